From an optimization exercise on the open Yosys and OpenROAD flow, aimed at small area, a short achievable clock period and few clock cycles; shortcuts taken in it are not production practice.
At most, simulation tests tie the RTL to the original design; equivalence was not proved.
Order is by start time. A run may have started before the one above it ended, and the first run may already hold edits.
Not every run is shown, and edits may drop behaviour that the tests do not exercise.
Function not checked in runs 2 to 6, 9 to 13, 24 to 28, 31 and 32: the RTL went through the layout flow alone.
Power figures rest on the tool's default switching activity, not on a simulated workload.

$ cat design/flow/design.v
module rle (
	clk,
	nreset,
	start,
	message_addr,
	message_size,
	rle_addr,
	rle_size,
	done,
        port_A_data_in,
        port_A_data_out,
        port_A_addr,
        port_A_we
	);
input	clk;
input	nreset;
input	start;
input 	[31:0] message_addr;
input	[31:0] message_size;
input	[31:0] rle_addr;
input   [31:0] port_A_data_out;
output  [31:0] port_A_data_in;
output  [15:0] port_A_addr;
output  port_A_we;
output	[31:0] rle_size;
output	done;
reg        busy;       
reg        done_r;
reg        we;         
reg        dv;         
reg        lastw;      
reg        fl;         
reg        fls;        
reg [13:0] ra;         
reg [13:0] wa;         
reg [10:0] wleft;      
reg [1:0]  nvl;        
reg [7:0]  val;        
reg [7:0]  cnt;        
reg [13:0] np;         
reg [2:0]  c;          
reg [15:0] q0, q1, q2, q3, q4;
wire [7:0] b0 = port_A_data_out[7:0];
wire [7:0] b1 = port_A_data_out[15:8];
wire [7:0] b2 = port_A_data_out[23:16];
wire [7:0] b3 = port_A_data_out[31:24];
assign port_A_we = we;
assign port_A_data_in = {q1, q0};
assign port_A_addr = ~busy ? {message_addr[15:2], 2'b00} :
                     we ? {wa, 2'b00} : {ra, 2'b00};
assign rle_size = {17'd0, np, 1'b0};
assign done = done_r;
wire have = (cnt != 8'd0);
wire [2:0] nv = (lastw && nvl != 2'd0) ? {1'b0, nvl} : 3'd4;
wire v1 = nv > 3'd1;
wire v2 = nv > 3'd2;
wire v3 = nv > 3'd3;
wire s0 = (cnt == 8'd255);
wire s1 = (cnt == 8'd254);
wire s2 = (cnt == 8'd253);
wire s3 = (cnt == 8'd252);
wire B0 = ~have | (b0 != val) | s0;
wire B1 = v1 & ((b1 != b0) | (~B0 & s1));
wire B2 = v2 & ((b2 != b1) | (~B0 & ~B1 & s2));
wire B3 = v3 & ((b3 != b2) | (~B0 & ~B1 & ~B2 & s3));
wire E0 = B0 & have;
wire E1 = B1;
wire E2 = B2;
wire E3 = B3;
wire [7:0] K0 = cnt;
wire [7:0] K1 = B0 ? 8'd1 : cnt + 8'd1;
wire [7:0] K2 = B1 ? 8'd1 : B0 ? 8'd2 : cnt + 8'd2;
wire [7:0] K3 = B2 ? 8'd1 : B1 ? 8'd2 : B0 ? 8'd3 : cnt + 8'd3;
wire [15:0] C0 = {val, K0};
wire [15:0] C1 = {b0, K1};
wire [15:0] C2 = {b1, K2};
wire [15:0] C3 = {b2, K3};
wire [7:0] cnt_w = ~v1 ? K1 : ~v2 ? K2 : ~v3 ? K3 :
                   (B3 ? 8'd1 : B2 ? 8'd2 : B1 ? 8'd3 : B0 ? 8'd4 : cnt + 8'd4);
wire [7:0] val_w = ~v1 ? b0 : ~v2 ? b1 : ~v3 ? b2 : b3;
wire [1:0] e01 = {1'b0, E0} + {1'b0, E1};
wire [2:0] ke = {2'b0, E0} + {2'b0, E1} + {2'b0, E2} + {2'b0, E3};
wire [15:0] N0 = E0 ? C0 : E1 ? C1 : E2 ? C2 : C3;
wire [15:0] N1 = (E0 & E1) ? C1 : (e01 == 2'd1 & E2) ? C2 : C3;
wire [15:0] N2 = (E0 & E1 & E2) ? C2 : C3;
wire [15:0] N3 = C3;
wire [2:0] cw = ~we ? c : (c[2:1] == 2'd0) ? 3'd0 : c - 3'd2;  
wire room = (cw <= 3'd1);
wire fire = dv & room;                         
wire flush = fl & room;                        
wire [2:0] k = fire ? ke : flush ? 3'd1 : 3'd0;
wire [15:0] M0 = fire ? N0 : {val, cnt};
wire [2:0] c_n = cw + k;
wire [15:0] S0 = we ? q2 : q0;
wire [15:0] S1 = we ? q3 : q1;
wire [15:0] S2 = we ? q4 : q2;
wire [15:0] S3 = we ? 16'd0 : q3;
wire [15:0] S4 = q4;
wire ins = fire | flush;
wire sh = ins & (cw == 3'd1);
always @(posedge clk) begin
    if (~nreset) begin
        busy <= 1'b0;
        done_r <= 1'b0;
        we <= 1'b0;
    end
    else if (~busy) begin
        if (start) begin
            busy <= 1'b1;
            done_r <= 1'b0;
            we <= 1'b0;
            dv <= 1'b1;
            fl <= 1'b0;
            fls <= 1'b0;
            ra <= message_addr[15:2] + 14'd1;
            wa <= rle_addr[15:2];
            wleft <= message_size[12:2] + {10'd0, |message_size[1:0]} - 11'd1;
            lastw <= (message_size[13:2] + {11'd0, |message_size[1:0]}) == 12'd1;
            nvl <= message_size[1:0];
            cnt <= 8'd0;
            np <= 14'd0;
            c <= 3'd0;
        end
    end
    else begin
        if (we) begin
            wa <= wa + 14'd1;
            if (fire) dv <= 1'b0;
        end
        else begin
            if (wleft != 11'd0) begin
                ra <= ra + 14'd1;
                wleft <= wleft - 11'd1;
                dv <= 1'b1;
                lastw <= (wleft == 11'd1);
            end
            else if (fire)
                dv <= 1'b0;
        end
        if (fire) begin
            val <= val_w;
            cnt <= cnt_w;
            if (lastw) fl <= 1'b1;
        end
        if (flush) begin
            fl <= 1'b0;
            fls <= 1'b1;
        end
        np <= np + {11'd0, k};
        c <= c_n;
        if (ins) begin
            q0 <= sh ? S0 : M0;
            q1 <= sh ? M0 : N1;
            q2 <= sh ? N1 : N2;
            q3 <= sh ? N2 : N3;
            q4 <= N3;
        end
        else begin
            q0 <= S0;
            q1 <= S1;
            q2 <= S2;
            q3 <= S3;
            q4 <= S4;
        end
        we <= (c_n >= 3'd2) | ((fls | flush) & (c_n == 3'd1));
        if (we & fls & (cw == 3'd0)) begin
            busy <= 1'b0;
            done_r <= 1'b1;
            we <= 1'b0;
        end
    end
end
endmodule
$ cat design/flow/run.sh
#!/bin/bash
# synth_recipe.tcl (not shown) runs the flow's synth.tcl, then flattens the netlist and writes it again
# the make line also repeats each setting of config.mk as NAME=value (left out here)
make -C /OpenROAD-flow-scripts/flow DESIGN_CONFIG=/design/flow/config.mk WORK_HOME=/design/flow/orfs CLKGATE_MAP_FILE= SYNTH_SCRIPT=/design/flow/synth_recipe.tcl finish
$ cat design/flow/config.mk
export PLATFORM = sky130hd
export DESIGN_NAME = rle
export DESIGN_NICKNAME = rle
export VERILOG_FILES = /design/flow/design.v
export SDC_FILE = /design/flow/constraint.sdc
export NUM_CORES = 4
export LEC_CHECK = 0
export CAP_MARGIN = 20
export CORE_MARGIN = 2
export CORE_UTILIZATION = 40
export SLEW_MARGIN = 20
$ cat design/flow/constraint.sdc
create_clock -name core_clock -period 5.0 [get_ports {clk}]
set_input_delay 1.0000 -clock core_clock [delete_from_list [all_inputs] [get_ports {clk}]]
set_output_delay 1.0000 -clock core_clock [all_outputs]
set_load 0.01 [all_outputs]
==> results of run 1 <==
-- area by class of cell --
type	instances	share of cell area [%]
timing repair buffer	223	14.6
tap	378	3.42
clock buffer	18	3.10
inverter	43	1.26
multi-input combinational	906	42.0
clock inverter	14	0.778
sequential	161	34.8
-- cells by family (layout without fill, tap and decap cells) --
| logic type | count (synthesis) | in the layout | synth area share, % |
|---|---|---|---|
| AOI/OAI and AO/OA | 343 | 343 | 20.3 |
| xor gates and xnor gates | 103 | 103 | 8.10 |
| adders and majority gates | 27 | 27 | 3.23 |
| buffers and inverters | 149 | 298 | 6.12 |
| DFF | 161 | 161 | 43.1 |
| muxes | 35 | 35 | 3.17 |
| other | 1 | 20 | 0.0337 |
| and+or+nand+nor | 378 | 378 | 15.9 |
-- worst min-delay path, cell delays in order, from the launching register on --
cell and delay (ns):
dfxtp_1 0.32, o21ai_0 0.06, a21boi_0 0.07
-- power by group through the flow --
| stage | Combinational (mW) | Clock, mW | Sequential, mW |
|---|---|---|---|
| finish | 0.818 | 1.25 | 1.65 |
| global route | 0.897 | 1.31 | 1.66 |
| detailed placement | 0.806 | 0 | 1.68 |
| global placement | 0.799 | 0 | 1.67 |
| floorplan | 0.488 | 0 | 1.67 |
| CTS | 0.811 | 1.26 | 1.65 |
-- metrics by stage --
stage	util, %	hold slack, ns	instance area [um^2]	cells
floorplan	-	0.406	11200	1216
global placement	47.8	0.479	13200	1708
detailed placement	47.8	0.488	13200	1708
CTS	49.8	0.501	13800	1740
global route	50.0	0.534	13800	1743
finish	50.0	0.499	13800	1743
-- state kept, by name, indices dropped and copies added (netlist names), 2 cells and up --
name	cells
val	8
q1	16
nvl	2
q2	16
c	3
q3	16
ra	14
wa	14
q0	16
cnt	8
q4	16
np	14
wleft	11
-- worst max-delay path by stage --
stage	to	slack [ns]	cells after the start
after global placement	np[4]$_SDFFCE_PN0P_	-0.61	18
after CTS	np[10]$_SDFFCE_PN0P_	0.01	18
after floorplan	np[13]$_SDFFCE_PN0P_	0.03	20
after detailed placement	np[10]$_SDFFCE_PN0P_	-0.71	17
after global routing	np[13]$_SDFFCE_PN0P_	-0.03	21
final	np[13]$_SDFFCE_PN0P_	0.18	20
-- cells in the mapped netlist (3+ instances only) --
master and instances:
nor2b_1 33, a22oi_1 11, xnor2_1 59, buf_1 7, a221oi_1 3, nor2_1 130
edfxtp_1 158, o21ai_1 9, nand3_1 30, and2_1 6, buf_4 23, or2_2 4
a32oi_1 7, clkbuf_1 67, buf_2 7, o211ai_1 12, xor2_1 44, nand4_1 12
o21ai_0 56, a32o_1 5, a21oi_1 92, a2bb2oi_1 8, and3_1 10, nand2_1 96
a211oi_1 14, nor4_1 10, nand2b_1 7, a22o_1 8, o21a_1 9, inv_1 39
o21bai_1 9, or3_1 8, o22ai_1 29, nor3_1 17, a31oi_1 16, ha_1 24
mux2i_1 33, o221ai_1 19, or4_1 3, a311oi_1 3, a21o_1 6, dfxtp_1 3
a221o_1 6, fa_1 3
-- layer usage --
metal,global-route usage (%),vias up,share of wire [%]
li1,-,4696,-
met2,34.3,396,46
met4,6.67,0,1.9
met5,0,-,0
met3,3.59,37,7.6
met1,31.0,4499,45
-- timing repair --
action	4_1_cts	5_1_grt
setup endpoints to repair	8	12
gates cloned	0	0
buffers inserted	0	3
resized for setup	10	9
pin swaps	2	5
==> impl_metrics.tcl, run 1 <==
set metrics [dict create \
    ios 213 \
    ant_nets 0 \
    clkTransAtPathRegs_ns 0.07 \
    num_rows 61 \
    crit_start "port_A_data_out[6]" \
    worst_skew_pair.late_latency_ns 0.44 \
    cts-root-buf "clkbuf_16" \
    ys.flop_type "edfxtp_1" \
    setup_viol 0 \
    end_kind "register" \
    status "complete, no violations" \
    finalHoldViolations 0 \
    cts_max_path_buffers 2 \
    dp_hpwl_mm 23.8 \
    p_clk_share_pct 33.6 \
    antenna_found_initial 0 \
    synth_top_area_share_pct 42.6 \
    seq_area_um2 4810 \
    fp.dieH_um 171 \
    grt_max_degree 70 \
    r2r_setup_slack_ns 0.41 \
    p_per_area_nw_per_um2 268 \
    multi_input_area_um2 5810 \
    worstPathRequired_ns 5.16 \
    critPathLaunchType "input port" \
    final_layout_size_suffix_gt1_share_pct 11.0 \
    finalSetupTns_ns 0 \
    fmax_mhz 208 \
    firstDrtPassIters 6 \
    portBuffers 138 \
    cts_buffers 17 \
    p_leak_nw 4.84 \
    path_max_fanout 3 \
    fillers 2584 \
    synthArstFlopShare_pct 0 \
    finalNetCount 1510 \
    area.growth.synth_to_final_pct 24.1 \
    netlist_area_um2 11100 \
    cts_tree "yes" \
    slowest_delay_ns 0.55 \
    holdPathStages 2 \
    maxSlewViolCount 0 \
    ys_seq_area_share_pct 43.1 \
    floorplan.initialDensity_pct 40.3 \
    worstMarginPinSlew_ns 1.09 \
    yosysUniqueCellTypes 75 \
    critPathKind "in -> reg" \
    synth_largest_area_cell "edfxtp_1" \
    via_count 9628 \
    htree_levels 4 \
    hold_path.class "reg -> reg" \
    skew_ns 0.0219 \
    total_power_mw 3.71 \
    synthTopCellsByArea "edfxtp_1 43%, xnor2_1 4.6%, nor2_1 4.4%, a21oi_1 4.1%, xor2_1 3.5%" \
    layout_commonest_cell "edfxtp_1" \
    synth_cells 1197 \
    cap_violations 0 \
    post-route-period-util_pct 96.3 \
    r2r_start "cnt[3]$_SDFFCE_PN0P_" \
    r2r_end "np[13]$_SDFFCE_PN0P_" \
    antenna_cells 0 \
    ys_ff_latch 161 \
    core_area_um2 27600 \
    place_congestion 0.955 \
    fin_ws_ns 0.185 \
    chipWidth_um 171 \
    synth_edf_count 158 \
    grt-ovfl-total 0 \
    die_area_um2 29200 \
    pre_cts_ws_ns -0.714 \
    r2r_cells 21 \
    fin_crit_ns 4.82 \
    drc 0 \
    pwr-share-seq_pct 44.4 \
    p_sw_share_pct 30.1 \
    vias_per_cell 5.52 \
    postCtsHoldBufs 0 \
    ys_warn_count 1 \
    syn_area_per_cell_um2 9.31 \
    slew_headroom_pct 26.6 \
    holdPathEnd "done_r$_SDFFE_PN0P_" \
    critPathArrivalTime_ns 4.97 \
    vdd_drop_max_mv 0.221 \
    wl_per_cell_um 18.4 \
    drtIter0Drc 912 \
    worst-path-buf-inv 4 \
    path_cells "dlygate4sd2_1, xor2_1, a311o_1, or4_4, o31a_1, buf_4, clkinv_8, fa_1, ha_2, ha_1, nand2_2, inv_1, ha_1, a21o_1, a21oi_2, nor2b_2, and4_1, nand3_1, xor2_1, nor2_1" \
    p_sw_mw 1.12 \
    holdCritStartpoint "done_r$_SDFFE_PN0P_" \
    p_int_mw 2.59 \
    grt_pass1_wl_mm 50.0 \
    layout_common_cells "158 x edfxtp_1, 130 x clkdlybuf4s50_1, 125 x nor2_1, 95 x nand2_1, 91 x a21oi_1" \
    critPathTopFamily "adder cells" \
    cp_slowest_cell "or4_4" \
    wl_mm 32.2 \
    cts_sinks 161 \
    p_comb_share_pct 22.0 \
    grt_usage_pct 21.9 \
    grt_pass1_vias 9040 \
]
Testbench counts, summed over its fixed seeds: cycles 22,297.
==> inputs of run 2 (changes only) <==
--- a/design/flow/design.v
+++ b/design/flow/design.v
@@ -41,8 +41,11 @@
 reg [2:0]  c;          
 reg [15:0] q0, q1, q2, q3, q4;
-wire [7:0] b0 = port_A_data_out[7:0];
-wire [7:0] b1 = port_A_data_out[15:8];
-wire [7:0] b2 = port_A_data_out[23:16];
-wire [7:0] b3 = port_A_data_out[31:24];
+reg [31:0] dr;         
+reg        dv2;        
+reg        lastw2;     
+wire [7:0] b0 = dr[7:0];
+wire [7:0] b1 = dr[15:8];
+wire [7:0] b2 = dr[23:16];
+wire [7:0] b3 = dr[31:24];
 assign port_A_we = we;
 assign port_A_data_in = {q1, q0};
@@ -52,5 +55,5 @@
 assign done = done_r;
 wire have = (cnt != 8'd0);
-wire [2:0] nv = (lastw && nvl != 2'd0) ? {1'b0, nvl} : 3'd4;
+wire [2:0] nv = (lastw2 && nvl != 2'd0) ? {1'b0, nvl} : 3'd4;
 wire v1 = nv > 3'd1;
 wire v2 = nv > 3'd2;
@@ -87,5 +90,5 @@
 wire [2:0] cw = ~we ? c : (c[2:1] == 2'd0) ? 3'd0 : c - 3'd2;  
 wire room = (cw <= 3'd1);
-wire fire = dv & room;                         
+wire fire = dv2 & room;                        
 wire flush = fl & room;                        
 wire [2:0] k = fire ? ke : flush ? 3'd1 : 3'd0;
@@ -111,4 +114,5 @@
             we <= 1'b0;
             dv <= 1'b1;
+            dv2 <= 1'b0;
             fl <= 1'b0;
             fls <= 1'b0;
@@ -124,7 +128,12 @@
     end
     else begin
+        if (fire | ~dv2) begin
+            dr <= port_A_data_out;
+            dv2 <= dv;
+            lastw2 <= lastw;
+        end
         if (we) begin
             wa <= wa + 14'd1;
-            if (fire) dv <= 1'b0;
+            if (fire | ~dv2) dv <= 1'b0;
         end
         else begin
@@ -135,5 +144,5 @@
                 lastw <= (wleft == 11'd1);
             end
-            else if (fire)
+            else
                 dv <= 1'b0;
         end
@@ -141,5 +150,5 @@
             val <= val_w;
             cnt <= cnt_w;
-            if (lastw) fl <= 1'b1;
+            if (lastw2) fl <= 1'b1;
         end
         if (flush) begin
==> impl_metrics.tcl, run 2 <==
set metrics [dict create \
    status "complete, no violations" \
    vdd_drop_max_mv 0.262 \
    ys_seq_area_share_pct 46.0 \
    worst-path-buf-inv 3 \
    worstMarginPinSlew_ns 1.01 \
    cap_violations 0 \
    grt_pass1_vias 9675 \
    synth_cells 1263 \
    skew_ns 0.0172 \
    synth_edf_count 192 \
    num_rows 65 \
    synth_largest_area_cell "edfxtp_1" \
    synthArstFlopShare_pct 0 \
    cts_max_path_buffers 2 \
    syn_area_per_cell_um2 10.0 \
    ant_nets 0 \
    hold_path.class "reg -> reg" \
    grt-ovfl-total 0 \
    critPathLaunchType "register" \
    worstPathRequired_ns 5.39 \
    fp.dieH_um 182 \
    setup_viol 0 \
    finalHoldViolations 0 \
    largest_register_ffs 32 \
    fmax_mhz 209 \
    post-route-period-util_pct 95.7 \
    antenna_found_initial 0 \
    worst_skew_pair.late_latency_ns 0.47 \
    firstDrtPassIters 7 \
    netlist_area_um2 12700 \
    antenna_cells 0 \
    htree_levels 4 \
    rsz0062_at_grt "no" \
    finalSetupTns_ns 0 \
    path_cells "inv_1, ha_1, and2_1, a211oi_1, and4_1, a31oi_4, inv_6, fa_1, ha_1, mux2i_1, nor3_1, ha_1, inv_1, fa_1, xor2_1, xnor2_1, and3b_1, o32a_1, nor2b_1" \
    ys.flop_type "edfxtp_1" \
    drtIter0Drc 1112 \
    cts_sinks 195 \
    maxSlewViolCount 0 \
    postCtsHoldBufs 0 \
    dp_hpwl_mm 25.7 \
    fin_ws_ns 0.217 \
    grt_max_degree 76 \
    cts_buffers 17 \
    final_design_area_no_fill_um2 15100 \
    synth_top_area_share_pct 45.5 \
    floorplan.initialDensity_pct 40.3 \
    via_count 10300 \
    place_congestion 0.914 \
    critPathTopFamily "adder cells" \
    grt_usage_pct 21.2 \
    slowest_delay_ns 0.48 \
    ys_warn_count 1 \
    wl_mm 35.4 \
    end_kind "register" \
    clkTransAtPathRegs_ns 0.08 \
    cp_slowest_cell "fa_1" \
    chipWidth_um 182 \
    grt_pass1_wl_mm 54.9 \
    p_leak_nw 5.14 \
    slew_headroom_pct 32.4 \
    final_layout_size_suffix_gt1_share_pct 9.16 \
    synth_most_common_cell "edfxtp_1" \
    drc 0 \
    path_max_fanout 4 \
    cts_tree "yes" \
    ys_ff_latch 195 \
    layout_common_cells "192 x edfxtp_1, 138 x clkdlybuf4s50_1, 123 x nor2_1, 89 x a21oi_1, 88 x nand2_1" \
    crit_top_cell "ha_1" \
    critPathArrivalTime_ns 5.17 \
    synthTopCellsByArea "edfxtp_1 46%, xor2_1 4.3%, nor2_1 3.8%, a21oi_1 3.6%, mux2i_1 3.6%" \
    ios 213 \
    yosysUniqueCellTypes 82 \
    top_register "dr" \
    finalNetCount 1533 \
    vias_per_cell 5.77 \
    die_area_um2 33100 \
    cts-root-buf "clkbuf_16" \
    critPathKind "reg -> reg" \
    portBuffers 138 \
    whs_ns 0.516 \
    area.growth.synth_to_final_pct 18.8 \
    layout_commonest_cell "edfxtp_1" \
    core_area_um2 31400 \
    fin_crit_ns 4.78 \
    synthTopCellsByCount "192 x edfxtp_1, 127 x nor2_1, 90 x a21oi_1" \
    postPlaceCellArea_um2 14400 \
    pre_cts_ws_ns 0.223 \
    wl_per_cell_um 19.8 \
    total_power_mw 4.06 \
    p_per_area_nw_per_um2 270 \
]
==> run 2: worst paths after layout <==
path,slack [ns],endpoint,cells past startpoint,start
worst max-delay path,0.22,we$_SDFFE_PN0N_,19,cnt[3]$_SDFFCE_PN0P_
worst min-delay path,0.52,lastw2$_DFFE_PP_,0,lastw$_DFFE_PP_
worst max register to register,0.22,we$_SDFFE_PN0N_,19,cnt[3]$_SDFFCE_PN0P_
worst min register to register,0.52,lastw2$_DFFE_PP_,0,lastw$_DFFE_PP_
==> run 2: area by class of cell <==
type | instances | area, um^2
clock inverter | 14 | 154
tap | 402 | 503
fill | 2899 | 16300
multi-input combinational | 947 | 6300
inverter | 31 | 121
timing repair buffer | 183 | 1720
sequential | 195 | 5830
clock buffer | 17 | 425
==> run 2: metrics by stage <==
step           utilization [%]  cells
6_report                  47.9   1789
5_1_grt                   47.9   1789
4_1_cts                   47.8   1785
3_5_place_dp              46.0   1754
3_3_place_gp              46.0   1754
2_1_floorplan                -   1282
==> run 2: worst register-to-register path: stages (launching register included) <==
cell and delay, ns:
edfxtp_1 0.47, inv_1 0.15, ha_1 0.24, and2_1 0.20
a211oi_1 0.35, and4_1 0.33, a31oi_4 0.13, inv_6 0.08
fa_1 0.48, ha_1 0.31, mux2i_1 0.08, nor3_1 0.30
ha_1 0.21, inv_1 0.05, fa_1 0.37, xor2_1 0.23
xnor2_1 0.18, and3b_1 0.21, o32a_1 0.27, nor2b_1 0.10
==> run 2: timing repair <==
action,4_1_cts,5_1_grt
setup buffers,0,4
gates resized for setup,0,1
endpoints found under the setup margin,0,2
==> run 2: logic make-up (layout without fill, tap and decap cells) <==
group	Yosys count	in the layout	synth area share [%]
mux	60	60	5.10
buf+inv	140	245	5.26
simple gates	426	426	17.0
fa+ha+maj	27	27	2.85
flops	195	195	46.0
compound gates	310	310	16.6
other cells	1	20	0.0296
xor+xnor	104	104	7.19
==> run 2: power breakdown <==
group | internal, mW | switching, mW
clock network | 0.741 | 0.658
logic | 0.299 | 0.384
registers | 1.90 | 0.0777
==> run 2: per-layer routing <==
| metal | part of all wire (%) | wire length, um | GRT usage, % | vias to the layer above |
|---|---|---|---|---|
| met2 | 44 | 15600 | 32.2 | 420 |
| met3 | 7.6 | 2700 | 3.97 | 44 |
| met4 | 1.6 | 566 | 5.97 | 0 |
| met5 | 0 | 0 | 0 | - |
| li1 | - | - | - | 4882 |
| met1 | 47 | 16500 | 31.0 | 4975 |
==> inputs of run 3 (changes only) <==
--- a/design/flow/design.v
+++ b/design/flow/design.v
@@ -39,4 +39,5 @@
 reg [7:0]  cnt;        
 reg [13:0] np;         
+reg [2:0]  kq;         
 reg [2:0]  c;          
 reg [15:0] q0, q1, q2, q3, q4;
@@ -52,5 +53,5 @@
 assign port_A_addr = ~busy ? {message_addr[15:2], 2'b00} :
                      we ? {wa, 2'b00} : {ra, 2'b00};
-assign rle_size = {17'd0, np, 1'b0};
+assign rle_size = {17'd0, np, 1'b0};    
 assign done = done_r;
 wire have = (cnt != 8'd0);
@@ -124,4 +125,5 @@
             cnt <= 8'd0;
             np <= 14'd0;
+            kq <= 3'd0;
             c <= 3'd0;
         end
@@ -156,5 +158,6 @@
             fls <= 1'b1;
         end
-        np <= np + {11'd0, k};
+        kq <= k;
+        np <= np + {11'd0, kq};
         c <= c_n;
         if (ins) begin
--- a/design/flow/config.mk
+++ b/design/flow/config.mk
@@ -6,6 +6,8 @@
 export NUM_CORES = 4
 export LEC_CHECK = 0
+export ABC_CLOCK_PERIOD_IN_PS = 2500
 export CAP_MARGIN = 20
 export CORE_MARGIN = 2
-export CORE_UTILIZATION = 40
+export CORE_UTILIZATION = 50
+export SETUP_SLACK_MARGIN = 2.0
 export SLEW_MARGIN = 20
==> impl_metrics.tcl, run 3 <==
set metrics [dict create \
    use_met2_pct 40.5 \
    synthTopCellsByArea "edfxtp_1 46%, nor2_1 3.9%, xor2_1 3.6%, xnor2_1 3.5%, nand2_1 3.0%" \
    ys_warn_count 1 \
    grt_pass1_wl_mm 58.6 \
    pre_cts_ws_ns 0.729 \
    setup_viol 0 \
    synth_most_common_cell "edfxtp_1" \
    slowest_delay_ns 0.54 \
    crit_path_end "we$_SDFFE_PN0N_" \
    path_max_fanout 4 \
    grt_util_met3_pct 6.87 \
    rsz0062_at_grt "yes" \
    ys_ff_latch 198 \
    layout_common_cells "195 x edfxtp_1, 122 x nor2_1, 117 x clkdlybuf4s50_1, 98 x nand2_1, 94 x buf_4" \
    critPathTopFamily "adder cells" \
    crit_start "dr[2]$_DFFE_PP_" \
    r2r_cells 19 \
    slew_headroom_pct 32.6 \
    critPathArrivalTime_ns 4.24 \
    synth_cells 1273 \
    r2r_end "we$_SDFFE_PN0N_" \
    path_cells "buf_4, buf_6, xnor2_4, nand4_4, buf_4, buf_4, o31a_1, nor3_2, a31oi_1, nor2_2, ha_4, nand2_4, o21ai_4, ha_4, inv_2, fa_2, nand2_1, o211ai_1, a21boi_1" \
    top_usage_layer "met1" \
    yosysUniqueCellTypes 81 \
    cap_violations 0 \
    maxSlewViolCount 0 \
    synth_edf_count 195 \
    wl_mm 38.1 \
    p_leak_nw 5.90 \
    ys_seq_area_share_pct 46.1 \
    layout.cells.non_filler 1798 \
    layout_commonest_cell "edfxtp_1" \
    r2r_start "dr[2]$_DFFE_PP_" \
    total_power_mw 4.30 \
    path_depth 19 \
    hold_path.class "reg -> reg" \
    htree_levels 4 \
    worst_skew_pair.late_latency_ns 0.44 \
    pwr-share-seq_pct 46.3 \
    cts_max_path_buffers 2 \
    top_register "dr" \
    critPathKind "reg -> reg" \
    cts-root-buf "clkbuf_16" \
    antenna_found_initial 0 \
    worstMarginPinSlew_ns 1.01 \
    p_sw_mw 1.28 \
    grt_pass1_vias 10200 \
    p_int_mw 3.03 \
    fp.dieH_um 164 \
    largest_register_ffs 32 \
    num_rows 58 \
    grt_usage_pct 28.3 \
    ant_nets 0 \
    cts_buffers 17 \
    fillers 2031 \
    core_area_um2 25200 \
    grt.met1_usage_pct 42.9 \
    die_area_um2 26900 \
    netlist_area_um2 12800 \
    finalNetCount 1613 \
    fin_util_pct 65.8 \
    syn_area_per_cell_um2 10.1 \
    floorplan.initialDensity_pct 50.9 \
    fin_ws_ns 1.09 \
    worstPathRequired_ns 5.32 \
    end_kind "register" \
    cts_tree "yes" \
    chipWidth_um 164 \
    ys.flop_type "edfxtp_1" \
    synth_largest_area_cell "edfxtp_1" \
    via_count 11000 \
    finalHoldViolations 0 \
    fin_crit_ns 3.91 \
    p_per_area_nw_per_um2 259 \
    antenna_cells 0 \
    skew_ns 0.0147 \
    wl_per_cell_um 21.2 \
    p_sw_share_pct 29.7 \
    worst-path-buf-inv 5 \
    vdd_drop_max_mv 0.194 \
    portBuffers 138 \
    p_comb_share_pct 18.9 \
    vias_per_cell 6.10 \
    critPathLaunchType "register" \
    final_layout_size_suffix_gt1_share_pct 20.6 \
    p_clk_share_pct 34.8 \
    synthArstFlopShare_pct 0 \
    dp_hpwl_mm 25.5 \
    synth_top_area_share_pct 45.7 \
    finalSetupTns_ns 0 \
    firstDrtPassIters 5 \
    area.growth.synth_to_final_pct 29.2 \
    drc 0 \
    ios 213 \
    drtIter0Drc 1145 \
    cp_slowest_cell "fa_2" \
    grt_max_degree 45 \
    synthTopCellsByCount "195 x edfxtp_1, 132 x nor2_1, 101 x nand2_1" \
    fmax_mhz 255 \
    status "complete, no violations" \
    crit_top_cell "buf_4" \
    place_congestion 0.950 \
    dp.cells 1679 \
    r2r_setup_slack_ns 1.09 \
    post-route-period-util_pct 78.3 \
    clkTransAtPathRegs_ns 0.09 \
    cts_sinks 198 \
    grt-ovfl-total 0 \
]
run 3: metrics by stage:
step / cell area [um^2] / hold slack, ns
global route: 16600 / 0.475
global placement: 14500 / 0.420
floorplan: 13000 / 0.400
finish: 16600 / 0.457
detailed placement: 14500 / 0.411
CTS: 16100 / 0.461
run 3: power by group through the flow:
stage	combinational [mW]	clock [mW]	sequential, mW
after CTS	0.770	1.51	1.99
after floorplan	0.463	0	2.01
after global placement	0.687	0	2.04
after detailed placement	0.696	0	2.04
final	0.815	1.49	1.99
after global routing	0.881	1.58	2.00
run 3: final cells by class:
cell class	instances	area, um^2	share of cell area [%]
inverter	46	201	1.22
timing repair buffer	257	2430	14.6
sequential	198	5920	35.7
clock buffer	17	425	2.57
clock inverter	15	218	1.31
timing repair inverter	1	5.00	0.0302
tap	330	413	2.49
multi-input combinational	934	6960	42.0
run 3: timing repair:
item	CTS	global route
pin swaps	56	29
hold buffers	0	0
setup endpoints to repair	126	117
buffers inserted	63	20
gates cloned	3	0
gates resized for setup	131	57
run 3: layer usage:
layer	wire length, um	up-vias
li1	-	5061
met1	17100	5290
met2	16600	566
met3	3790	42
met4	612	0
met5	0	-
run 3: kinds of logic after synthesis:
group           after synthesis  share of synthesized area (%)
mux                          49                           4.15
flops                       198                           46.1
fa+ha+maj                    27                           2.81
buf+inv                     160                           6.04
xor+xnor                    103                           7.03
other cells                   1                         0.0292
compound gates              299                           16.8
simple gates                436                           17.1
run 3: how the worst min path moves through the flow:
| stage | slack [ns] | from | depth (start not counted) | to |
|---|---|---|---|---|
| after global routing | 0.48 | lastw$_DFFE_PP_ | 0 | lastw2$_DFFE_PP_ |
| after global placement | 0.42 | lastw$_DFFE_PP_ | 0 | lastw2$_DFFE_PP_ |
| final | 0.46 | lastw$_DFFE_PP_ | 0 | lastw2$_DFFE_PP_ |
| after detailed placement | 0.41 | lastw$_DFFE_PP_ | 0 | lastw2$_DFFE_PP_ |
| after floorplan | 0.40 | lastw$_DFFE_PP_ | 0 | lastw2$_DFFE_PP_ |
| after CTS | 0.46 | lastw$_DFFE_PP_ | 0 | lastw2$_DFFE_PP_ |
run 3: worst reg2reg max path: stages (launching register included):
cell	delay, ns
edfxtp_1	0.46
buf_4	0.18
buf_6	0.12
xnor2_4	0.16
nand4_4	0.15
buf_4	0.17
buf_4	0.14
o31a_1	0.35
nor3_2	0.20
a31oi_1	0.14
nor2_2	0.32
ha_4	0.21
nand2_4	0.05
o21ai_4	0.09
ha_4	0.15
inv_2	0.04
fa_2	0.54
nand2_1	0.06
o211ai_1	0.20
a21boi_1	0.09
==> inputs of run 4 (changes only) <==
--- a/design/flow/config.mk
+++ b/design/flow/config.mk
@@ -6,5 +6,4 @@
 export NUM_CORES = 4
 export LEC_CHECK = 0
-export ABC_CLOCK_PERIOD_IN_PS = 2500
 export CAP_MARGIN = 20
 export CORE_MARGIN = 2
==> impl_metrics.tcl, run 4 <==
set metrics [dict create \
    status "complete, no violations" \
    critPathTopFamily "adder cells" \
    finalNetCount 1613 \
    area.growth.synth_to_final_pct 29.2 \
    chipWidth_um 164 \
    wl_met1_mm 17.1 \
    dp_hpwl_mm 25.5 \
    wl_mm 38.1 \
    cts_buffers 17 \
    worst-path-buf-inv 5 \
    core_area_um2 25200 \
    postCtsHoldBufs 0 \
    critPathArrivalTime_ns 4.24 \
    netlist_area_um2 12800 \
    r2r_start "dr[2]$_DFFE_PP_" \
    skew_ns 0.0147 \
    top_layer_used "met4" \
    grt_max_degree 45 \
    crit_top_cell "buf_4" \
    synth_largest_area_cell "edfxtp_1" \
    grt_usage_pct 28.3 \
    cts_sinks 198 \
    final_layout_size_suffix_gt1_share_pct 20.6 \
    num_rows 58 \
    cts-root-buf "clkbuf_16" \
    ys_warn_count 1 \
    worst_skew_pair.late_latency_ns 0.44 \
    slowest_delay_ns 0.54 \
    setup_viol 0 \
    holdPathStages 0 \
    largest_register_ffs 32 \
    path_cells "buf_4, buf_6, xnor2_4, nand4_4, buf_4, buf_4, o31a_1, nor3_2, a31oi_1, nor2_2, ha_4, nand2_4, o21ai_4, ha_4, inv_2, fa_2, nand2_1, o211ai_1, a21boi_1" \
    floorplan.initialDensity_pct 50.9 \
    wl_met3_mm 3.79 \
    p_sw_share_pct 29.7 \
    firstDrtPassIters 5 \
    grt_pass1_wl_mm 58.6 \
    end_kind "register" \
    grt-ovfl-total 0 \
    r2r_end "we$_SDFFE_PN0N_" \
    ys_ff_latch 198 \
    slew_headroom_pct 32.6 \
    portBuffers 138 \
    layout_commonest_cell "edfxtp_1" \
    ys.flop_type "edfxtp_1" \
    synth_top_area_share_pct 45.7 \
    drc 0 \
    top_register "dr" \
    r2r_setup_slack_ns 1.09 \
    total_power_mw 4.30 \
    holdCritStartpoint "lastw$_DFFE_PP_" \
    synthTopCellsByCount "195 x edfxtp_1, 132 x nor2_1, 101 x nand2_1" \
    cts_tree "yes" \
    maxSlewViolCount 0 \
    worstPathRequired_ns 5.32 \
    critPathLaunchType "register" \
    syn_area_per_cell_um2 10.1 \
    via_count 11000 \
    fillers 2031 \
    grt_pass1_vias 10200 \
    fmax_mhz 255 \
    synth_most_common_cell "edfxtp_1" \
    r2r_cells 19 \
    die_area_um2 26900 \
    critPathKind "reg -> reg" \
    ant_nets 0 \
    wl_met2_mm 16.6 \
    cp_slowest_cell "fa_2" \
    synthTopCellsByArea "edfxtp_1 46%, nor2_1 3.9%, xor2_1 3.6%, xnor2_1 3.5%, nand2_1 3.0%" \
    htree_levels 4 \
    synthArstFlopShare_pct 0 \
    cap_violations 0 \
    yosysUniqueCellTypes 81 \
    fin_util_pct 65.8 \
    finalSetupTns_ns 0 \
    synth_edf_count 195 \
    clkTransAtPathRegs_ns 0.09 \
    layout_common_cells "195 x edfxtp_1, 122 x nor2_1, 117 x clkdlybuf4s50_1, 98 x nand2_1, 94 x buf_4" \
    worstMarginPinSlew_ns 1.01 \
    fp.dieH_um 164 \
    hold_path.class "reg -> reg" \
    p_int_mw 3.03 \
    vias_per_cell 6.10 \
    p_clk_share_pct 34.8 \
    synth_cells 1273 \
    ys_seq_area_share_pct 46.1 \
    p_per_area_nw_per_um2 259 \
    holdPathEnd "lastw2$_DFFE_PP_" \
    place_congestion 0.950 \
    antenna_cells 0 \
    rsz0062_at_grt "yes" \
    vdd_drop_max_mv 0.194 \
    ios 213 \
    pwr-share-seq_pct 46.3 \
    p_comb_share_pct 18.9 \
    wl_per_cell_um 21.2 \
    cts_max_path_buffers 2 \
    post-route-period-util_pct 78.3 \
    path_max_fanout 4 \
    p_leak_nw 5.90 \
    antenna_found_initial 0 \
    drtIter0Drc 1145 \
    fin_crit_ns 3.91 \
    p_sw_mw 1.28 \
    finalHoldViolations 0 \
]
## run 4: power groups by stage
stage | Combinational [mW] | Sequential [mW] | Clock (mW)
2_1_floorplan | 0.463 | 2.01 | 0
3_3_place_gp | 0.687 | 2.04 | 0
3_5_place_dp | 0.696 | 2.04 | 0
4_1_cts | 0.770 | 1.99 | 1.51
5_1_grt | 0.881 | 2.00 | 1.58
6_report | 0.815 | 1.99 | 1.49
## run 4: worst max path at each step
stage	from	endpoint	slack, ns	depth (start not counted)
2_1_floorplan	cnt[2]$_SDFFCE_PN0P_	we$_SDFFE_PN0N_	1.22	19
3_3_place_gp	cnt[0]$_SDFFCE_PN0P_	we$_SDFFE_PN0N_	0.76	18
3_5_place_dp	cnt[0]$_SDFFCE_PN0P_	we$_SDFFE_PN0N_	0.73	18
4_1_cts	dr[1]$_DFFE_PP_	we$_SDFFE_PN0N_	1.22	16
5_1_grt	val[2]$_DFFE_PP_	we$_SDFFE_PN0N_	0.95	17
6_report	dr[2]$_DFFE_PP_	we$_SDFFE_PN0N_	1.09	19
## run 4: layout make-up
type / instances / area (um^2) / area share (%)
Timing Repair inverter: 1 / 5.00 / 0.0302
Inverter: 46 / 201 / 1.22
Tap cell: 330 / 413 / 2.49
Clock inverter: 15 / 218 / 1.31
Clock buffer: 17 / 425 / 2.57
Multi-Input combinational cell: 934 / 6960 / 42.0
Sequential cell: 198 / 5920 / 35.7
Timing Repair Buffer: 257 / 2430 / 14.6
## run 4: cells by family (layout without fill, tap and decap cells)
group	Yosys count	count (layout)	share of synthesized area, %
fa+ha+maj	27	27	2.81
other cells	1	20	0.0292
mux	49	49	4.15
flops	198	198	46.1
compound gates	299	299	16.8
buf+inv	160	336	6.04
xor+xnor	103	103	7.03
simple gates	436	436	17.1
## run 4: timing repair
action | CTS | global route
resized for setup | 131 | 57
buffers inserted | 63 | 20
pin swaps | 56 | 29
gates cloned | 3 | 0
endpoints found under the setup margin | 126 | 117
## run 4: layer usage
layer	vias to the layer above	global-route usage (%)
met5	-	0
met4	0	6.82
met3	42	6.87
met2	566	40.5
met1	5290	42.9
li1	5061	-
## run 4: metrics by stage
stage | hold slack [ns] | setup WS, ns | area (um^2) | std cells
floorplan | 0.400 | 1.22 | 13000 | 1292
global placement | 0.420 | 0.755 | 14500 | 1679
detailed placement | 0.411 | 0.729 | 14500 | 1679
CTS | 0.461 | 1.22 | 16100 | 1777
global route | 0.475 | 0.953 | 16600 | 1798
finish | 0.457 | 1.09 | 16600 | 1798
==> inputs of run 5 (changes only) <==
==> design/flow/design.v (replaced) <==
module rle (
	clk,
	nreset,
	start,
	message_addr,
	message_size,
	rle_addr,
	rle_size,
	done,
        port_A_data_in,
        port_A_data_out,
        port_A_addr,
        port_A_we
	);
input	clk;
input	nreset;
input	start;
input 	[31:0] message_addr;
input	[31:0] message_size;
input	[31:0] rle_addr;
input   [31:0] port_A_data_out;
output  [31:0] port_A_data_in;
output  [15:0] port_A_addr;
output  port_A_we;
output	[31:0] rle_size;
output	done;
reg        busy;       
reg        done_r;
reg        we;         
reg        dv;         
reg        lastw;      
reg        fl;         
reg        fls;        
reg [13:0] ra;         
reg [13:0] wa;         
reg [10:0] wleft;      
reg [1:0]  nvl;        
reg [7:0]  val;        
reg [7:0]  cnt;        
reg [13:0] np;         
reg [3:0]  kq;         
reg [4:0]  T;          
reg [15:0] q0, q1, q2, q3, q4;
wire [7:0] b0 = port_A_data_out[7:0];
wire [7:0] b1 = port_A_data_out[15:8];
wire [7:0] b2 = port_A_data_out[23:16];
wire [7:0] b3 = port_A_data_out[31:24];
assign port_A_we = we;
assign port_A_data_in = {q1, q0};
assign port_A_addr = ~busy ? {message_addr[15:2], 2'b00} :
                     we ? {wa, 2'b00} : {ra, 2'b00};
assign rle_size = {17'd0, np, 1'b0};    
assign done = done_r;
wire have = (cnt != 8'd0);
wire part = lastw & (nvl != 2'd0);      
wire v1 = ~part | (nvl[1]);             
wire v2 = ~part | (nvl == 2'd3);        
wire v3 = ~part;                        
wire x0 = (b0 == val);
wire x1 = (b1 == b0);
wire x2 = (b2 == b1);
wire x3 = (b3 == b2);
wire s0 = (cnt == 8'd255);
wire s1 = (cnt == 8'd254);
wire s2 = (cnt == 8'd253);
wire s3 = (cnt == 8'd252);
wire B0 = ~have | ~x0 | s0;
wire B1 = v1 & (~x1 | (x0 & s1));
wire B2 = v2 & (~x2 | (x0 & x1 & s2));
wire B3 = v3 & (~x3 | (x0 & x1 & x2 & s3));
wire E0 = have & (~x0 | s0);
wire E1 = B1;
wire E2 = B2;
wire E3 = B3;
wire ke1 = E0 | E1 | E2 | E3;
wire ke2 = (E0 & (E1 | E2 | E3)) | (E1 & (E2 | E3)) | (E2 & E3);
wire ke3 = (E0 & E1 & (E2 | E3)) | (E2 & E3 & (E0 | E1));
wire ke4 = E0 & E1 & E2 & E3;
wire [7:0] cp1 = cnt + 8'd1;
wire [7:0] cp2 = cnt + 8'd2;
wire [7:0] cp3 = cnt + 8'd3;
wire [15:0] N0 = E0 ? {val, cnt} : E1 ? {b0, cp1} : E2 ? {b1, cp2} : {b2, cp3};
wire n1a = E0 & E1;
wire n1b = E2 & (E0 ^ E1);
wire [1:0] n1c = n1a ? 2'd1 : n1b ? (E0 ? 2'd2 : 2'd1) : (E0 ? 2'd3 : E1 ? 2'd2 : 2'd1);
wire [15:0] N1 = {n1a ? b0 : n1b ? b1 : b2, 6'd0, n1c};
wire n2a = E0 & E1 & E2;
wire [1:0] n2c = n2a ? 2'd1 : (E2 ? 2'd1 : E1 ? 2'd2 : 2'd3);
wire [15:0] N2 = {n2a ? b1 : b2, 6'd0, n2c};
wire [15:0] N3 = {b2, 8'd1};
wire [2:0] nv = part ? {1'b0, nvl} : 3'd4;
wire [7:0] cnt_w = B3 ? 8'd1 : B2 ? {5'd0, nv - 3'd2} : B1 ? {5'd0, nv - 3'd1} :
                   B0 ? {5'd0, nv} : cnt + {5'd0, nv};
wire [7:0] val_w = ~v1 ? b0 : ~v2 ? b1 : ~v3 ? b2 : b3;
wire W1 = we ? T[2] : T[0];
wire W2 = we & T[3];
wire W3 = we & T[4];
wire room = ~W2;
wire fire = dv & room;                  
wire flush = fl & room;                 
wire ins = fire | flush;
wire sh = ins & W1;                     
wire k1 = flush | ke1;
wire k2 = ~flush & ke2;
wire k3 = ~flush & ke3;
wire k4 = ~flush & ke4;
wire [4:0] Tn = ~ins ? {2'b0, W3, W2, W1} :
                W1 ? {k4, k3, k2, k1, 1'b1} : {1'b0, k4, k3, k2, k1};
wire [15:0] M0 = fire ? N0 : {val, cnt};
wire [15:0] S0 = we ? q2 : q0;
wire [15:0] S1 = we ? q3 : q1;
wire [15:0] S2 = we ? q4 : q2;
always @(posedge clk) begin
    if (~nreset) begin
        busy <= 1'b0;
        done_r <= 1'b0;
        we <= 1'b0;
    end
    else if (~busy) begin
        if (start) begin
            busy <= 1'b1;
            done_r <= 1'b0;
            we <= 1'b0;
            dv <= 1'b1;
            fl <= 1'b0;
            fls <= 1'b0;
            ra <= message_addr[15:2] + 14'd1;
            wa <= rle_addr[15:2];
            wleft <= message_size[12:2] + {10'd0, |message_size[1:0]} - 11'd1;
            lastw <= (message_size[13:2] + {11'd0, |message_size[1:0]}) == 12'd1;
            nvl <= message_size[1:0];
            cnt <= 8'd0;
            np <= 14'd0;
            kq <= 4'd0;
            T <= 5'd0;
        end
    end
    else begin
        if (we) begin
            wa <= wa + 14'd1;
            if (fire) dv <= 1'b0;
        end
        else begin
            if (wleft != 11'd0) begin
                ra <= ra + 14'd1;
                wleft <= wleft - 11'd1;
                dv <= 1'b1;
                lastw <= (wleft == 11'd1);
            end
            else if (fire)
                dv <= 1'b0;
        end
        if (fire) begin
            val <= val_w;
            cnt <= cnt_w;
            if (lastw) fl <= 1'b1;
        end
        if (flush) begin
            fl <= 1'b0;
            fls <= 1'b1;
        end
        kq <= ins ? {k4, k3, k2, k1} : 4'd0;
        np <= np + {11'd0, kq[3], kq[1] & ~kq[3], (kq[0] & ~kq[1]) | (kq[2] & ~kq[3])};
        T <= Tn;
        if (ins) begin
            q0 <= sh ? S0 : M0;
            q1 <= sh ? M0 : N1;
            q2 <= sh ? N1 : N2;
            q3 <= sh ? N2 : N3;
            q4 <= N3;
        end
        else begin
            q0 <= S0;
            q1 <= S1;
            q2 <= S2;
            q3 <= we ? q4 : q3;
        end
        we <= Tn[1] | ((fls | flush) & Tn[0]);
        if (we & fls & ~W1) begin
            busy <= 1'b0;
            done_r <= 1'b1;
            we <= 1'b0;
        end
    end
end
endmodule
==> impl_metrics.tcl, run 5 <==
set metrics [dict create \
    status "complete, no violations" \
    fin_ws_ns 1.54 \
    postCtsHoldBufs 0 \
    finalSetupTns_ns 0 \
    worstPathRequired_ns 5.14 \
    end_kind "register" \
    cts_max_path_buffers 2 \
    ys_warn_count 1 \
    wl_mm 32.2 \
    drc 0 \
    slowest_delay_ns 0.44 \
    final_layout_size_suffix_gt1_share_pct 25.6 \
    p_sw_mw 1.13 \
    maxSlewViolCount 0 \
    skew_ns 0.0112 \
    critPathArrivalTime_ns 3.61 \
    r2r_end "q1[12]$_DFFE_PP_" \
    path_cells "buf_12, xor2_4, nor4_4, and4_4, nor2_8, ha_4, and2_4, nand4_1, o22ai_4, buf_12, buf_16, nor2b_1, o311ai_2, o211ai_1" \
    grt_usage_pct 27.2 \
    cap_violations 0 \
    seq_area_um2 4360 \
    synthArstFlopShare_pct 0 \
    crit_path_end "q1[12]$_DFFE_PP_" \
    grt_pass1_wl_mm 47.0 \
    rsz0062_at_grt "yes" \
    place_congestion 0.903 \
    path_depth 14 \
    cts_buffers 17 \
    pre_cts_ws_ns 0.263 \
    yosysUniqueCellTypes 80 \
    synth_largest_area_cell "edfxtp_1" \
    critPathTopFamily "simple AND/OR/NAND/NOR gates" \
    synth_edf_count 143 \
    antenna_found_initial 0 \
    p_sw_share_pct 29.7 \
    cts_tree "yes" \
    cts-root-buf "clkbuf_16" \
    portBuffers 138 \
    synthTopCellsByCount "143 x edfxtp_1, 90 x nand2_1, 82 x nor2_1" \
    ys.flop_type "edfxtp_1" \
    clkTransAtPathRegs_ns 0.06 \
    chipWidth_um 148 \
    synth_cells 1078 \
    p_clk_share_pct 35.4 \
    critPathLaunchType "input port" \
    critPathKind "in -> reg" \
    p_leak_nw 5.24 \
    synth_most_common_cell "edfxtp_1" \
    ant_nets 0 \
    largestRegisters "q0 (16), q1 (16)" \
    vias_per_cell 5.99 \
    synthTopCellsByArea "edfxtp_1 41%, mux2i_1 5.2%, xor2_1 4.6%, a21oi_1 3.6%, nand2_1 3.3%" \
    fp.dieH_um 148 \
    fin_crit_ns 3.46 \
    p_per_area_nw_per_um2 264 \
    p_comb_share_pct 24.6 \
    r2r_cells 14 \
    ios 213 \
    area.growth.synth_to_final_pct 38.6 \
    dp_hpwl_mm 20.1 \
    finalHoldViolations 0 \
    r2r_start "cnt[5]$_SDFFCE_PP0P_" \
    die_area_um2 21900 \
    firstDrtPassIters 7 \
    num_rows 52 \
    worstMarginPinSlew_ns 0.943 \
    crit_start "port_A_data_out[7]" \
    grt_pass1_vias 8741 \
    p_int_mw 2.67 \
    cts_sinks 146 \
    grt-ovfl-total 0 \
    cp_slowest_cell "nor4_4" \
    grt_max_degree 43 \
    setup_viol 0 \
    synth_top_area_share_pct 41.3 \
    crit_top_cell "buf_12" \
    fillers 1532 \
    holdCritStartpoint "done_r$_SDFFE_PN0P_" \
    pwr-share-seq_pct 40.0 \
    htree_levels 4 \
    ys_ff_latch 146 \
    fmax_mhz 289 \
    layout_commonest_cell "edfxtp_1" \
    antenna_cells 0 \
    worst-path-buf-inv 3 \
    drtIter0Drc 959 \
    multi_input_area_um2 6420 \
    worst_skew_pair.late_latency_ns 0.43 \
    layout_common_cells "143 x edfxtp_1, 97 x clkdlybuf4s50_1, 94 x buf_4, 89 x nand2_1, 78 x nor2_1" \
    slew_headroom_pct 36.9 \
    path_max_fanout 6 \
    via_count 9413 \
    netlist_area_um2 10400 \
    syn_area_per_cell_um2 9.64 \
    hold_path.class "reg -> reg" \
    vdd_drop_max_mv 0.221 \
    core_area_um2 20300 \
    floorplan.initialDensity_pct 51.2 \
    post-route-period-util_pct 69.3 \
    ys_seq_area_share_pct 41.9 \
    r2r_setup_slack_ns 1.54 \
    wl_per_cell_um 20.5 \
    finalNetCount 1445 \
]
[run 5: cell count changes after synthesis, sizes merged, moves of 11 or more]
| cell | before | now |
|---|---|---|
| edfxtp | 195 | 143 |
| nor2 | 132 | 83 |
| mux2i | 34 | 54 |
| inv | 46 | 29 |
| o211ai | 29 | 13 |
| xnor2 | 51 | 36 |
| a211oi | 23 | 11 |
| mux2 | 15 | 3 |
| nor2b | 32 | 44 |
| a221oi | 12 | 1 |
| nand2 | 102 | 91 |
[run 5: cell type report]
class / count / share of cell area (%)
multi-input combinational: 823 / 44.6
tap: 270 / 2.35
sequential: 146 / 30.3
clock inverter: 14 / 1.24
clock buffer: 18 / 2.98
timing repair buffer: 268 / 17.6
inverter: 32 / 0.904
[run 5: worst reg2reg max path, stage by stage, from the launching register on]
cell,delay [ns]
edfxtp_1,0.49
nand4_1,0.20
buf_4,0.21
nor3_1,0.39
and4_4,0.35
nor2_8,0.06
ha_4,0.26
and2_4,0.13
nand4_1,0.12
o22ai_4,0.22
buf_12,0.15
buf_16,0.14
nor2b_1,0.08
o311ai_2,0.26
o211ai_1,0.12
[run 5: power by group through the flow]
stage          combinational [mW]  sequential [mW]  clock [mW]
4_1_cts                     0.845             1.52        1.36
3_3_place_gp                0.750             1.56           0
2_1_floorplan               0.499             1.53           0
5_1_grt                      1.00             1.53        1.41
3_5_place_dp                0.757             1.56           0
6_report                    0.936             1.52        1.35
[run 5: how the worst min path moves through the flow]
stage               cells after the start  slack (ns)                   to
finish                                  2        0.49  done_r$_SDFFE_PN0P_
global route                            2        0.50  done_r$_SDFFE_PN0P_
CTS                                     2        0.48  done_r$_SDFFE_PN0P_
detailed placement                      2        0.48  done_r$_SDFFE_PN0P_
global placement                        2        0.47  done_r$_SDFFE_PN0P_
floorplan                               0        0.41        fls$_DFFE_PP_
[run 5: timing repair]
action,CTS,global route
setup buffers,48,38
gates resized for setup,161,117
pin swaps,43,64
cloned,2,1
endpoints found under the setup margin,84,75
[run 5: metrics by stage]
stage                     power (mW)  hold WS, ns  cell area, um^2  util, %  cells
after floorplan                 2.03        0.406            10800        -   1097
after global placement          2.31        0.474            12200     60.2   1450
final                           3.80        0.492            14400     70.9   1571
after detailed placement        2.32        0.477            12200     60.2   1450
after global routing            3.94        0.501            14400     70.9   1571
after CTS                       3.73        0.485            13700     67.4   1532
[run 5: cells by family after synthesis]
| logic type | Yosys count | synth area share (%) |
|---|---|---|
| AO/OA/AOI/OAI | 246 | 16.1 |
| XOR/XNOR | 90 | 7.59 |
| adder cells (fa/ha/maj) | 27 | 3.37 |
| buffers and inverters | 129 | 5.99 |
| flip-flops | 146 | 41.9 |
| multiplexers | 57 | 5.53 |
| other | 1 | 0.0361 |
| AND/OR/NAND/NOR | 382 | 19.5 |
[run 5: metal layers]
| layer | track usage [%] | vias up | routed length, um |
|---|---|---|---|
| li1 | - | 4341 | - |
| met5 | 0 | - | 0 |
| met3 | 5.40 | 87 | 2220 |
| met1 | 38.7 | 4542 | 13800 |
| met2 | 42.8 | 443 | 15000 |
| met4 | 7.57 | 0 | 1180 |
==> inputs of run 6 (changes only) <==
--- a/design/flow/config.mk
+++ b/design/flow/config.mk
@@ -8,5 +8,4 @@
 export CAP_MARGIN = 20
 export CORE_MARGIN = 2
-export CORE_UTILIZATION = 50
-export SETUP_SLACK_MARGIN = 2.0
+export CORE_UTILIZATION = 40
 export SLEW_MARGIN = 20
==> impl_metrics.tcl, run 6 <==
set metrics [dict create \
    holdCritStartpoint "done_r$_SDFFE_PN0P_" \
    end_kind "register" \
    hold_path.class "reg -> reg" \
    worstMarginPinSlew_ns 1.08 \
    r2r_start "cnt[0]$_SDFFCE_PN0P_" \
    ys.flop_type "edfxtp_1" \
    antenna_found_initial 0 \
    fp.dieH_um 165 \
    ios 213 \
    layout_common_cells "143 x edfxtp_1, 138 x clkdlybuf4s50_1, 90 x nand2_1, 80 x nor2_1, 73 x a21oi_1" \
    synthTopCellsByCount "143 x edfxtp_1, 90 x nand2_1, 82 x nor2_1" \
    grt_pass1_vias 8186 \
    place_congestion 0.908 \
    vias_per_cell 5.57 \
    synthAdderAreaFrac_pct 3.37 \
    synthTopCellsByArea "edfxtp_1 41%, mux2i_1 5.2%, xor2_1 4.6%, a21oi_1 3.6%, nand2_1 3.3%" \
    maxSlewViolCount 0 \
    postCtsHoldBufs 0 \
    yosys.area_share.simple_pct 19.5 \
    synth_compound_area_share_pct 16.1 \
    pre_cts_ws_ns 0.388 \
    p_per_area_nw_per_um2 280 \
    ys_warn_count 1 \
    cts-root-buf "clkbuf_16" \
    fmax_mhz 237 \
    die_area_um2 27300 \
    grt_pass1_wl_mm 43.3 \
    ys_ff_latch 146 \
    r2r_cells 13 \
    num_rows 58 \
    worst_skew_pair.late_latency_ns 0.43 \
    area.growth.synth_to_final_pct 21.4 \
    finalSetupTns_ns 0 \
    cap_violations 0 \
    fin_crit_ns 4.21 \
    cts_sinks 146 \
    finalHoldViolations 0 \
    crit_top_cell "and2_1" \
    synth_most_common_cell "edfxtp_1" \
    synth_mux_area_share_pct 5.53 \
    dp_hpwl_mm 19.8 \
    synth_largest_area_cell "edfxtp_1" \
    fin_util_pct 49.8 \
    ant_nets 0 \
    postPlaceCellArea_um2 12000 \
    p_leak_nw 4.44 \
    grt_usage_pct 20.2 \
    synthArstFlopShare_pct 0 \
    cts_resized 0 \
    synthXorXnorAreaFrac_pct 7.59 \
    syn_area_per_cell_um2 9.64 \
    skew_ns 0.0131 \
    grt-ovfl-total 0 \
    final_layout_size_suffix_gt1_share_pct 8.31 \
    final_design_area_no_fill_um2 12600 \
    antenna_cells 0 \
    r2r_setup_slack_ns 1.09 \
    drtIter0Drc 637 \
    via_count 8542 \
    synth_edf_count 143 \
    holdPathStages 2 \
    portBuffers 138 \
    vdd_drop_max_mv 0.207 \
    htree_levels 4 \
    cts_buffers 17 \
    wl_per_cell_um 17.6 \
    setup_viol 0 \
    wl_mm 27.0 \
    post-route-period-util_pct 84.2 \
    cp_slowest_cell "clkdlybuf4s50_1" \
    holdPathEnd "done_r$_SDFFE_PN0P_" \
    drc 0 \
    core_area_um2 25300 \
    layout_commonest_cell "edfxtp_1" \
    cts_max_path_buffers 2 \
    finalNetCount 1347 \
    path_max_fanout 14 \
    chipWidth_um 165 \
    critPathArrivalTime_ns 4.37 \
    clkTransAtPathRegs_ns 0.07 \
    fillers 2412 \
    floorplan.initialDensity_pct 41.0 \
    largestRegisters "q0 (16), q1 (16)" \
    slew_headroom_pct 26.1 \
    grt_max_degree 83 \
    firstDrtPassIters 6 \
    rsz0062_at_grt "no" \
    critPathKind "in -> reg" \
    post_cts_buffers 0 \
    total_power_mw 3.53 \
    status "complete, no violations" \
    cts_tree "yes" \
    slowest_delay_ns 0.54 \
    fin_ws_ns 0.788 \
    worstPathRequired_ns 5.15 \
    path_cells "clkdlybuf4s50_1, xor2_1, nor4_4, and4_1, nor2_8, ha_1, and2_1, nand4_1, o22ai_2, buf_12, and2_1, o311ai_0, o211ai_1" \
    yosysUniqueCellTypes 80 \
    synth_top_area_share_pct 41.3 \
    synth_top_family_by_area "simple AND/OR/NAND/NOR gates" \
    critPathLaunchType "input port" \
    crit_start "port_A_data_out[4]" \
    synth_cells 1078 \
    ys_seq_area_share_pct 41.9 \
    netlist_area_um2 10400 \
    r2r_end "q1[10]$_DFFE_PP_" \
]
## run 6: routing by layer
layer / part of all wire (%) / up-vias / track usage (%)
met5: 0 / - / 0
met4: 1.7 / 0 / 6.17
met3: 5.8 / 23 / 3.32
met2: 47 / 261 / 32.3
met1: 46 / 4090 / 28.2
li1: - / 4168 / -
## run 6: cell families (layout without fill, tap and decap cells)
| group | count (synthesis) | in the layout |
|---|---|---|
| muxes | 57 | 57 |
| xor gates and xnor gates | 90 | 90 |
| DFF | 146 | 146 |
| buffers and inverters | 129 | 235 |
| adders and majority gates | 27 | 27 |
| AOI/OAI and AO/OA | 246 | 246 |
| other | 1 | 20 |
| and+or+nand+nor | 382 | 382 |
## run 6: final cells by class
| class | count | area [um^2] | area share, % |
|---|---|---|---|
| tap | 330 | 413 | 3.28 |
| multi-input combinational | 822 | 5510 | 43.7 |
| timing repair buffer | 171 | 1640 | 13.0 |
| inverter | 32 | 120 | 0.953 |
| sequential | 146 | 4360 | 34.6 |
| clock buffer | 17 | 425 | 3.37 |
| clock inverter | 15 | 140 | 1.11 |
## run 6: metrics by stage
stage	instances	hold slack, ns
after floorplan	1097	0.406
after global placement	1501	0.475
after detailed placement	1501	0.509
after CTS	1533	0.521
after global routing	1533	0.557
final	1533	0.521
## run 6: worst max-delay path: cells and delay by family
family | cells | cell delay (ns)
AOI/OAI and AO/OA | 3 | 0.79
and+or+nand+nor | 6 | 1.28
xor gates and xnor gates | 1 | 0.24
buffers and inverters | 2 | 0.71
adders and majority gates | 1 | 0.31
## run 6: report_power, final
part	leakage (nW)	internal, mW	switching (mW)
sequential	1.37	1.46	0.0808
combinational	2.79	0.327	0.399
clock	0.280	0.661	0.609
## run 6: worst max-delay path by stage
stage                             endpoint  cells past startpoint  slack [ns]
after global routing      q1[10]$_DFFE_PP_                     13        0.64
after global placement    q2[15]$_DFFE_PP_                     12        0.46
final                     q1[10]$_DFFE_PP_                     13        0.79
after detailed placement  q1[10]$_DFFE_PP_                     13        0.39
after floorplan           q1[10]$_DFFE_PP_                     14        1.11
after CTS                 q1[10]$_DFFE_PP_                     13        0.84
==> inputs of run 7 (changes only) <==
--- a/design/flow/design.v
+++ b/design/flow/design.v
@@ -38,4 +38,6 @@
 reg [7:0]  val;        
 reg [7:0]  cnt;        
+reg        have;       
+reg        hi;         
 reg [13:0] np;         
 reg [3:0]  kq;         
@@ -52,5 +54,4 @@
 assign rle_size = {17'd0, np, 1'b0};    
 assign done = done_r;
-wire have = (cnt != 8'd0);
 wire part = lastw & (nvl != 2'd0);      
 wire v1 = ~part | (nvl[1]);             
@@ -61,8 +62,8 @@
 wire x2 = (b2 == b1);
 wire x3 = (b3 == b2);
-wire s0 = (cnt == 8'd255);
-wire s1 = (cnt == 8'd254);
-wire s2 = (cnt == 8'd253);
-wire s3 = (cnt == 8'd252);
+wire s0 = hi & (cnt[1:0] == 2'd3);
+wire s1 = hi & (cnt[1:0] == 2'd2);
+wire s2 = hi & (cnt[1:0] == 2'd1);
+wire s3 = hi & (cnt[1:0] == 2'd0);
 wire B0 = ~have | ~x0 | s0;
 wire B1 = v1 & (~x1 | (x0 & s1));
@@ -92,4 +93,5 @@
 wire [7:0] cnt_w = B3 ? 8'd1 : B2 ? {5'd0, nv - 3'd2} : B1 ? {5'd0, nv - 3'd1} :
                    B0 ? {5'd0, nv} : cnt + {5'd0, nv};
+wire hi_w = ~(B0 | B1 | B2 | B3) & (part ? (cnt >= 8'd252 - {6'd0, nvl}) : (cnt >= 8'd248));
 wire [7:0] val_w = ~v1 ? b0 : ~v2 ? b1 : ~v3 ? b2 : b3;
 wire W1 = we ? T[2] : T[0];
@@ -131,4 +133,6 @@
             nvl <= message_size[1:0];
             cnt <= 8'd0;
+            have <= 1'b0;
+            hi <= 1'b0;
             np <= 14'd0;
             kq <= 4'd0;
@@ -154,4 +158,6 @@
             val <= val_w;
             cnt <= cnt_w;
+            have <= 1'b1;
+            hi <= hi_w;
             if (lastw) fl <= 1'b1;
         end
--- a/design/flow/config.mk
+++ b/design/flow/config.mk
@@ -8,4 +8,5 @@
 export CAP_MARGIN = 20
 export CORE_MARGIN = 2
-export CORE_UTILIZATION = 40
+export CORE_UTILIZATION = 50
+export SETUP_SLACK_MARGIN = 2.0
 export SLEW_MARGIN = 20
==> impl_metrics.tcl, run 7 <==
set metrics [dict create \
    status "complete, no violations" \
    end_kind "register" \
    portBuffers 138 \
    largestRegisters "q0 (16), q1 (16)" \
    final_layout_size_suffix_gt1_share_pct 18.2 \
    synth_most_common_cell "edfxtp_1" \
    chipWidth_um 148 \
    htree_levels 4 \
    antenna_cells 0 \
    core_area_um2 20200 \
    wl_mm 29.0 \
    cts_buffers 17 \
    path_cells "buf_12, xnor2_4, nand4_4, o311ai_4, nand2_4, ha_4, nand3_2, nor3_2, a21oi_2, buf_6, mux2_4, o211ai_1, o211ai_1" \
    finalHoldViolations 0 \
    ys_seq_area_share_pct 42.7 \
    post-route-period-util_pct 63.8 \
    synth_top_family_by_area "simple AND/OR/NAND/NOR gates" \
    layout.cells.non_filler 1492 \
    synthAdderAreaFrac_pct 3.90 \
    clkTransAtPathRegs_ns 0.07 \
    skew_ns 0.0112 \
    cts_sinks 148 \
    p_per_area_nw_per_um2 282 \
    cts-root-buf "clkbuf_16" \
    synth_compound_area_share_pct 16.0 \
    wl_per_cell_um 19.4 \
    whs_ns 0.535 \
    vias_per_cell 5.85 \
    via_count 8726 \
    layout_common_cells "145 x edfxtp_1, 97 x clkdlybuf4s50_1, 94 x nand2_1, 90 x nor2_1, 76 x a21oi_1" \
    ios 213 \
    grt_pass1_vias 8006 \
    rsz0062_at_grt "yes" \
    grt-ovfl-total 0 \
    setup_viol 0 \
    hold_path.class "reg -> reg" \
    ant_nets 0 \
    finalSetupTns_ns 0 \
    cts_tree "yes" \
    finalNetCount 1371 \
    fillers 1673 \
    synthArstFlopShare_pct 0 \
    synth_top_area_share_pct 42.2 \
    synthTopCellsByArea "edfxtp_1 42%, mux2i_1 5.4%, xnor2_1 4.5%, a21oi_1 3.8%, nor2_1 3.6%" \
    drtIter0Drc 702 \
    seq_area_um2 4420 \
    crit_top_cell "o211ai_1" \
    cap_violations 0 \
    ys.flop_type "edfxtp_1" \
    area.growth.synth_to_final_pct 28.4 \
    dp.cells 1426 \
    maxSlewViolCount 0 \
    layout_commonest_cell "edfxtp_1" \
    synth_mux_area_share_pct 6.63 \
    netlist_area_um2 10300 \
    p_leak_nw 4.95 \
    path_max_fanout 5 \
    cts_max_path_buffers 2 \
    dp_hpwl_mm 20.1 \
    postCtsHoldBufs 0 \
    drc 0 \
    ys_warn_count 1 \
    critPathArrivalTime_ns 3.33 \
    syn_area_per_cell_um2 9.69 \
    fp.dieH_um 148 \
    ys_ff_latch 148 \
    slowest_delay_ns 0.35 \
    place_congestion 0.860 \
    worst_skew_pair.late_latency_ns 0.43 \
    synth_largest_area_cell "edfxtp_1" \
    r2r_cells 12 \
    holdPathStages 1 \
    fmax_mhz 313 \
    grt_pass1_wl_mm 45.4 \
    fin_crit_ns 3.19 \
    critPathKind "in -> reg" \
    worstMarginPinSlew_ns 0.983 \
    synth_edf_count 145 \
    grt_max_degree 65 \
    synthXorXnorAreaFrac_pct 7.38 \
    floorplan.initialDensity_pct 51.0 \
    antenna_found_initial 0 \
    worstPathRequired_ns 5.14 \
    synthTopCellsByCount "145 x edfxtp_1, 98 x nor2_1, 97 x nand2_1" \
    yosys.area_share.simple_pct 17.7 \
    vdd_drop_max_mv 0.234 \
    firstDrtPassIters 5 \
    num_rows 52 \
    die_area_um2 21800 \
    slew_headroom_pct 34.0 \
    grt_usage_pct 26.6 \
    critPathLaunchType "input port" \
    yosysUniqueCellTypes 79 \
    synth_cells 1066 \
    cp_slowest_cell "o311ai_4" \
    multi_input_area_um2 6030 \
]
[run 7: final cells by class]
type                    count  area share, %
multi-input cells         815           45.5
flip-flops and latches    148           33.3
repair buffers            188           12.9
clock buffers              17           3.21
well taps                 270           2.55
clock inverters            15           1.27
inverters                  38           1.20
repair inverters            1         0.0377
[run 7: power breakdown]
part / internal [mW] / switching, mW
Clock: 0.710 / 0.588
Sequential: 1.48 / 0.0786
Combinational: 0.390 / 0.495
[run 7: critical path: cells and delay by family]
kind | cells | cell delay (ns)
xor+xnor | 1 | 0.17
compound gates | 4 | 0.94
simple gates | 4 | 0.35
fa+ha+maj | 1 | 0.22
mux | 1 | 0.32
buf+inv | 2 | 0.32
[run 7: repair_timing]
action                                 CTS  global route
gates cloned                             2             0
setup buffers                           24             8
pin swaps                               29            13
resized for setup                      204            50
endpoints found under the hold margin    0             0
setup endpoints to repair              102            65
[run 7: cells by family (layout without fill, tap and decap cells)]
family          after synthesis  after routing
compound gates              244            244
simple gates                366            366
flops                       148            148
xor+xnor                     87             87
fa+ha+maj                    31             31
mux                          67             67
buf+inv                     122            259
other cells                   1             20
[run 7: per-stage QoR]
| stage | total power, mW | instance area, um^2 | util [%] | worst slack (ns) |
|---|---|---|---|---|
| after CTS | 3.72 | 13100 | 64.7 | 1.85 |
| after global routing | 3.89 | 13300 | 65.5 | 1.75 |
| final | 3.74 | 13300 | 65.5 | 1.81 |
| after detailed placement | 2.39 | 12100 | 60.0 | 0.647 |
| after global placement | 2.38 | 12100 | 60.0 | 0.622 |
| after floorplan | 2.10 | 10700 | - | 1.52 |
[run 7: worst paths after layout]
kind | slack (ns) | to | from
max | 1.81 | q1[10]$_DFFE_PP_ | port_A_data_out[4]
min | 0.53 | done_r$_SDFFE_PN0P_ | done_r$_SDFFE_PN0P_
max reg2reg | 1.90 | q1[10]$_DFFE_PP_ | cnt[1]$_SDFFCE_PP0P_
min reg2reg | 0.53 | done_r$_SDFFE_PN0P_ | done_r$_SDFFE_PN0P_
[run 7: layer usage]
| layer | part of all wire [%] | vias up | GRT usage (%) |
|---|---|---|---|
| met5 | 0 | - | 0 |
| met4 | 1.0 | 0 | 5.34 |
| met3 | 7.1 | 32 | 3.95 |
| met2 | 45 | 322 | 39.5 |
| met1 | 47 | 4194 | 41.4 |
| li1 | - | 4178 | - |
Testbench counts for the RTL of run 7, summed over its fixed seeds: cycles 22,297.
==> inputs of run 8 (changes only) <==
==> design/flow/flow/run.sh (new file) <==
#!/bin/bash
# The standard layout, with every port buffered by a plain buf_1 cell
# (the resizer may still size it up) instead of the default delay buffer.
set -euo pipefail
export BUFFER_PORTS_ARGS="-buffer_cell sky130_fd_sc_hd__buf_1"
bash standard.sh > standard_flow.log 2>&1
==> design/flow/standard.sh (new file) <==
#!/bin/bash
# synth_recipe.tcl (not shown) runs the flow's synth.tcl, then flattens the netlist and writes it again
# the make line also repeats each setting of config.mk as NAME=value (left out here)
make -C /OpenROAD-flow-scripts/flow DESIGN_CONFIG=/design/flow/config.mk WORK_HOME=/design/flow/orfs CLKGATE_MAP_FILE= SYNTH_SCRIPT=/design/flow/synth_recipe.tcl "${@:-finish}"
removed: design/flow/run.sh
==> impl_metrics.tcl, run 8 <==
set metrics [dict create \
    worstPathRequired_ns 5.15 \
    wl_per_cell_um 18.9 \
    grt_usage_pct 25.4 \
    critPathArrivalTime_ns 3.37 \
    floorplan.initialDensity_pct 51.0 \
    maxSlewViolCount 0 \
    cts_sinks 148 \
    pre_cts_ws_ns 0.886 \
    critPathLaunchType "input port" \
    cts_max_path_buffers 2 \
    top_usage_layer "met2" \
    grt_pass1_wl_mm 43.4 \
    total_power_mw 3.63 \
    status "complete, no violations" \
    crit_start "port_A_data_out[6]" \
    cts-root-buf "clkbuf_16" \
    fmax_mhz 310 \
    finalNetCount 1375 \
    synth_cells 1066 \
    p_leak_nw 4.56 \
    htree_levels 4 \
    path_cells "buf_12, xnor2_4, nand4_4, buf_6, o31ai_4, ha_4, nand3_2, nor3_2, a21oi_2, buf_6, mux2_4, buf_6, nor2_4, o221ai_2" \
    holdPathStages 2 \
    portBuffers 138 \
    area.growth.synth_to_final_pct 21.3 \
    ios 213 \
    synth_most_common_cell "edfxtp_1" \
    yosysUniqueCellTypes 79 \
    slew_headroom_pct 37.1 \
    synth_largest_area_cell "edfxtp_1" \
    layout_common_cells "145 x edfxtp_1, 114 x buf_1, 93 x nand2_1, 89 x nor2_1, 77 x a21oi_1" \
    fin_crit_ns 3.22 \
    layout_commonest_cell "edfxtp_1" \
    worst_skew_pair.late_latency_ns 0.43 \
    ys_warn_count 1 \
    grt_pass1_vias 7812 \
    postCtsHoldBufs 0 \
    grt_util_met3_pct 4.44 \
    chipWidth_um 148 \
    fin_ws_ns 1.78 \
    crit_top_cell "buf_6" \
    post-route-period-util_pct 64.5 \
    skew_ns 0.0123 \
    synthArstFlopShare_pct 0 \
    worstMarginPinSlew_ns 0.938 \
    slowest_delay_ns 0.32 \
    fp.dieH_um 148 \
    final_layout_size_suffix_gt1_share_pct 16.2 \
    vias_per_cell 5.74 \
    die_area_um2 21800 \
    setup_viol 0 \
    netlist_area_um2 10300 \
    use_met2_pct 38.3 \
    ys_ff_latch 148 \
    cap_violations 0 \
    r2r_setup_slack_ns 1.84 \
    finalHoldViolations 0 \
    r2r_start "cnt[1]$_SDFFCE_PP0P_" \
    ys.flop_type "edfxtp_1" \
    grt-ovfl-total 0 \
    dp.cells 1422 \
    drtIter0Drc 724 \
    finalSetupTns_ns 0 \
    cts_buffers 17 \
    r2r_cells 12 \
    via_count 8582 \
    holdPathEnd "q1[12]$_DFFE_PP_" \
    p_per_area_nw_per_um2 290 \
    dp_hpwl_mm 19.7 \
    num_rows 52 \
    r2r_end "q2[10]$_DFFE_PP_" \
    largestRegisters "q0 (16), q1 (16)" \
    synthTopCellsByArea "edfxtp_1 42%, mux2i_1 5.4%, xnor2_1 4.5%, a21oi_1 3.8%, nor2_1 3.6%" \
    layout.cells.non_filler 1495 \
    cp_slowest_cell "mux2_4" \
    grt.met1_usage_pct 38.2 \
    antenna_found_initial 0 \
    grt_max_degree 42 \
    place_congestion 0.855 \
    synth_top_area_share_pct 42.2 \
    rsz0062_at_grt "yes" \
    drc 0 \
    clkTransAtPathRegs_ns 0.06 \
    holdCritStartpoint "q3[12]$_DFFE_PP_" \
    hold_path.class "reg -> reg" \
    end_kind "register" \
    core_area_um2 20200 \
    ant_nets 0 \
    cts_tree "yes" \
    critPathKind "in -> reg" \
    synthTopCellsByCount "145 x edfxtp_1, 98 x nor2_1, 97 x nand2_1" \
    vdd_drop_max_mv 0.221 \
    syn_area_per_cell_um2 9.69 \
    wl_mm 28.2 \
    path_max_fanout 5 \
    ys_seq_area_share_pct 42.7 \
    synth_edf_count 145 \
    firstDrtPassIters 5 \
    antenna_cells 0 \
]
-- run 8: changes by cell type in the layout (fill, tap and decap cells not counted), sizes merged, moves of 2 or more --
cell           before  now
buf                77  186
clkdlybuf4s50      97    0
dlygate4sd2         4    0
inv                41   37
clkdlybuf4s15       3    0
clkbuf             22   24
dlymetal6s2s        2    0
-- run 8: layout make-up --
| type | instances | area (um^2) |
|---|---|---|
| clock inverter | 12 | 133 |
| sequential | 148 | 4420 |
| timing repair inverter | 1 | 5.00 |
| tap | 270 | 338 |
| fill | 1784 | 7710 |
| clock buffer | 19 | 433 |
| timing repair buffer | 191 | 1130 |
| inverter | 38 | 149 |
| multi-input combinational | 816 | 5920 |
-- run 8: metrics by stage --
step                util (%)  instance area [um^2]  hold slack, ns
finish                  61.9                 12500           0.547
floorplan                  -                 10700           0.504
detailed placement      55.6                 11200           0.533
global placement        55.6                 11200           0.513
global route            61.9                 12500           0.566
CTS                     60.0                 12100           0.550
-- run 8: worst max-delay path by stage --
stage,to
finish,q2[10]$_DFFE_PP_
global route,q1[13]$_DFFE_PP_
CTS,q1[12]$_DFFE_PP_
detailed placement,q2[15]$_DFFE_PP_
global placement,q2[15]$_DFFE_PP_
floorplan,q1[10]$_DFFE_PP_
-- run 8: layer usage --
layer  share of wire, %  vias up  routed length [um]
met1                 47     4060               13300
met3                6.8       33                1910
met5                  0        -                   0
li1                   -     4204                   -
met2                 45      285               12600
met4                1.4        0                 399
-- run 8: worst max-delay path, delay by kind of cell --
kind	cells	cell delay [ns]
AOI/OAI and AO/OA	3	0.69
buffers and inverters	4	0.58
muxes	1	0.32
and+or+nand+nor	4	0.31
adders and majority gates	1	0.26
xor gates and xnor gates	1	0.20
-- run 8: logic make-up (layout without fill, tap and decap cells) --
family	Yosys count	count (layout)	synth area share [%]
and+or+nand+nor	366	366	17.7
AOI/OAI and AO/OA	244	245	16.0
DFF	148	148	42.7
buffers and inverters	122	261	5.59
xor gates and xnor gates	87	87	7.38
muxes	67	67	6.63
adders and majority gates	31	31	3.90
other	1	20	0.0363
-- run 8: repair_timing --
action | CTS | global route
endpoints found under the hold margin | 0 | 0
cloned | 2 | 1
pin swaps | 16 | 21
setup endpoints to repair | 76 | 63
buffers inserted | 15 | 23
gates resized for setup | 64 | 35
-- run 8: power by group --
group | switching, mW | internal [mW] | total, mW
clock network | 0.527 | 0.734 | 1.26
registers | 0.0736 | 1.48 | 1.55
logic | 0.486 | 0.332 | 0.818
==> inputs of run 9 (changes only) <==
--- a/design/flow/design.v
+++ b/design/flow/design.v
@@ -83,5 +83,5 @@
 wire [15:0] N0 = E0 ? {val, cnt} : E1 ? {b0, cp1} : E2 ? {b1, cp2} : {b2, cp3};
 wire n1a = E0 & E1;
-wire n1b = E2 & (E0 ^ E1);
+wire n1b = (E0 | E1) & E2;
 wire [1:0] n1c = n1a ? 2'd1 : n1b ? (E0 ? 2'd2 : 2'd1) : (E0 ? 2'd3 : E1 ? 2'd2 : 2'd1);
 wire [15:0] N1 = {n1a ? b0 : n1b ? b1 : b2, 6'd0, n1c};
@@ -111,6 +111,4 @@
 wire [15:0] M0 = fire ? N0 : {val, cnt};
 wire [15:0] S0 = we ? q2 : q0;
-wire [15:0] S1 = we ? q3 : q1;
-wire [15:0] S2 = we ? q4 : q2;
 always @(posedge clk) begin
     if (~nreset) begin
@@ -135,7 +133,4 @@
             have <= 1'b0;
             hi <= 1'b0;
-            np <= 14'd0;
-            kq <= 4'd0;
-            T <= 5'd0;
         end
     end
@@ -166,20 +161,4 @@
             fls <= 1'b1;
         end
-        kq <= ins ? {k4, k3, k2, k1} : 4'd0;
-        np <= np + {11'd0, kq[3], kq[1] & ~kq[3], (kq[0] & ~kq[1]) | (kq[2] & ~kq[3])};
-        T <= Tn;
-        if (ins) begin
-            q0 <= sh ? S0 : M0;
-            q1 <= sh ? M0 : N1;
-            q2 <= sh ? N1 : N2;
-            q3 <= sh ? N2 : N3;
-            q4 <= N3;
-        end
-        else begin
-            q0 <= S0;
-            q1 <= S1;
-            q2 <= S2;
-            q3 <= we ? q4 : q3;
-        end
         we <= Tn[1] | ((fls | flush) & Tn[0]);
         if (we & fls & ~W1) begin
@@ -190,3 +169,16 @@
     end
 end
+always @(posedge clk) begin
+    kq <= (busy & ins) ? {k4, k3, k2, k1} : 4'd0;
+    T <= busy ? Tn : 5'd0;
+    if (start & ~busy)
+        np <= 14'd0;
+    else
+        np <= np + {11'd0, kq[3], kq[1] & ~kq[3], (kq[0] & ~kq[1]) | (kq[2] & ~kq[3])};
+    q0 <= ins ? (sh ? S0 : M0) : S0;
+    q1 <= ins ? (sh ? M0 : N1) : q3;
+    q2 <= ins ? (sh ? N1 : N2) : q4;
+    q3 <= sh ? N2 : N3;
+    q4 <= N3;
+end
 endmodule
==> impl_metrics.tcl, run 9 <==
set metrics [dict create \
    finalNetCount 1313 \
    grt_pass1_wl_mm 39.1 \
    cts_tree "yes" \
    grt_pass1_vias 7404 \
    critPathLaunchType "input port" \
    fin_ws_ns 1.98 \
    antenna_cells 0 \
    multi_input_area_um2 5340 \
    synthArstFlopShare_pct 0 \
    fin_crit_ns 3.02 \
    maxSlewViolCount 0 \
    status "complete, no violations" \
    critPathKind "in -> reg" \
    seq_area_um2 3600 \
    final_layout_size_suffix_gt1_share_pct 13.9 \
    drc 0 \
    cts_max_path_buffers 2 \
    htree_levels 4 \
    area.growth.synth_to_final_pct 20.1 \
    pre_cts_ws_ns 1.07 \
    layout_common_cells "116 x buf_1, 101 x a21oi_1, 98 x nor2_1, 83 x dfxtp_1, 73 x nand2_1" \
    grt_max_degree 48 \
    ys_ff_latch 148 \
    floorplan.initialDensity_pct 50.7 \
    rsz0062_at_grt "yes" \
    ys_seq_area_share_pct 39.6 \
    via_count 8007 \
    synth_largest_area_cell "edfxtp_1" \
    grt-ovfl-total 0 \
    cts-root-buf "clkbuf_16" \
    place_congestion 0.842 \
    finalHoldViolations 0 \
    firstDrtPassIters 5 \
    hold_path.class "reg -> reg" \
    syn_area_per_cell_um2 8.90 \
    end_kind "register" \
    chipWidth_um 139 \
    netlist_area_um2 9080 \
    core_area_um2 17900 \
    vdd_drop_max_mv 0.258 \
    path_max_fanout 5 \
    cts_buffers 17 \
    largestRegisters "q0 (16), q1 (16)" \
    synth_top_area_share_pct 20.8 \
    clkTransAtPathRegs_ns 0.07 \
    synth_most_common_cell "a21oi_1" \
    synthTopCellsByCount "102 x a21oi_1, 101 x nor2_1, 85 x dfxtp_1" \
    setup_viol 0 \
    fillers 1639 \
    wl_per_cell_um 17.7 \
    grt_usage_pct 25.1 \
    worstMarginPinSlew_ns 1.09 \
    p_per_area_nw_per_um2 318 \
    cts_sinks 148 \
    ant_nets 0 \
    finalSetupTns_ns 0 \
    ios 213 \
    wl_mm 24.7 \
    critPathArrivalTime_ns 3.32 \
    worstPathRequired_ns 5.31 \
    skew_ns 0.00999 \
    fmax_mhz 331 \
    vias_per_cell 5.74 \
    fp.dieH_um 139 \
    cap_violations 0 \
    dp_hpwl_mm 16.8 \
    synth_cells 1021 \
    yosysUniqueCellTypes 59 \
    die_area_um2 19300 \
    slew_headroom_pct 27.2 \
    ys.flop_type "dfxtp_1" \
    drtIter0Drc 529 \
    portBuffers 138 \
    synth_edf_count 63 \
    ys_warn_count 1 \
    p_leak_nw 4.07 \
    antenna_found_initial 0 \
    num_rows 49 \
    synthTopCellsByArea "edfxtp_1 21%, dfxtp_1 19%, a21oi_1 5.6%, xor2_1 5.6%, mux2i_1 5.3%" \
    layout_commonest_cell "buf_1" \
    worst_skew_pair.late_latency_ns 0.44 \
    post-route-period-util_pct 60.3 \
]
-- run 9: cell types whose count changed after synthesis, moves of 12 or more --
cell | before | now
clkbuf_1 | 36 | 54
edfxtp_1 | 145 | 63
xor2_1 | 34 | 58
xnor2_1 | 53 | 35
nor3_1 | 23 | 8
nand2_1 | 97 | 75
buf_2 | 17 | 4
o21ai_1 | 2 | 15
dfxtp_1 | 3 | 85
nand3_1 | 36 | 24
o211ai_1 | 16 | 3
a21oi_1 | 79 | 102
-- run 9: cell families (layout without fill, tap and decap cells) --
logic type | after synthesis | in the layout | synth area share, %
and+or+nand+nor | 304 | 305 | 16.2
xor gates and xnor gates | 93 | 93 | 8.97
adders and majority gates | 29 | 29 | 4.16
DFF | 148 | 148 | 39.6
buffers and inverters | 116 | 241 | 5.72
other | 1 | 20 | 0.0413
AOI/OAI and AO/OA | 264 | 264 | 17.8
muxes | 66 | 66 | 7.52
-- run 9: layout make-up --
class / count / area share, %
flip-flops and latches: 148 / 33.0
inverters: 30 / 1.11
clock buffers: 17 / 3.90
multi-input cells: 777 / 49.0
well taps: 229 / 2.63
repair buffers: 179 / 8.96
clock inverters: 15 / 1.41
-- run 9: worst max-delay path, stage by stage --
cell and delay (ns):
clkbuf_2 0.14, xor2_1 0.22, nor4_4 0.37, and3_4 0.28
a31oi_4 0.15, buf_6 0.18, or3_4 0.46, mux2_4 0.32
a22oi_2 0.11, o21ai_1 0.09
-- run 9: through the flow --
step / utilization, % / cell area, um^2 / power (mW) / instances / hold WS [ns]
6_report: 60.9 / 10900 / 3.46 / 1395 / 0.429
5_1_grt: 60.9 / 10900 / 3.62 / 1395 / 0.454
4_1_cts: 59.1 / 10600 / 3.44 / 1383 / 0.437
3_5_place_dp: 54.2 / 9690 / 2.13 / 1335 / 0.422
3_3_place_gp: 54.2 / 9690 / 2.13 / 1335 / 0.417
2_1_floorplan: - / 9200 / 1.94 / 1040 / 0.401
-- run 9: worst paths after layout --
kind / start / endpoint / slack (ns) / depth (start not counted)
worst max-delay path: port_A_data_out[6] / q2[15]$_DFF_P_ / 1.98 / 10
worst min register to register: q4[12]$_DFF_P_ / q2[12]$_DFF_P_ / 0.43 / 2
worst min-delay path: q4[12]$_DFF_P_ / q2[12]$_DFF_P_ / 0.43 / 2
worst max register to register: nvl[1]$_DFFE_PP_ / q0[5]$_DFF_P_ / 2.05 / 13
-- run 9: repair_timing --
item                                    4_1_cts  5_1_grt
setup buffers                                14       12
cloned                                        2        0
endpoints found under the setup margin       80       58
gates resized for setup                      38       65
hold buffers                                  0        0
pin swaps                                     9       19
-- run 9: routing by layer --
layer,vias up,share of wire (%),global-route usage [%]
met2,291,46,39.1
met1,3795,46,35.6
li1,3877,-,-
met5,-,0,0
met4,0,2.1,8.29
met3,44,6.2,4.42
-- run 9: power breakdown --
group / total (mW) / switching [mW] / leakage (nW) / internal (mW)
clock: 1.28 / 0.613 / 0.279 / 0.667
sequential: 1.47 / 0.0839 / 1.30 / 1.39
combinational: 0.710 / 0.425 / 2.49 / 0.285
total: 3.46 / 1.12 / 4.07 / 2.34
==> inputs of run 10 (changes only) <==
--- a/design/flow/config.mk
+++ b/design/flow/config.mk
@@ -9,4 +9,6 @@
 export CORE_MARGIN = 2
 export CORE_UTILIZATION = 50
+export CTS_BUF_LIST = sky130_fd_sc_hd__clkbuf_8
+export CTS_CLUSTER_SIZE = 20
 export SETUP_SLACK_MARGIN = 2.0
 export SLEW_MARGIN = 20
==> impl_metrics.tcl, run 10 <==
set metrics [dict create \
    ys_ff_latch 148 \
    core_area_um2 17900 \
    vias_per_cell 5.75 \
    synth_top_family_by_area "compound AO/OA/AOI/OAI gates" \
    finalHoldViolations 0 \
    synth_largest_area_cell "edfxtp_1" \
    critPathLaunchType "input port" \
    rsz0062_at_grt "yes" \
    yosysUniqueCellTypes 59 \
    ant_nets 0 \
    synthArstFlopShare_pct 0 \
    end_kind "register" \
    fp.dieH_um 139 \
    cts_sinks 148 \
    status "complete, no violations" \
    worstPathRequired_ns 5.36 \
    p_leak_nw 3.94 \
    grt-ovfl-total 0 \
    wl_per_cell_um 17.6 \
    cts-root-buf "clkbuf_8" \
    worst_skew_pair.late_latency_ns 0.47 \
    cts_max_path_buffers 2 \
    syn_area_per_cell_um2 8.90 \
    ios 213 \
    area.growth.synth_to_final_pct 17.1 \
    post-route-period-util_pct 60.3 \
    fillers 1667 \
    drc 0 \
    critPathArrivalTime_ns 3.37 \
    synthAdderAreaFrac_pct 4.16 \
    cts_buffers 17 \
    synth_compound_area_share_pct 17.8 \
    chipWidth_um 139 \
    synth_mux_area_share_pct 7.52 \
    place_congestion 0.842 \
    path_cells "buf_2, xor2_2, nor4_4, buf_4, and3_4, a31oi_4, buf_6, or3_4, mux2_1, o21ai_0, o21ai_1" \
    ys.flop_type "dfxtp_1" \
    layout_common_cells "119 x buf_1, 101 x a21oi_1, 97 x nor2_1, 83 x dfxtp_1, 72 x nand2_1" \
    finalNetCount 1310 \
    final_layout_size_suffix_gt1_share_pct 12.7 \
    final_design_area_no_fill_um2 10600 \
    slew_headroom_pct 39.0 \
    fin_crit_ns 3.02 \
    ys_warn_count 1 \
    cap_violations 0 \
    drtIter0Drc 582 \
    setup_viol 0 \
    slowest_delay_ns 0.37 \
    floorplan.initialDensity_pct 50.7 \
    synthTopCellsByArea "edfxtp_1 21%, dfxtp_1 19%, a21oi_1 5.6%, xor2_1 5.6%, mux2i_1 5.3%" \
    netlist_area_um2 9080 \
    yosys.area_share.simple_pct 16.2 \
    num_rows 49 \
    maxSlewViolCount 0 \
    postCtsHoldBufs 0 \
    synth_most_common_cell "a21oi_1" \
    hold_path.class "reg -> reg" \
    critPathKind "in -> reg" \
    via_count 8010 \
    die_area_um2 19300 \
    finalSetupTns_ns 0 \
    critPathTopFamily "simple AND/OR/NAND/NOR gates" \
    path_max_fanout 7 \
    grt_pass1_wl_mm 38.3 \
    postPlaceCellArea_um2 9690 \
    antenna_cells 0 \
    ys_seq_area_share_pct 39.6 \
    portBuffers 138 \
    worst-path-buf-inv 3 \
    synth_top_area_share_pct 20.8 \
    grt_max_degree 48 \
    vdd_drop_max_mv 0.209 \
    firstDrtPassIters 5 \
    fmax_mhz 332 \
    wl_mm 24.5 \
    layout_commonest_cell "buf_1" \
    synth_cells 1021 \
    synthTopCellsByCount "102 x a21oi_1, 101 x nor2_1, 85 x dfxtp_1" \
    synthXorXnorAreaFrac_pct 8.97 \
    cp_slowest_cell "nor4_4" \
    grt_pass1_vias 7331 \
    cts_tree "yes" \
    largestRegisters "q0 (16), q1 (16)" \
    p_per_area_nw_per_um2 293 \
    synth_edf_count 63 \
    clkTransAtPathRegs_ns 0.10 \
    worstMarginPinSlew_ns 0.915 \
    antenna_found_initial 0 \
    fin_util_pct 59.4 \
    grt_usage_pct 24.6 \
    skew_ns 0.0151 \
    dp_hpwl_mm 16.8 \
    htree_levels 4 \
]
## run 10: cell counts after synthesis
No cell type changed its count.
## run 10: final cells by class
cell class | count | area [um^2] | area share [%]
tap | 229 | 287 | 2.69
timing repair buffer | 176 | 936 | 8.80
multi-input combinational | 777 | 5300 | 49.8
sequential | 148 | 3600 | 33.9
clock inverter | 15 | 154 | 1.45
inverter | 30 | 121 | 1.14
clock buffer | 17 | 234 | 2.20
## run 10: tightest hold or removal path, delay by kind of cell (launching register included)
family	cells	cell delay, ns
flip-flops	1	0.31
AND/OR/NAND/NOR	1	0.04
AO/OA/AOI/OAI	1	0.05
## run 10: final timing paths
path,startpoint,endpoint,slack (ns),cells past startpoint
worst min register to register,q4[12]$_DFF_P_,q2[12]$_DFF_P_,0.43,2
worst max-delay path,port_A_data_out[6],q2[13]$_DFF_P_,1.98,11
worst max register to register,nvl[1]$_DFFE_PP_,q0[5]$_DFF_P_,2.03,13
worst min-delay path,q4[12]$_DFF_P_,q2[12]$_DFF_P_,0.43,2
## run 10: stage by stage
stage	instances	hold slack (ns)	power, mW	worst slack (ns)
floorplan	1040	0.401	1.94	2.01
global placement	1335	0.417	2.13	1.12
detailed placement	1335	0.422	2.13	1.07
CTS	1381	0.443	3.09	1.93
global route	1392	0.459	3.27	1.89
finish	1392	0.431	3.11	1.98
## run 10: cell families (layout without fill, tap and decap cells)
group           count (synthesis)  count (layout)
buf+inv                       116             238
compound gates                264             264
xor+xnor                       93              93
other cells                     1              20
flops                         148             148
fa+ha+maj                      29              29
mux                            66              66
simple gates                  304             305
## run 10: power by group
part	total, mW	leakage, nW	internal, mW	switching, mW
logic	0.697	2.44	0.277	0.421
registers	1.47	1.30	1.39	0.0838
clock network	0.943	0.192	0.375	0.568
## run 10: repair_timing
| item | 4_1_cts | 5_1_grt |
|---|---|---|
| resized for setup | 23 | 63 |
| setup endpoints to repair | 81 | 70 |
| gates cloned | 0 | 2 |
| pin swaps | 6 | 12 |
| buffers inserted | 14 | 9 |
## run 10: metal layers
| layer | track usage (%) | vias to the layer above | share of wire [%] |
|---|---|---|---|
| li1 | - | 3874 | - |
| met1 | 35.1 | 3808 | 47 |
| met2 | 38.2 | 285 | 46 |
| met3 | 4.52 | 43 | 5.9 |
| met4 | 7.66 | 0 | 1.9 |
| met5 | 0 | - | 0 |
==> inputs of run 11 (changes only) <==
--- a/design/flow/config.mk
+++ b/design/flow/config.mk
@@ -9,6 +9,4 @@
 export CORE_MARGIN = 2
 export CORE_UTILIZATION = 50
-export CTS_BUF_LIST = sky130_fd_sc_hd__clkbuf_8
-export CTS_CLUSTER_SIZE = 20
-export SETUP_SLACK_MARGIN = 2.0
+export SETUP_SLACK_MARGIN = 2.5
 export SLEW_MARGIN = 20
==> impl_metrics.tcl, run 11 <==
set metrics [dict create \
    status "complete, no violations" \
    synthArstFlopShare_pct 0 \
    htree_levels 4 \
    synth_largest_area_cell "edfxtp_1" \
    worstPathRequired_ns 5.31 \
    core_area_um2 17900 \
    drc 0 \
    fillers 1310 \
    firstDrtPassIters 6 \
    slowest_delay_ns 0.47 \
    vias_per_cell 5.87 \
    netlist_area_um2 9080 \
    antenna_cells 0 \
    whs_ns 0.433 \
    critPathLaunchType "input port" \
    area.growth.synth_to_final_pct 39.6 \
    post-route-period-util_pct 60.5 \
    setup_viol 0 \
    cts_sinks 148 \
    grt_pass1_wl_mm 42.7 \
    grt_max_degree 45 \
    vdd_drop_max_mv 0.270 \
    clkTransAtPathRegs_ns 0.06 \
    synth_most_common_cell "a21oi_1" \
    final_layout_size_suffix_gt1_share_pct 29.1 \
    drtIter0Drc 701 \
    synthTopCellsByArea "edfxtp_1 21%, dfxtp_1 19%, a21oi_1 5.6%, xor2_1 5.6%, mux2i_1 5.3%" \
    ios 213 \
    yosysUniqueCellTypes 59 \
    synth_cells 1021 \
    fin_util_pct 70.8 \
    synthTopCellsByCount "102 x a21oi_1, 101 x nor2_1, 85 x dfxtp_1" \
    portBuffers 138 \
    grt_pass1_vias 8149 \
    cts-root-buf "clkbuf_16" \
    place_congestion 0.811 \
    holdPathEnd "q2[12]$_DFF_P_" \
    die_area_um2 19300 \
    finalHoldViolations 0 \
    via_count 8598 \
    finalSetupTns_ns 0 \
    layout_common_cells "101 x buf_1, 91 x nor2_1, 83 x dfxtp_1, 75 x a21oi_1, 67 x nand2_1" \
    layout_commonest_cell "buf_1" \
    cts_max_path_buffers 2 \
    r2r_setup_slack_ns 2.12 \
    maxSlewViolCount 0 \
    fmax_mhz 331 \
    floorplan.initialDensity_pct 50.7 \
    dp_hpwl_mm 16.7 \
    num_rows 49 \
    antenna_found_initial 0 \
    critPathArrivalTime_ns 3.33 \
    r2r_end "q2[13]$_DFF_P_" \
    synth_top_area_share_pct 20.8 \
    ys_seq_area_share_pct 39.6 \
    grt_usage_pct 27.6 \
    ys.flop_type "dfxtp_1" \
    holdCritStartpoint "q4[12]$_DFF_P_" \
    r2r_cells 10 \
    wl_mm 29.4 \
    r2r_start "val[2]$_DFFE_PP_" \
    worst_skew_pair.late_latency_ns 0.43 \
    wl_per_cell_um 20.1 \
    worstMarginPinSlew_ns 0.908 \
    cap_violations 0 \
    holdPathStages 2 \
    path_cells "buf_12, xor2_4, nor4_4, nand4_1, buf_6, a21o_4, or3_4, mux2_4, o21ai_2, o21ai_1" \
    synth_edf_count 63 \
    ys_ff_latch 148 \
    hold_path.class "reg -> reg" \
    cts_tree "yes" \
    seq_area_um2 3600 \
    path_max_fanout 5 \
    p_per_area_nw_per_um2 295 \
    cp_slowest_cell "or3_4" \
    finalNetCount 1383 \
    syn_area_per_cell_um2 8.90 \
    ant_nets 0 \
    cts_buffers 17 \
    multi_input_area_um2 6170 \
    fp.dieH_um 139 \
    end_kind "register" \
    p_leak_nw 4.73 \
    grt-ovfl-total 0 \
    largestRegisters "q0 (16), q1 (16)" \
    skew_ns 0.00971 \
    rsz0062_at_grt "yes" \
    fin_crit_ns 3.03 \
    ys_warn_count 1 \
    critPathKind "in -> reg" \
    slew_headroom_pct 39.1 \
    chipWidth_um 139 \
]
[run 11: cell types whose count changed in the layout (fill, tap and decap cells not counted), moves of 18 or more]
cell     delta
buf_4      +33
buf_1      -18
a21oi_1    -26
buf_6      +33
a21oi_2    +23
[run 11: logic make-up (layout without fill, tap and decap cells)]
kind of cell,after synthesis,in the layout,share of synthesized area (%)
compound gates,264,265,17.8
xor+xnor,93,93,8.97
fa+ha+maj,29,29,4.16
buf+inv,116,309,5.72
flops,148,148,39.6
mux,66,66,7.52
other cells,1,20,0.0413
simple gates,304,306,16.2
[run 11: per-layer routing]
layer	wire, um	global-route usage, %	up-vias
li1	-	-	4015
met1	12300	38.1	4031
met2	13500	42.6	436
met3	2330	5.42	116
met4	1260	11.7	0
met5	0	0	-
[run 11: worst max-delay path by stage]
stage                                   from             end  slack (ns)
after floorplan           port_A_data_out[4]  q2[15]$_DFF_P_        2.04
after global placement      nvl[1]$_DFFE_PP_  q3[11]$_DFF_P_        1.24
after detailed placement    nvl[1]$_DFFE_PP_  q3[14]$_DFF_P_        1.25
after CTS                 port_A_data_out[4]  q2[14]$_DFF_P_        2.10
after global routing      port_A_data_out[6]  q2[14]$_DFF_P_        1.97
final                     port_A_data_out[6]  q2[13]$_DFF_P_        1.97
[run 11: area by class of cell]
class                   count  area share, %
inverters                  30          0.957
clock buffers              21           3.64
repair buffers            246           14.9
multi-input cells         779           48.7
repair inverters            1         0.0395
clock inverters            11           1.15
flip-flops and latches    148           28.4
well taps                 229           2.26
[run 11: stage by stage]
stage	power (mW)	worst slack (ns)	std cells	area (um^2)
2_1_floorplan	1.96	2.04	1040	9470
3_3_place_gp	2.14	1.24	1333	9840
3_5_place_dp	2.15	1.25	1333	9840
4_1_cts	3.63	2.10	1431	11900
5_1_grt	3.87	1.97	1465	12700
6_report	3.74	1.97	1465	12700
[run 11: worst max-delay path, delay by kind of cell]
kind / cells / cell delay, ns
xor gates and xnor gates: 1 / 0.18
and+or+nand+nor: 3 / 1.06
muxes: 1 / 0.34
AOI/OAI and AO/OA: 3 / 0.46
buffers and inverters: 2 / 0.27
[run 11: power breakdown]
part	switching [mW]	internal (mW)
clock network	0.528	0.818
registers	0.0847	1.39
logic	0.520	0.397
[run 11: repair_timing]
action / 4_1_cts / 5_1_grt
endpoints found under the setup margin: 108 / 81
gates cloned: 9 / 1
buffers inserted: 57 / 33
hold buffers: 0 / 0
gates resized for setup: 195 / 133
pin swaps: 67 / 51
==> inputs of run 12 (changes only) <==
--- a/design/flow/design.v
+++ b/design/flow/design.v
@@ -28,4 +28,6 @@
 reg        done_r;
 reg        we;         
+reg        aM;         
+reg        aR;         
 reg        dv;         
 reg        lastw;      
@@ -50,6 +52,6 @@
 assign port_A_we = we;
 assign port_A_data_in = {q1, q0};
-assign port_A_addr = ~busy ? {message_addr[15:2], 2'b00} :
-                     we ? {wa, 2'b00} : {ra, 2'b00};
+assign port_A_addr = aM ? {message_addr[15:2], 2'b00} :
+                     aR ? {ra, 2'b00} : {wa, 2'b00};
 assign rle_size = {17'd0, np, 1'b0};    
 assign done = done_r;
@@ -110,4 +112,5 @@
                 W1 ? {k4, k3, k2, k1, 1'b1} : {1'b0, k4, k3, k2, k1};
 wire [15:0] M0 = fire ? N0 : {val, cnt};
+wire we_n = Tn[1] | ((fls | flush) & Tn[0]);
 wire [15:0] S0 = we ? q2 : q0;
 always @(posedge clk) begin
@@ -116,4 +119,6 @@
         done_r <= 1'b0;
         we <= 1'b0;
+        aM <= 1'b1;
+        aR <= 1'b0;
     end
     else if (~busy) begin
@@ -122,4 +127,6 @@
             done_r <= 1'b0;
             we <= 1'b0;
+            aM <= 1'b0;
+            aR <= 1'b1;
             dv <= 1'b1;
             fl <= 1'b0;
@@ -161,9 +168,12 @@
             fls <= 1'b1;
         end
-        we <= Tn[1] | ((fls | flush) & Tn[0]);
+        we <= we_n;
+        aR <= ~we_n;
         if (we & fls & ~W1) begin
             busy <= 1'b0;
             done_r <= 1'b1;
             we <= 1'b0;
+            aM <= 1'b1;
+            aR <= 1'b0;
         end
     end
--- a/design/flow/config.mk
+++ b/design/flow/config.mk
@@ -9,4 +9,6 @@
 export CORE_MARGIN = 2
 export CORE_UTILIZATION = 50
-export SETUP_SLACK_MARGIN = 2.5
+export CTS_BUF_LIST = sky130_fd_sc_hd__clkbuf_8
+export CTS_CLUSTER_SIZE = 20
+export SETUP_SLACK_MARGIN = 1.7
 export SLEW_MARGIN = 20
==> impl_metrics.tcl, run 12 <==
set metrics [dict create \
    synth_edf_count 63 \
    final_design_area_no_fill_um2 10200 \
    finalHoldViolations 0 \
    grt_max_degree 65 \
    layout_commonest_cell "buf_1" \
    largestRegisters "q0 (16), q1 (16)" \
    worstMarginPinSlew_ns 1.01 \
    yosysUniqueCellTypes 70 \
    firstDrtPassIters 4 \
    synth_top_area_share_pct 20.7 \
    vias_per_cell 5.52 \
    final_layout_size_suffix_gt1_share_pct 7.83 \
    worstPathRequired_ns 5.32 \
    critPathKind "in -> reg" \
    r2r_end "aR$_SDFFE_PN0N_" \
    critPathArrivalTime_ns 3.48 \
    cts_tree "yes" \
    clkTransAtPathRegs_ns 0.08 \
    p_leak_nw 3.71 \
    maxSlewViolCount 0 \
    portBuffers 138 \
    htree_levels 4 \
    layout_common_cells "138 x buf_1, 94 x nand2_1, 93 x nor2_1, 86 x dfxtp_1, 71 x a21oi_1" \
    fin_crit_ns 3.16 \
    finalNetCount 1284 \
    postPlaceCellArea_um2 9620 \
    die_area_um2 19400 \
    p_comb_share_pct 20.3 \
    drc 0 \
    slew_headroom_pct 32.3 \
    worst_skew_pair.late_latency_ns 0.46 \
    ys_warn_count 1 \
    p_clk_share_pct 30.9 \
    grt-ovfl-total 0 \
    hold_path.class "reg -> reg" \
    rsz0062_at_grt "no" \
    cts-root-buf "clkbuf_8" \
    path_max_fanout 11 \
    p_int_mw 2.11 \
    synth_cells 1018 \
    chipWidth_um 139 \
    ys_ff_latch 150 \
    setup_viol 0 \
    area.growth.synth_to_final_pct 11.2 \
    antenna_cells 0 \
    grt_pass1_vias 7037 \
    synthTopCellsByArea "edfxtp_1 21%, dfxtp_1 19%, mux2i_1 5.9%, xor2_1 4.8%, nor2_1 3.9%" \
    ys.flop_type "dfxtp_1" \
    crit_start "port_A_data_out[1]" \
    p_sw_share_pct 30.8 \
    via_count 7533 \
    postCtsHoldBufs 0 \
    num_rows 49 \
    synthTopCellsByCount "96 x nor2_1, 95 x nand2_1, 87 x dfxtp_1" \
    synth_most_common_cell "nor2_1" \
    cap_violations 0 \
    netlist_area_um2 9130 \
    syn_area_per_cell_um2 8.97 \
    crit_path_end "q0[4]$_DFF_P_" \
    antenna_found_initial 1 \
    cts_max_path_buffers 2 \
    r2r_start "nvl[1]$_DFFE_PP_" \
    finalSetupTns_ns 0 \
    status "complete, no violations" \
    ant_nets 0 \
    core_area_um2 18000 \
    vdd_drop_max_mv 0.168 \
    r2r_cells 11 \
    floorplan.initialDensity_pct 50.8 \
    grt_pass1_wl_mm 36.7 \
    drtIter0Drc 473 \
    post-route-period-util_pct 63.2 \
    p_per_area_nw_per_um2 300 \
    r2r_setup_slack_ns 1.96 \
    ys_seq_area_share_pct 39.8 \
    fmax_mhz 316 \
    cts_buffers 17 \
    pwr-share-seq_pct 48.7 \
    ios 213 \
    end_kind "register" \
    synth_largest_area_cell "edfxtp_1" \
    skew_ns 0.0161 \
    dp_hpwl_mm 16.4 \
    p_sw_uw 938 \
    critPathLaunchType "input port" \
    cts_sinks 150 \
    wl_per_cell_um 16.5 \
    grt_usage_pct 23.3 \
    fp.dieH_um 139 \
    wl_mm 22.6 \
    synthArstFlopShare_pct 0 \
    place_congestion 0.849 \
]
==> run 12: cell count changes in the layout (fill, tap and decap cells not counted), moves of 13 or more <==
cell / delta
buf_4: -48
o21ai_0: +40
nand2_1: +27
buf_6: -37
buf_1: +37
a21oi_2: -23
clkbuf_8: +19
mux2i_1: +13
clkbuf_16: -19
==> run 12: area by class of cell <==
cell class / instances / area, um^2
well taps: 229 / 287
fillers: 1663 / 7810
multi-input cells: 771 / 5070
inverters: 30 / 120
flip-flops and latches: 150 / 3630
repair buffers: 154 / 654
clock buffers: 19 / 262
clock inverters: 12 / 126
==> run 12: how the worst min path moves through the flow <==
stage                          start              to  slack [ns]  cells after the start
global route        q3[1]$_SDFF_PN0_   q1[1]$_DFF_P_        0.47                      2
floorplan           q3[1]$_SDFF_PN0_   q1[1]$_DFF_P_        0.41                      2
detailed placement  q3[1]$_SDFF_PN0_   q1[1]$_DFF_P_        0.43                      2
CTS                   q4[15]$_DFF_P_  q2[15]$_DFF_P_        0.45                      2
finish              q3[1]$_SDFF_PN0_   q1[1]$_DFF_P_        0.44                      2
global placement      q4[15]$_DFF_P_  q2[15]$_DFF_P_        0.42                      2
==> run 12: metrics by stage <==
stage / total power, mW / hold WS [ns] / utilization (%) / worst slack, ns / cells
after floorplan: 1.94 / 0.409 / - / 1.75 / 1037
after global placement: 2.11 / 0.423 / 53.6 / 0.886 / 1328
after detailed placement: 2.12 / 0.429 / 53.6 / 0.929 / 1328
after CTS: 3.06 / 0.448 / 56.0 / 1.63 / 1359
after global routing: 3.20 / 0.466 / 56.5 / 1.70 / 1365
final: 3.05 / 0.439 / 56.5 / 1.84 / 1365
==> run 12: kinds of logic (layout without fill, tap and decap cells) <==
family	Yosys count	after routing	share of synthesized area (%)
buffers and inverters	116	215	6.29
AND/OR/NAND/NOR	328	328	17.5
flip-flops	150	150	39.8
adder cells (fa/ha/maj)	31	31	4.36
XOR/XNOR	90	90	8.63
multiplexers	66	66	7.40
AO/OA/AOI/OAI	236	236	16.0
other	1	20	0.0411
==> run 12: metal layers <==
metal	share of wire (%)	vias to the layer above	global-route usage, %
li1	-	3798	-
met1	49	3534	33.3
met2	45	172	36.3
met3	4.3	27	3.90
met4	1.5	2	7.18
met5	0.035	-	0
==> run 12: power by group through the flow <==
stage | combinational (mW) | clock (mW) | sequential, mW
detailed placement | 0.608 | 0 | 1.51
CTS | 0.615 | 0.964 | 1.49
floorplan | 0.433 | 0 | 1.51
global route | 0.695 | 1.01 | 1.50
finish | 0.620 | 0.943 | 1.49
global placement | 0.603 | 0 | 1.51
==> run 12: worst max-delay path: stages <==
cell and delay [ns]:
buf_1 0.26, xor2_1 0.17, nor4_4 0.43, a31o_2 0.36, and2_2 0.34, buf_4 0.19
nand3_1 0.08, a211oi_1 0.31, xnor2_1 0.22, o21ai_0 0.11
==> run 12: timing repair <==
action / CTS / global route
resized for setup: 12 / 10
buffers inserted: 0 / 6
pin swaps: 1 / 2
gates cloned: 0 / 0
setup endpoints to repair: 67 / 56
==> inputs of run 13 (changes only) <==
--- a/design/flow/config.mk
+++ b/design/flow/config.mk
@@ -11,4 +11,4 @@
 export CTS_BUF_LIST = sky130_fd_sc_hd__clkbuf_8
 export CTS_CLUSTER_SIZE = 20
-export SETUP_SLACK_MARGIN = 1.7
+export SETUP_SLACK_MARGIN = 2.0
 export SLEW_MARGIN = 20
==> impl_metrics.tcl, run 13 <==
set metrics [dict create \
    die_area_um2 19400 \
    cts_buffers 17 \
    drc 0 \
    grt-ovfl-total 0 \
    antenna_found_initial 0 \
    chipWidth_um 139 \
    wl_per_cell_um 16.8 \
    cap_violations 0 \
    fp.dieH_um 139 \
    ys_warn_count 1 \
    grt_pass1_wl_mm 37.6 \
    ys.flop_type "dfxtp_1" \
    rsz0062_at_grt "yes" \
    worstMarginPinSlew_ns 0.996 \
    cts_max_path_buffers 2 \
    portBuffers 138 \
    core_area_um2 18000 \
    synth_largest_area_cell "edfxtp_1" \
    maxSlewViolCount 0 \
    firstDrtPassIters 5 \
    path_max_fanout 7 \
    p_int_mw 2.21 \
    htree_levels 4 \
    critPathArrivalTime_ns 3.38 \
    largestRegisters "q0 (16), q1 (16)" \
    vias_per_cell 5.60 \
    cts_tree "yes" \
    finalNetCount 1298 \
    synthTopCellsByArea "edfxtp_1 21%, dfxtp_1 19%, mux2i_1 5.9%, xor2_1 4.8%, nor2_1 3.9%" \
    synth_cells 1018 \
    worstPathRequired_ns 5.38 \
    synth_edf_count 63 \
    postCtsHoldBufs 0 \
    p_comb_share_pct 20.2 \
    num_rows 49 \
    dp_hpwl_mm 16.6 \
    pwr-share-seq_pct 47.2 \
    p_sw_share_pct 30.4 \
    layout_commonest_cell "buf_1" \
    grt_usage_pct 23.8 \
    p_clk_share_pct 32.6 \
    synthArstFlopShare_pct 0 \
    post-route-period-util_pct 59.9 \
    antenna_cells 0 \
    skew_ns 0.0172 \
    cts-root-buf "clkbuf_8" \
    ios 213 \
    pre_cts_ws_ns 1.13 \
    finalSetupTns_ns 0 \
    critPathLaunchType "input port" \
    worst_skew_pair.late_latency_ns 0.45 \
    grt_pass1_vias 7357 \
    cp_slowest_cell "nor4_4" \
    hold_path.class "reg -> reg" \
    drtIter0Drc 450 \
    yosysUniqueCellTypes 70 \
    status "complete, no violations" \
    slew_headroom_pct 33.5 \
    via_count 7731 \
    p_leak_nw 3.90 \
    final_layout_size_suffix_gt1_share_pct 13.5 \
    ys_seq_area_share_pct 39.8 \
    floorplan.initialDensity_pct 50.8 \
    synth_most_common_cell "nor2_1" \
    end_kind "register" \
    path_cells "clkbuf_4, xor2_2, nor4_4, nand2_1, a31oi_2, nor4b_1, or3_4, or4_4, o21ai_2" \
    grt_max_degree 53 \
    layout_common_cells "115 x buf_1, 92 x nand2_1, 92 x nor2_1, 85 x dfxtp_1, 69 x a21oi_1" \
    p_sw_uw 964 \
    finalHoldViolations 0 \
    wl_mm 23.2 \
    ant_nets 0 \
    critPathKind "in -> reg" \
    fmax_mhz 334 \
    syn_area_per_cell_um2 8.97 \
    synth_top_area_share_pct 20.7 \
    place_congestion 0.851 \
    holdPathStages 2 \
    r2r_cells 13 \
    setup_viol 0 \
    clkTransAtPathRegs_ns 0.08 \
    p_per_area_nw_per_um2 301 \
    fin_crit_ns 3.00 \
    netlist_area_um2 9130 \
    ys_ff_latch 150 \
    vdd_drop_max_mv 0.243 \
    fin_ws_ns 2.00 \
    area.growth.synth_to_final_pct 15.3 \
    synthTopCellsByCount "96 x nor2_1, 95 x nand2_1, 87 x dfxtp_1" \
    cts_sinks 150 \
    slowest_delay_ns 0.52 \
]
run 13: cell counts after synthesis:
No cell type changed its count.
run 13: area by class of cell:
| class | count | area, um^2 |
|---|---|---|
| clock buffer | 17 | 234 |
| clock inverter | 15 | 200 |
| fill | 1629 | 7440 |
| inverter | 30 | 120 |
| multi-input combinational | 773 | 5280 |
| sequential | 150 | 3640 |
| tap | 229 | 287 |
| timing repair buffer | 166 | 771 |
run 13: critical path, delay by kind of cell:
| family | cells | cell delay [ns] |
|---|---|---|
| AOI/OAI and AO/OA | 2 | 0.39 |
| xor gates and xnor gates | 1 | 0.20 |
| buffers and inverters | 1 | 0.17 |
| and+or+nand+nor | 5 | 1.62 |
run 13: repair_timing:
action                     in CTS  in global routing
setup buffers                   6                 12
setup endpoints to repair      69                 58
gates cloned                    0                  2
gates resized for setup        22                 59
pin swaps                       2                 12
hold endpoints to repair        0                  0
run 13: power by group through the flow:
stage	clock network [mW]	registers, mW	logic, mW
final	1.03	1.49	0.641
after global routing	1.10	1.51	0.720
after CTS	1.06	1.49	0.618
after detailed placement	0	1.52	0.607
after global placement	0	1.52	0.601
after floorplan	0	1.51	0.436
run 13: metal layers:
metal  global-route usage (%)  wire length, um  vias to the layer above
met5                        0                0                        -
met2                     38.0            10700                      203
met3                     4.42             1140                       31
met1                     33.2            11000                     3678
li1                         -                -                     3819
met4                     6.65              346                        0
run 13: final timing paths:
check                 startpoint                   end  slack [ns]
min               q4[15]$_DFF_P_        q2[15]$_DFF_P_        0.44
min reg2reg       q4[15]$_DFF_P_        q2[15]$_DFF_P_        0.44
max reg2reg     nvl[0]$_DFFE_PP_  cnt[6]$_SDFFCE_PP0P_        2.12
max          port_A_data_out[13]       aR$_SDFFE_PN0N_        2.00
run 13: stage by stage:
stage                     power (mW)  cells  hold WS, ns  instance area [um^2]  util [%]
after floorplan                 1.94   1037        0.409                  9240         -
final                           3.17   1380        0.443                 10500      58.6
after global routing            3.33   1380        0.480                 10500      58.6
after detailed placement        2.13   1328        0.432                  9650      53.7
after CTS                       3.17   1366        0.451                 10200      56.8
after global placement          2.12   1328        0.426                  9650      53.7
run 13: cells by family after synthesis:
group | share of synthesized area [%]
buffers and inverters | 6.29
other | 0.0411
AO/OA/AOI/OAI | 16.0
XOR/XNOR | 8.63
flip-flops | 39.8
adder cells (fa/ha/maj) | 4.36
multiplexers | 7.40
AND/OR/NAND/NOR | 17.5
==> inputs of run 14 (changes only) <==
--- a/design/flow/design.v
+++ b/design/flow/design.v
@@ -52,6 +52,8 @@
 assign port_A_we = we;
 assign port_A_data_in = {q1, q0};
-assign port_A_addr = aM ? {message_addr[15:2], 2'b00} :
-                     aR ? {ra, 2'b00} : {wa, 2'b00};
+wire [13:0] pa = aM ? message_addr[15:2] : aR ? ra : wa;
+wire [12:0] szm1 = message_size[12:0] - 13'd1;    
+wire [13:0] pa1 = pa + 14'd1;           
+assign port_A_addr = {pa, 2'b00};
 assign rle_size = {17'd0, np, 1'b0};    
 assign done = done_r;
@@ -83,5 +85,4 @@
 wire [7:0] cp2 = cnt + 8'd2;
 wire [7:0] cp3 = cnt + 8'd3;
-wire [15:0] N0 = E0 ? {val, cnt} : E1 ? {b0, cp1} : E2 ? {b1, cp2} : {b2, cp3};
 wire n1a = E0 & E1;
 wire n1b = (E0 | E1) & E2;
@@ -111,5 +112,5 @@
 wire [4:0] Tn = ~ins ? {2'b0, W3, W2, W1} :
                 W1 ? {k4, k3, k2, k1, 1'b1} : {1'b0, k4, k3, k2, k1};
-wire [15:0] M0 = fire ? N0 : {val, cnt};
+wire [15:0] M0 = (fl | E0) ? {val, cnt} : E1 ? {b0, cp1} : E2 ? {b1, cp2} : {b2, cp3};
 wire we_n = Tn[1] | ((fls | flush) & Tn[0]);
 wire [15:0] S0 = we ? q2 : q0;
@@ -132,8 +133,8 @@
             fl <= 1'b0;
             fls <= 1'b0;
-            ra <= message_addr[15:2] + 14'd1;
+            ra <= pa1;
             wa <= rle_addr[15:2];
-            wleft <= message_size[12:2] + {10'd0, |message_size[1:0]} - 11'd1;
-            lastw <= (message_size[13:2] + {11'd0, |message_size[1:0]}) == 12'd1;
+            wleft <= szm1[12:2];
+            lastw <= (szm1[12:2] == 11'd0);
             nvl <= message_size[1:0];
             cnt <= 8'd0;
@@ -144,10 +145,10 @@
     else begin
         if (we) begin
-            wa <= wa + 14'd1;
+            wa <= pa1;
             if (fire) dv <= 1'b0;
         end
         else begin
             if (wleft != 11'd0) begin
-                ra <= ra + 14'd1;
+                ra <= pa1;
                 wleft <= wleft - 11'd1;
                 dv <= 1'b1;
==> impl_metrics.tcl, run 14 <==
set metrics [dict create \
    status "complete, no violations" \
    drc 0 \
    synth_edf_count 63 \
    cts_buffers 17 \
    core_area_um2 17200 \
    post-route-period-util_pct 59.4 \
    fmax_mhz 337 \
    vdd_drop_max_mv 0.167 \
    cts_max_path_buffers 2 \
    cts_tree "yes" \
    hold_path.class "reg -> reg" \
    portBuffers 137 \
    use_met2_pct 37.8 \
    synth_largest_area_cell "edfxtp_1" \
    worstPathRequired_ns 5.30 \
    grt_pass1_vias 6638 \
    p_per_area_nw_per_um2 307 \
    finalSetupTns_ns 0 \
    cts-root-buf "clkbuf_8" \
    grt_pass1_wl_mm 35.0 \
    num_rows 48 \
    skew_ns 0.0126 \
    place_congestion 0.911 \
    grt_util_met3_pct 3.84 \
    rsz0062_at_grt "yes" \
    grt_max_degree 49 \
    slew_headroom_pct 36.1 \
    slowest_delay_ns 0.40 \
    largestRegisters "q0 (16), q1 (16)" \
    floorplan.initialDensity_pct 50.8 \
    ios 213 \
    total_power_mw 3.18 \
    grt-ovfl-total 0 \
    synthTopCellsByCount "91 x nor2_1, 87 x dfxtp_1, 86 x nand2_1" \
    grt_usage_pct 24.3 \
    ys_seq_area_share_pct 41.6 \
    path_cells "inv_2, buf_12, ha_4, nor2b_1, buf_4, clkinvlp_4, buf_12, nor2_4, nand4b_1, o22a_4, buf_4, mux2i_1, a21oi_1, a21oi_1, o221ai_1" \
    yosysUniqueCellTypes 67 \
    critPathLaunchType "register" \
    ys.flop_type "dfxtp_1" \
    ys_ff_latch 150 \
    worstMarginPinSlew_ns 0.958 \
    vias_per_cell 5.48 \
    wl_per_cell_um 16.9 \
    cp_slowest_cell "edfxtp_1" \
    critPathKind "reg -> reg" \
    fin_ws_ns 2.03 \
    worst_skew_pair.late_latency_ns 0.46 \
    antenna_cells 0 \
    p_leak_nw 3.92 \
    htree_levels 4 \
    synthArstFlopShare_pct 0 \
    layout.cells.non_filler 1348 \
    critPathArrivalTime_ns 3.27 \
    layout_common_cells "119 x buf_1, 86 x nand2_1, 86 x nor2_1, 84 x dfxtp_1, 72 x a21oi_1" \
    wl_mm 22.7 \
    fin_crit_ns 2.97 \
    grt.met1_usage_pct 34.7 \
    pre_cts_ws_ns 1.02 \
    fp.dieH_um 136 \
    antenna_found_initial 0 \
    synthTopCellsByArea "edfxtp_1 22%, dfxtp_1 20%, xnor2_1 5.5%, a21oi_1 4.2%, mux2i_1 4.0%" \
    path_max_fanout 6 \
    final_layout_size_suffix_gt1_share_pct 15.3 \
    maxSlewViolCount 0 \
    top_usage_layer "met2" \
    firstDrtPassIters 5 \
    chipWidth_um 136 \
    ant_nets 0 \
    ys_warn_count 1 \
    setup_viol 0 \
    clkTransAtPathRegs_ns 0.08 \
    via_count 7387 \
    cts_sinks 150 \
    postPlaceCellArea_um2 9300 \
    dp.cells 1278 \
    synth_most_common_cell "nor2_1" \
    whs_ns 0.434 \
    final_design_area_no_fill_um2 10300 \
    die_area_um2 18500 \
    drtIter0Drc 534 \
    fin_util_pct 60.2 \
    netlist_area_um2 8730 \
    syn_area_per_cell_um2 9.12 \
    layout_commonest_cell "buf_1" \
    cap_violations 0 \
    end_kind "register" \
    finalHoldViolations 0 \
    synth_cells 957 \
    dp_hpwl_mm 15.6 \
    synth_top_area_share_pct 21.7 \
    finalNetCount 1265 \
    area.growth.synth_to_final_pct 18.5 \
]
## run 14: changes by cell type in the layout (fill, tap and decap cells not counted), sizes merged, moves of 9 or more
cell	previous run	this run
mux2i	54	35
xnor2	40	55
a211oi	6	17
mux2	12	24
xor2	50	22
nand2	96	87
buf	149	173
## run 14: repair_timing
item	CTS	global route
resized for setup	24	40
setup endpoints to repair	84	59
buffers inserted	10	24
hold buffers	0	0
gates cloned	0	4
pin swaps	4	17
## run 14: final cells by class
type,count,area [um^2]
Inverter,38,146
Tap cell,225,282
Fill cell,1611,6830
Timing Repair Buffer,191,1070
Multi-Input combinational cell,712,4760
Sequential cell,150,3640
Clock buffer,19,262
Clock inverter,13,181
## run 14: power by group
group | total [mW] | switching, mW | internal, mW
logic | 0.657 | 0.387 | 0.270
clock network | 1.04 | 0.473 | 0.570
registers | 1.48 | 0.0744 | 1.40
## run 14: logic make-up (layout without fill, tap and decap cells)
kind of cell | count (synthesis) | after routing | share of synthesized area, %
adder cells (fa/ha/maj) | 25 | 25 | 3.74
AO/OA/AOI/OAI | 227 | 228 | 15.9
other | 1 | 20 | 0.0430
XOR/XNOR | 77 | 77 | 7.73
multiplexers | 59 | 59 | 7.41
flip-flops | 150 | 150 | 41.6
AND/OR/NAND/NOR | 303 | 303 | 17.0
buffers and inverters | 115 | 261 | 6.55
## run 14: critical path, delay by kind of cell, from the launching register on
kind | cells | cell delay, ns
compound gates | 4 | 0.91
mux | 1 | 0.17
flops | 1 | 0.40
buf+inv | 6 | 0.72
fa+ha+maj | 1 | 0.16
simple gates | 3 | 0.46
## run 14: worst paths after layout
| path | from | end | slack (ns) | depth (start not counted) |
|---|---|---|---|---|
| setup / recovery | nvl[1]$_DFFE_PP_ | q1[10]$_DFF_P_ | 2.03 | 15 |
| setup reg to reg | nvl[1]$_DFFE_PP_ | q1[10]$_DFF_P_ | 2.03 | 15 |
| hold / removal | q4[13]$_DFF_P_ | q2[13]$_DFF_P_ | 0.43 | 2 |
| hold reg to reg | q4[13]$_DFF_P_ | q2[13]$_DFF_P_ | 0.43 | 2 |
## run 14: metal layers
layer	share of wire (%)	vias to the layer above
met5	0	-
met4	2.1	0
met3	5.1	31
met2	45	202
met1	47	3486
li1	-	3668
Testbench counts for the RTL of run 14, summed over its fixed seeds: cycles 22,297.
==> inputs of run 15 (changes only) <==
--- a/design/flow/config.mk
+++ b/design/flow/config.mk
@@ -8,7 +8,7 @@
 export CAP_MARGIN = 20
 export CORE_MARGIN = 2
-export CORE_UTILIZATION = 50
+export CORE_UTILIZATION = 60
 export CTS_BUF_LIST = sky130_fd_sc_hd__clkbuf_8
 export CTS_CLUSTER_SIZE = 20
-export SETUP_SLACK_MARGIN = 2.0
+export SETUP_SLACK_MARGIN = 2.2
 export SLEW_MARGIN = 20
==> impl_metrics.tcl, run 15 <==
set metrics [dict create \
    floorplan.initialDensity_pct 60.7 \
    rsz0062_at_grt "yes" \
    finalSetupTns_ns 0 \
    critPathKind "reg -> out" \
    synth_mux_area_share_pct 7.41 \
    wl_mm 21.4 \
    vias_per_cell 5.69 \
    fp.dieH_um 125 \
    vdd_drop_max_mv 0.246 \
    critPathArrivalTime_ns 1.77 \
    p_sw_share_pct 30.1 \
    yosysUniqueCellTypes 67 \
    end_kind "primary output" \
    antenna_found_initial 0 \
    wl_per_cell_um 16.5 \
    path_depth 6 \
    worstMarginPinSlew_ns 0.974 \
    post-route-period-util_pct 55.4 \
    firstDrtPassIters 5 \
    netlist_area_um2 8730 \
    ys_ff_latch 150 \
    critPathLaunchType "register" \
    synthTopCellsByCount "91 x nor2_1, 87 x dfxtp_1, 86 x nand2_1" \
    cts_tree "yes" \
    r2r_cells 10 \
    layout_common_cells "113 x buf_1, 86 x nor2_1, 84 x dfxtp_1, 83 x nand2_1, 69 x a21oi_1" \
    p_leak_nw 3.89 \
    worst_skew_pair.late_latency_ns 0.47 \
    p_per_area_nw_per_um2 305 \
    finalHoldViolations 0 \
    ys_warn_count 1 \
    grt_pass1_vias 6734 \
    synth_cells 957 \
    synthAdderAreaFrac_pct 3.74 \
    final_design_area_no_fill_um2 10200 \
    maxSlewViolCount 0 \
    ys.flop_type "dfxtp_1" \
    p_int_mw 2.18 \
    drtIter0Drc 551 \
    synthXorXnorAreaFrac_pct 7.73 \
    ys_seq_area_share_pct 41.6 \
    cts-root-buf "clkbuf_8" \
    synth_top_family_by_area "simple AND/OR/NAND/NOR gates" \
    ios 213 \
    fillers 1159 \
    crit_path_end "port_A_addr[4]" \
    portBuffers 137 \
    place_congestion 0.883 \
    grt_max_degree 30 \
    path_max_fanout 15 \
    crit_start "aR$_SDFFE_PN0N_" \
    synthTopCellsByArea "edfxtp_1 22%, dfxtp_1 20%, xnor2_1 5.5%, a21oi_1 4.2%, mux2i_1 4.0%" \
    status "complete, no violations" \
    synth_edf_count 63 \
    synthArstFlopShare_pct 0 \
    r2r_start "nvl[0]$_DFFE_PP_" \
    cts_sinks 150 \
    yosys.area_share.simple_pct 17.0 \
    largestRegisters "q0 (16), q1 (16)" \
    critPathTopFamily "flip-flops" \
    die_area_um2 15500 \
    multi_input_area_um2 4930 \
    drc 0 \
    skew_ns 0.0185 \
    setup_viol 0 \
    grt-ovfl-total 0 \
    synth_most_common_cell "nor2_1" \
    path_cells "buf_4, mux2i_1, nor2_1, a21oi_2, inv_1, buf_1" \
    core_area_um2 14400 \
    whs_ns 0.439 \
    chipWidth_um 125 \
    ant_nets 0 \
    finalNetCount 1249 \
    final_layout_size_suffix_gt1_share_pct 16.5 \
    slew_headroom_pct 34.9 \
    grt_pass1_wl_mm 34.0 \
    layout_commonest_cell "buf_1" \
    r2r_end "q1[13]$_DFF_P_" \
    seq_area_um2 3640 \
    synth_compound_area_share_pct 15.9 \
    syn_area_per_cell_um2 9.12 \
    cap_violations 0 \
    total_power_mw 3.13 \
    fin_crit_ns 2.77 \
    p_clk_share_pct 31.8 \
    fmax_mhz 361 \
    via_count 7352 \
    r2r_setup_slack_ns 2.33 \
    worstPathRequired_ns 4.00 \
    cts_buffers 17 \
    num_rows 44 \
    htree_levels 4 \
    cp_slowest_cell "dfxtp_4" \
    p_comb_share_pct 20.9 \
    worst-path-buf-inv 3 \
    synth_largest_area_cell "edfxtp_1" \
    grt_usage_pct 27.2 \
    slowest_delay_ns 0.50 \
    clkTransAtPathRegs_ns 0.09 \
    synth_top_area_share_pct 21.7 \
    hold_path.class "reg -> reg" \
    pwr-share-seq_pct 47.4 \
    fin_util_pct 71.3 \
    area.growth.synth_to_final_pct 17.4 \
    antenna_cells 0 \
    cts_max_path_buffers 2 \
    dp_hpwl_mm 15.1 \
    postPlaceCellArea_um2 9310 \
    p_sw_uw 942 \
]
==> run 15: layout make-up <==
class	instances	share of cell area (%)
Clock buffer	18	2.42
Multi-Input combinational cell	711	48.1
Tap cell	184	2.25
Clock inverter	14	1.72
Inverter	38	1.39
Timing Repair Buffer	176	8.54
Sequential cell	150	35.5
==> run 15: kinds of logic after synthesis <==
| kind of cell | after synthesis |
|---|---|
| muxes | 59 |
| other | 1 |
| buffers and inverters | 115 |
| xor gates and xnor gates | 77 |
| adders and majority gates | 25 |
| AOI/OAI and AO/OA | 227 |
| and+or+nand+nor | 303 |
| DFF | 150 |
==> run 15: worst register-to-register path, delay by kind of cell, from the launching register on <==
kind,cells,cell delay [ns]
and+or+nand+nor,5,1.08
adders and majority gates,1,0.23
DFF,1,0.49
buffers and inverters,1,0.10
AOI/OAI and AO/OA,3,0.66
==> run 15: per-stage QoR <==
| step | setup WS, ns | std cells |
|---|---|---|
| floorplan | 2.03 | 976 |
| global placement | 1.23 | 1231 |
| detailed placement | 1.10 | 1231 |
| CTS | 2.21 | 1283 |
| global route | 2.13 | 1291 |
| finish | 2.23 | 1291 |
==> run 15: timing repair <==
item	4_1_cts	5_1_grt
pin swaps	9	7
resized for setup	43	35
setup endpoints to repair	99	65
hold buffers	0	0
buffers inserted	20	8
hold endpoints to repair	0	0
==> run 15: layer usage <==
metal / GRT usage (%) / vias up / routed length (um)
li1: - / 3635 / -
met1: 36.3 / 3455 / 9640
met2: 45.1 / 231 / 10200
met3: 5.03 / 31 / 1090
met4: 8.33 / 0 / 377
met5: 0 / - / 0
==> run 15: worst min-delay path by stage <==
| stage | start | end | slack, ns | cells past startpoint |
|---|---|---|---|---|
| after floorplan | q3[0]$_SDFF_PN1_ | q1[0]$_DFF_P_ | 0.41 | 2 |
| after global placement | q4[9]$_DFF_P_ | q2[9]$_DFF_P_ | 0.42 | 2 |
| after detailed placement | q3[9]$_DFF_P_ | q1[9]$_DFF_P_ | 0.42 | 2 |
| after CTS | q3[10]$_DFF_P_ | q1[10]$_DFF_P_ | 0.44 | 2 |
| after global routing | q4[14]$_DFF_P_ | q2[14]$_DFF_P_ | 0.46 | 2 |
| final | q4[14]$_DFF_P_ | q2[14]$_DFF_P_ | 0.44 | 2 |
==> run 15: power by group through the flow <==
stage	sequential, mW	clock [mW]	combinational [mW]
after floorplan	1.50	0	0.436
after global placement	1.50	0	0.594
after global routing	1.49	1.07	0.717
final	1.48	0.994	0.652
after CTS	1.48	1.01	0.628
after detailed placement	1.51	0	0.600
==> inputs of run 16 (changes only) <==
==> design/flow/flow/run.sh (replaced) <==
#!/bin/bash
# The standard layout, with two changes:
# - every port is buffered by a plain buf_1 cell (the resizer may still size
#   it up) instead of the default delay buffer;
# - clock tree synthesis inserts no dummy loads.
set -euo pipefail
export BUFFER_PORTS_ARGS="-buffer_cell sky130_fd_sc_hd__buf_1"
export CTS_ARGS="-sink_clustering_enable -repair_clock_nets -dont_use_dummy_load -buf_list sky130_fd_sc_hd__clkbuf_8 -sink_clustering_size 20"
bash standard.sh > standard_flow.log 2>&1
--- a/design/flow/config.mk
+++ b/design/flow/config.mk
@@ -9,6 +9,4 @@
 export CORE_MARGIN = 2
 export CORE_UTILIZATION = 60
-export CTS_BUF_LIST = sky130_fd_sc_hd__clkbuf_8
-export CTS_CLUSTER_SIZE = 20
 export SETUP_SLACK_MARGIN = 2.2
 export SLEW_MARGIN = 20
==> impl_metrics.tcl, run 16 <==
set metrics [dict create \
    status "complete, no violations" \
    ys_seq_area_share_pct 41.6 \
    drc 0 \
    wl_mm 21.1 \
    maxSlewViolCount 0 \
    r2r_cells 11 \
    finalHoldViolations 0 \
    synth_most_common_cell "nor2_1" \
    fin_crit_ns 2.75 \
    syn_area_per_cell_um2 9.12 \
    worstPathRequired_ns 5.20 \
    yosysUniqueCellTypes 67 \
    worst_skew_pair.late_latency_ns 0.46 \
    ys_warn_count 1 \
    grt_max_degree 30 \
    ys.flop_type "dfxtp_1" \
    cts-root-buf "clkbuf_8" \
    layout_common_cells "113 x buf_1, 86 x nor2_1, 84 x dfxtp_1, 82 x nand2_1, 68 x a21oi_1" \
    synthTopCellsByCount "91 x nor2_1, 87 x dfxtp_1, 86 x nand2_1" \
    clkTransAtPathRegs_ns 0.09 \
    cap_violations 0 \
    firstDrtPassIters 5 \
    dp_hpwl_mm 15.1 \
    end_kind "register" \
    antenna_found_initial 0 \
    drtIter0Drc 494 \
    grt_pass1_vias 6640 \
    critPathArrivalTime_ns 2.95 \
    largestRegisters "q0 (16), q1 (16)" \
    postPlaceCellArea_um2 9310 \
    synthArstFlopShare_pct 0 \
    fin_util_pct 69.7 \
    skew_ns 0.0274 \
    area.growth.synth_to_final_pct 14.8 \
    r2r_start "nvl[0]$_DFFE_PP_" \
    fmax_mhz 363 \
    cts_sinks 150 \
    grt_usage_pct 27.0 \
    p_per_area_nw_per_um2 281 \
    setup_viol 0 \
    fp.dieH_um 125 \
    wl_per_cell_um 16.6 \
    crit_start "port_A_data_out[5]" \
    hold_path.class "reg -> reg" \
    path_cells "buf_2, xnor2_2, nand4_4, buf_4, nor3_2, a31oi_4, or2_4, nand2_2, nand4b_1, buf_4, nor2_1" \
    fillers 1182 \
    cp_slowest_cell "or2_4" \
    grt-ovfl-total 0 \
    rsz0062_at_grt "yes" \
    layout_commonest_cell "buf_1" \
    critPathKind "in -> reg" \
    synth_top_area_share_pct 21.7 \
    worstMarginPinSlew_ns 0.957 \
    ant_nets 0 \
    via_count 7287 \
    synth_edf_count 63 \
    p_leak_nw 3.75 \
    htree_levels 4 \
    synth_cells 957 \
    num_rows 44 \
    holdCritStartpoint "q3[10]$_DFF_P_" \
    cts_tree "yes" \
    slew_headroom_pct 36.1 \
    vdd_drop_max_mv 0.228 \
    synthTopCellsByArea "edfxtp_1 22%, dfxtp_1 20%, xnor2_1 5.5%, a21oi_1 4.2%, mux2i_1 4.0%" \
    ys_ff_latch 150 \
    layout.cells.non_filler 1268 \
    dp.cells 1231 \
    final_design_area_no_fill_um2 10000 \
    cts_buffers 17 \
    place_congestion 0.883 \
    floorplan.initialDensity_pct 60.7 \
    total_power_mw 2.82 \
    slowest_delay_ns 0.29 \
    vias_per_cell 5.75 \
    antenna_cells 0 \
    chipWidth_um 125 \
    die_area_um2 15500 \
    crit_top_cell "buf_4" \
    cts_max_path_buffers 2 \
    finalNetCount 1241 \
    core_area_um2 14400 \
    synth_largest_area_cell "edfxtp_1" \
    holdPathStages 2 \
    portBuffers 137 \
    netlist_area_um2 8730 \
    critPathLaunchType "input port" \
    final_layout_size_suffix_gt1_share_pct 15.1 \
    finalSetupTns_ns 0 \
    path_max_fanout 7 \
    grt_pass1_wl_mm 33.7 \
    ios 213 \
    post-route-period-util_pct 55.0 \
]
run 16: final cells by class:
cell class / count / area (um^2) / share of cell area, %
well taps: 184 / 230 / 2.30
flip-flops and latches: 150 / 3640 / 36.4
clock buffers: 17 / 234 / 2.34
multi-input cells: 712 / 4960 / 49.5
inverters: 38 / 143 / 1.42
repair buffers: 167 / 807 / 8.06
run 16: cells by family after synthesis:
group | count (synthesis) | share of synthesized area [%]
XOR/XNOR | 77 | 7.73
other | 1 | 0.0430
adder cells (fa/ha/maj) | 25 | 3.74
AND/OR/NAND/NOR | 303 | 17.0
AO/OA/AOI/OAI | 227 | 15.9
buffers and inverters | 115 | 6.55
multiplexers | 59 | 7.41
flip-flops | 150 | 41.6
run 16: critical path: cells and delay by family:
| kind | cells | cell delay (ns) |
|---|---|---|
| AND/OR/NAND/NOR | 6 | 1.08 |
| buffers and inverters | 3 | 0.51 |
| XOR/XNOR | 1 | 0.23 |
| AO/OA/AOI/OAI | 1 | 0.13 |
run 16: where the power goes:
part	switching, mW	internal, mW	total, mW
clock network	0.391	0.300	0.691
registers	0.0782	1.40	1.48
logic	0.382	0.263	0.645
run 16: through the flow:
step | hold WS (ns) | worst slack, ns
after global routing | 0.437 | 2.16
after detailed placement | 0.420 | 1.10
final | 0.415 | 2.25
after CTS | 0.416 | 2.18
after global placement | 0.417 | 1.23
after floorplan | 0.407 | 2.03
run 16: metal layers:
metal / wire, um / global-route usage (%) / vias to the layer above
met5: 0 / 0 / -
met4: 314 / 7.93 / 0
met3: 1080 / 5.07 / 28
met2: 10100 / 45.1 / 223
met1: 9610 / 36.0 / 3435
li1: - / - / 3601
run 16: path summary, 6_finish.rpt:
check	to	slack [ns]
setup / recovery	cnt[5]$_SDFFCE_PP0P_	2.25
hold / removal	q1[10]$_DFF_P_	0.41
setup reg to reg	q0[6]$_DFF_P_	2.30
hold reg to reg	q1[10]$_DFF_P_	0.41
run 16: timing repair:
action | 4_1_cts | 5_1_grt
buffers inserted | 11 | 8
pin swaps | 6 | 11
cloned | 1 | 0
hold buffers | 0 | 0
resized for setup | 53 | 31
setup endpoints to repair | 96 | 64
==> inputs of run 17 (changes only) <==
--- a/design/flow/config.mk
+++ b/design/flow/config.mk
@@ -6,4 +6,5 @@
 export NUM_CORES = 4
 export LEC_CHECK = 0
+export ABC_AREA = 1
 export CAP_MARGIN = 20
 export CORE_MARGIN = 2
==> impl_metrics.tcl, run 17 <==
set metrics [dict create \
    wl_mm 22.7 \
    rsz0062_at_grt "no" \
    via_count 8205 \
    chipWidth_um 127 \
    synth_most_common_cell "nand2_1" \
    fp.dieH_um 127 \
    firstDrtPassIters 5 \
    ys.flop_type "dfxtp_1" \
    netlist_area_um2 9050 \
    skew_ns 0.0285 \
    r2r_start "nvl[1]$_DFFE_PP_" \
    grt_usage_pct 28.2 \
    htree_levels 4 \
    p_leak_nw 4.33 \
    vdd_drop_max_mv 0.141 \
    pre_cts_ws_ns 1.48 \
    r2r_setup_slack_ns 2.38 \
    place_congestion 0.892 \
    slew_headroom_pct 26.9 \
    ios 213 \
    p_per_area_nw_per_um2 294 \
    grt_pass1_wl_mm 36.1 \
    layout_commonest_cell "nand2_1" \
    dp_hpwl_mm 16.5 \
    cts_tree "yes" \
    slowest_delay_ns 0.46 \
    largestRegisters "q0 (16), q1 (16)" \
    setup_viol 0 \
    portBuffers 137 \
    status "complete, no violations" \
    wl_per_cell_um 14.7 \
    synth_largest_area_cell "edfxtp_1" \
    finalHoldViolations 0 \
    synth_cells 1232 \
    worst_skew_pair.late_latency_ns 0.46 \
    antenna_found_initial 0 \
    drc 0 \
    synth_top_area_share_pct 20.9 \
    synth_edf_count 63 \
    grt-ovfl-total 0 \
    yosysUniqueCellTypes 55 \
    drtIter0Drc 721 \
    cp_slowest_cell "dfxtp_4" \
    hold_path.class "reg -> reg" \
    finalNetCount 1519 \
    cts_sinks 150 \
    worstMarginPinSlew_ns 1.10 \
    holdPathEnd "q2[13]$_DFF_P_" \
    grt_pass1_vias 7365 \
    core_area_um2 14600 \
    post-route-period-util_pct 53.8 \
    critPathArrivalTime_ns 1.69 \
    ant_nets 0 \
    maxSlewViolCount 0 \
    r2r_cells 12 \
    finalSetupTns_ns 0 \
    path_max_fanout 16 \
    critPathLaunchType "register" \
    final_layout_size_suffix_gt1_share_pct 9.84 \
    syn_area_per_cell_um2 7.34 \
    grt_max_degree 37 \
    holdPathStages 2 \
    r2r_end "cnt[6]$_SDFFCE_PP0P_" \
    ys_seq_area_share_pct 40.2 \
    worstPathRequired_ns 4.00 \
    cts-root-buf "clkbuf_8" \
    fin_crit_ns 2.69 \
    vias_per_cell 5.31 \
    fin_ws_ns 2.31 \
    area.growth.synth_to_final_pct 10.1 \
    num_rows 44 \
    holdCritStartpoint "q4[13]$_DFF_P_" \
    ys_ff_latch 150 \
    fmax_mhz 372 \
    synthTopCellsByCount "374 x nand2_1, 133 x inv_1, 102 x nor2_1" \
    floorplan.initialDensity_pct 61.8 \
    cap_violations 0 \
    antenna_cells 0 \
    cts_max_path_buffers 2 \
    clkTransAtPathRegs_ns 0.09 \
    die_area_um2 16100 \
    end_kind "primary output" \
    ys_warn_count 1 \
    synthArstFlopShare_pct 0 \
    path_cells "inv_4, or2_2, o211ai_1, o21ai_2, buf_1" \
    synthTopCellsByArea "edfxtp_1 21%, dfxtp_1 19%, nand2_1 16%, inv_1 5.5%, nor2_1 4.2%" \
    critPathKind "reg -> out" \
    layout_common_cells "374 x nand2_1, 128 x inv_1, 119 x buf_1, 98 x nor2_1, 86 x dfxtp_1" \
    cts_buffers 17 \
    postCtsHoldBufs 0 \
]
[run 17: changes by cell type in the layout (fill, tap and decap cells not counted), moves of 17 or more]
| cell | delta |
|---|---|
| a21oi_1 | -20 |
| buf_2 | -23 |
| clkbuf_2 | +17 |
| inv_1 | +92 |
| mux2_2 | -17 |
| mux2i_1 | -34 |
| nand2_1 | +292 |
| nor2b_1 | -18 |
| o211ai_1 | +19 |
| o21ai_0 | +21 |
| or2_2 | +18 |
| xnor2_1 | -18 |
[run 17: kinds of logic (layout without fill, tap and decap cells)]
group           after synthesis  count (layout)  share of synthesized area [%]
simple gates                584             585                           27.5
buf+inv                     214             324                           10.4
compound gates              212             212                           13.8
flops                       150             150                           40.2
xor+xnor                     46              46                           4.54
fa+ha+maj                    24              24                           3.48
other cells                   1              20                         0.0414
mux                           1               1                          0.111
[run 17: how the worst max path moves through the flow]
stage                             from              endpoint  slack (ns)  depth (start not counted)
global placement    port_A_data_out[7]        q1[10]$_DFF_P_        1.51                         16
finish                 aR$_SDFFE_PN0N_        port_A_addr[2]        2.31                          5
global route          nvl[1]$_DFFE_PP_  cnt[6]$_SDFFCE_PP0P_        2.19                         12
detailed placement  port_A_data_out[7]        q1[10]$_DFF_P_        1.48                         16
CTS                    aR$_SDFFE_PN0N_       port_A_addr[13]        2.20                          4
floorplan             nvl[1]$_DFFE_PP_  cnt[6]$_SDFFCE_PP0P_        2.26                         11
[run 17: per-layer routing]
layer | vias to the layer above | wire, um | GRT usage, % | share of wire (%)
met4 | 0 | 308 | 7.95 | 1.4
met5 | - | 0 | 0 | 0
met3 | 29 | 1750 | 4.43 | 7.7
met2 | 305 | 10200 | 44.8 | 45
li1 | 4195 | - | - | -
met1 | 3676 | 10400 | 40.4 | 46
[run 17: stage by stage]
stage                     utilization, %  power [mW]  cell area, um^2  std cells  hold WS [ns]
after CTS                           67.3        2.91             9850       1539         0.435
after detailed placement            65.3        2.22             9560       1516         0.431
after global placement              65.3        2.20             9560       1516         0.428
final                               68.0        2.93             9960       1546         0.434
after floorplan                        -        2.01             9120       1251         0.419
after global routing                68.0        3.09             9960       1546         0.470
[run 17: area by class of cell]
| class | instances | area, um^2 |
|---|---|---|
| fill | 1325 | 4680 |
| multi-input combinational | 888 | 4590 |
| sequential | 150 | 3640 |
| timing repair buffer | 157 | 687 |
| inverter | 149 | 577 |
| clock buffer | 17 | 234 |
| tap | 184 | 230 |
| timing repair inverter | 1 | 5.00 |
[run 17: timing repair]
item / CTS / global route
setup buffers: 5 / 6
gates cloned: 1 / 1
gates resized for setup: 6 / 34
endpoints found under the setup margin: 34 / 58
pin swaps: 4 / 4
[run 17: report_power, final]
group / switching (mW) / internal, mW
clock: 0.407 / 0.300
sequential: 0.0655 / 1.43
combinational: 0.484 / 0.243
[run 17: critical path: cells and delay by family (launching register included)]
kind / cells / cell delay [ns]
DFF: 1 / 0.46
and+or+nand+nor: 1 / 0.30
buffers and inverters: 2 / 0.27
AOI/OAI and AO/OA: 2 / 0.23
==> inputs of run 18 (changes only) <==
--- a/design/flow/config.mk
+++ b/design/flow/config.mk
@@ -6,8 +6,7 @@
 export NUM_CORES = 4
 export LEC_CHECK = 0
-export ABC_AREA = 1
 export CAP_MARGIN = 20
 export CORE_MARGIN = 2
-export CORE_UTILIZATION = 60
-export SETUP_SLACK_MARGIN = 2.2
+export CORE_UTILIZATION = 65
+export SETUP_SLACK_MARGIN = 2.3
 export SLEW_MARGIN = 20
==> impl_metrics.tcl, run 18 <==
set metrics [dict create \
    largestRegisters "q0 (16), q1 (16)" \
    netlist_area_um2 8730 \
    htree_levels 4 \
    setup_viol 0 \
    clkTransAtPathRegs_ns 0.07 \
    p_sw_share_pct 30.2 \
    cts-root-buf "clkbuf_8" \
    path_cells "buf_12, mux2i_1, o21ai_0, buf_1" \
    finalSetupTns_ns 0 \
    fin_crit_ns 2.70 \
    synth_most_common_cell "nor2_1" \
    maxSlewViolCount 0 \
    cts_sinks 150 \
    critPathKind "reg -> out" \
    ys_seq_area_share_pct 41.6 \
    p_leak_nw 3.88 \
    cp_slowest_cell "o21ai_0" \
    postPlaceCellArea_um2 9470 \
    grt_usage_pct 29.3 \
    holdPathStages 2 \
    fmax_mhz 370 \
    ys_warn_count 1 \
    antenna_cells 0 \
    worst-path-buf-inv 2 \
    cap_violations 0 \
    post-route-period-util_pct 54.0 \
    ys_ff_latch 150 \
    grt-ovfl-total 0 \
    via_count 7477 \
    layout_commonest_cell "buf_1" \
    p_clk_share_pct 24.2 \
    portBuffers 137 \
    ant_nets 0 \
    synthTopCellsByArea "edfxtp_1 22%, dfxtp_1 20%, xnor2_1 5.5%, a21oi_1 4.2%, mux2i_1 4.0%" \
    core_area_um2 13200 \
    layout_common_cells "112 x buf_1, 86 x nor2_1, 85 x dfxtp_1, 82 x nand2_1, 67 x a21oi_1" \
    r2r_end "we$_SDFFE_PN0N_" \
    synthArstFlopShare_pct 0 \
    end_kind "primary output" \
    firstDrtPassIters 5 \
    status "complete, no violations" \
    wl_per_cell_um 17.1 \
    worstPathRequired_ns 4.00 \
    p_sw_uw 864 \
    layout.cells.non_filler 1272 \
    ys.flop_type "dfxtp_1" \
    antenna_found_initial 0 \
    synthTopCellsByCount "91 x nor2_1, 87 x dfxtp_1, 86 x nand2_1" \
    vias_per_cell 5.88 \
    hold_path.class "reg -> reg" \
    r2r_cells 11 \
    synth_cells 957 \
    path_max_fanout 6 \
    num_rows 42 \
    area.growth.synth_to_final_pct 17.9 \
    p_comb_share_pct 24.4 \
    p_int_mw 1.99 \
    finalNetCount 1253 \
    dp_hpwl_mm 15.0 \
    wl_mm 21.8 \
    holdCritStartpoint "q4[8]$_DFF_P_" \
    syn_area_per_cell_um2 9.12 \
    slew_headroom_pct 30.7 \
    final_layout_size_suffix_gt1_share_pct 16.6 \
    critPathLaunchType "register" \
    vdd_drop_max_mv 0.182 \
    final_design_area_no_fill_um2 10300 \
    fp.dieH_um 120 \
    cts_tree "yes" \
    critPathArrivalTime_ns 1.70 \
    synth_edf_count 63 \
    yosysUniqueCellTypes 67 \
    slowest_delay_ns 0.43 \
    drc 0 \
    fin_util_pct 78.0 \
    p_per_area_nw_per_um2 278 \
    r2r_start "nvl[1]$_DFFE_PP_" \
    grt_pass1_wl_mm 33.1 \
    place_congestion 0.915 \
    pwr-share-seq_pct 51.4 \
    cts_max_path_buffers 2 \
    critPathTopFamily "compound AO/OA/AOI/OAI gates" \
    ios 213 \
    floorplan.initialDensity_pct 66.2 \
    synth_largest_area_cell "edfxtp_1" \
    fillers 994 \
    rsz0062_at_grt "yes" \
    grt_max_degree 48 \
    drtIter0Drc 611 \
    holdPathEnd "q2[8]$_DFF_P_" \
    synth_top_area_share_pct 21.7 \
    dp.cells 1224 \
    cts_buffers 17 \
    die_area_um2 14400 \
    finalHoldViolations 0 \
    chipWidth_um 120 \
    grt_pass1_vias 6718 \
    skew_ns 0.0194 \
    postCtsHoldBufs 0 \
    worst_skew_pair.late_latency_ns 0.46 \
    worstMarginPinSlew_ns 1.04 \
    r2r_setup_slack_ns 2.36 \
]
-- run 18: cell types whose count changed after synthesis, sizes merged, moves of 20 or more --
cell,delta
nand2,-296
a21oi,+22
inv,-110
mux2,+24
mux2i,+34
xnor2,+33
or2,-20
nor2,-21
-- run 18: power groups by stage --
stage                     clock [mW]  combinational, mW  sequential, mW
final                          0.691              0.698            1.47
after global routing           0.753              0.760            1.48
after CTS                      0.696              0.651            1.47
after detailed placement           0              0.622            1.50
after global placement             0              0.611            1.49
after floorplan                    0              0.453            1.50
-- run 18: cell families after synthesis --
kind of cell | share of synthesized area [%]
AND/OR/NAND/NOR | 17.0
flip-flops | 41.6
other | 0.0430
buffers and inverters | 6.55
adder cells (fa/ha/maj) | 3.74
AO/OA/AOI/OAI | 15.9
XOR/XNOR | 7.73
multiplexers | 7.41
-- run 18: worst max-delay path by stage --
stage	from	endpoint	cells after the start
3_5_place_dp	port_A_data_out[2]	q0[6]$_DFF_P_	9
6_report	aR$_SDFFE_PN0N_	port_A_addr[2]	4
4_1_cts	port_A_data_out[6]	q0[4]$_DFF_P_	10
5_1_grt	aR$_SDFFE_PN0N_	port_A_addr[2]	4
2_1_floorplan	port_A_data_out[15]	q3[10]$_DFF_P_	9
3_3_place_gp	port_A_data_out[2]	q0[6]$_DFF_P_	9
-- run 18: per-layer routing --
layer / vias to the layer above / GRT usage (%) / part of all wire, %
li1: 3628 / - / -
met1: 3553 / 39.9 / 43
met2: 276 / 47.9 / 49
met3: 20 / 5.32 / 6.8
met4: 0 / 9.12 / 1.3
met5: - / 0 / 0
-- run 18: per-stage QoR --
step | total power, mW | hold slack (ns) | setup slack (ns)
4_1_cts | 2.82 | 0.422 | 2.30
3_3_place_gp | 2.11 | 0.416 | 1.25
2_1_floorplan | 1.95 | 0.407 | 2.03
6_report | 2.86 | 0.421 | 2.30
5_1_grt | 2.99 | 0.454 | 2.20
3_5_place_dp | 2.12 | 0.418 | 1.23
-- run 18: final cells by class --
type                    instances  area, um^2  share of cell area (%)
well taps                     176         220                    2.14
repair buffers                180         986                    9.58
multi-input cells             711        5060                    49.2
inverters                      38         150                    1.46
flip-flops and latches        150        3640                    35.4
clock buffers                  17         234                    2.27
-- run 18: timing repair --
item                                    in CTS  in global routing
setup buffers                               14                 17
pin swaps                                   11                 21
resized for setup                           60                 47
endpoints found under the setup margin      91                 58
-- run 18: worst reg2reg max path, stage by stage (launching register included) --
cell	delay, ns
edfxtp_1	0.43
buf_4	0.15
ha_2	0.39
nor2_4	0.10
nand4b_1	0.23
o22a_4	0.28
buf_4	0.16
buf_4	0.14
and4_1	0.16
a221o_1	0.32
nand3_2	0.09
a41o_1	0.16
==> inputs of run 19 (changes only) <==
--- a/design/flow/config.mk
+++ b/design/flow/config.mk
@@ -6,7 +6,8 @@
 export NUM_CORES = 4
 export LEC_CHECK = 0
+export ABC_AREA = 1
 export CAP_MARGIN = 20
 export CORE_MARGIN = 2
-export CORE_UTILIZATION = 65
-export SETUP_SLACK_MARGIN = 2.3
+export CORE_UTILIZATION = 60
+export SETUP_SLACK_MARGIN = 2.5
 export SLEW_MARGIN = 20
==> impl_metrics.tcl, run 19 <==
set metrics [dict create \
    layout_commonest_cell "nand2_1" \
    chipWidth_um 127 \
    grt_max_degree 37 \
    slew_headroom_pct 39.2 \
    worst_skew_pair.late_latency_ns 0.45 \
    postPlaceCellArea_um2 9610 \
    finalHoldViolations 0 \
    num_rows 44 \
    critPathLaunchType "register" \
    cts_buffers 17 \
    core_area_um2 14600 \
    portBuffers 137 \
    wl_mm 25.6 \
    worstMarginPinSlew_ns 0.909 \
    grt_usage_pct 29.2 \
    firstDrtPassIters 7 \
    die_area_um2 16100 \
    setup_viol 0 \
    rsz0062_at_grt "yes" \
    floorplan.initialDensity_pct 61.8 \
    grt_pass1_vias 7619 \
    path_cells "buf_6, or2_4, o211ai_1, o21ai_1, buf_2" \
    end_kind "primary output" \
    grt_pass1_wl_mm 37.4 \
    cap_violations 0 \
    synth_top_area_share_pct 20.9 \
    synthTopCellsByCount "374 x nand2_1, 133 x inv_1, 102 x nor2_1" \
    cp_slowest_cell "dfxtp_4" \
    final_layout_size_suffix_gt1_share_pct 22.0 \
    cts_sinks 150 \
    slowest_delay_ns 0.38 \
    holdPathEnd "q2[13]$_DFF_P_" \
    cts_max_path_buffers 2 \
    ant_nets 0 \
    fmax_mhz 388 \
    holdPathStages 2 \
    via_count 8920 \
    layout_common_cells "346 x nand2_1, 113 x inv_1, 98 x buf_1, 87 x nor2_1, 84 x dfxtp_1" \
    synthArstFlopShare_pct 0 \
    p_per_area_nw_per_um2 276 \
    drc 0 \
    dp_hpwl_mm 16.4 \
    r2r_end "cnt[6]$_SDFFCE_PP0P_" \
    finalNetCount 1589 \
    synthTopCellsByArea "edfxtp_1 21%, dfxtp_1 19%, nand2_1 16%, inv_1 5.5%, nor2_1 4.2%" \
    skew_ns 0.0146 \
    fin_crit_ns 2.58 \
    critPathKind "reg -> out" \
    status "complete, no violations" \
    fillers 1125 \
    post-route-period-util_pct 51.5 \
    hold_path.class "reg -> reg" \
    worstPathRequired_ns 4.00 \
    final_design_area_no_fill_um2 11200 \
    largestRegisters "q0 (16), q1 (16)" \
    syn_area_per_cell_um2 7.34 \
    r2r_start "nvl[1]$_DFFE_PP_" \
    finalSetupTns_ns 0 \
    ys_ff_latch 150 \
    maxSlewViolCount 0 \
    synth_most_common_cell "nand2_1" \
    yosysUniqueCellTypes 55 \
    drtIter0Drc 651 \
    synth_cells 1232 \
    netlist_area_um2 9050 \
    grt-ovfl-total 0 \
    ys_seq_area_share_pct 40.2 \
    ys.flop_type "dfxtp_1" \
    critPathArrivalTime_ns 1.58 \
    r2r_setup_slack_ns 2.57 \
    wl_per_cell_um 15.8 \
    holdCritStartpoint "q4[13]$_DFF_P_" \
    fin_ws_ns 2.42 \
    htree_levels 4 \
    r2r_cells 12 \
    vias_per_cell 5.52 \
    path_max_fanout 8 \
    ios 213 \
    synth_edf_count 63 \
    pre_cts_ws_ns 1.41 \
    ys_warn_count 1 \
    antenna_found_initial 1 \
    cts_tree "yes" \
    vdd_drop_max_mv 0.243 \
    place_congestion 0.906 \
    p_leak_nw 4.84 \
    area.growth.synth_to_final_pct 24.0 \
    fp.dieH_um 127 \
    clkTransAtPathRegs_ns 0.08 \
    synth_largest_area_cell "edfxtp_1" \
    cts-root-buf "clkbuf_8" \
]
-- run 19: cell types whose count changed in the layout (fill, tap and decap cells not counted), moves of 16 or more --
cell / change
o211ai_1: +19
inv_1: +79
inv_2: +16
xnor2_1: -18
nand2_2: +25
a21oi_1: -26
mux2i_1: -34
buf_6: +18
buf_4: +30
nand2_1: +264
nor2b_1: -18
o21ai_0: +19
-- run 19: critical path, delay by kind of cell (launching register included) --
kind / cells / cell delay [ns]
AOI/OAI and AO/OA: 2 / 0.22
buffers and inverters: 2 / 0.29
DFF: 1 / 0.38
and+or+nand+nor: 1 / 0.24
-- run 19: through the flow --
step / total power [mW] / util [%] / hold WS [ns] / cells
final: 3.09 / 76.6 / 0.450 / 1617
after global placement: 2.21 / 65.6 / 0.439 / 1513
after detailed placement: 2.22 / 65.6 / 0.429 / 1513
after floorplan: 2.02 / - / 0.419 / 1251
after global routing: 3.24 / 76.6 / 0.472 / 1616
after CTS: 2.96 / 70.2 / 0.452 / 1563
-- run 19: kinds of logic (layout without fill, tap and decap cells) --
| family | count (synthesis) | in the layout | synth area share [%] |
|---|---|---|---|
| simple gates | 584 | 589 | 27.5 |
| buf+inv | 214 | 390 | 10.4 |
| compound gates | 212 | 212 | 13.8 |
| flops | 150 | 150 | 40.2 |
| xor+xnor | 46 | 46 | 4.54 |
| fa+ha+maj | 24 | 24 | 3.48 |
| other cells | 1 | 21 | 0.0414 |
| mux | 1 | 1 | 0.111 |
-- run 19: worst max-delay path by stage --
stage / startpoint / endpoint / slack [ns] / cells past startpoint
2_1_floorplan: message_addr[3] / wa[12]$_DFFE_PP_ / 2.40 / 11
3_3_place_gp: port_A_data_out[7] / q0[7]$_DFF_P_ / 1.48 / 17
3_5_place_dp: port_A_data_out[7] / q0[7]$_DFF_P_ / 1.41 / 17
4_1_cts: aR$_SDFFE_PN0N_ / port_A_addr[2] / 2.37 / 5
5_1_grt: port_A_data_out[2] / we$_SDFFE_PN0N_ / 2.33 / 19
6_report: aR$_SDFFE_PN0N_ / port_A_addr[8] / 2.42 / 5
-- run 19: repair_timing --
action,in CTS,in global routing
pin swaps,16,53
setup endpoints to repair,104,124
cloned,4,5
resized for setup,71,175
buffers inserted,29,48
hold buffers,0,0
-- run 19: area by class of cell --
type / count / area, um^2 / area share, %
antenna: 1 / 2.50 / 0.0223
clock buffer: 17 / 234 / 2.09
inverter: 149 / 639 / 5.70
multi-input combinational: 892 / 5080 / 45.3
sequential: 150 / 3640 / 32.5
tap: 184 / 230 / 2.05
timing repair buffer: 220 / 1360 / 12.1
timing repair inverter: 4 / 32.5 / 0.290
-- run 19: metal layers --
layer	global-route usage, %	vias up	routed length (um)	share of wire, %
met1	39.8	4125	11100	44
met5	0	-	0	0
met4	9.05	0	709	2.8
met2	47.6	390	11800	46
met3	5.10	57	1950	7.6
li1	-	4348	-	-
-- run 19: power breakdown --
group	internal [mW]	switching, mW
Clock	0.300	0.394
Sequential	1.43	0.0741
Combinational	0.343	0.553
Total	2.07	1.02
==> inputs of run 20 (changes only) <==
--- a/design/flow/design.v
+++ b/design/flow/design.v
@@ -106,12 +106,11 @@
 wire ins = fire | flush;
 wire sh = ins & W1;                     
-wire k1 = flush | ke1;
-wire k2 = ~flush & ke2;
-wire k3 = ~flush & ke3;
-wire k4 = ~flush & ke4;
-wire [4:0] Tn = ~ins ? {2'b0, W3, W2, W1} :
-                W1 ? {k4, k3, k2, k1, 1'b1} : {1'b0, k4, k3, k2, k1};
+wire [4:0] Tn = ({5{fire & W1}}  & {ke4, ke3, ke2, ke1, 1'b1}) |
+                ({5{fire & ~W1}} & {1'b0, ke4, ke3, ke2, ke1}) |
+                ({5{flush}}      & {3'b0, W1, 1'b1}) |
+                ({5{~ins}}       & {2'b0, W3, W2, W1});
+wire [3:0] kt = ({4{fire}} & {ke4, ke3, ke2, ke1}) | {3'b0, flush};
 wire [15:0] M0 = (fl | E0) ? {val, cnt} : E1 ? {b0, cp1} : E2 ? {b1, cp2} : {b2, cp3};
-wire we_n = Tn[1] | ((fls | flush) & Tn[0]);
+wire we_n = flush | (fire & (W1 ? ke1 : ke2)) | (~ins & (W2 | (fls & W1)));
 wire [15:0] S0 = we ? q2 : q0;
 always @(posedge clk) begin
@@ -181,5 +180,5 @@
 end
 always @(posedge clk) begin
-    kq <= (busy & ins) ? {k4, k3, k2, k1} : 4'd0;
+    kq <= busy ? kt : 4'd0;
     T <= busy ? Tn : 5'd0;
     if (start & ~busy)
--- a/design/flow/config.mk
+++ b/design/flow/config.mk
@@ -6,8 +6,7 @@
 export NUM_CORES = 4
 export LEC_CHECK = 0
-export ABC_AREA = 1
 export CAP_MARGIN = 20
 export CORE_MARGIN = 2
 export CORE_UTILIZATION = 60
-export SETUP_SLACK_MARGIN = 2.5
+export SETUP_SLACK_MARGIN = 2.2
 export SLEW_MARGIN = 20
==> impl_metrics.tcl, run 20 <==
set metrics [dict create \
    crit_path_end "q2[9]$_DFF_P_" \
    chipWidth_um 123 \
    worstPathRequired_ns 5.29 \
    fin_util_pct 73.4 \
    p_leak_nw 3.80 \
    cts_max_path_buffers 2 \
    cap_violations 0 \
    pre_cts_ws_ns 0.974 \
    r2r_setup_slack_ns 2.23 \
    core_area_um2 13800 \
    seq_area_um2 3640 \
    synth_most_common_cell "dfxtp_1" \
    grt_usage_pct 28.3 \
    finalSetupTns_ns 0 \
    hold_path.class "reg -> reg" \
    fmax_mhz 353 \
    postCtsHoldBufs 0 \
    yosysUniqueCellTypes 69 \
    cts-root-buf "clkbuf_8" \
    slew_headroom_pct 33.5 \
    r2r_cells 14 \
    p_int_mw 2.01 \
    grt_max_degree 58 \
    clkTransAtPathRegs_ns 0.08 \
    vdd_drop_max_mv 0.192 \
    path_max_fanout 8 \
    netlist_area_um2 8480 \
    r2r_end "q1[13]$_DFF_P_" \
    total_power_mw 2.91 \
    critPathArrivalTime_ns 3.13 \
    finalHoldViolations 0 \
    cts_buffers 17 \
    ant_nets 0 \
    maxSlewViolCount 0 \
    p_sw_share_pct 30.8 \
    synth_cells 901 \
    end_kind "register" \
    post-route-period-util_pct 56.7 \
    grt.met1_usage_pct 36.3 \
    slowest_delay_ns 0.35 \
    layout.cells.non_filler 1242 \
    synth_edf_count 63 \
    num_rows 43 \
    via_count 7284 \
    grt_pass1_vias 6901 \
    fin_ws_ns 2.16 \
    ys.flop_type "dfxtp_1" \
    htree_levels 4 \
    final_design_area_no_fill_um2 10200 \
    fp.dieH_um 123 \
    floorplan.initialDensity_pct 61.3 \
    p_comb_share_pct 24.5 \
    antenna_cells 0 \
    pwr-share-seq_pct 51.7 \
    synthTopCellsByCount "87 x dfxtp_1, 77 x nand2_1, 74 x nor2_1" \
    cts_tree "yes" \
    drtIter0Drc 493 \
    r2r_start "nvl[1]$_DFFE_PP_" \
    place_congestion 0.862 \
    grt-ovfl-total 0 \
    critPathKind "in -> reg" \
    synthTopCellsByArea "edfxtp_1 22%, dfxtp_1 21%, mux2i_1 5.0%, xnor2_1 4.3%, mux2_2 4.0%" \
    antenna_found_initial 0 \
    critPathLaunchType "input port" \
    synth_top_area_share_pct 22.3 \
    p_per_area_nw_per_um2 286 \
    synthArstFlopShare_pct 0 \
    multi_input_area_um2 4800 \
    rsz0062_at_grt "yes" \
    p_sw_uw 895 \
    dp.cells 1171 \
    portBuffers 137 \
    drc 0 \
    wl_mm 21.5 \
    ios 213 \
    synth_largest_area_cell "edfxtp_1" \
    cts_sinks 150 \
    ys_warn_count 1 \
    postPlaceCellArea_um2 9080 \
    area.growth.synth_to_final_pct 19.8 \
    largestRegisters "q0 (16), q1 (16)" \
    use_met2_pct 47.3 \
    cp_slowest_cell "mux2_4" \
    layout_common_cells "113 x buf_1, 84 x dfxtp_1, 71 x nand2_1, 68 x nor2_1, 63 x edfxtp_1" \
    worstMarginPinSlew_ns 0.993 \
    whs_ns 0.446 \
    final_layout_size_suffix_gt1_share_pct 19.9 \
    setup_viol 0 \
    grt_pass1_wl_mm 33.5 \
    firstDrtPassIters 5 \
    syn_area_per_cell_um2 9.41 \
    top_usage_layer "met2" \
    grt_util_met3_pct 5.39 \
    crit_start "port_A_data_out[3]" \
    dp_hpwl_mm 14.9 \
    skew_ns 0.0233 \
    ys_seq_area_share_pct 42.9 \
    ys_ff_latch 150 \
    finalNetCount 1219 \
    die_area_um2 15100 \
    status "complete, no violations" \
    p_clk_share_pct 23.8 \
    layout_commonest_cell "buf_1" \
    fin_crit_ns 2.84 \
    fillers 1030 \
    path_cells "buf_12, xor2_2, nor4_4, buf_4, nand4_1, a21oi_4, buf_6, nand3_4, mux2_4, a22oi_2, o21ai_1" \
    wl_per_cell_um 17.3 \
    vias_per_cell 5.86 \
    worst_skew_pair.late_latency_ns 0.44 \
]
-- run 20: cell types whose count changed in the layout (fill, tap and decap cells not counted), moves of 17 or more --
| cell | change |
|---|---|
| xnor2_1 | +22 |
| mux2i_1 | +40 |
| nand2_2 | -23 |
| buf_6 | -17 |
| inv_1 | -83 |
| nor2_1 | -19 |
| o21ai_0 | -19 |
| mux2_2 | +27 |
| nand2_1 | -275 |
-- run 20: critical path, delay by kind of cell --
family,cells,cell delay [ns]
buffers and inverters,3,0.45
AO/OA/AOI/OAI,3,0.51
multiplexers,1,0.35
AND/OR/NAND/NOR,3,0.63
XOR/XNOR,1,0.17
-- run 20: power by group through the flow --
| stage | combinational, mW | sequential, mW | clock, mW |
|---|---|---|---|
| 2_1_floorplan | 0.443 | 1.53 | 0 |
| 3_3_place_gp | 0.616 | 1.52 | 0 |
| 3_5_place_dp | 0.634 | 1.53 | 0 |
| 5_1_grt | 0.787 | 1.52 | 0.753 |
| 4_1_cts | 0.661 | 1.50 | 0.703 |
| 6_report | 0.711 | 1.50 | 0.693 |
-- run 20: how the worst min path moves through the flow --
stage,startpoint,endpoint,slack [ns],cells past startpoint
after floorplan,q3[0]$_SDFF_PN1_,q1[0]$_DFF_P_,0.40,2
after global placement,q4[15]$_DFF_P_,q2[15]$_DFF_P_,0.42,2
after detailed placement,q4[15]$_DFF_P_,q2[15]$_DFF_P_,0.44,2
after CTS,q3[14]$_DFF_P_,q1[14]$_DFF_P_,0.45,2
after global routing,q3[14]$_DFF_P_,q1[14]$_DFF_P_,0.46,2
final,q4[15]$_DFF_P_,q2[15]$_DFF_P_,0.45,2
-- run 20: layer usage --
metal  part of all wire [%]  up-vias
li1                       -     3487
met1                     43     3484
met2                     49      275
met3                    6.1       38
met4                    2.2        0
met5                      0        -
-- run 20: kinds of logic (layout without fill, tap and decap cells) --
| group | count (synthesis) | in the layout | synth area share (%) |
|---|---|---|---|
| other cells | 1 | 20 | 0.0442 |
| fa+ha+maj | 26 | 26 | 3.97 |
| xor+xnor | 75 | 75 | 7.75 |
| mux | 72 | 72 | 8.94 |
| simple gates | 268 | 268 | 15.5 |
| flops | 150 | 150 | 42.9 |
| compound gates | 201 | 201 | 14.8 |
| buf+inv | 108 | 250 | 6.08 |
-- run 20: final cells by class --
class                      instances  share of cell area, %
clock buffer                      17                   2.30
timing repair buffer             197                   10.9
inverter                          35                   1.38
tap                              180                   2.22
multi-input combinational        662                   47.3
sequential                       150                   35.9
timing repair inverter             1                 0.0493
-- run 20: repair_timing --
item | 4_1_cts | 5_1_grt
endpoints found under the setup margin | 90 | 70
endpoints found under the hold margin | 0 | 0
cloned | 1 | 1
gates resized for setup | 41 | 79
buffers inserted | 25 | 27
pin swaps | 11 | 31
Testbench counts for the RTL of run 20, summed over its fixed seeds: cycles 22,297.
==> inputs of run 21 (changes only) <==
--- a/design/flow/config.mk
+++ b/design/flow/config.mk
@@ -6,4 +6,5 @@
 export NUM_CORES = 4
 export LEC_CHECK = 0
+export ABC_AREA = 1
 export CAP_MARGIN = 20
 export CORE_MARGIN = 2
@@ -11,2 +12,3 @@
 export SETUP_SLACK_MARGIN = 2.2
 export SLEW_MARGIN = 20
+export TNS_END_PERCENT = 20
==> impl_metrics.tcl, run 21 <==
set metrics [dict create \
    status "complete, no violations" \
    synth_top_area_share_pct 21.0 \
    ys_warn_count 1 \
    final_layout_size_suffix_gt1_share_pct 8.82 \
    fp.dieH_um 126 \
    yosys.area_share.simple_pct 29.5 \
    holdPathEnd "q1[8]$_DFF_P_" \
    netlist_area_um2 9000 \
    crit_start "aR$_SDFFE_PN0N_" \
    cts_sinks 150 \
    synth_largest_area_cell "edfxtp_1" \
    cts_tree "yes" \
    floorplan.initialDensity_pct 61.7 \
    antenna_found_initial 0 \
    cap_violations 0 \
    r2r_cells 13 \
    path_cells "inv_2, or2_2, o211ai_1, o21ai_2, buf_1" \
    cts_max_path_buffers 2 \
    die_area_um2 16000 \
    area.growth.synth_to_final_pct 10.1 \
    layout_commonest_cell "nand2_1" \
    post-route-period-util_pct 55.4 \
    yosysUniqueCellTypes 52 \
    critPathKind "reg -> out" \
    grt-ovfl-total 0 \
    grt_max_degree 37 \
    grt_pass1_wl_mm 35.8 \
    synth_top_family_by_area "simple AND/OR/NAND/NOR gates" \
    place_congestion 0.906 \
    p_per_area_nw_per_um2 296 \
    antenna_cells 0 \
    synth_mux_area_share_pct 0.223 \
    finalSetupTns_ns 0 \
    synth_edf_count 63 \
    layout_common_cells "394 x nand2_1, 123 x buf_1, 116 x inv_1, 110 x nor2_1, 85 x dfxtp_1" \
    hold_path.class "reg -> reg" \
    p_clk_share_pct 23.5 \
    p_sw_uw 952 \
    r2r_end "cnt[6]$_SDFFCE_PP0P_" \
    via_count 8178 \
    grt_usage_pct 28.1 \
    wl_per_cell_um 14.5 \
    p_sw_share_pct 32.5 \
    vdd_drop_max_mv 0.203 \
    fmax_mhz 361 \
    slowest_delay_ns 0.46 \
    path_max_fanout 16 \
    whs_ns 0.442 \
    drtIter0Drc 662 \
    syn_area_per_cell_um2 7.28 \
    ys_seq_area_share_pct 40.4 \
    largestRegisters "q0 (16), q1 (16)" \
    wl_mm 22.4 \
    synthAdderAreaFrac_pct 3.50 \
    pwr-share-seq_pct 51.2 \
    fillers 1334 \
    cts-root-buf "clkbuf_8" \
    r2r_setup_slack_ns 2.41 \
    r2r_start "nvl[0]$_DFFE_PP_" \
    chipWidth_um 126 \
    cts_buffers 17 \
    clkTransAtPathRegs_ns 0.06 \
    vias_per_cell 5.30 \
    worstPathRequired_ns 4.00 \
    dp_hpwl_mm 15.6 \
    cp_slowest_cell "dfxtp_4" \
    worst_skew_pair.late_latency_ns 0.46 \
    holdPathStages 2 \
    portBuffers 137 \
    p_int_mw 1.98 \
    skew_ns 0.0269 \
    worstMarginPinSlew_ns 0.902 \
    htree_levels 4 \
    holdCritStartpoint "q3[8]$_DFF_P_" \
    grt_pass1_vias 7361 \
    p_comb_share_pct 25.3 \
    finalHoldViolations 0 \
    critPathArrivalTime_ns 1.77 \
    num_rows 44 \
    synthXorXnorAreaFrac_pct 4.58 \
    synth_cells 1235 \
    synthTopCellsByArea "edfxtp_1 21%, dfxtp_1 19%, nand2_1 16%, inv_1 5.0%, nor2_1 4.8%" \
    core_area_um2 14600 \
    setup_viol 0 \
    synthTopCellsByCount "395 x nand2_1, 119 x inv_1, 114 x nor2_1" \
    slew_headroom_pct 39.9 \
    rsz0062_at_grt "yes" \
    synth_compound_area_share_pct 11.7 \
    drc 0 \
    ys_ff_latch 150 \
    ios 213 \
    p_leak_nw 4.31 \
    end_kind "primary output" \
    ys.flop_type "dfxtp_1" \
    ant_nets 0 \
    synthArstFlopShare_pct 0 \
    synth_most_common_cell "nand2_1" \
    finalNetCount 1517 \
    fin_crit_ns 2.77 \
    critPathLaunchType "register" \
    maxSlewViolCount 0 \
    firstDrtPassIters 5 \
]
run 21: cell count changes in the layout (fill, tap and decap cells not counted), moves of 11 or more:
cell / delta
nand2_1: +323
inv_1: +86
nor2_1: +42
buf_4: -39
mux2i_1: -39
mux2_2: -27
nand3_1: +27
xnor2_1: -19
o211ai_1: +14
a22oi_1: -11
run 21: logic make-up after synthesis:
logic type	after synthesis
compound gates	177
xor+xnor	47
fa+ha+maj	24
buf+inv	204
flops	150
mux	2
other cells	1
simple gates	630
run 21: per-layer routing:
layer,part of all wire (%),GRT usage (%),vias to the layer above,wire (um)
li1,-,-,4182,-
met1,46,38.1,3707,10300
met2,45,44.4,250,10200
met3,6.3,5.48,39,1420
met4,2.4,10.9,0,532
met5,0,0,-,0
run 21: what timing repair did:
| action | 4_1_cts | 5_1_grt |
|---|---|---|
| hold buffers | 0 | 0 |
| resized for setup | 10 | 30 |
| endpoints found under the setup margin | 63 | 70 |
| setup buffers | 4 | 7 |
| pin swaps | 2 | 2 |
run 21: layout make-up:
type / count / area (um^2) / share of cell area, %
multi-input combinational: 900 / 4570 / 46.1
tap: 184 / 230 / 2.32
sequential: 150 / 3640 / 36.7
clock buffer: 17 / 234 / 2.36
inverter: 135 / 528 / 5.33
timing repair buffer: 158 / 704 / 7.11
run 21: power groups by stage:
stage	Sequential, mW	Clock [mW]	Combinational (mW)
detailed placement	1.53	0	0.717
finish	1.50	0.690	0.741
CTS	1.50	0.702	0.727
floorplan	1.54	0	0.489
global placement	1.52	0	0.703
global route	1.52	0.742	0.837
run 21: how the worst max path moves through the flow:
stage               depth (start not counted)              end  slack (ns)
detailed placement                         15   q1[15]$_DFF_P_        1.26
global route                                5   port_A_addr[2]        2.14
CTS                                         5   port_A_addr[2]        2.10
floorplan                                  10  lastw$_DFFE_PP_        2.37
finish                                      5   port_A_addr[2]        2.23
global placement                           15   q1[15]$_DFF_P_        1.34
run 21: critical path, delay by kind of cell, from the launching register on:
family / cells / cell delay (ns)
flip-flops: 1 / 0.46
buffers and inverters: 2 / 0.33
AND/OR/NAND/NOR: 1 / 0.31
AO/OA/AOI/OAI: 2 / 0.22
run 21: per-stage QoR:
stage | setup WS, ns | power (mW) | instances | util, % | area, um^2
after CTS | 2.10 | 2.93 | 1537 | 67.1 | 9790
after detailed placement | 1.26 | 2.24 | 1516 | 65.1 | 9500
final | 2.23 | 2.93 | 1544 | 67.9 | 9900
after global routing | 2.14 | 3.10 | 1544 | 67.9 | 9900
after global placement | 1.34 | 2.23 | 1516 | 65.1 | 9500
after floorplan | 2.37 | 2.03 | 1254 | - | 9070
==> inputs of run 22 (changes only) <==
--- a/design/flow/config.mk
+++ b/design/flow/config.mk
@@ -10,5 +10,5 @@
 export CORE_MARGIN = 2
 export CORE_UTILIZATION = 60
-export SETUP_SLACK_MARGIN = 2.2
+export SETUP_SLACK_MARGIN = 2.35
 export SLEW_MARGIN = 20
 export TNS_END_PERCENT = 20
==> impl_metrics.tcl, run 22 <==
set metrics [dict create \
    cts_buffers 17 \
    ant_nets 0 \
    grt_pass1_vias 7362 \
    fp.dieH_um 126 \
    layout_common_cells "390 x nand2_1, 115 x inv_1, 114 x buf_1, 106 x nor2_1, 85 x dfxtp_1" \
    finalSetupTns_ns 0 \
    wl_per_cell_um 15.0 \
    maxSlewViolCount 0 \
    fillers 1274 \
    layout_commonest_cell "nand2_1" \
    clkTransAtPathRegs_ns 0.06 \
    critPathArrivalTime_ns 1.66 \
    total_power_mw 2.98 \
    synthXorXnorAreaFrac_pct 4.58 \
    area.growth.synth_to_final_pct 14.2 \
    finalHoldViolations 0 \
    num_rows 44 \
    holdCritStartpoint "q3[8]$_DFF_P_" \
    ios 213 \
    yosysUniqueCellTypes 52 \
    grt_max_degree 37 \
    floorplan.initialDensity_pct 61.7 \
    ys_warn_count 1 \
    ys_ff_latch 150 \
    critPathKind "reg -> out" \
    p_per_area_nw_per_um2 290 \
    die_area_um2 16000 \
    ys.flop_type "dfxtp_1" \
    skew_ns 0.0260 \
    synth_mux_area_share_pct 0.223 \
    synth_edf_count 63 \
    worst_skew_pair.late_latency_ns 0.46 \
    vdd_drop_max_mv 0.204 \
    firstDrtPassIters 5 \
    cts_tree "yes" \
    holdPathEnd "q1[8]$_DFF_P_" \
    holdPathStages 2 \
    synth_compound_area_share_pct 11.7 \
    synth_cells 1235 \
    fin_crit_ns 2.66 \
    place_congestion 0.906 \
    yosys.area_share.simple_pct 29.5 \
    synthTopCellsByCount "395 x nand2_1, 119 x inv_1, 114 x nor2_1" \
    path_max_fanout 14 \
    ys_seq_area_share_pct 40.4 \
    synthAdderAreaFrac_pct 3.50 \
    synth_most_common_cell "nand2_1" \
    synthTopCellsByArea "edfxtp_1 21%, dfxtp_1 19%, nand2_1 16%, inv_1 5.0%, nor2_1 4.8%" \
    status "complete, no violations" \
    antenna_cells 0 \
    setup_viol 0 \
    htree_levels 4 \
    syn_area_per_cell_um2 7.28 \
    synth_top_area_share_pct 21.0 \
    cap_violations 0 \
    drtIter0Drc 712 \
    drc 0 \
    dp_hpwl_mm 15.6 \
    p_leak_nw 4.49 \
    whs_ns 0.443 \
    synthArstFlopShare_pct 0 \
    core_area_um2 14600 \
    rsz0062_at_grt "yes" \
    cts-root-buf "clkbuf_8" \
    synth_largest_area_cell "edfxtp_1" \
    slew_headroom_pct 40.3 \
    largestRegisters "q0 (16), q1 (16)" \
    grt-ovfl-total 0 \
    layout.cells.non_filler 1571 \
    end_kind "primary output" \
    cts_max_path_buffers 2 \
    r2r_cells 15 \
    r2r_start "nvl[0]$_DFFE_PP_" \
    finalNetCount 1544 \
    post-route-period-util_pct 53.2 \
    cts_sinks 150 \
    r2r_setup_slack_ns 2.42 \
    via_count 8456 \
    fmax_mhz 376 \
    antenna_found_initial 0 \
    grt_usage_pct 28.1 \
    synth_top_family_by_area "simple AND/OR/NAND/NOR gates" \
    dp.cells 1516 \
    worstMarginPinSlew_ns 0.895 \
    wl_mm 23.6 \
    worstPathRequired_ns 4.00 \
    critPathLaunchType "register" \
    vias_per_cell 5.38 \
    portBuffers 137 \
    final_layout_size_suffix_gt1_share_pct 12.7 \
    netlist_area_um2 9000 \
    r2r_end "cnt[2]$_SDFFCE_PP0P_" \
    chipWidth_um 126 \
    hold_path.class "reg -> reg" \
    grt_pass1_wl_mm 35.8 \
    postCtsHoldBufs 0 \
]
run 22: report_power, final:
group / internal, mW / leakage [nW] / switching (mW)
Sequential: 1.43 / 1.32 / 0.0686
Combinational: 0.274 / 3.05 / 0.517
Clock: 0.299 / 0.122 / 0.388
run 22: critical path, stage by stage (launching register included):
cell and delay [ns]:
dfxtp_4 0.45, inv_4 0.12, or2_2 0.29, o211ai_1 0.10
o21ai_2 0.12, buf_1 0.15
run 22: stage by stage:
step | instance area (um^2) | utilization (%) | worst slack (ns)
3_3_place_gp | 9500 | 65.1 | 1.34
3_5_place_dp | 9500 | 65.1 | 1.26
4_1_cts | 9840 | 67.4 | 2.27
2_1_floorplan | 9070 | - | 2.37
5_1_grt | 10300 | 70.4 | 2.25
6_report | 10300 | 70.4 | 2.34
run 22: worst max-delay path by stage:
stage / from / to / slack [ns]
2_1_floorplan: message_size[1] / lastw$_DFFE_PP_ / 2.37
3_3_place_gp: port_A_data_out[2] / q1[15]$_DFF_P_ / 1.34
3_5_place_dp: port_A_data_out[3] / q1[15]$_DFF_P_ / 1.26
4_1_cts: aM$_SDFFE_PN1P_ / port_A_addr[10] / 2.27
5_1_grt: aR$_SDFFE_PN0N_ / port_A_addr[2] / 2.25
6_report: aR$_SDFFE_PN0N_ / port_A_addr[2] / 2.34
run 22: cell type report:
class                           instances  area, um^2  share of cell area (%)
Timing Repair inverter                  2        16.3                   0.158
Multi-Input combinational cell        900        4660                    45.3
Tap cell                              184         230                    2.24
Inverter                              135         543                    5.29
Sequential cell                       150        3640                    35.4
Clock buffer                           17         234                    2.28
Timing Repair Buffer                  183         951                    9.26
run 22: kinds of logic after synthesis:
| group | Yosys count |
|---|---|
| AND/OR/NAND/NOR | 630 |
| multiplexers | 2 |
| XOR/XNOR | 47 |
| other | 1 |
| AO/OA/AOI/OAI | 177 |
| flip-flops | 150 |
| adder cells (fa/ha/maj) | 24 |
| buffers and inverters | 204 |
run 22: metal layers:
| layer | share of wire, % | global-route usage [%] | wire length [um] |
|---|---|---|---|
| met5 | 0 | 0 | 0 |
| met4 | 2.2 | 10.5 | 523 |
| met3 | 7.4 | 5.61 | 1750 |
| met2 | 45 | 44.5 | 10700 |
| met1 | 45 | 38.2 | 10600 |
run 22: repair_timing:
action | in CTS | in global routing
pin swaps | 3 | 12
setup endpoints to repair | 74 | 74
gates resized for setup | 29 | 59
buffers inserted | 6 | 29
cloned | 0 | 3
==> inputs of run 23 (changes only) <==
--- a/design/flow/config.mk
+++ b/design/flow/config.mk
@@ -10,5 +10,4 @@
 export CORE_MARGIN = 2
 export CORE_UTILIZATION = 60
-export SETUP_SLACK_MARGIN = 2.35
+export SETUP_SLACK_MARGIN = 2.2
 export SLEW_MARGIN = 20
-export TNS_END_PERCENT = 20
==> impl_metrics.tcl, run 23 <==
set metrics [dict create \
    maxSlewViolCount 0 \
    wl_mm 22.4 \
    layout_common_cells "393 x nand2_1, 122 x buf_1, 116 x inv_1, 110 x nor2_1, 85 x dfxtp_1" \
    synthTopCellsByCount "395 x nand2_1, 119 x inv_1, 114 x nor2_1" \
    synthXorXnorAreaFrac_pct 4.58 \
    p_leak_nw 4.32 \
    synth_most_common_cell "nand2_1" \
    grt_pass1_wl_mm 35.8 \
    whs_ns 0.442 \
    synth_largest_area_cell "edfxtp_1" \
    core_area_um2 14600 \
    finalSetupTns_ns 0 \
    yosys.area_share.simple_pct 29.5 \
    end_kind "primary output" \
    worst-path-buf-inv 2 \
    synth_top_family_by_area "simple AND/OR/NAND/NOR gates" \
    path_cells "inv_4, or2_2, o211ai_1, o21ai_2, buf_1" \
    finalNetCount 1520 \
    finalHoldViolations 0 \
    cts-root-buf "clkbuf_8" \
    critPathKind "reg -> out" \
    grt_usage_pct 28.1 \
    holdCritStartpoint "q3[8]$_DFF_P_" \
    fin_crit_ns 2.71 \
    grt-ovfl-total 0 \
    largestRegisters "q0 (16), q1 (16)" \
    r2r_end "q2[9]$_DFF_P_" \
    layout.cells.non_filler 1547 \
    wl_per_cell_um 14.5 \
    dp.cells 1516 \
    synthTopCellsByArea "edfxtp_1 21%, dfxtp_1 19%, nand2_1 16%, inv_1 5.0%, nor2_1 4.8%" \
    ys_warn_count 1 \
    multi_input_area_um2 4580 \
    status "complete, no violations" \
    worst_skew_pair.late_latency_ns 0.46 \
    synthAdderAreaFrac_pct 3.50 \
    total_power_mw 2.93 \
    worstMarginPinSlew_ns 0.892 \
    die_area_um2 16000 \
    p_per_area_nw_per_um2 295 \
    firstDrtPassIters 5 \
    netlist_area_um2 9000 \
    cts_tree "yes" \
    via_count 8253 \
    cp_slowest_cell "dfxtp_4" \
    ios 213 \
    synth_top_area_share_pct 21.0 \
    synth_edf_count 63 \
    grt_max_degree 37 \
    r2r_setup_slack_ns 2.42 \
    syn_area_per_cell_um2 7.28 \
    r2r_cells 15 \
    antenna_cells 0 \
    skew_ns 0.0262 \
    drtIter0Drc 662 \
    place_congestion 0.906 \
    yosysUniqueCellTypes 52 \
    holdPathStages 2 \
    critPathTopFamily "flip-flops" \
    ant_nets 0 \
    ys.flop_type "dfxtp_1" \
    seq_area_um2 3640 \
    vdd_drop_max_mv 0.203 \
    dp_hpwl_mm 15.6 \
    setup_viol 0 \
    cts_max_path_buffers 2 \
    rsz0062_at_grt "yes" \
    ys_seq_area_share_pct 40.4 \
    path_max_fanout 16 \
    post-route-period-util_pct 54.1 \
    fp.dieH_um 126 \
    cap_violations 0 \
    area.growth.synth_to_final_pct 10.5 \
    fmax_mhz 370 \
    slowest_delay_ns 0.47 \
    floorplan.initialDensity_pct 61.7 \
    cts_sinks 150 \
    fillers 1330 \
    ys_ff_latch 150 \
    antenna_found_initial 0 \
    hold_path.class "reg -> reg" \
    grt_pass1_vias 7361 \
    critPathLaunchType "register" \
    synth_cells 1235 \
    clkTransAtPathRegs_ns 0.06 \
    holdPathEnd "q1[8]$_DFF_P_" \
    final_layout_size_suffix_gt1_share_pct 9.17 \
    synth_compound_area_share_pct 11.7 \
    r2r_start "nvl[0]$_DFFE_PP_" \
    vias_per_cell 5.33 \
    num_rows 44 \
    chipWidth_um 126 \
    synth_mux_area_share_pct 0.223 \
    slew_headroom_pct 40.6 \
    htree_levels 4 \
    postCtsHoldBufs 0 \
    cts_buffers 17 \
    worstPathRequired_ns 4.00 \
    drc 0 \
    synthArstFlopShare_pct 0 \
    portBuffers 137 \
    layout_commonest_cell "nand2_1" \
    critPathArrivalTime_ns 1.71 \
]
## run 23: worst max path at each step
stage,startpoint,end,slack [ns],depth (start not counted)
6_report,aR$_SDFFE_PN0N_,port_A_addr[2],2.29,5
3_5_place_dp,port_A_data_out[3],q1[15]$_DFF_P_,1.26,15
4_1_cts,nvl[0]$_DFFE_PP_,q2[15]$_DFF_P_,2.19,16
2_1_floorplan,message_size[1],lastw$_DFFE_PP_,2.37,10
3_3_place_gp,port_A_data_out[2],q1[15]$_DFF_P_,1.34,15
5_1_grt,nvl[0]$_DFFE_PP_,q2[9]$_DFF_P_,2.20,15
## run 23: cells by family (layout without fill, tap and decap cells)
family	Yosys count	after routing
AO/OA/AOI/OAI	177	177
XOR/XNOR	47	47
adder cells (fa/ha/maj)	24	24
buffers and inverters	204	312
flip-flops	150	150
multiplexers	2	2
other	1	20
AND/OR/NAND/NOR	630	631
## run 23: metrics by stage
stage / setup WS [ns] / util, % / cell area, um^2
2_1_floorplan: 2.37 / - / 9070
3_3_place_gp: 1.34 / 65.1 / 9500
3_5_place_dp: 1.26 / 65.1 / 9500
4_1_cts: 2.19 / 67.2 / 9800
5_1_grt: 2.20 / 68.1 / 9940
6_report: 2.29 / 68.1 / 9940
## run 23: where the power goes
part	internal, mW	leakage [nW]	switching (mW)
Sequential	1.43	1.32	0.0686
Clock	0.299	0.122	0.389
Combinational	0.251	2.88	0.494
## run 23: cell type report
cell class,instances,share of cell area (%)
tap,184,2.32
sequential,150,36.6
timing repair buffer,160,7.29
inverter,135,5.34
clock buffer,17,2.35
multi-input combinational,901,46.1
## run 23: worst reg2reg max path: stages, from the launching register on
cell	delay [ns]
edfxtp_1	0.38
inv_1	0.07
ha_1	0.19
inv_1	0.09
nand2_2	0.06
buf_8	0.17
nor2_1	0.14
buf_6	0.19
inv_1	0.09
nand2_4	0.18
nor2_4	0.07
inv_4	0.26
nor2_8	0.09
buf_4	0.16
o21ai_0	0.20
o211ai_1	0.12
## run 23: routing by layer
metal | vias to the layer above | share of wire [%] | GRT usage (%)
met4 | 0 | 2.1 | 10.9
met3 | 36 | 6.7 | 5.48
met5 | - | 0 | 0
met1 | 3756 | 45 | 38.1
met2 | 274 | 46 | 44.4
li1 | 4187 | - | -
## run 23: repair_timing
action | in CTS | in global routing
cloned | 0 | 1
hold endpoints to repair | 0 | 0
pin swaps | 2 | 3
setup buffers | 4 | 9
setup endpoints to repair | 63 | 62
gates resized for setup | 13 | 31
==> inputs of run 24 (changes only) <==
--- a/design/flow/design.v
+++ b/design/flow/design.v
@@ -31,5 +31,4 @@
 reg        aR;         
 reg        dv;         
-reg        lastw;      
 reg        fl;         
 reg        fls;        
@@ -37,5 +36,4 @@
 reg [13:0] wa;         
 reg [10:0] wleft;      
-reg [1:0]  nvl;        
 reg [7:0]  val;        
 reg [7:0]  cnt;        
@@ -58,4 +56,6 @@
 assign rle_size = {17'd0, np, 1'b0};    
 assign done = done_r;
+wire lastw = (wleft == 11'd0);         
+wire [1:0] nvl = message_size[1:0];   
 wire part = lastw & (nvl != 2'd0);      
 wire v1 = ~part | (nvl[1]);             
@@ -135,6 +135,4 @@
             wa <= rle_addr[15:2];
             wleft <= szm1[12:2];
-            lastw <= (szm1[12:2] == 11'd0);
-            nvl <= message_size[1:0];
             cnt <= 8'd0;
             have <= 1'b0;
@@ -152,5 +150,4 @@
                 wleft <= wleft - 11'd1;
                 dv <= 1'b1;
-                lastw <= (wleft == 11'd1);
             end
             else if (fire)
==> impl_metrics.tcl, run 24 <==
set metrics [dict create \
    grt_pass1_vias 7226 \
    final_layout_size_suffix_gt1_share_pct 11.7 \
    synth_edf_count 60 \
    largestRegisters "q0 (16), q1 (16)" \
    synth_most_common_cell "nand2_1" \
    finalNetCount 1518 \
    syn_area_per_cell_um2 7.41 \
    place_congestion 0.883 \
    clkTransAtPathRegs_ns 0.07 \
    fin_ws_ns 2.33 \
    ys_warn_count 1 \
    fmax_mhz 374 \
    p_int_mw 1.93 \
    drtIter0Drc 614 \
    fin_crit_ns 2.67 \
    cts-root-buf "clkbuf_8" \
    firstDrtPassIters 5 \
    p_comb_share_pct 24.1 \
    cts_buffers 17 \
    worstMarginPinSlew_ns 0.935 \
    drc 0 \
    layout_commonest_cell "nand2_1" \
    num_rows 44 \
    cts_sinks 147 \
    yosysUniqueCellTypes 61 \
    floorplan.initialDensity_pct 61.9 \
    htree_levels 4 \
    ant_nets 0 \
    finalHoldViolations 0 \
    critPathArrivalTime_ns 2.87 \
    vias_per_cell 5.29 \
    finalSetupTns_ns 0 \
    path_max_fanout 6 \
    worstPathRequired_ns 5.19 \
    total_power_mw 2.83 \
    slew_headroom_pct 37.7 \
    pre_cts_ws_ns 1.22 \
    layout.cells.non_filler 1545 \
    synthArstFlopShare_pct 0 \
    fin_util_pct 69.2 \
    wl_mm 22.4 \
    ys.flop_type "dfxtp_1" \
    portBuffers 137 \
    skew_ns 0.0289 \
    postCtsHoldBufs 0 \
    p_sw_uw 908 \
    dp.cells 1503 \
    ios 213 \
    p_clk_share_pct 24.3 \
    ys_ff_latch 147 \
    grt_pass1_wl_mm 35.9 \
    grt-ovfl-total 0 \
    netlist_area_um2 9060 \
    cts_tree "yes" \
    grt_max_degree 36 \
    wl_per_cell_um 14.5 \
    synthTopCellsByArea "edfxtp_1 20%, dfxtp_1 19%, nand2_1 16%, inv_1 4.9%, nor2_1 4.8%" \
    grt_usage_pct 28.0 \
    maxSlewViolCount 0 \
    post-route-period-util_pct 53.5 \
    synth_cells 1223 \
    synth_largest_area_cell "edfxtp_1" \
    layout_common_cells "379 x nand2_1, 115 x buf_1, 113 x inv_1, 111 x nor2_1, 86 x dfxtp_1" \
    synth_top_area_share_pct 19.9 \
    final_design_area_no_fill_um2 10100 \
    vdd_drop_max_mv 0.167 \
    antenna_found_initial 0 \
    synthTopCellsByCount "379 x nand2_1, 118 x inv_1, 116 x nor2_1" \
    fp.dieH_um 127 \
    die_area_um2 16100 \
    fillers 1308 \
    pwr-share-seq_pct 51.6 \
    cts_max_path_buffers 2 \
    p_sw_share_pct 32.0 \
    area.growth.synth_to_final_pct 11.8 \
    core_area_um2 14600 \
    dp_hpwl_mm 16.2 \
    p_per_area_nw_per_um2 280 \
    worst_skew_pair.late_latency_ns 0.45 \
    chipWidth_um 127 \
    whs_ns 0.442 \
    end_kind "register" \
    hold_path.class "reg -> reg" \
    rsz0062_at_grt "yes" \
    via_count 8176 \
    ys_seq_area_share_pct 39.1 \
    critPathKind "in -> reg" \
    antenna_cells 0 \
    setup_viol 0 \
    status "complete, no violations" \
    cap_violations 0 \
    critPathLaunchType "input port" \
    p_leak_nw 4.42 \
    postPlaceCellArea_um2 9600 \
]
-- run 24: changes by cell type after synthesis, sizes merged, moves of 6 or more --
cell and change:
clkbuf -7, nor2 +7, or2 -6, a21oi -7, xor2 +7, nor3 -6, nand2 -13
-- run 24: layout make-up --
type / count / area (um^2) / share of cell area (%)
Clock buffer: 17 / 234 / 2.31
Inverter: 137 / 539 / 5.32
Multi-Input combinational cell: 893 / 4770 / 47.1
Sequential cell: 147 / 3550 / 35.0
Tap cell: 184 / 230 / 2.27
Timing Repair Buffer: 167 / 807 / 7.97
-- run 24: critical path: stages --
cell      delay [ns]
clkbuf_4        0.19
inv_4           0.06
ha_4            0.16
inv_4           0.11
nand3_4         0.15
nor2_4          0.14
ha_4            0.14
inv_2           0.04
fa_2            0.37
o21ai_2         0.16
nand3_1         0.11
xor2_1          0.17
nor2_1          0.05
-- run 24: per-layer routing --
layer | global-route usage, % | share of wire (%) | vias to the layer above
met1 | 39.7 | 46 | 3665
met3 | 4.77 | 6.7 | 35
met5 | 0 | 0 | -
met4 | 8.40 | 1.9 | 0
li1 | - | - | 4180
met2 | 44.1 | 45 | 296
-- run 24: power groups by stage --
stage	clock (mW)	sequential, mW	combinational, mW
6_report	0.689	1.46	0.682
5_1_grt	0.742	1.48	0.765
4_1_cts	0.700	1.46	0.673
3_5_place_dp	0	1.49	0.654
3_3_place_gp	0	1.49	0.641
2_1_floorplan	0	1.50	0.444
-- run 24: cells by family (layout without fill, tap and decap cells) --
group / count (synthesis) / in the layout / synth area share (%)
other: 1 / 20 / 0.0414
XOR/XNOR: 52 / 52 / 5.11
flip-flops: 147 / 147 / 39.1
AO/OA/AOI/OAI: 178 / 178 / 12.0
multiplexers: 4 / 4 / 0.442
AND/OR/NAND/NOR: 613 / 615 / 29.7
adder cells (fa/ha/maj): 24 / 24 / 3.48
buffers and inverters: 204 / 321 / 10.1
-- run 24: final timing paths --
kind / startpoint / slack, ns / end / cells past startpoint
setup reg to reg: wleft[5]$_DFFE_PP_ / 2.41 / cnt[6]$_SDFFCE_PP0P_ / 12
hold / removal: q4[15]$_DFF_P_ / 0.44 / q2[15]$_DFF_P_ / 2
hold reg to reg: q4[15]$_DFF_P_ / 0.44 / q2[15]$_DFF_P_ / 2
setup / recovery: message_size[1] / 2.33 / cnt[6]$_SDFFCE_PP0P_ / 13
-- run 24: repair_timing --
item / 4_1_cts / 5_1_grt
hold endpoints to repair: 0 / 0
pin swaps: 5 / 7
buffers inserted: 17 / 6
endpoints found under the setup margin: 83 / 70
gates cloned: 2 / 0
resized for setup: 10 / 29
==> inputs of run 25 (changes only) <==
--- a/design/flow/flow/run.sh
+++ b/design/flow/flow/run.sh
@@ -6,4 +6,4 @@
 set -euo pipefail
 export BUFFER_PORTS_ARGS="-buffer_cell sky130_fd_sc_hd__buf_1"
-export CTS_ARGS="-sink_clustering_enable -repair_clock_nets -dont_use_dummy_load -buf_list sky130_fd_sc_hd__clkbuf_8 -sink_clustering_size 20"
+export CTS_ARGS="-sink_clustering_enable -repair_clock_nets -dont_use_dummy_load -buf_list sky130_fd_sc_hd__clkbuf_8 -sink_clustering_size 30 -sink_clustering_max_diameter 60"
 bash standard.sh > standard_flow.log 2>&1
==> impl_metrics.tcl, run 25 <==
set metrics [dict create \
    fp.dieH_um 127 \
    antenna_found_initial 0 \
    chipWidth_um 127 \
    worstPathRequired_ns 5.19 \
    syn_area_per_cell_um2 7.41 \
    postPlaceCellArea_um2 9600 \
    fmax_mhz 374 \
    synth_cells 1223 \
    layout.cells.non_filler 1545 \
    p_int_mw 1.93 \
    firstDrtPassIters 5 \
    hold_path.class "reg -> reg" \
    top_layer_used "met4" \
    clkTransAtPathRegs_ns 0.07 \
    worstMarginPinSlew_ns 0.935 \
    synth_top_area_share_pct 19.9 \
    wl_met1_mm 10.3 \
    ant_nets 0 \
    place_congestion 0.883 \
    antenna_cells 0 \
    drc 0 \
    die_area_um2 16100 \
    synth_edf_count 60 \
    slew_headroom_pct 37.7 \
    critPathArrivalTime_ns 2.87 \
    setup_viol 0 \
    vdd_drop_max_mv 0.167 \
    end_kind "register" \
    rsz0062_at_grt "yes" \
    status "complete, no violations" \
    htree_levels 4 \
    layout_commonest_cell "nand2_1" \
    grt_max_degree 36 \
    p_clk_share_pct 24.3 \
    via_count 8176 \
    wl_met3_mm 1.50 \
    p_leak_nw 4.42 \
    dp.cells 1503 \
    p_sw_share_pct 32.0 \
    wl_mm 22.4 \
    ys_seq_area_share_pct 39.1 \
    cts-root-buf "clkbuf_8" \
    synthTopCellsByCount "379 x nand2_1, 118 x inv_1, 116 x nor2_1" \
    finalSetupTns_ns 0 \
    dp_hpwl_mm 16.2 \
    synth_most_common_cell "nand2_1" \
    num_rows 44 \
    largestRegisters "q0 (16), q1 (16)" \
    cts_buffers 17 \
    ys.flop_type "dfxtp_1" \
    postCtsHoldBufs 0 \
    p_sw_uw 908 \
    grt_pass1_vias 7226 \
    vias_per_cell 5.29 \
    area.growth.synth_to_final_pct 11.8 \
    critPathLaunchType "input port" \
    p_per_area_nw_per_um2 280 \
    pwr-share-seq_pct 51.6 \
    ys_ff_latch 147 \
    portBuffers 137 \
    seq_area_um2 3550 \
    ys_warn_count 1 \
    post-route-period-util_pct 53.5 \
    path_max_fanout 6 \
    fillers 1308 \
    finalNetCount 1518 \
    floorplan.initialDensity_pct 61.9 \
    cts_max_path_buffers 2 \
    wl_per_cell_um 14.5 \
    synthArstFlopShare_pct 0 \
    layout_common_cells "379 x nand2_1, 115 x buf_1, 113 x inv_1, 111 x nor2_1, 86 x dfxtp_1" \
    finalHoldViolations 0 \
    grt_pass1_wl_mm 35.9 \
    final_layout_size_suffix_gt1_share_pct 11.7 \
    core_area_um2 14600 \
    ios 213 \
    drtIter0Drc 614 \
    maxSlewViolCount 0 \
    final_design_area_no_fill_um2 10100 \
    cap_violations 0 \
    pre_cts_ws_ns 1.22 \
    fin_util_pct 69.2 \
    cts_sinks 147 \
    grt-ovfl-total 0 \
    yosysUniqueCellTypes 61 \
    multi_input_area_um2 4770 \
    fin_crit_ns 2.67 \
    worst_skew_pair.late_latency_ns 0.45 \
    critPathKind "in -> reg" \
    synth_largest_area_cell "edfxtp_1" \
    skew_ns 0.0289 \
    grt_usage_pct 28.0 \
    p_comb_share_pct 24.1 \
    wl_met2_mm 10.1 \
    fin_ws_ns 2.33 \
    netlist_area_um2 9060 \
    cts_tree "yes" \
    synthTopCellsByArea "edfxtp_1 20%, dfxtp_1 19%, nand2_1 16%, inv_1 4.9%, nor2_1 4.8%" \
]
## run 25: cell counts after synthesis
No cell type changed its count.
## run 25: layout make-up
type,count,share of cell area [%]
Tap cell,184,2.27
Timing Repair Buffer,167,7.97
Multi-Input combinational cell,893,47.1
Sequential cell,147,35.0
Inverter,137,5.32
Clock buffer,17,2.31
## run 25: timing repair
| item | 4_1_cts | 5_1_grt |
|---|---|---|
| pin swaps | 5 | 7 |
| endpoints found under the setup margin | 83 | 70 |
| endpoints found under the hold margin | 0 | 0 |
| setup buffers | 17 | 6 |
| gates cloned | 2 | 0 |
| gates resized for setup | 10 | 29 |
## run 25: power by group through the flow
stage          sequential [mW]  combinational [mW]  clock [mW]
3_3_place_gp              1.49               0.641           0
5_1_grt                   1.48               0.765       0.742
2_1_floorplan             1.50               0.444           0
4_1_cts                   1.46               0.673       0.700
6_report                  1.46               0.682       0.689
3_5_place_dp              1.49               0.654           0
## run 25: logic make-up after synthesis
kind of cell,Yosys count,synth area share [%]
AO/OA/AOI/OAI,178,12.0
XOR/XNOR,52,5.11
adder cells (fa/ha/maj),24,3.48
buffers and inverters,204,10.1
flip-flops,147,39.1
multiplexers,4,0.442
other,1,0.0414
AND/OR/NAND/NOR,613,29.7
## run 25: worst max-delay path: stages
cell and delay (ns):
clkbuf_4 0.19, inv_4 0.06, ha_4 0.16, inv_4 0.11
nand3_4 0.15, nor2_4 0.14, ha_4 0.14, inv_2 0.04
fa_2 0.37, o21ai_2 0.16, nand3_1 0.11, xor2_1 0.17
nor2_1 0.05
## run 25: routing by layer
metal / vias to the layer above / global-route usage (%)
li1: 4180 / -
met1: 3665 / 39.7
met2: 296 / 44.1
met3: 35 / 4.77
met4: 0 / 8.40
met5: - / 0
## run 25: worst paths after layout
kind	startpoint	to	slack, ns	depth (start not counted)
worst min-delay path	q4[15]$_DFF_P_	q2[15]$_DFF_P_	0.44	2
worst max register to register	wleft[5]$_DFFE_PP_	cnt[6]$_SDFFCE_PP0P_	2.41	12
worst min register to register	q4[15]$_DFF_P_	q2[15]$_DFF_P_	0.44	2
worst max-delay path	message_size[1]	cnt[6]$_SDFFCE_PP0P_	2.33	13
## run 25: metrics by stage
step | hold WS, ns | total power, mW
final | 0.442 | 2.83
after global routing | 0.473 | 2.98
after CTS | 0.441 | 2.84
after detailed placement | 0.427 | 2.15
after global placement | 0.425 | 2.13
after floorplan | 0.419 | 1.95
==> inputs of run 26 (changes only) <==
==> design/flow/flow/run.sh (replaced) <==
#!/bin/bash
# The standard layout, with two changes:
# - every port is buffered by a plain buf_1 cell (the resizer may still size
#   it up) instead of the default delay buffer;
# - clock tree synthesis inserts no dummy loads.
set -euo pipefail
export BUFFER_PORTS_ARGS="-buffer_cell sky130_fd_sc_hd__buf_1"
export CTS_ARGS="-sink_clustering_enable -repair_clock_nets -dont_use_dummy_load -buf_list sky130_fd_sc_hd__clkbuf_8 -sink_clustering_size 20"
bash standard.sh > standard_flow.log 2>&1
--- a/design/flow/config.mk
+++ b/design/flow/config.mk
@@ -10,4 +10,5 @@
 export CORE_MARGIN = 2
 export CORE_UTILIZATION = 60
+export GPL_ROUTABILITY_DRIVEN = 0
 export SETUP_SLACK_MARGIN = 2.2
 export SLEW_MARGIN = 20
==> impl_metrics.tcl, run 26 <==
set metrics [dict create \
    hold_path.class "reg -> reg" \
    layout_commonest_cell "nand2_1" \
    dp_hpwl_mm 16.2 \
    finalNetCount 1518 \
    synthArstFlopShare_pct 0 \
    path_cells "clkbuf_4, inv_4, ha_4, inv_4, nand3_4, nor2_4, ha_4, inv_2, fa_2, o21ai_2, nand3_1, xor2_1, nor2_1" \
    path_max_fanout 6 \
    syn_area_per_cell_um2 7.41 \
    floorplan.initialDensity_pct 61.9 \
    finalHoldViolations 0 \
    critPathKind "in -> reg" \
    synth_top_area_share_pct 19.9 \
    ys.flop_type "dfxtp_1" \
    fin_crit_ns 2.67 \
    grt_max_degree 36 \
    cts_sinks 147 \
    r2r_start "wleft[5]$_DFFE_PP_" \
    cts-root-buf "clkbuf_8" \
    firstDrtPassIters 5 \
    r2r_cells 12 \
    netlist_area_um2 9060 \
    slew_headroom_pct 37.7 \
    drtIter0Drc 614 \
    fp.dieH_um 127 \
    post-route-period-util_pct 53.5 \
    r2r_setup_slack_ns 2.41 \
    grt-ovfl-total 0 \
    synth_cells 1223 \
    worstMarginPinSlew_ns 0.935 \
    final_layout_size_suffix_gt1_share_pct 11.7 \
    vdd_drop_max_mv 0.167 \
    pre_cts_ws_ns 1.22 \
    cts_tree "yes" \
    clkTransAtPathRegs_ns 0.07 \
    synthTopCellsByCount "379 x nand2_1, 118 x inv_1, 116 x nor2_1" \
    worst_skew_pair.late_latency_ns 0.45 \
    setup_viol 0 \
    p_leak_nw 4.42 \
    fin_ws_ns 2.33 \
    portBuffers 137 \
    critPathArrivalTime_ns 2.87 \
    wl_mm 22.4 \
    ios 213 \
    num_rows 44 \
    largestRegisters "q0 (16), q1 (16)" \
    synthTopCellsByArea "edfxtp_1 20%, dfxtp_1 19%, nand2_1 16%, inv_1 4.9%, nor2_1 4.8%" \
    ys_seq_area_share_pct 39.1 \
    critPathLaunchType "input port" \
    synth_most_common_cell "nand2_1" \
    layout_common_cells "379 x nand2_1, 115 x buf_1, 113 x inv_1, 111 x nor2_1, 86 x dfxtp_1" \
    skew_ns 0.0289 \
    cap_violations 0 \
    area.growth.synth_to_final_pct 11.8 \
    ant_nets 0 \
    synth_edf_count 60 \
    cts_buffers 17 \
    crit_path_end "cnt[6]$_SDFFCE_PP0P_" \
    synth_largest_area_cell "edfxtp_1" \
    drc 0 \
    antenna_cells 0 \
    die_area_um2 16100 \
    r2r_end "cnt[6]$_SDFFCE_PP0P_" \
    htree_levels 4 \
    maxSlewViolCount 0 \
    slowest_delay_ns 0.37 \
    postCtsHoldBufs 0 \
    cp_slowest_cell "fa_2" \
    via_count 8176 \
    status "complete, no violations" \
    p_per_area_nw_per_um2 280 \
    vias_per_cell 5.29 \
    grt_pass1_wl_mm 35.9 \
    ys_ff_latch 147 \
    core_area_um2 14600 \
    rsz0062_at_grt "yes" \
    antenna_found_initial 0 \
    ys_warn_count 1 \
    wl_per_cell_um 14.5 \
    whs_ns 0.442 \
    total_power_mw 2.83 \
    yosysUniqueCellTypes 61 \
    crit_start "message_size[1]" \
    fmax_mhz 374 \
    worstPathRequired_ns 5.19 \
    grt_pass1_vias 7226 \
    grt_usage_pct 28.0 \
    finalSetupTns_ns 0 \
    cts_max_path_buffers 2 \
    end_kind "register" \
    chipWidth_um 127 \
]
-- run 26: cell counts after synthesis --
Identical to the previous run, type by type.
-- run 26: cells by family after synthesis --
group | share of synthesized area (%)
flip-flops | 39.1
multiplexers | 0.442
other | 0.0414
XOR/XNOR | 5.11
AO/OA/AOI/OAI | 12.0
adder cells (fa/ha/maj) | 3.48
buffers and inverters | 10.1
AND/OR/NAND/NOR | 29.7
-- run 26: metal layers --
metal | up-vias | GRT usage, % | share of wire [%]
met5 | - | 0 | 0
li1 | 4180 | - | -
met2 | 296 | 44.1 | 45
met3 | 35 | 4.77 | 6.7
met4 | 0 | 8.40 | 1.9
met1 | 3665 | 39.7 | 46
-- run 26: timing repair --
| action | in CTS | in global routing |
|---|---|---|
| setup buffers | 17 | 6 |
| pin swaps | 5 | 7 |
| resized for setup | 10 | 29 |
| setup endpoints to repair | 83 | 70 |
| cloned | 2 | 0 |
-- run 26: cell type report --
type,count,area (um^2)
Timing Repair Buffer,167,807
Sequential cell,147,3550
Fill cell,1308,4520
Multi-Input combinational cell,893,4770
Tap cell,184,230
Inverter,137,539
Clock buffer,17,234
-- run 26: how the worst min path moves through the flow --
stage                   startpoint        endpoint  slack (ns)  depth (start not counted)
floorplan           q4[15]$_DFF_P_  q2[15]$_DFF_P_        0.42                          2
global placement    q4[15]$_DFF_P_  q2[15]$_DFF_P_        0.43                          2
detailed placement  q4[15]$_DFF_P_  q2[15]$_DFF_P_        0.43                          2
CTS                 q4[15]$_DFF_P_  q2[15]$_DFF_P_        0.44                          2
global route        q3[15]$_DFF_P_  q1[15]$_DFF_P_        0.47                          2
finish              q4[15]$_DFF_P_  q2[15]$_DFF_P_        0.44                          2
-- run 26: stage by stage --
step                      util [%]  instances  area [um^2]
after floorplan                  -       1242         9190
after global placement        65.5       1503         9600
after detailed placement      65.5       1503         9600
after CTS                     68.6       1539        10000
after global routing          69.2       1545        10100
final                         69.2       1545        10100
-- run 26: worst max-delay path, delay by kind of cell --
kind,cells,cell delay (ns)
xor+xnor,1,0.17
buf+inv,4,0.40
simple gates,4,0.45
fa+ha+maj,3,0.67
compound gates,1,0.16
-- run 26: where the power goes --
part           switching, mW  internal [mW]  leakage [nW]
Sequential            0.0665           1.40          1.29
Clock                  0.389          0.299         0.122
Combinational          0.452          0.230          3.00
Total                  0.908           1.93          4.42
==> inputs of run 27 (changes only) <==
--- a/design/flow/config.mk
+++ b/design/flow/config.mk
@@ -7,8 +7,7 @@
 export LEC_CHECK = 0
 export ABC_AREA = 1
-export CAP_MARGIN = 20
+export CAP_MARGIN = 5
 export CORE_MARGIN = 2
 export CORE_UTILIZATION = 60
-export GPL_ROUTABILITY_DRIVEN = 0
 export SETUP_SLACK_MARGIN = 2.2
-export SLEW_MARGIN = 20
+export SLEW_MARGIN = 5
==> impl_metrics.tcl, run 27 <==
set metrics [dict create \
    status "complete, no violations" \
    critPathKind "in -> reg" \
    path_max_fanout 6 \
    layout.cells.non_filler 1545 \
    slew_headroom_pct 37.7 \
    fmax_mhz 374 \
    largestRegisters "q0 (16), q1 (16)" \
    synth_largest_area_cell "edfxtp_1" \
    maxSlewViolCount 0 \
    ys.flop_type "dfxtp_1" \
    synthArstFlopShare_pct 0 \
    p_clk_share_pct 24.3 \
    grt_usage_pct 28.0 \
    wl_met1_mm 10.3 \
    hold_path.class "reg -> reg" \
    grt_max_degree 36 \
    floorplan.initialDensity_pct 61.9 \
    cts_sinks 147 \
    critPathLaunchType "input port" \
    finalHoldViolations 0 \
    drc 0 \
    netlist_area_um2 9060 \
    layout_commonest_cell "nand2_1" \
    ys_ff_latch 147 \
    cap_violations 0 \
    clkTransAtPathRegs_ns 0.07 \
    synth_cells 1223 \
    wl_per_cell_um 14.5 \
    vias_per_cell 5.29 \
    synth_mux_area_share_pct 0.442 \
    fin_ws_ns 2.33 \
    r2r_setup_slack_ns 2.41 \
    p_per_area_nw_per_um2 280 \
    cts_max_path_buffers 2 \
    antenna_cells 0 \
    yosysUniqueCellTypes 61 \
    die_area_um2 16100 \
    pwr-share-seq_pct 51.6 \
    synth_compound_area_share_pct 12.0 \
    portBuffers 137 \
    grt-ovfl-total 0 \
    synth_top_area_share_pct 19.9 \
    dp_hpwl_mm 16.2 \
    wl_met2_mm 10.1 \
    fillers 1308 \
    top_layer_used "met4" \
    critPathArrivalTime_ns 2.87 \
    drtIter0Drc 614 \
    end_kind "register" \
    cts-root-buf "clkbuf_8" \
    worstMarginPinSlew_ns 0.935 \
    chipWidth_um 127 \
    synth_most_common_cell "nand2_1" \
    final_design_area_no_fill_um2 10100 \
    holdPathStages 2 \
    yosys.area_share.simple_pct 29.7 \
    synthTopCellsByCount "379 x nand2_1, 118 x inv_1, 116 x nor2_1" \
    p_comb_share_pct 24.1 \
    synthAdderAreaFrac_pct 3.48 \
    synth_edf_count 60 \
    num_rows 44 \
    postPlaceCellArea_um2 9600 \
    ios 213 \
    area.growth.synth_to_final_pct 11.8 \
    cts_tree "yes" \
    r2r_start "wleft[5]$_DFFE_PP_" \
    final_layout_size_suffix_gt1_share_pct 11.7 \
    synthXorXnorAreaFrac_pct 5.11 \
    skew_ns 0.0289 \
    fp.dieH_um 127 \
    holdCritStartpoint "q4[15]$_DFF_P_" \
    rsz0062_at_grt "yes" \
    p_leak_nw 4.42 \
    synthTopCellsByArea "edfxtp_1 20%, dfxtp_1 19%, nand2_1 16%, inv_1 4.9%, nor2_1 4.8%" \
    fin_crit_ns 2.67 \
    p_sw_share_pct 32.0 \
    ant_nets 0 \
    total_power_mw 2.83 \
    p_int_mw 1.93 \
    finalNetCount 1518 \
    layout_common_cells "379 x nand2_1, 115 x buf_1, 113 x inv_1, 111 x nor2_1, 86 x dfxtp_1" \
    setup_viol 0 \
    wl_mm 22.4 \
    r2r_cells 12 \
    worst_skew_pair.late_latency_ns 0.45 \
    p_sw_uw 908 \
    via_count 8176 \
    htree_levels 4 \
    post-route-period-util_pct 53.5 \
    ys_seq_area_share_pct 39.1 \
    ys_warn_count 1 \
    wl_met3_mm 1.50 \
    antenna_found_initial 0 \
    r2r_end "cnt[6]$_SDFFCE_PP0P_" \
    dp.cells 1503 \
    pre_cts_ws_ns 1.22 \
    firstDrtPassIters 5 \
    grt_pass1_wl_mm 35.9 \
    cts_buffers 17 \
    place_congestion 0.883 \
    grt_pass1_vias 7226 \
    vdd_drop_max_mv 0.167 \
    worstPathRequired_ns 5.19 \
    syn_area_per_cell_um2 7.41 \
    finalSetupTns_ns 0 \
    synth_top_family_by_area "simple AND/OR/NAND/NOR gates" \
    core_area_um2 14600 \
    holdPathEnd "q2[15]$_DFF_P_" \
]
## run 27: cell counts in the layout (fill, tap and decap cells not counted)
Identical to the previous run, type by type.
## run 27: critical path, stage by stage
cell and delay (ns):
clkbuf_4 0.19, inv_4 0.06, ha_4 0.16, inv_4 0.11, nand3_4 0.15, nor2_4 0.14
ha_4 0.14, inv_2 0.04, fa_2 0.37, o21ai_2 0.16, nand3_1 0.11, xor2_1 0.17
nor2_1 0.05
## run 27: what timing repair did
item,in CTS,in global routing
hold buffers,0,0
cloned,2,0
endpoints found under the hold margin,0,0
pin swaps,5,7
buffers inserted,17,6
endpoints found under the setup margin,83,70
gates resized for setup,10,29
## run 27: how the worst max path moves through the flow
stage,slack [ns],to,startpoint,cells past startpoint
final,2.33,cnt[6]$_SDFFCE_PP0P_,message_size[1],13
after global placement,1.28,hi$_SDFFCE_PN0P_,message_size[1],12
after detailed placement,1.22,q0[14]$_DFF_P_,message_size[1],14
after global routing,2.18,q3[9]$_DFF_P_,we$_SDFFE_PN0N_,10
after CTS,2.21,cnt[6]$_SDFFCE_PP0P_,message_size[0],13
after floorplan,2.17,cnt[6]$_SDFFCE_PP0P_,message_size[0],12
## run 27: cell families after synthesis
group / after synthesis
mux: 4
buf+inv: 204
simple gates: 613
fa+ha+maj: 24
xor+xnor: 52
flops: 147
compound gates: 178
other cells: 1
## run 27: area by class of cell
type,count,area [um^2],area share [%]
sequential,147,3550,35.0
tap,184,230,2.27
clock buffer,17,234,2.31
inverter,137,539,5.32
multi-input combinational,893,4770,47.1
timing repair buffer,167,807,7.97
## run 27: metrics by stage
step | hold WS, ns | utilization (%)
floorplan | 0.419 | -
global placement | 0.425 | 65.5
detailed placement | 0.427 | 65.5
CTS | 0.441 | 68.6
global route | 0.473 | 69.2
finish | 0.442 | 69.2
## run 27: metal layers
metal | vias to the layer above | track usage (%)
li1 | 4180 | -
met1 | 3665 | 39.7
met2 | 296 | 44.1
met3 | 35 | 4.77
met4 | 0 | 8.40
met5 | - | 0
## run 27: power by group through the flow
stage	Combinational, mW	Sequential [mW]	Clock (mW)
finish	0.682	1.46	0.689
global placement	0.641	1.49	0
global route	0.765	1.48	0.742
detailed placement	0.654	1.49	0
CTS	0.673	1.46	0.700
floorplan	0.444	1.50	0
==> inputs of run 28 (changes only) <==
--- a/design/flow/design.v
+++ b/design/flow/design.v
@@ -35,5 +35,5 @@
 reg [13:0] ra;         
 reg [13:0] wa;         
-reg [10:0] wleft;      
+reg        lastw;      
 reg [7:0]  val;        
 reg [7:0]  cnt;        
@@ -53,8 +53,8 @@
 wire [12:0] szm1 = message_size[12:0] - 13'd1;    
 wire [13:0] pa1 = pa + 14'd1;           
+wire [13:0] rend = message_addr[15:2] + {3'd0, szm1[12:2]} + 14'd1;
 assign port_A_addr = {pa, 2'b00};
 assign rle_size = {17'd0, np, 1'b0};    
 assign done = done_r;
-wire lastw = (wleft == 11'd0);         
 wire [1:0] nvl = message_size[1:0];   
 wire part = lastw & (nvl != 2'd0);      
@@ -134,5 +134,5 @@
             ra <= pa1;
             wa <= rle_addr[15:2];
-            wleft <= szm1[12:2];
+            lastw <= (szm1[12:2] == 11'd0);
             cnt <= 8'd0;
             have <= 1'b0;
@@ -146,8 +146,8 @@
         end
         else begin
-            if (wleft != 11'd0) begin
+            if (~lastw) begin
                 ra <= pa1;
-                wleft <= wleft - 11'd1;
                 dv <= 1'b1;
+                lastw <= (pa1 == rend);
             end
             else if (fire)
--- a/design/flow/config.mk
+++ b/design/flow/config.mk
@@ -6,8 +6,7 @@
 export NUM_CORES = 4
 export LEC_CHECK = 0
-export ABC_AREA = 1
-export CAP_MARGIN = 5
+export CAP_MARGIN = 20
 export CORE_MARGIN = 2
 export CORE_UTILIZATION = 60
 export SETUP_SLACK_MARGIN = 2.2
-export SLEW_MARGIN = 5
+export SLEW_MARGIN = 20
==> impl_metrics.tcl, run 28 <==
set metrics [dict create \
    synth_top_family_by_area "simple AND/OR/NAND/NOR gates" \
    synth_top_area_share_pct 19.9 \
    postPlaceCellArea_um2 9620 \
    final_layout_size_suffix_gt1_share_pct 31.6 \
    finalNetCount 1361 \
    synth_mux_area_share_pct 7.36 \
    synthXorXnorAreaFrac_pct 10.3 \
    finalHoldViolations 0 \
    chipWidth_um 125 \
    cts_buffers 17 \
    p_per_area_nw_per_um2 261 \
    num_rows 44 \
    p_sw_share_pct 33.6 \
    firstDrtPassIters 7 \
    clkTransAtPathRegs_ns 0.07 \
    cts_sinks 137 \
    maxSlewViolCount 0 \
    critPathArrivalTime_ns 3.65 \
    worstMarginPinSlew_ns 0.869 \
    status "complete, no violations" \
    critPathKind "in -> reg" \
    critPathLaunchType "input port" \
    final_design_area_no_fill_um2 11900 \
    synth_edf_count 50 \
    netlist_area_um2 8760 \
    cts-root-buf "clkbuf_8" \
    post-route-period-util_pct 67.1 \
    finalSetupTns_ns 0 \
    rsz0062_at_grt "yes" \
    fin_crit_ns 3.35 \
    synthTopCellsByCount "100 x nand2_1, 87 x dfxtp_1, 65 x a21oi_1" \
    drtIter0Drc 780 \
    dp_hpwl_mm 16.9 \
    cap_violations 0 \
    layout_commonest_cell "buf_1" \
    via_count 8427 \
    yosysUniqueCellTypes 81 \
    synth_largest_area_cell "dfxtp_1" \
    ys_warn_count 1 \
    ios 213 \
    grt_pass1_vias 7735 \
    antenna_cells 0 \
    synthArstFlopShare_pct 0 \
    cts_max_path_buffers 2 \
    vias_per_cell 6.14 \
    p_int_mw 2.05 \
    wl_mm 28.3 \
    end_kind "register" \
    area.growth.synth_to_final_pct 35.3 \
    drc 0 \
    p_clk_share_pct 22.1 \
    ys_seq_area_share_pct 37.0 \
    grt_pass1_wl_mm 39.8 \
    synth_cells 963 \
    worst_skew_pair.late_latency_ns 0.46 \
    layout_common_cells "112 x buf_1, 97 x buf_4, 90 x nand2_1, 85 x dfxtp_1, 51 x nor2_1" \
    p_comb_share_pct 34.6 \
    portBuffers 137 \
    total_power_mw 3.09 \
    antenna_found_initial 0 \
    slew_headroom_pct 42.0 \
    largestRegisters "q0 (16), q1 (16)" \
    fp.dieH_um 125 \
    hold_path.class "reg -> reg" \
    synth_compound_area_share_pct 16.3 \
    place_congestion 0.940 \
    synthTopCellsByArea "dfxtp_1 20%, edfxtp_1 17%, xnor2_1 5.6%, ha_1 5.3%, nand2_1 4.3%" \
    wl_per_cell_um 20.7 \
    synthAdderAreaFrac_pct 6.33 \
    ys_ff_latch 137 \
    floorplan.initialDensity_pct 60.7 \
    synth_most_common_cell "nand2_1" \
    yosys.area_share.simple_pct 16.5 \
    syn_area_per_cell_um2 9.09 \
    postCtsHoldBufs 0 \
    grt-ovfl-total 0 \
    p_leak_nw 4.70 \
    cts_tree "yes" \
    vdd_drop_max_mv 0.238 \
    skew_ns 0.0227 \
    die_area_um2 15600 \
    grt_usage_pct 32.2 \
    core_area_um2 14400 \
    pwr-share-seq_pct 43.3 \
    path_max_fanout 4 \
    setup_viol 0 \
    grt_max_degree 40 \
    htree_levels 4 \
    ys.flop_type "dfxtp_1" \
    p_sw_mw 1.04 \
    worstPathRequired_ns 5.30 \
    ant_nets 0 \
    fmax_mhz 298 \
]
-- run 28: cell count changes after synthesis, sizes merged, moves of 14 or more --
cell,change
mux2,+25
mux2i,+31
nor2,-68
o211ai,-28
nand3,-29
a211oi,+14
xnor2,+37
inv,-98
nor2b,+20
a21oi,+27
nand2,-287
ha,+15
o21ai,-20
-- run 28: routing by layer --
layer / routed length (um) / GRT usage, % / part of all wire [%]
met4: 1700 / 15.0 / 6.0
met1: 10600 / 39.9 / 38
met3: 1920 / 5.07 / 6.8
met2: 14100 / 55.3 / 50
met5: 0 / 0 / 0
-- run 28: logic make-up after synthesis --
logic type	after synthesis
compound gates	223
fa+ha+maj	43
mux	60
flops	137
simple gates	290
buf+inv	113
xor+xnor	96
other cells	1
-- run 28: power groups by stage --
stage | combinational (mW) | clock (mW) | sequential (mW)
2_1_floorplan | 0.572 | 0 | 1.37
3_5_place_dp | 0.796 | 0 | 1.36
3_3_place_gp | 0.785 | 0 | 1.36
5_1_grt | 1.14 | 0.730 | 1.35
4_1_cts | 0.928 | 0.681 | 1.34
6_report | 1.07 | 0.683 | 1.34
-- run 28: repair_timing --
action | in CTS | in global routing
cloned | 2 | 1
setup buffers | 66 | 34
gates resized for setup | 165 | 126
pin swaps | 56 | 63
setup endpoints to repair | 86 | 71
-- run 28: area by class of cell --
class                           count  area [um^2]
Multi-Input combinational cell    732         6070
Clock buffer                       17          234
Fill cell                         857         2570
Timing Repair inverter              1         6.26
Timing Repair Buffer              264         1890
Inverter                           37          178
Tap cell                          184          230
Sequential cell                   137         3250
-- run 28: final timing paths --
check / startpoint / end / slack, ns / cells past startpoint
worst max-delay path: message_size[3] / lastw$_DFFE_PP_ / 1.65 / 14
worst min-delay path: q4[15]$_DFF_P_ / q2[15]$_DFF_P_ / 0.43 / 2
worst max register to register: aR$_SDFFE_PN0N_ / lastw$_DFFE_PP_ / 2.00 / 12
worst min register to register: q4[15]$_DFF_P_ / q2[15]$_DFF_P_ / 0.43 / 2
-- run 28: per-stage QoR --
| step | util [%] | hold WS (ns) | instances | setup slack, ns |
|---|---|---|---|---|
| detailed placement | 66.7 | 0.414 | 1252 | 0.541 |
| global route | 82.2 | 0.446 | 1372 | 1.49 |
| floorplan | - | 0.399 | 982 | 1.59 |
| CTS | 76.3 | 0.432 | 1337 | 1.73 |
| global placement | 66.7 | 0.409 | 1252 | 0.592 |
| finish | 82.2 | 0.429 | 1372 | 1.65 |
-- run 28: critical path, stage by stage --
cell	delay (ns)
buf_6	0.10
nor4_4	0.35
nand2_2	0.17
xnor2_2	0.22
ha_4	0.25
buf_4	0.14
nand2_1	0.08
nand4b_1	0.18
a31oi_4	0.23
o21ai_4	0.10
a32oi_1	0.29
xor2_1	0.22
nand4_1	0.16
o21ai_1	0.15
==> inputs of run 29 (changes only) <==
--- a/design/flow/design.v
+++ b/design/flow/design.v
@@ -31,9 +31,11 @@
 reg        aR;         
 reg        dv;         
+reg        lastw;      
 reg        fl;         
 reg        fls;        
 reg [13:0] ra;         
 reg [13:0] wa;         
-reg        lastw;      
+reg [10:0] wleft;      
+reg [1:0]  nvl;        
 reg [7:0]  val;        
 reg [7:0]  cnt;        
@@ -53,9 +55,7 @@
 wire [12:0] szm1 = message_size[12:0] - 13'd1;    
 wire [13:0] pa1 = pa + 14'd1;           
-wire [13:0] rend = message_addr[15:2] + {3'd0, szm1[12:2]} + 14'd1;
 assign port_A_addr = {pa, 2'b00};
 assign rle_size = {17'd0, np, 1'b0};    
 assign done = done_r;
-wire [1:0] nvl = message_size[1:0];   
 wire part = lastw & (nvl != 2'd0);      
 wire v1 = ~part | (nvl[1]);             
@@ -134,5 +134,7 @@
             ra <= pa1;
             wa <= rle_addr[15:2];
+            wleft <= szm1[12:2];
             lastw <= (szm1[12:2] == 11'd0);
+            nvl <= message_size[1:0];
             cnt <= 8'd0;
             have <= 1'b0;
@@ -146,8 +148,9 @@
         end
         else begin
-            if (~lastw) begin
+            if (wleft != 11'd0) begin
                 ra <= pa1;
+                wleft <= wleft - 11'd1;
                 dv <= 1'b1;
-                lastw <= (pa1 == rend);
+                lastw <= (wleft == 11'd1);
             end
             else if (fire)
--- a/design/flow/config.mk
+++ b/design/flow/config.mk
@@ -6,7 +6,8 @@
 export NUM_CORES = 4
 export LEC_CHECK = 0
+export ABC_AREA = 1
 export CAP_MARGIN = 20
 export CORE_MARGIN = 2
-export CORE_UTILIZATION = 60
+export CORE_UTILIZATION = 55
 export SETUP_SLACK_MARGIN = 2.2
 export SLEW_MARGIN = 20
==> impl_metrics.tcl, run 29 <==
set metrics [dict create \
    crit_path_end "port_A_addr[5]" \
    setup_viol 0 \
    end_kind "primary output" \
    fmax_mhz 369 \
    p_sw_share_pct 32.8 \
    ant_nets 0 \
    crit_start "aR$_SDFFE_PN0N_" \
    ys_seq_area_share_pct 40.4 \
    core_area_um2 15900 \
    vdd_drop_max_mv 0.195 \
    syn_area_per_cell_um2 7.28 \
    path_max_fanout 14 \
    largestRegisters "q0 (16), q1 (16)" \
    layout_common_cells "394 x nand2_1, 117 x buf_1, 116 x inv_1, 109 x nor2_1, 86 x dfxtp_1" \
    cts_max_path_buffers 2 \
    critPathArrivalTime_ns 1.71 \
    r2r_cells 13 \
    yosys.area_share.simple_pct 29.5 \
    status "complete, no violations" \
    r2r_setup_slack_ns 2.39 \
    wl_mm 23.0 \
    worstPathRequired_ns 4.00 \
    final_layout_size_suffix_gt1_share_pct 9.52 \
    p_sw_uw 968 \
    critPathKind "reg -> out" \
    chipWidth_um 132 \
    place_congestion 0.901 \
    cts_buffers 17 \
    dp_hpwl_mm 16.0 \
    synth_largest_area_cell "edfxtp_1" \
    finalNetCount 1522 \
    ys_ff_latch 150 \
    slew_headroom_pct 40.1 \
    area.growth.synth_to_final_pct 11.0 \
    netlist_area_um2 9000 \
    synth_edf_count 63 \
    grt_max_degree 34 \
    p_comb_share_pct 25.7 \
    ios 213 \
    fp.dieH_um 132 \
    die_area_um2 17400 \
    synthArstFlopShare_pct 0 \
    grt-ovfl-total 0 \
    vias_per_cell 5.16 \
    synthXorXnorAreaFrac_pct 4.58 \
    fin_util_pct 62.7 \
    synth_top_family_by_area "simple AND/OR/NAND/NOR gates" \
    p_int_mw 1.99 \
    drtIter0Drc 576 \
    grt_pass1_wl_mm 36.6 \
    fin_crit_ns 2.71 \
    ys_warn_count 1 \
    cts_sinks 150 \
    floorplan.initialDensity_pct 56.4 \
    ys.flop_type "dfxtp_1" \
    skew_ns 0.0256 \
    synth_top_area_share_pct 21.0 \
    yosysUniqueCellTypes 52 \
    post-route-period-util_pct 54.2 \
    num_rows 46 \
    p_clk_share_pct 23.5 \
    path_cells "or2_2, o211ai_1, o21a_1, inv_1, buf_1" \
    synthTopCellsByCount "395 x nand2_1, 119 x inv_1, 114 x nor2_1" \
    firstDrtPassIters 5 \
    cap_violations 0 \
    portBuffers 137 \
    via_count 8154 \
    antenna_cells 0 \
    fillers 1539 \
    synth_most_common_cell "nand2_1" \
    worstMarginPinSlew_ns 0.895 \
    path_depth 5 \
    synthTopCellsByArea "edfxtp_1 21%, dfxtp_1 19%, nand2_1 16%, inv_1 5.0%, nor2_1 4.8%" \
    worst-path-buf-inv 2 \
    grt_usage_pct 26.5 \
    critPathTopFamily "flip-flops" \
    cts_tree "yes" \
    hold_path.class "reg -> reg" \
    postCtsHoldBufs 0 \
    worst_skew_pair.late_latency_ns 0.47 \
    synth_compound_area_share_pct 11.7 \
    cp_slowest_cell "dfxtp_4" \
    finalHoldViolations 0 \
    clkTransAtPathRegs_ns 0.07 \
    rsz0062_at_grt "yes" \
    wl_per_cell_um 14.6 \
    p_per_area_nw_per_um2 296 \
    finalSetupTns_ns 0 \
    cts-root-buf "clkbuf_8" \
    critPathLaunchType "register" \
    synth_mux_area_share_pct 0.223 \
    synth_cells 1235 \
    p_leak_nw 4.34 \
    layout_commonest_cell "nand2_1" \
    slowest_delay_ns 0.41 \
    synthAdderAreaFrac_pct 3.50 \
    maxSlewViolCount 0 \
    drc 0 \
    r2r_end "cnt[6]$_SDFFCE_PP0P_" \
    pwr-share-seq_pct 50.8 \
    antenna_found_initial 0 \
    grt_pass1_vias 7227 \
    htree_levels 4 \
    r2r_start "nvl[0]$_DFFE_PP_" \
]
-- run 29: worst min path at each step --
stage	start	end	slack, ns	cells after the start
4_1_cts	q3[14]$_DFF_P_	q1[14]$_DFF_P_	0.44	2
5_1_grt	q0[6]$_DFF_P_	q0[6]$_DFF_P_	0.47	2
3_5_place_dp	q3[9]$_DFF_P_	q1[9]$_DFF_P_	0.43	2
2_1_floorplan	q3[8]$_DFF_P_	q1[8]$_DFF_P_	0.42	2
6_report	q3[9]$_DFF_P_	q1[9]$_DFF_P_	0.44	2
3_3_place_gp	q4[14]$_DFF_P_	q2[14]$_DFF_P_	0.43	2
-- run 29: per-stage QoR --
step	setup slack (ns)	cell area (um^2)	hold slack [ns]	cells	power [mW]
6_report	2.29	9990	0.443	1581	2.95
3_5_place_dp	1.31	9550	0.426	1549	2.25
4_1_cts	2.21	9860	0.444	1572	2.95
5_1_grt	2.18	9990	0.469	1581	3.12
3_3_place_gp	1.25	9540	0.427	1548	2.24
2_1_floorplan	2.37	9070	0.419	1254	2.03
-- run 29: power by group through the flow --
stage | registers (mW) | logic (mW) | clock network (mW)
2_1_floorplan | 1.54 | 0.489 | 0
3_3_place_gp | 1.52 | 0.713 | 0
3_5_place_dp | 1.53 | 0.721 | 0
4_1_cts | 1.50 | 0.740 | 0.710
5_1_grt | 1.52 | 0.853 | 0.753
6_report | 1.50 | 0.758 | 0.695
-- run 29: area by class of cell --
cell class | count | area, um^2 | area share (%)
clock buffer | 17 | 234 | 2.34
timing repair inverter | 1 | 7.51 | 0.0752
multi-input combinational | 901 | 4580 | 45.9
timing repair buffer | 161 | 731 | 7.31
tap | 216 | 270 | 2.71
inverter | 135 | 528 | 5.29
sequential | 150 | 3640 | 36.4
-- run 29: worst reg2reg max path, cell delays in order (launching register included) --
cell and delay (ns):
edfxtp_1 0.39, inv_1 0.08, ha_1 0.19, inv_1 0.09
nand2_2 0.10, buf_8 0.19, nor2_2 0.12, ha_2 0.19
inv_1 0.05, fa_1 0.39, o21ai_1 0.25, nand3_1 0.12
xor2_1 0.14, nor2_1 0.06
-- run 29: what timing repair did --
action / 4_1_cts / 5_1_grt
gates resized for setup: 13 / 34
setup endpoints to repair: 66 / 59
gates cloned: 1 / 1
pin swaps: 2 / 2
buffers inserted: 5 / 8
-- run 29: kinds of logic (layout without fill, tap and decap cells) --
logic type      after synthesis  after routing
flops                       150            150
fa+ha+maj                    24             24
buf+inv                     204            314
mux                           2              2
xor+xnor                     47             47
compound gates              177            177
other cells                   1             20
simple gates                630            631
-- run 29: routing by layer --
metal | vias to the layer above | share of wire (%) | routed length, um | GRT usage (%)
met5 | - | 0 | 0 | 0
met4 | 0 | 1.5 | 344 | 7.25
met3 | 24 | 6.0 | 1380 | 5.27
met2 | 243 | 46 | 10700 | 42.4
met1 | 3693 | 46 | 10600 | 36.7
li1 | 4194 | - | - | -
Testbench counts for the RTL of run 29, summed over its fixed seeds: cycles 22,297.
==> inputs of run 30 (changes only) <==
--- a/design/flow/config.mk
+++ b/design/flow/config.mk
@@ -9,5 +9,5 @@
 export CAP_MARGIN = 20
 export CORE_MARGIN = 2
-export CORE_UTILIZATION = 55
-export SETUP_SLACK_MARGIN = 2.2
+export CORE_UTILIZATION = 65
+export SETUP_SLACK_MARGIN = 2.3
 export SLEW_MARGIN = 20
==> impl_metrics.tcl, run 30 <==
set metrics [dict create \
    status "complete, no violations" \
    pwr-share-seq_pct 50.3 \
    ys.flop_type "dfxtp_1" \
    antenna_found_initial 0 \
    cts_sinks 150 \
    synth_most_common_cell "nand2_1" \
    dp.cells 1507 \
    worst_skew_pair.late_latency_ns 0.46 \
    htree_levels 4 \
    r2r_setup_slack_ns 2.45 \
    finalHoldViolations 0 \
    p_leak_nw 4.42 \
    slew_headroom_pct 39.1 \
    final_layout_size_suffix_gt1_share_pct 11.6 \
    grt_usage_pct 30.6 \
    fmax_mhz 378 \
    p_sw_share_pct 32.9 \
    multi_input_area_um2 4630 \
    hold_path.class "reg -> reg" \
    synth_top_area_share_pct 21.0 \
    path_cells "buf_4, or2_2, o211ai_1, o21ai_2, buf_1" \
    drtIter0Drc 729 \
    slowest_delay_ns 0.39 \
    finalSetupTns_ns 0 \
    r2r_start "nvl[0]$_DFFE_PP_" \
    cts_tree "yes" \
    skew_ns 0.0253 \
    p_clk_share_pct 23.3 \
    critPathArrivalTime_ns 1.64 \
    vias_per_cell 5.50 \
    fillers 1095 \
    p_per_area_nw_per_um2 295 \
    clkTransAtPathRegs_ns 0.08 \
    r2r_cells 12 \
    core_area_um2 13400 \
    fp.dieH_um 122 \
    num_rows 42 \
    cts_max_path_buffers 2 \
    ys_ff_latch 150 \
    via_count 8530 \
    post-route-period-util_pct 52.8 \
    vdd_drop_max_mv 0.202 \
    p_sw_uw 982 \
    postPlaceCellArea_um2 9480 \
    cts-root-buf "clkbuf_8" \
    antenna_cells 0 \
    postCtsHoldBufs 0 \
    area.growth.synth_to_final_pct 12.4 \
    wl_per_cell_um 14.9 \
    setup_viol 0 \
    cap_violations 0 \
    ios 213 \
    cts_buffers 17 \
    r2r_end "cnt[6]$_SDFFCE_PP0P_" \
    final_design_area_no_fill_um2 10100 \
    chipWidth_um 122 \
    path_max_fanout 10 \
    ys_seq_area_share_pct 40.4 \
    ant_nets 0 \
    wl_mm 23.2 \
    critPathKind "reg -> out" \
    die_area_um2 14800 \
    synthTopCellsByCount "395 x nand2_1, 119 x inv_1, 114 x nor2_1" \
    maxSlewViolCount 0 \
    portBuffers 137 \
    grt_pass1_vias 7400 \
    critPathLaunchType "register" \
    synth_largest_area_cell "edfxtp_1" \
    p_comb_share_pct 26.4 \
    total_power_mw 2.98 \
    floorplan.initialDensity_pct 67.1 \
    finalNetCount 1532 \
    grt-ovfl-total 0 \
    netlist_area_um2 9000 \
    largestRegisters "q0 (16), q1 (16)" \
    worstMarginPinSlew_ns 0.914 \
    yosysUniqueCellTypes 52 \
    rsz0062_at_grt "yes" \
    p_int_mw 2.00 \
    firstDrtPassIters 5 \
    layout_commonest_cell "nand2_1" \
    grt_max_degree 37 \
    synthTopCellsByArea "edfxtp_1 21%, dfxtp_1 19%, nand2_1 16%, inv_1 5.0%, nor2_1 4.8%" \
    fin_crit_ns 2.64 \
    pre_cts_ws_ns 1.35 \
    critPathTopFamily "flip-flops" \
    grt_pass1_wl_mm 35.3 \
    worstPathRequired_ns 4.00 \
    synthArstFlopShare_pct 0 \
    worst-path-buf-inv 2 \
    synth_edf_count 63 \
    crit_start "aR$_SDFFE_PN0N_" \
    layout.cells.non_filler 1551 \
    ys_warn_count 1 \
    crit_path_end "port_A_addr[11]" \
    path_depth 5 \
    seq_area_um2 3640 \
    fin_ws_ns 2.36 \
    cp_slowest_cell "dfxtp_4" \
    drc 0 \
    syn_area_per_cell_um2 7.28 \
    synth_cells 1235 \
    dp_hpwl_mm 15.4 \
    place_congestion 0.885 \
    end_kind "primary output" \
    layout_common_cells "392 x nand2_1, 115 x inv_1, 113 x buf_1, 107 x nor2_1, 85 x dfxtp_1" \
]
[run 30: cell counts after synthesis]
No cell type changed its count.
[run 30: what timing repair did]
item                       4_1_cts  5_1_grt
pin swaps                        2       11
setup endpoints to repair       60       71
hold endpoints to repair         0        0
setup buffers                    7       17
gates cloned                     1        2
gates resized for setup         21       54
[run 30: worst min path at each step]
stage,startpoint,endpoint,slack (ns),cells past startpoint
after detailed placement,q3[12]$_DFF_P_,q1[12]$_DFF_P_,0.43,2
after global placement,q4[15]$_DFF_P_,q2[15]$_DFF_P_,0.43,2
after floorplan,q3[8]$_DFF_P_,q1[8]$_DFF_P_,0.42,2
after global routing,q3[11]$_DFF_P_,q1[11]$_DFF_P_,0.47,2
final,q3[12]$_DFF_P_,q1[12]$_DFF_P_,0.44,2
after CTS,q3[12]$_DFF_P_,q1[12]$_DFF_P_,0.44,2
[run 30: per-layer routing]
| metal | GRT usage, % | vias to the layer above | share of wire, % |
|---|---|---|---|
| met2 | 50.5 | 401 | 47 |
| met4 | 10.1 | 0 | 2.2 |
| li1 | - | 4210 | - |
| met5 | 0 | - | 0 |
| met3 | 5.81 | 49 | 9.3 |
| met1 | 40.6 | 3870 | 41 |
[run 30: logic make-up after synthesis]
| kind of cell | Yosys count | synth area share (%) |
|---|---|---|
| AND/OR/NAND/NOR | 630 | 29.5 |
| buffers and inverters | 204 | 10.0 |
| AO/OA/AOI/OAI | 177 | 11.7 |
| flip-flops | 150 | 40.4 |
| XOR/XNOR | 47 | 4.58 |
| adder cells (fa/ha/maj) | 24 | 3.50 |
| multiplexers | 2 | 0.223 |
| other | 1 | 0.0417 |
[run 30: final cells by class]
| cell class | count | share of cell area (%) |
|---|---|---|
| Tap cell | 176 | 2.18 |
| Multi-Input combinational cell | 900 | 45.8 |
| Inverter | 135 | 5.34 |
| Timing Repair Buffer | 170 | 8.21 |
| Clock buffer | 17 | 2.31 |
| Sequential cell | 150 | 36.0 |
| Timing Repair inverter | 3 | 0.210 |
[run 30: worst min-delay path: cells and delay by family (launching register included)]
family,cells,cell delay (ns)
and+or+nand+nor,2,0.10
DFF,1,0.31
[run 30: power by group through the flow]
stage	clock network [mW]	registers (mW)	logic, mW
2_1_floorplan	0	1.54	0.489
3_3_place_gp	0	1.52	0.702
3_5_place_dp	0	1.52	0.720
4_1_cts	0.700	1.50	0.742
5_1_grt	0.755	1.51	0.877
6_report	0.695	1.50	0.787
[run 30: metrics by stage]
stage,hold WS [ns],utilization [%]
6_report,0.442,75.5
5_1_grt,0.469,75.5
4_1_cts,0.443,73.2
3_5_place_dp,0.427,70.8
3_3_place_gp,0.427,70.8
2_1_floorplan,0.419,-
==> inputs of run 31 (changes only) <==
--- a/design/flow/design.v
+++ b/design/flow/design.v
@@ -54,5 +54,6 @@
 wire [13:0] pa = aM ? message_addr[15:2] : aR ? ra : wa;
 wire [12:0] szm1 = message_size[12:0] - 13'd1;    
-wire [13:0] pa1 = pa + 14'd1;           
+wire [13:0] pb = aM ? message_addr[15:2] : we ? wa : ra;
+wire [13:0] pa1 = pb + 14'd1;
 assign port_A_addr = {pa, 2'b00};
 assign rle_size = {17'd0, np, 1'b0};    
--- a/design/flow/config.mk
+++ b/design/flow/config.mk
@@ -9,5 +9,5 @@
 export CAP_MARGIN = 20
 export CORE_MARGIN = 2
-export CORE_UTILIZATION = 65
-export SETUP_SLACK_MARGIN = 2.3
+export CORE_UTILIZATION = 60
+export SETUP_SLACK_MARGIN = 2.2
 export SLEW_MARGIN = 20
==> impl_metrics.tcl, run 31 <==
set metrics [dict create \
    worstPathRequired_ns 4.00 \
    ys_ff_latch 150 \
    vdd_drop_max_mv 0.230 \
    slowest_delay_ns 0.39 \
    via_count 8630 \
    finalHoldViolations 0 \
    skew_ns 0.0210 \
    postCtsHoldBufs 0 \
    synthTopCellsByArea "edfxtp_1 21%, dfxtp_1 19%, nand2_1 15%, nor2_1 5.4%, inv_1 4.7%" \
    largestRegisters "q0 (16), q1 (16)" \
    critPathKind "reg -> out" \
    ys_warn_count 1 \
    path_max_fanout 16 \
    r2r_cells 12 \
    ys.flop_type "dfxtp_1" \
    synth_largest_area_cell "edfxtp_1" \
    layout_commonest_cell "nand2_1" \
    dp_hpwl_mm 16.9 \
    end_kind "primary output" \
    crit_top_cell "o21ai_0" \
    post-route-period-util_pct 53.6 \
    grt-ovfl-total 0 \
    die_area_um2 16300 \
    cts_buffers 17 \
    fillers 1400 \
    setup_viol 0 \
    grt_pass1_wl_mm 37.2 \
    layout_common_cells "367 x nand2_1, 123 x nor2_1, 121 x buf_1, 113 x inv_1, 84 x dfxtp_1" \
    fin_util_pct 68.6 \
    fmax_mhz 373 \
    netlist_area_um2 9200 \
    drc 0 \
    critPathLaunchType "register" \
    synthArstFlopShare_pct 0 \
    finalSetupTns_ns 0 \
    grt_pass1_vias 7969 \
    portBuffers 137 \
    fin_crit_ns 2.68 \
    r2r_end "cnt[6]$_SDFFCE_PP0P_" \
    status "complete, no violations" \
    synth_edf_count 63 \
    hold_path.class "reg -> reg" \
    synth_top_area_share_pct 20.6 \
    slew_headroom_pct 41.1 \
    critPathArrivalTime_ns 1.68 \
    cap_violations 0 \
    wl_mm 23.4 \
    finalNetCount 1558 \
    holdPathStages 2 \
    final_layout_size_suffix_gt1_share_pct 10.5 \
    vias_per_cell 5.43 \
    area.growth.synth_to_final_pct 12.5 \
    worst-path-buf-inv 3 \
    worstMarginPinSlew_ns 0.880 \
    cts_tree "yes" \
    antenna_found_initial 0 \
    wl_per_cell_um 14.7 \
    antenna_cells 0 \
    firstDrtPassIters 5 \
    maxSlewViolCount 0 \
    p_leak_nw 4.49 \
    p_per_area_nw_per_um2 289 \
    synth_cells 1259 \
    holdPathEnd "q1[12]$_DFF_P_" \
    r2r_start "nvl[1]$_DFFE_PP_" \
    rsz0062_at_grt "no" \
    clkTransAtPathRegs_ns 0.07 \
    ios 213 \
    path_cells "clkinvlp_4, buf_4, o21ai_0, o21ai_0, buf_1" \
    cp_slowest_cell "dfxtp_4" \
    fp.dieH_um 128 \
    num_rows 45 \
    grt_usage_pct 28.7 \
    worst_skew_pair.late_latency_ns 0.45 \
    holdCritStartpoint "q3[12]$_DFF_P_" \
    r2r_setup_slack_ns 2.34 \
    ys_seq_area_share_pct 39.5 \
    core_area_um2 15100 \
    drtIter0Drc 644 \
    synthTopCellsByCount "369 x nand2_1, 132 x nor2_1, 116 x inv_1" \
    grt_max_degree 36 \
    yosysUniqueCellTypes 53 \
    place_congestion 0.857 \
    syn_area_per_cell_um2 7.31 \
    ant_nets 0 \
    htree_levels 4 \
    cts_sinks 150 \
    cts-root-buf "clkbuf_8" \
    synth_most_common_cell "nand2_1" \
    floorplan.initialDensity_pct 61.0 \
    critPathTopFamily "buffers and inverters" \
    chipWidth_um 128 \
    cts_max_path_buffers 2 \
]
-- run 31: worst max path at each step --
stage,endpoint,slack (ns),cells after the start,start
global placement,q1[4]$_SDFF_PN0_,1.55,14,port_A_data_out[3]
CTS,cnt[6]$_SDFFCE_PP0P_,2.13,12,nvl[1]$_DFFE_PP_
detailed placement,q0[4]$_DFF_P_,1.53,15,port_A_data_out[3]
global route,q0[14]$_DFF_P_,2.16,17,port_A_data_out[0]
floorplan,wa[12]$_DFFE_PP_,2.32,13,message_addr[2]
finish,port_A_addr[9],2.32,5,aM$_SDFFE_PN1P_
-- run 31: per-layer routing --
layer | vias to the layer above | wire length (um) | GRT usage [%]
li1 | 4327 | - | -
met5 | - | 0 | 0
met1 | 4007 | 10700 | 37.0
met4 | 0 | 476 | 10.6
met3 | 42 | 1070 | 4.97
met2 | 254 | 11200 | 48.7
-- run 31: power by group --
group	switching [mW]	internal, mW
clock network	0.394	0.300
logic	0.516	0.275
registers	0.0734	1.43
-- run 31: tightest hold or removal path: cells and delay by family (launching register included) --
| kind | cells | cell delay (ns) |
|---|---|---|
| AND/OR/NAND/NOR | 2 | 0.11 |
| flip-flops | 1 | 0.30 |
-- run 31: timing repair --
action,in CTS,in global routing
buffers inserted,12,17
cloned,1,0
pin swaps,3,2
endpoints found under the setup margin,97,70
gates resized for setup,21,33
-- run 31: cells by family (layout without fill, tap and decap cells) --
| kind of cell | count (synthesis) | in the layout | share of synthesized area, % |
|---|---|---|---|
| adder cells (fa/ha/maj) | 24 | 24 | 3.43 |
| flip-flops | 150 | 150 | 39.5 |
| other | 1 | 20 | 0.0408 |
| XOR/XNOR | 48 | 48 | 4.57 |
| AND/OR/NAND/NOR | 615 | 615 | 27.9 |
| buffers and inverters | 205 | 328 | 9.76 |
| multiplexers | 4 | 4 | 0.435 |
| AO/OA/AOI/OAI | 212 | 212 | 14.4 |
-- run 31: final cells by class --
cell class	instances	area (um^2)	share of cell area, %
multi-input cells	923	4820	46.6
repair inverters	1	7.51	0.0725
repair buffers	177	892	8.62
clock buffers	17	234	2.26
well taps	188	235	2.27
flip-flops and latches	150	3640	35.2
inverters	133	515	4.98
-- run 31: stage by stage --
step / setup WS, ns / instance area [um^2] / cells / hold slack [ns] / power [mW]
4_1_cts: 2.13 / 10100 / 1572 / 0.432 / 2.97
2_1_floorplan: 2.32 / 9280 / 1278 / 0.419 / 2.05
6_report: 2.32 / 10300 / 1589 / 0.428 / 2.99
3_5_place_dp: 1.53 / 9710 / 1542 / 0.432 / 2.27
5_1_grt: 2.16 / 10300 / 1589 / 0.430 / 3.17
3_3_place_gp: 1.55 / 9710 / 1542 / 0.433 / 2.25
==> inputs of run 32 (changes only) <==
--- a/design/flow/design.v
+++ b/design/flow/design.v
@@ -112,7 +112,10 @@
                 ({5{~ins}}       & {2'b0, W3, W2, W1});
 wire [3:0] kt = ({4{fire}} & {ke4, ke3, ke2, ke1}) | {3'b0, flush};
-wire [15:0] M0 = (fl | E0) ? {val, cnt} : E1 ? {b0, cp1} : E2 ? {b1, cp2} : {b2, cp3};
 wire we_n = flush | (fire & (W1 ? ke1 : ke2)) | (~ins & (W2 | (fls & W1)));
-wire [15:0] S0 = we ? q2 : q0;
+wire mv = fl | E0;                     
+wire m0 = ~fl & ~E0 & E1;
+wire m1 = ~fl & ~E0 & ~E1 & E2;
+wire m2 = ~fl & ~E0 & ~E1 & ~E2;
+wire a0 = ins & ~sh;                    
 always @(posedge clk) begin
     if (~nreset) begin
@@ -187,6 +190,10 @@
     else
         np <= np + {11'd0, kq[3], kq[1] & ~kq[3], (kq[0] & ~kq[1]) | (kq[2] & ~kq[3])};
-    q0 <= ins ? (sh ? S0 : M0) : S0;
-    q1 <= ins ? (sh ? M0 : N1) : q3;
+    q0 <= ({16{a0 & mv}} & {val, cnt}) | ({16{a0 & m0}} & {b0, cp1}) |
+          ({16{a0 & m1}} & {b1, cp2}) | ({16{a0 & m2}} & {b2, cp3}) |
+          ({16{~a0 & we}} & q2) | ({16{~a0 & ~we}} & q0);
+    q1 <= ({16{sh & mv}} & {val, cnt}) | ({16{sh & m0}} & {b0, cp1}) |
+          ({16{sh & m1}} & {b1, cp2}) | ({16{sh & m2}} & {b2, cp3}) |
+          ({16{a0}} & N1) | ({16{~ins}} & q3);
     q2 <= ins ? (sh ? N1 : N2) : q4;
     q3 <= sh ? N2 : N3;
==> impl_metrics.tcl, run 32 <==
set metrics [dict create \
    cts_buffers 17 \
    fin_ws_ns 2.26 \
    setup_viol 0 \
    floorplan.initialDensity_pct 61.4 \
    wl_mm 26.7 \
    slew_headroom_pct 29.2 \
    status "complete, no violations" \
    cts_sinks 150 \
    syn_area_per_cell_um2 7.15 \
    antenna_cells 0 \
    chipWidth_um 131 \
    ys_seq_area_share_pct 37.3 \
    firstDrtPassIters 5 \
    layout_commonest_cell "nand2_1" \
    critPathTopFamily "simple AND/OR/NAND/NOR gates" \
    core_area_um2 15900 \
    final_design_area_no_fill_um2 10900 \
    drtIter0Drc 731 \
    hold_path.class "reg -> reg" \
    portBuffers 137 \
    final_layout_size_suffix_gt1_share_pct 10.6 \
    dp_hpwl_mm 17.6 \
    pre_cts_ws_ns 1.35 \
    synth_edf_count 63 \
    largestRegisters "q0 (16), q1 (16)" \
    vias_per_cell 5.44 \
    postPlaceCellArea_um2 10200 \
    yosysUniqueCellTypes 56 \
    area.growth.synth_to_final_pct 11.9 \
    r2r_start "we$_SDFFE_PN0N_" \
    synthTopCellsByArea "edfxtp_1 19%, dfxtp_1 18%, nand2_1 16%, inv_1 5.7%, o21ai_0 4.8%" \
    p_leak_nw 4.73 \
    drc 0 \
    place_congestion 0.936 \
    via_count 9358 \
    grt_pass1_vias 8368 \
    post-route-period-util_pct 54.7 \
    synth_cells 1365 \
    postCtsHoldBufs 0 \
    fmax_mhz 365 \
    fin_crit_ns 2.74 \
    vdd_drop_max_mv 0.188 \
    whs_ns 0.448 \
    grt_pass1_wl_mm 40.9 \
    yosys.area_share.simple_pct 28.3 \
    worstPathRequired_ns 5.30 \
    die_area_um2 17300 \
    wl_per_cell_um 15.5 \
    critPathKind "in -> reg" \
    crit_start "port_A_data_out[9]" \
    synth_largest_area_cell "edfxtp_1" \
    ys_ff_latch 150 \
    antenna_found_initial 0 \
    grt_max_degree 34 \
    fp.dieH_um 131 \
    synthAdderAreaFrac_pct 3.23 \
    synth_mux_area_share_pct 0 \
    netlist_area_um2 9750 \
    grt_usage_pct 29.7 \
    cts-root-buf "clkbuf_8" \
    cts_tree "yes" \
    ys.flop_type "dfxtp_1" \
    holdCritStartpoint "q2[14]$_DFF_P_" \
    grt-ovfl-total 0 \
    synthTopCellsByCount "408 x nand2_1, 149 x inv_1, 117 x nor2_1" \
    synth_top_family_by_area "simple AND/OR/NAND/NOR gates" \
    synthXorXnorAreaFrac_pct 4.85 \
    synth_compound_area_share_pct 14.9 \
    worstMarginPinSlew_ns 1.06 \
    worst-path-buf-inv 3 \
    finalNetCount 1662 \
    maxSlewViolCount 0 \
    finalHoldViolations 0 \
    worst_skew_pair.late_latency_ns 0.47 \
    cp_slowest_cell "or3_1" \
    finalSetupTns_ns 0 \
    ant_nets 0 \
    synth_top_area_share_pct 19.4 \
    htree_levels 4 \
    p_per_area_nw_per_um2 281 \
    cap_violations 0 \
    num_rows 46 \
    layout_common_cells "407 x nand2_1, 144 x inv_1, 117 x buf_1, 109 x nor2_1, 92 x o21ai_0" \
    path_cells "buf_1, inv_1, nand2_1, nand2_1, o21ai_0, nor2_1, nand2_1, inv_1, nand2_1, nand2_4, nand2_2, or3_1, a21oi_1" \
    rsz0062_at_grt "yes" \
    end_kind "register" \
    path_max_fanout 9 \
    ios 213 \
    critPathArrivalTime_ns 3.04 \
    slowest_delay_ns 0.49 \
    crit_top_cell "nand2_1" \
    clkTransAtPathRegs_ns 0.07 \
    synthArstFlopShare_pct 0 \
    critPathLaunchType "input port" \
    synth_most_common_cell "nand2_1" \
    cts_max_path_buffers 2 \
    ys_warn_count 1 \
    skew_ns 0.0223 \
]
run 32: cell count changes after synthesis, moves of 9 or more:
cell	change
a22oi_1	-9
o31ai_1	-11
nand2_1	+39
a21oi_1	+18
inv_1	+33
o21ai_0	+24
nand4_1	+11
nor2_1	-15
run 32: path summary, 6_finish.rpt:
check                                             to  slack (ns)  cells past startpoint
worst max-delay path            cnt[5]$_SDFFCE_PP0P_        2.26                     13
worst min register to register        q0[14]$_DFF_P_        0.45                      2
worst max register to register         q1[6]$_DFF_P_        2.34                     15
worst min-delay path                  q0[14]$_DFF_P_        0.45                      2
run 32: layout make-up:
class	count	area, um^2
inverters	164	631
clock buffers	17	234
repair buffers	183	918
repair inverters	2	12.5
fillers	1448	4970
flip-flops and latches	150	3640
well taps	216	270
multi-input cells	989	5200
run 32: repair_timing:
item	CTS	global route
gates cloned	2	3
pin swaps	4	7
setup buffers	17	18
setup endpoints to repair	92	75
resized for setup	17	41
run 32: metrics by stage:
| stage | instances | total power [mW] | util (%) |
|---|---|---|---|
| after floorplan | 1384 | 2.09 | - |
| after global placement | 1664 | 2.29 | 64.1 |
| after detailed placement | 1664 | 2.31 | 64.1 |
| after CTS | 1700 | 3.03 | 67.0 |
| after global routing | 1721 | 3.24 | 68.7 |
| final | 1721 | 3.07 | 68.7 |
run 32: tightest hold or removal path: cells and delay by family, from the launching register on:
kind	cells	cell delay, ns
AND/OR/NAND/NOR	2	0.12
flip-flops	1	0.31
run 32: kinds of logic (layout without fill, tap and decap cells):
family                   Yosys count  count (layout)
adder cells (fa/ha/maj)           24              24
buffers and inverters            247             366
AND/OR/NAND/NOR                  647             649
other                              1              20
XOR/XNOR                          54              54
flip-flops                       150             150
AO/OA/AOI/OAI                    242             242
run 32: per-layer routing:
metal	wire length [um]	GRT usage, %	vias to the layer above
met5	0	0	-
met1	11200	38.9	4192
met3	2100	5.52	78
met4	1030	12.1	0
li1	-	-	4673
met2	12300	48.4	415
run 32: power breakdown:
part / leakage, nW / switching [mW] / internal, mW
Clock: 0.122 / 0.398 / 0.299
Combinational: 3.29 / 0.563 / 0.291
Sequential: 1.32 / 0.0782 / 1.44
Total: 4.73 / 1.04 / 2.03

[re-timing with driven ports]
No port has a modelled driver above. Below, the same layouts with a new extraction and two added sets of constraints. Step 1: set_driving_cell puts a clkbuf_16 on clk and a buf_2 on each other input, an assumption about the parent block. Step 2 moves the port delays by t, midway between the first and last clock arrival at a register: inputs arrive t later, outputs are due t later. That takes back most of the time a late clock gives input paths. a / b / c = ideal ports / drivers / drivers and shift; a / b = the first two.
| run | shift t [ns] | slack for setup (ns) | clock arrival spread, ns | worst data-port slew with drivers (ns) |
|---|---|---|---|---|
| run 1 | 0.474 | 0.185 / 0.207 / -0.267 | 0.022 / 0.022 | 0.06 |
| run 2 | 0.509 | 0.217 / 0.217 / 0.217 | 0.019 / 0.018 | 0.07 |
| run 3 | 0.485 | 1.085 / 1.085 / 1.085 | 0.016 / 0.016 | 0.06 |
| run 4 | 0.485 | 1.085 / 1.085 / 1.085 | 0.016 / 0.016 | 0.06 |
| run 5 | 0.471 | 1.536 / 1.536 / 1.068 | 0.012 / 0.012 | 0.07 |
| run 6 | 0.475 | 0.788 / 0.808 / 0.333 | 0.013 / 0.013 | 0.05 |
| run 7 | 0.470 | 1.810 / 1.811 / 1.341 | 0.012 / 0.012 | 0.06 |
| run 8 | 0.467 | 1.777 / 1.762 / 1.295 | 0.013 / 0.012 | 0.08 |
| run 9 | 0.480 | 1.983 / 1.986 / 1.506 | 0.011 / 0.011 | 0.07 |
| run 10 | 0.508 | 1.984 / 2.007 / 1.500 | 0.018 / 0.017 | 0.07 |
| run 11 | 0.468 | 1.974 / 1.972 / 1.504 | 0.010 / 0.010 | 0.08 |
| run 12 | 0.493 | 1.839 / 1.846 / 1.353 | 0.016 / 0.016 | 0.07 |
| run 13 | 0.481 | 2.003 / 2.019 / 1.537 | 0.017 / 0.017 | 0.06 |
| run 14 | 0.490 | 2.031 / 2.031 / 1.546 | 0.013 / 0.013 | 0.05 |
| run 15 | 0.496 | 2.231 / 2.191 / 1.770 | 0.019 / 0.019 | 0.05 |
| run 16 | 0.484 | 2.249 / 2.216 / 1.777 | 0.031 / 0.031 | 0.05 |
| run 17 | 0.484 | 2.310 / 2.273 / 1.853 | 0.030 / 0.029 | 0.06 |
| run 18 | 0.482 | 2.298 / 2.262 / 1.831 | 0.020 / 0.020 | 0.06 |
| run 19 | 0.488 | 2.425 / 2.381 / 1.929 | 0.015 / 0.016 | 0.07 |
| run 20 | 0.465 | 2.164 / 2.155 / 1.691 | 0.024 / 0.023 | 0.06 |
| run 21 | 0.491 | 2.230 / 2.189 / 1.871 | 0.027 / 0.027 | 0.06 |
| run 22 | 0.487 | 2.339 / 2.296 / 1.938 | 0.026 / 0.026 | 0.07 |
| run 23 | 0.488 | 2.295 / 2.253 / 1.921 | 0.026 / 0.026 | 0.06 |
| run 24 | 0.476 | 2.326 / 2.299 / 1.863 | 0.030 / 0.030 | 0.07 |
| run 25 | 0.476 | 2.326 / 2.299 / 1.863 | 0.030 / 0.030 | 0.07 |
| run 26 | 0.476 | 2.326 / 2.299 / 1.863 | 0.030 / 0.030 | 0.07 |
| run 27 | 0.476 | 2.326 / 2.299 / 1.863 | 0.030 / 0.030 | 0.07 |
| run 28 | 0.485 | 1.645 / 1.629 / 1.143 | 0.023 / 0.023 | 0.07 |
| run 29 | 0.496 | 2.289 / 2.247 / 1.856 | 0.029 / 0.029 | 0.07 |
| run 30 | 0.482 | 2.358 / 2.319 / 1.913 | 0.025 / 0.025 | 0.05 |
| run 31 | 0.482 | 2.319 / 2.279 / 1.865 | 0.028 / 0.029 | 0.06 |
| run 32 | 0.497 | 2.264 / 2.252 / 1.786 | 0.024 / 0.024 | 0.05 |
Met with ideal ports but missed after step 2: setup timing in run 1. The setup slack of run 28, which loses most, moves by -0.016 ns with the drivers and by -0.502 ns with both steps.
